Context: an optimization exercise on an open-source flow, tuned for small area and a short achievable clock period. The choices shown serve that exercise and are no tape-out recipe.
At most, simulation tests tie the RTL to the original design; equivalence was not proved.
Runs are listed by start time; runs that overlapped did not see each other's results, and the first one shown may already differ from the original design.
The series may have gaps, and a smaller design here may also do less where the tests do not look.
Function not checked in runs 3 to 13: the RTL went through the layout flow alone.

<file path="flow/design.v">
module FIFO_BUFFER( 
    input clock,             
    input reset_n,           
    input write_enable,      
    input read_enable,       
    input [7:0] data_in,     
    input [5:0] full_tresh,  
    output [7:0] data_out,   
    output empty,            
    output full              
 );
 wire rd_en_mem, wr_en_mem;
 wire [5:0] full_tresh_limited;
 reg [4:0] write_ptr_reg, read_ptr_reg;
 reg [5:0] fifo_counter;
 reg [7:0] memory [0:31];
always@(posedge clock) begin
    if(reset_n == 0)
        write_ptr_reg <= 0;
    else if (wr_en_mem == 1)
        write_ptr_reg <= write_ptr_reg + 1;
end
always@(posedge clock) begin
    if(reset_n == 0)
        read_ptr_reg <= 0;
    else if (rd_en_mem == 1)
        read_ptr_reg <= read_ptr_reg + 1;
end
always@(posedge clock) begin
    if(reset_n == 0)
        fifo_counter <= 0;
    else if (rd_en_mem && !wr_en_mem)
        fifo_counter <= fifo_counter - 1;
    else if (!rd_en_mem && wr_en_mem)
        fifo_counter <= fifo_counter + 1;	
    end
assign wr_en_mem = write_enable & ~full;
assign rd_en_mem = read_enable & ~empty;
assign full_tresh_limited = (full_tresh > 6'd32) ? 6'd32 : full_tresh;
assign full  = (fifo_counter >= full_tresh_limited);
assign empty = (fifo_counter == 0);
always@(posedge clock) begin
    if(wr_en_mem)
        memory[write_ptr_reg] <= data_in;
end
assign data_out = memory[read_ptr_reg];
endmodule
module TX_BAUD_GEN(
    input clock,
    input reset_n,
    input [1:0] baudrate_select,
    output reg tx_baud
    );
reg [6:0] counter;
always@(posedge clock) begin
    if(~reset_n)
        counter <= 0;
    else 
        counter <= counter + 1;
end    
always@(*) begin
    case(baudrate_select)
        2'b00: tx_baud = counter[3:0] == 4'b1111;
        2'b01: tx_baud = counter[4:0] == 5'b11111;
        2'b10: tx_baud = counter[5:0] == 6'b111111;
        2'b11: tx_baud = counter[6:0] == 7'b1111111;
        default: tx_baud = counter[0]; 
    endcase
end    
endmodule
module UART_TX(
    input clock,
    input reset_n,
    input tx_start,
    input tx_baud,
    input [7:0] data_in,
    output reg tx_done,
    output reg tx
    );
localparam IDLE = 2'b00;
localparam START = 2'b01;
localparam DATA = 2'b10;
localparam STOP = 2'b11;  
reg [1:0] state, state_next;
reg tx_next;
reg [8:0] buffer_in, buffer_in_next;
wire control;
reg [3:0] bit_counter, bit_counter_next;
assign control = ^data_in;
always@(posedge clock) begin
    if(~reset_n) begin
        state <= IDLE;
        tx <= 1'b1;
        buffer_in <= 0;
        bit_counter <= 0;
    end else begin
        state <= state_next;
        tx <= tx_next;
        buffer_in <= buffer_in_next;
        bit_counter <= bit_counter_next;
    end
end
always@(*) begin
    tx_next = tx;
    tx_done = 1'b0;
    buffer_in_next = buffer_in;
    case(state)
        IDLE:   begin
                    tx_next = 1'b1;
                    if(tx_start) begin  
                        buffer_in_next = {control, data_in};
                    end
                end
        START:  begin
                    tx_next = 1'b0;       
                end
        DATA:   begin
                    tx_next = buffer_in[0];
                    if(tx_baud) begin
                        buffer_in_next = buffer_in >> 1;     
                    end        
                end
        STOP:   begin
                    tx_next = 1'b1;
                    if(tx_baud) begin
                        tx_done = 1'b1;   
                    end        
                end
    endcase
end
always@(*) begin
    state_next = state;
    bit_counter_next = bit_counter;
    case(state)
        IDLE:   begin
                    if(tx_start & tx_baud) begin  
                        state_next = START;
                    end
                end
        START:  begin
                    if(tx_baud) begin
                        state_next = DATA;
                        bit_counter_next = 1'b0;        
                    end        
                end
        DATA:   begin
                    if(tx_baud) begin
                        if(bit_counter == 8)
                            state_next = STOP;
                        bit_counter_next = bit_counter + 1;        
                    end        
                end
        STOP:   begin
                    if(tx_baud) begin
                        state_next = IDLE;
                    end        
                end
    endcase
end
endmodule
module UART_TRANSMITTER(
    input clock_i,
    input reset_n_i,
    input [7:0] data_i,
    input data_write_i,
    input [5:0] data_buffer_full_tresh_i,
    input [1:0] baudrate_select_i,
    output data_buffer_full_o,
    output uart_tx_o
    );
wire read_from_fifo;
wire [7:0] data_from_fifo;
wire empty_status_fifo;
wire baud_tick;
FIFO_BUFFER fifo_buffer( 
    .clock(clock_i),            
    .reset_n(reset_n_i),         
    .write_enable(data_write_i),    
    .read_enable(read_from_fifo),     
    .data_in(data_i),   
    .full_tresh(data_buffer_full_tresh_i),
    .data_out(data_from_fifo),  
    .empty(empty_status_fifo),           
    .full(data_buffer_full_o)            
 ); 
TX_BAUD_GEN tx_baud_gen(
    .clock(clock_i),
    .reset_n(reset_n_i),
    .baudrate_select(baudrate_select_i),
    .tx_baud(baud_tick)
    ); 
UART_TX uart_tx(
    .clock(clock_i),
    .reset_n(reset_n_i),
    .tx_start(~empty_status_fifo),
    .tx_baud(baud_tick),
    .data_in(data_from_fifo),
    .tx_done(read_from_fifo),
    .tx(uart_tx_o)
    );      
endmodule
</file>
<file path="flow/run.sh">
#!/bin/bash
# synth_recipe.tcl (not shown) runs the flow's synth.tcl, then flattens the netlist and writes it again
# the make line also repeats each setting of config.mk as NAME=value (left out here)
make -C /OpenROAD-flow-scripts/flow DESIGN_CONFIG=/design/flow/config.mk WORK_HOME=/design/flow/orfs CLKGATE_MAP_FILE= SYNTH_SCRIPT=/design/flow/synth_recipe.tcl finish
</file>
<file path="flow/config.mk">
export PLATFORM = sky130hd
export DESIGN_NAME = UART_TRANSMITTER
export DESIGN_NICKNAME = UART_TRANSMITTER
export VERILOG_FILES = /design/flow/design.v
export SDC_FILE = /design/flow/constraint.sdc
export NUM_CORES = 4
export LEC_CHECK = 0
export CAP_MARGIN = 20
export CORE_MARGIN = 2
export CORE_UTILIZATION = 40
export SLEW_MARGIN = 20
</file>
<file path="flow/constraint.sdc">
create_clock -name core_clock -period 4.6 [get_ports {clock_i}]
set_input_delay 0.9200 -clock core_clock [delete_from_list [all_inputs] [get_ports {clock_i}]]
set_output_delay 0.9200 -clock core_clock [all_outputs]
set_load 0.01 [all_outputs]
</file>
==> impl_metrics.ini, run 1 <==
[status]
status = finished clean

[sta]
final-max-slew-violation-count = 0
tightest_slew_ns = 0.9772
relSlewSlack_pct = 34.72
setup_viol = 0
grt_setup_unrepaired = no
period_needed_ns = 4.298
tns_ns = 0
max_clock_freq_mhz = 232.6
hold_violations = 0
post-route-period-util_pct = 93.44
skew_ns = 0.02722

[logic_synthesis]
syn_avg_cell_area_sq_um = 16.35
yosys_warnings = 3
async_reset_ff_share_pct = 0
syn_area_sq_um = 12410
synth-seq-cells = 300
synth_edf_count = 256
netlist-cell-type-count = 49
netlist_instances = 759
synthFlopType = edfxtp_1
ys_seq_area_share_pct = 69.04

[die]
core_sq_um = 30590
fp-row-count = 64
pin_count = 21
fp.dieW_um = 180.1
initial_utilization_pct = 40.57
fp.dieArea_sq_um = 32450
die-height_um = 180.1

[setup_path]
r2r_cells = 20
critical_path.endpoint = data_buffer_full_o
r2r_slack_ns = 0.99
r2r-end = fifo_buffer.fifo_counter[4]$_SDFFE_PN0P_
critPathArrivalTime_ns = 3.38
critPathLaunchType = input pin
setup.worst_path.end_class = primary output
critical_path_class = in2out
worstPathRequired_ns = 3.68
reg2reg_from = fifo_buffer.fifo_counter[0]$_SDFFE_PN0P_
critPathMaxFanout = 3
cp-startpoint = data_buffer_full_tresh_i[0]

[grt]
gr-total-overflow = 0
gr-usage-all-layers_pct = 15.82
grt_pass1_wl_mm = 39.70
grt_pass1_vias = 6557
antenna_found_initial = 0
grt_max_degree = 47

[placed_design]
dpl.hpwl_mm = 15.65
finalWeightedCongestion = 0.7826
io_buffer_count = 20

[clock_tree]
clk_pin_slew_ns = 0.06
cts_resized = 0
cts_tree = yes
clock_latency_ns = 0.58
numCtsBuffers = 31
cts_buffer_depth = 3
cts_setup_buffers = 0
root_buffer = clkbuf_16
h-tree-depth = 1
hold_buffers = 0
cts.sinks = 300

[cells_and_area]
regMostFlops = fifo_buffer.memory
drive_above_1_share_pct = 19.88
largest_register_ffs = 256
reg_top3 = fifo_buffer.memory (256), uart_tx.buffer_in (9), tx_baud_gen.counter (7)
diodes = 0
area_growth_pct = 14.59
register_area_sq_um = 8576
multi_input_area_sq_um = 3527
layout.nets = 861
fillers = 2649

[run]
cap_violations = 0

[detailed_routing]
wire_per_inst_um = 20.55
dr_total_vias = 6618
drc = 0
drt_wl_total_mm = 25.50
vias_per_cell = 5.333
drtAntennaViolNets = 0
drt_iter0_drc = 537
dr.pass1.iters = 5

[worst_hold_path]
hp-class = reg2reg
## logic make-up (layout without fill, tap and decap cells)
kind of cell | Yosys count | in the layout | synth area share (%)
muxes | 77 | 77 | 11.86
adders and majority gates | 22 | 22 | 2.218
buffers and inverters | 56 | 142 | 2.540
DFF | 300 | 300 | 69.04
and+or+nand+nor | 169 | 169 | 6.382
AOI/OAI and AO/OA | 112 | 112 | 6.341
xor gates and xnor gates | 23 | 23 | 1.623
## cells in the mapped netlist, types with 5 or more instances
cell	number	share of area, %
a221oi_2	8	0.97
buf_2	7	0.28
dfxtp_1	44	7.1
mux2i_1	21	1.7
inv_1	15	0.45
clkbuf_1	15	0.45
a21o_1	6	0.36
a21boi_0	7	0.42
buf_6	5	0.45
nor2b_1	5	0.25
buf_1	6	0.18
xnor2_1	14	0.99
nand3_1	7	0.28
a22oi_1	8	0.48
ha_1	22	2.2
nand2_1	37	1.1
mux4_2	56	10
nor2_1	72	2.2
a31oi_1	16	0.81
xor2_1	9	0.64
a21oi_1	22	0.89
o21bai_1	8	0.48
o21ai_0	21	0.85
edfxtp_1	256	62
nand3b_1	9	0.54
and2_1	11	0.55
and3_1	11	0.55
## layer usage
layer | part of all wire [%] | vias up | track usage [%] | wire length, um
li1 | - | 3062 | - | -
met4 | 2.5 | 0 | 3.871 | 628
met3 | 4.9 | 41 | 2.243 | 1241
met2 | 45 | 164 | 24.15 | 11550
met5 | 0 | - | 0 | 0
met1 | 47 | 3351 | 24.04 | 12080
## placed cells by master (no fill, tap or decap), drive strengths merged, types with 17 or more instances in the layout
cell type,n
nor2,73
edfxtp,256
nand2,37
dfxtp,44
a21oi,22
clkbuf,40
inv,18
ha,22
mux2i,21
clkdlybuf4s50,17
mux4,56
buf,51
o21ai,21
## metrics by stage
stage / util [%] / hold slack [ns] / worst slack [ns] / instances / cell area (sq um)
after floorplan: - / 0.4130 / 0.09758 / 759 / 12410
after global placement: 43.26 / 0.4287 / 0.05368 / 1183 / 13230
after global routing: 46.49 / 0.4842 / 0.1618 / 1241 / 14220
final: 46.49 / 0.4374 / 0.3017 / 1241 / 14220
after detailed placement: 43.24 / 0.4327 / 0.003805 / 1183 / 13230
after CTS: 46.52 / 0.4419 / 0.2995 / 1241 / 14230
## how the worst min path moves through the flow
stage,start,cells after the start,end
after floorplan,tx_baud_gen.counter[0]$_SDFF_PN0_,1,tx_baud_gen.counter[0]$_SDFF_PN0_
after global placement,tx_baud_gen.counter[0]$_SDFF_PN0_,1,tx_baud_gen.counter[0]$_SDFF_PN0_
after detailed placement,tx_baud_gen.counter[0]$_SDFF_PN0_,1,tx_baud_gen.counter[0]$_SDFF_PN0_
after CTS,tx_baud_gen.counter[0]$_SDFF_PN0_,1,tx_baud_gen.counter[0]$_SDFF_PN0_
after global routing,tx_baud_gen.counter[0]$_SDFF_PN0_,1,tx_baud_gen.counter[0]$_SDFF_PN0_
final,tx_baud_gen.counter[0]$_SDFF_PN0_,1,tx_baud_gen.counter[0]$_SDFF_PN0_
## critical path, stage by stage
cell             delay, ns
clkdlybuf4s50_1       0.45
nor2b_1               0.15
ha_1                  0.24
nand2b_1              0.14
a21o_1                0.17
a21o_1                0.16
a21o_1                0.16
a21o_1                0.19
buf_4                 0.14
a21o_1                0.17
clkdlybuf4s50_1       0.48
## cell type report
cell class                      count  area share [%]
Sequential cell                   300           60.30
Tap cell                          396           3.484
Timing Repair Buffer               68           3.924
Inverter                           16          0.4223
Clock inverter                     18           1.373
Multi-Input combinational cell    403           24.80
Clock buffer                       40           5.692
Power of run 1 is not shown: the default activity estimate is doubtful for this run.
==> run 2: changes to the inputs <==
==> flow/design.v (replaced) <==
module UART_TRANSMITTER(
    input clock_i,
    input reset_n_i,
    input [7:0] data_i,
    input data_write_i,
    input [5:0] data_buffer_full_tresh_i,
    input [1:0] baudrate_select_i,
    output data_buffer_full_o,
    output uart_tx_o
    );
localparam PARITY = 4'd0;
localparam STOP   = 4'd1;
localparam IDLE   = 4'd2;
localparam START  = 4'd3;
reg [5:0] count;
reg [7:0] mem [0:31];      
reg [6:0] baud;
reg [3:0] state;
reg       parity;
reg       tx;
wire [5:0] th = data_buffer_full_tresh_i;
assign data_buffer_full_o = count[5] | (~th[5] & (count[4:0] >= th[4:0]));
wire wr = data_write_i & ~data_buffer_full_o;
reg tick;
always @(*) begin
    case (baudrate_select_i)
        2'b00: tick = &baud[3:0];
        2'b01: tick = &baud[4:0];
        2'b10: tick = &baud[5:0];
        default: tick = &baud[6:0];
    endcase
end
wire rd = tick & (state == STOP);
wire empty = (count == 6'd0);
integer i;
always @(posedge clock_i) begin
    if (wr) begin
        mem[1] <= data_i;
        for (i = 2; i < 32; i = i + 1)
            mem[i] <= mem[i-1];
        mem[0] <= mem[31];
    end
end
wire [7:0] oldest = mem[count[4:0]];
wire bit_now = oldest[state[2:0]];
always @(posedge clock_i) begin
    if (~reset_n_i) begin
        count <= 6'd0;
        baud <= 7'd0;
        state <= IDLE;
        tx <= 1'b1;
    end else begin
        count <= count + {{5{rd & ~wr}}, rd ^ wr};
        baud <= baud + 7'd1;
        if (tick & (state != IDLE | ~empty))
            state <= (state == START) ? 4'd8 : state + 4'd1;
        tx <= state[3] ? bit_now : (state == PARITY) ? parity : (state != START);
    end
end
always @(posedge clock_i) begin
    if (state == START)
        parity <= 1'b0;
    else if (tick & state[3])
        parity <= parity ^ bit_now;
end
assign uart_tx_o = tx;
endmodule
==> impl_metrics.ini, run 2 <==
[logic_synthesis]
synth_area_leaders = edfxtp_1 66%, dfxtp_1 3.3%, nand3_1 2.1%, mux2i_1 2.0%, ha_1 1.8%
netlist_instances = 755
synth-seq-cells = 275
netlist-cell-type-count = 84
ys_seq_area_share_pct = 69.78
synthFlopType = edfxtp_1
synthTopCellsByCount = 256 x edfxtp_1, 49 x nand3_1, 28 x and3_1
synth_top_area_share_pct = 66.49
syn_avg_cell_area_sq_um = 15.31
synth_area_leader_cell = edfxtp_1
async_reset_ff_share_pct = 0
synth_edf_count = 256
yosys_warnings = 2
post-synth-top-count-cell = edfxtp_1
syn_area_sq_um = 11560

[clock_tree]
clock_latency_ns = 0.54
cts.sinks = 275
numCtsBuffers = 29
h-tree-depth = 1
cts_buffer_depth = 3
clk_pin_slew_ns = 0.06
cts_resized = 0
cts_tree = yes
hold_buffers = 0
cts_setup_buffers = 0
root_buffer = clkbuf_16

[sta]
relSlewSlack_pct = 23.18
period_needed_ns = 4.140
post-route-period-util_pct = 90.00
grt_setup_unrepaired = no
max_clock_freq_mhz = 241.5
setup_viol = 0
tightest_slew_ns = 1.149
hold_violations = 0
final-max-slew-violation-count = 0
tns_ns = 0
skew_ns = 0.007345

[grt]
gr-total-overflow = 0
grt_max_degree = 38
grt_pass1_wl_mm = 44.75
antenna_found_initial = 0
grt_pass1_vias = 6970
gr-usage-all-layers_pct = 19.61

[run]
cap_violations = 0

[cells_and_area]
largest_register_ffs = 256
layout.nets = 825
reg_top3 = mem (256), baud (7), count (6)
regMostFlops = mem
design_area_sq_um = 13080
final_common_cell = edfxtp_1
diodes = 0
area_growth_pct = 13.15
fillers = 2585
final_cell_mix = 256 x edfxtp_1, 49 x nand3_1, 29 x clkbuf_16
drive_above_1_share_pct = 13.26

[setup_path]
critPathMaxFanout = 9
critical_path_class = reg2out
cpMaxStageDelayCell = clkdlybuf4s50_1
cpMostUsedCell = a21o_1
crit_chain = clkinv_1, ha_1, nand2b_1, a21o_1, a21o_1, a21o_1, a21oi_1, nor2_1, nor2_1, inv_1, clkdlybuf4s50_1
cp_slowest_stage_delay_ns = 0.48
worstPathRequired_ns = 3.68
critPathLaunchType = flop
crit_family = buffers and inverters
setup.worst_path.end_class = primary output
cp_num_buf_inv = 3
critPathArrivalTime_ns = 3.22

[die]
fp.dieArea_sq_um = 30280
fp.dieW_um = 174.0
die-height_um = 174.0
fp-row-count = 62
pin_count = 21
core_sq_um = 28550
initial_utilization_pct = 40.50

[detailed_routing]
drtAntennaViolNets = 0
drt_iter0_drc = 901
dr_total_vias = 7056
wire_per_inst_um = 25.05
vias_per_cell = 5.924
drt_wl_total_mm = 29.84
drc = 0
dr.pass1.iters = 6

[worst_hold_path]
hp-class = reg2reg

[placed_design]
finalWeightedCongestion = 0.8399
dpl.hpwl_mm = 19.37
io_buffer_count = 20
place_area_sq_um = 12210

[status]
status = finished clean
run 2: cell types whose count changed after synthesis, moves of 17 or more:
cell     previous run  this run
a32oi_1             1        21
nand2_1            37        20
nand3_1             7        49
nor2_1             72        21
mux4_2             56         1
and3_1             11        28
dfxtp_1            44        19
run 2: final timing paths:
path | startpoint | to | slack (ns) | cells past startpoint
worst max-delay path | count[0]$_SDFF_PN0_ | data_buffer_full_o | 0.46 | 11
worst max register to register | count[0]$_SDFF_PN0_ | count[5]$_SDFF_PN0_ | 0.76 | 18
worst min-delay path | mem[30][5]$_DFFE_PP_ | mem[31][5]$_DFFE_PP_ | 0.43 | 0
worst min register to register | mem[30][5]$_DFFE_PP_ | mem[31][5]$_DFFE_PP_ | 0.43 | 0
run 2: worst register-to-register path: stages, from the launching register on:
cell	delay [ns]
dfxtp_1	0.33
clkinv_1	0.38
ha_1	0.44
nand2b_1	0.14
a21o_1	0.18
a21o_1	0.17
a21o_1	0.17
a21oi_1	0.13
nor2_1	0.05
nor2_1	0.16
nand2_1	0.08
ha_1	0.30
ha_1	0.30
a21o_1	0.17
a21oi_1	0.22
o21bai_1	0.09
a21oi_1	0.19
xnor2_1	0.09
and2_1	0.15
run 2: cell type report:
class	count	area, sq um	area share, %
multi-input combinational	423	3132	23.94
timing repair buffer	45	475.5	3.635
inverter	14	52.55	0.4017
sequential	275	8071	61.70
tap	384	480.5	3.673
clock inverter	15	121.4	0.9278
clock buffer	35	748.2	5.720
run 2: cells by family after synthesis:
group	Yosys count	synth area share, %
and+or+nand+nor	224	11.66
muxes	40	3.810
AOI/OAI and AO/OA	132	8.885
adders and majority gates	18	2.013
xor gates and xnor gates	9	0.6819
DFF	275	69.78
buffers and inverters	57	3.171
run 2: stage by stage:
step / hold WS, ns / worst slack (ns) / instances / util (%)
after detailed placement: 0.4251 / 0.2831 / 1141 / 42.78
after global routing: 0.4429 / 0.2971 / 1191 / 45.82
after global placement: 0.4217 / 0.3602 / 1141 / 42.77
after CTS: 0.4373 / 0.4462 / 1191 / 45.82
final: 0.4346 / 0.4599 / 1191 / 45.82
after floorplan: 0.4135 / 0.2172 / 755 / -
run 2: layer usage:
| metal | up-vias | global-route usage, % | wire [um] |
|---|---|---|---|
| met5 | - | 0 | 0 |
| met1 | 3509 | 27.87 | 12620 |
| met4 | 0 | 7.038 | 923 |
| met2 | 399 | 29.17 | 13140 |
| li1 | 3082 | - | - |
| met3 | 66 | 5.074 | 3158 |
Power of run 2 is not shown: the default activity estimate is doubtful for this run.
==> run 3: changes to the inputs <==
--- a/flow/design.v
+++ b/flow/design.v
@@ -43,4 +43,20 @@
 end
-wire [7:0] oldest = mem[count[4:0]];
-wire bit_now = oldest[state[2:0]];
+wire [255:0] flat;
+genvar g;
+generate for (g = 0; g < 32; g = g + 1) begin : fl
+    assign flat[g*8 +: 8] = mem[g];
+end endgenerate
+wire [7:0] sel = {count[4:0], state[2:0]};
+wire [127:0] l1; wire [63:0] l2; wire [31:0] l3; wire [15:0] l4;
+wire [7:0] l5; wire [3:0] l6; wire [1:0] l7;
+generate
+for (g = 0; g < 128; g = g + 1) begin : m1 assign l1[g] = sel[0] ? flat[2*g+1] : flat[2*g]; end
+for (g = 0; g < 64; g = g + 1) begin : m2 assign l2[g] = sel[1] ? l1[2*g+1] : l1[2*g]; end
+for (g = 0; g < 32; g = g + 1) begin : m3 assign l3[g] = sel[2] ? l2[2*g+1] : l2[2*g]; end
+for (g = 0; g < 16; g = g + 1) begin : m4 assign l4[g] = sel[3] ? l3[2*g+1] : l3[2*g]; end
+for (g = 0; g < 8; g = g + 1) begin : m5 assign l5[g] = sel[4] ? l4[2*g+1] : l4[2*g]; end
+for (g = 0; g < 4; g = g + 1) begin : m6 assign l6[g] = sel[5] ? l5[2*g+1] : l5[2*g]; end
+for (g = 0; g < 2; g = g + 1) begin : m7 assign l7[g] = sel[6] ? l6[2*g+1] : l6[2*g]; end
+endgenerate
+wire bit_now = sel[7] ? l7[1] : l7[0];
 always @(posedge clock_i) begin
--- a/flow/config.mk
+++ b/flow/config.mk
@@ -9,3 +9,4 @@
 export CORE_MARGIN = 2
-export CORE_UTILIZATION = 40
+export CORE_UTILIZATION = 60
+export SETUP_SLACK_MARGIN = 1.2
 export SLEW_MARGIN = 20
==> impl_metrics.ini, run 3 <==
[status]
status = finished clean

[logic_synthesis]
synth_edf_count = 256
synthFlopType = edfxtp_1
ys_seq_area_share_pct = 73.29
synth_top_area_share_pct = 69.83
synthTopCellsByCount = 256 x edfxtp_1, 57 x mux4_2, 24 x nor2_1
synth_area_leaders = edfxtp_1 70%, mux4_2 12%, dfxtp_1 3.5%, ha_1 1.9%, mux2i_1 1.5%
syn_avg_cell_area_sq_um = 19.14
synth_area_leader_cell = edfxtp_1
netlist_instances = 575
yosys_warnings = 2
async_reset_ff_share_pct = 0
synth-seq-cells = 275
post-synth-top-count-cell = edfxtp_1
netlist-cell-type-count = 53
syn_area_sq_um = 11010

[sta]
tns_ns = 0
final-max-slew-violation-count = 0
max_clock_freq_mhz = 303.7
setup_viol = 0
skew_ns = 0.02088
tightest_slew_ns = 0.8385
period_needed_ns = 3.292
grt_setup_unrepaired = no
hold_violations = 0
relSlewSlack_pct = 44.10
post-route-period-util_pct = 71.57

[placed_design]
dpl.hpwl_mm = 13.31
finalWeightedCongestion = 0.8049
io_buffer_count = 20

[worst_hold_path]
min_from = mem[24][0]$_DFFE_PP_
hold_depth = 0
hp-class = reg2reg

[detailed_routing]
dr_total_vias = 5468
routed.top_layer = met4
drc = 0
vias_per_cell = 6.271
drt_wl_total_mm = 20.48
dr.pass1.iters = 5
dr_wl_met3_mm = 1.509
wire_per_inst_um = 23.48
wl_met1_mm = 8.815
wl_met2_mm = 9.754
drt_iter0_drc = 422
drtAntennaViolNets = 0

[cells_and_area]
layout.nets = 659
reg_top3 = mem (256), baud (7), count (6)
area_growth_pct = 14.20
largest_register_ffs = 256
regMostFlops = mem
multi_input_area_sq_um = 2801
final_cell_mix = 256 x edfxtp_1, 57 x mux4_2, 28 x clkbuf_16
drive_above_1_share_pct = 22.40
register_area_sq_um = 8078
final_common_cell = edfxtp_1
fillers = 1156
diodes = 0

[clock_tree]
clock_latency_ns = 0.54
cts_buffer_depth = 3
cts.sinks = 275
h-tree-depth = 1
root_buffer = clkbuf_16
clk_pin_slew_ns = 0.06
cts_tree = yes
numCtsBuffers = 28
hold_buffers = 0

[setup_path]
cp-startpoint = data_buffer_full_tresh_i[1]
setup.worst_path.end_class = flop
worstPathRequired_ns = 5.01
cpMaxStageDelayCell = fa_2
critPathArrivalTime_ns = 3.70
r2r_cells = 19
critPathMaxFanout = 2
cp_slowest_stage_delay_ns = 0.37
critPathLaunchType = input pin
crit_chain = dlygate4sd2_1, inv_1, ha_1, a21o_1, a21o_1, a21o_1, a21oi_2, o21ba_4, buf_6, nand2_2, ha_4, inv_2, ha_4, fa_2, a21oi_2, nor2_1, nor2_1, xor2_1, nor2_1
critical_path_class = in2reg
reg2reg_from = count[0]$_SDFF_PN0_

[grt]
gr-usage-all-layers_pct = 21.66
antenna_found_initial = 0
gr-total-overflow = 0
grt_pass1_wl_mm = 32.41
grt_pass1_vias = 5603
grt_max_degree = 50

[die]
initial_utilization_pct = 61.28
pin_count = 21
core_sq_um = 17960
fp.dieArea_sq_um = 19450
fp-row-count = 49
die-height_um = 139.5
fp.dieW_um = 139.5

[run]
cap_violations = 0
[run 3: layout make-up]
cell class | count | share of cell area (%)
sequential | 275 | 64.26
clock inverter | 17 | 0.9157
clock buffer | 34 | 5.753
inverter | 16 | 0.4778
timing repair buffer | 44 | 4.031
tap | 229 | 2.279
multi-input combinational | 257 | 22.29
[run 3: repair_timing]
item                                    CTS  global route
gates resized for setup                  14             7
cloned                                    0             0
endpoints found under the setup margin    3             3
pin swaps                                10            11
buffers inserted                          2             2
[run 3: cell families after synthesis]
group                    synth area share, %
flip-flops                             73.29
AND/OR/NAND/NOR                        3.717
multiplexers                           14.03
AO/OA/AOI/OAI                          4.240
buffers and inverters                  1.898
adder cells (fa/ha/maj)                2.114
XOR/XNOR                              0.7161
[run 3: path summary, 6_finish.rpt]
kind	end	slack, ns
setup / recovery	count[4]$_SDFF_PN0_	1.31
hold / removal	mem[25][0]$_DFFE_PP_	0.44
setup reg to reg	count[4]$_SDFF_PN0_	1.38
hold reg to reg	mem[25][0]$_DFFE_PP_	0.44
[run 3: routing by layer]
layer	global-route usage, %	up-vias
met2	33.77	199
met4	4.891	0
li1	-	2443
met3	4.714	33
met1	32.25	2793
met5	0	-
[run 3: critical path, delay by kind of cell]
family | cells | cell delay (ns)
fa+ha+maj | 4 | 1.06
compound gates | 6 | 0.90
buf+inv | 4 | 0.37
simple gates | 4 | 0.28
xor+xnor | 1 | 0.16
[run 3: per-stage QoR]
stage	hold WS (ns)	cells	setup slack (ns)	utilization [%]	area [sq um]
2_1_floorplan	0.4132	575	0.4278	-	11040
5_1_grt	0.4510	872	1.195	69.98	12570
3_5_place_dp	0.4284	817	0.4958	64.92	11660
4_1_cts	0.4430	870	1.206	69.78	12530
6_report	0.4433	872	1.308	69.98	12570
3_3_place_gp	0.4244	817	0.5764	64.92	11660
Power of run 3 is not shown: the default activity estimate is doubtful for this run.
==> run 4: changes to the inputs <==
--- a/flow/config.mk
+++ b/flow/config.mk
@@ -10,3 +10,3 @@
 export CORE_UTILIZATION = 60
-export SETUP_SLACK_MARGIN = 1.2
+export SETUP_SLACK_MARGIN = 2.0
 export SLEW_MARGIN = 20
==> impl_metrics.ini, run 4 <==
[cells_and_area]
area_growth_pct = 18.46
final_cell_mix = 256 x edfxtp_1, 57 x mux4_2, 30 x clkbuf_16
reg_top3 = mem (256), baud (7), count (6)
largest_register_ffs = 256
drive_above_1_share_pct = 27.82
regMostFlops = mem
final_common_cell = edfxtp_1
diodes = 0
layout.nets = 680

[detailed_routing]
wire_per_inst_um = 23.53
drtAntennaViolNets = 0
dr_total_vias = 5602
vias_per_cell = 6.266
drt_wl_total_mm = 21.04
drc = 0
drt_iter0_drc = 645
dr.pass1.iters = 5

[die]
fp-row-count = 49
fp.dieArea_sq_um = 19450
core_sq_um = 17960
fp.dieW_um = 139.5
initial_utilization_pct = 61.28
pin_count = 21
die-height_um = 139.5

[logic_synthesis]
syn_avg_cell_area_sq_um = 19.14
synth_area_leaders = edfxtp_1 70%, mux4_2 12%, dfxtp_1 3.5%, ha_1 1.9%, mux2i_1 1.5%
syn_area_sq_um = 11010
synth-seq-cells = 275
post-synth-top-count-cell = edfxtp_1
async_reset_ff_share_pct = 0
ys_seq_area_share_pct = 73.29
netlist-cell-type-count = 53
synth_top_area_share_pct = 69.83
synth_area_leader_cell = edfxtp_1
synth_edf_count = 256
netlist_instances = 575
synthFlopType = edfxtp_1
yosys_warnings = 2
synthTopCellsByCount = 256 x edfxtp_1, 57 x mux4_2, 24 x nor2_1

[setup_path]
critPathArrivalTime_ns = 3.60
setup.worst_path.end_class = flop
critPathLaunchType = input pin
critPathMaxFanout = 2
reg2reg_from = count[0]$_SDFF_PN0_
worstPathRequired_ns = 5.00
critical_path_class = in2reg
cp-startpoint = data_buffer_full_tresh_i[0]

[sta]
post-route-period-util_pct = 69.50
max_clock_freq_mhz = 312.8
tns_ns = 0
skew_ns = 0.008039
hold_violations = 0
hold_ws_ns = 0.4404
period_needed_ns = 3.197
tightest_slew_ns = 0.5666
final-max-slew-violation-count = 0
relSlewSlack_pct = 62.23
setup_viol = 0
grt_setup_unrepaired = yes

[run]
cap_violations = 0

[status]
status = finished clean

[grt]
gr-usage-all-layers_pct = 21.81
grt_pass1_vias = 5707
grt_pass1_wl_mm = 32.50
antenna_found_initial = 0
gr-total-overflow = 0
grt_max_degree = 54

[placed_design]
dpl.hpwl_mm = 12.78
io_buffer_count = 20
finalWeightedCongestion = 0.7885

[clock_tree]
hold_buffers = 0
h-tree-depth = 1
cts_tree = yes
cts_buffer_depth = 3
clock_latency_ns = 0.53
clk_pin_slew_ns = 0.06
numCtsBuffers = 28
cts.sinks = 275
root_buffer = clkbuf_16

[worst_hold_path]
hp-class = reg2reg
min_from = mem[29][7]$_DFFE_PP_
[run 4: path summary, 6_finish.rpt]
check	to	slack, ns	depth (start not counted)
max	count[4]$_SDFF_PN0_	1.40	19
min	mem[30][7]$_DFFE_PP_	0.44	0
max reg2reg	count[4]$_SDFF_PN0_	1.48	19
min reg2reg	mem[30][7]$_DFFE_PP_	0.44	0
[run 4: metrics by stage]
| step | util, % | setup slack [ns] | instance area, sq um | instances |
|---|---|---|---|---|
| 4_1_cts | 71.46 | 1.383 | 12840 | 882 |
| 6_report | 72.59 | 1.403 | 13040 | 894 |
| 5_1_grt | 72.59 | 1.308 | 13040 | 894 |
| 3_5_place_dp | 64.60 | 0.4696 | 11600 | 816 |
| 2_1_floorplan | - | 0.4282 | 11060 | 575 |
| 3_3_place_gp | 64.60 | 0.5884 | 11600 | 816 |
[run 4: repair_timing]
item | CTS | global route
endpoints found under the hold margin | 0 | 0
setup endpoints to repair | 265 | 266
buffers inserted | 14 | 11
pin swaps | 17 | 26
gates cloned | 0 | 1
gates resized for setup | 37 | 19
[run 4: logic make-up (layout without fill, tap and decap cells)]
kind of cell	Yosys count	in the layout	synth area share [%]
multiplexers	82	82	14.03
adder cells (fa/ha/maj)	18	18	2.114
AO/OA/AOI/OAI	65	65	4.240
flip-flops	275	275	73.29
buffers and inverters	43	133	1.898
AND/OR/NAND/NOR	83	83	3.717
XOR/XNOR	9	9	0.7161
[run 4: cell type report]
type	instances	area [sq um]
timing repair buffer	65	726.9
fill	1092	4923
clock buffer	30	729.5
multi-input combinational	257	2894
inverter	16	60.06
tap	229	286.5
clock inverter	22	262.8
sequential	275	8080
[run 4: critical path: stages]
cell      delay (ns)
buf_6           0.10
ha_4            0.20
nand2b_4        0.12
a21o_1          0.14
a21o_1          0.15
a21o_1          0.15
a21oi_2         0.13
o21ba_4         0.17
buf_6           0.10
nand2_4         0.04
ha_4            0.26
inv_2           0.03
ha_4            0.16
fa_2            0.38
a21oi_2         0.15
nor2_1          0.06
nor2_1          0.12
xor2_1          0.14
nor2_1          0.06
[run 4: metal layers]
layer	routed length [um]	up-vias	GRT usage [%]	part of all wire (%)
li1	-	2490	-	-
met1	8913	2864	31.79	42
met2	10170	210	34.11	48
met3	1526	38	5.265	7.3
met4	426	0	5.476	2.0
met5	0	-	0	0
Power of run 4 is not shown: the default activity estimate is doubtful for this run.
==> run 5: changes to the inputs <==
--- a/flow/design.v
+++ b/flow/design.v
@@ -21,3 +21,11 @@
 wire [5:0] th = data_buffer_full_tresh_i;
-assign data_buffer_full_o = count[5] | (~th[5] & (count[4:0] >= th[4:0]));
+wire [4:0] c = count[4:0];
+wire [4:0] t = th[4:0];
+wire [4:0] e = c ~^ t;
+wire lt = (~c[4] & t[4])
+        | (e[4] & ~c[3] & t[3])
+        | (e[4] & e[3] & ~c[2] & t[2])
+        | (e[4] & e[3] & e[2] & ~c[1] & t[1])
+        | (e[4] & e[3] & e[2] & e[1] & ~c[0] & t[0]);
+assign data_buffer_full_o = count[5] | (~th[5] & ~lt);
 wire wr = data_write_i & ~data_buffer_full_o;
@@ -34,2 +42,23 @@
 wire empty = (count == 6'd0);
+wire [5:0] count_up, count_down;
+wire [6:0] baud_up;
+genvar k;
+generate
+for (k = 0; k < 6; k = k + 1) begin : cud
+    if (k == 0) begin : b0
+        assign count_up[k] = ~count[k];
+        assign count_down[k] = ~count[k];
+    end else begin : bk
+        assign count_up[k] = count[k] ^ (&count[k-1:0]);
+        assign count_down[k] = count[k] ^ ~(|count[k-1:0]);
+    end
+end
+for (k = 0; k < 7; k = k + 1) begin : bu
+    if (k == 0) begin : b0
+        assign baud_up[k] = ~baud[k];
+    end else begin : bk
+        assign baud_up[k] = baud[k] ^ (&baud[k-1:0]);
+    end
+end
+endgenerate
 integer i;
@@ -68,4 +97,7 @@
     end else begin
-        count <= count + {{5{rd & ~wr}}, rd ^ wr};
-        baud <= baud + 7'd1;
+        if (wr & ~rd)
+            count <= count_up;
+        else if (rd & ~wr)
+            count <= count_down;
+        baud <= baud_up;
         if (tick & (state != IDLE | ~empty))
==> impl_metrics.ini, run 5 <==
[detailed_routing]
drt_iter0_drc = 684
vias_per_cell = 6.441
wire_per_inst_um = 27.05
drc = 0
dr_total_vias = 5964
drt_wl_total_mm = 25.05
dr.pass1.iters = 6
drtAntennaViolNets = 0

[clock_tree]
cts.sinks = 275
root_buffer = clkbuf_16
numCtsBuffers = 27
clock_latency_ns = 0.52
clk_pin_slew_ns = 0.06
cts_tree = yes
h-tree-depth = 1
cts_buffer_depth = 3

[logic_synthesis]
synthFlopType = edfxtp_1
synth_top_area_share_pct = 68.91
syn_avg_cell_area_sq_um = 19.40
netlist-cell-type-count = 53
synth_area_leaders = edfxtp_1 69%, mux4_2 8.3%, mux4_1 3.5%, dfxtp_1 3.4%, mux2i_1 2.7%
netlist_instances = 575
yosys_warnings = 2
async_reset_ff_share_pct = 0
syn_area_sq_um = 11160
ys_seq_area_share_pct = 72.32
synth_edf_count = 256
post-synth-top-count-cell = edfxtp_1
synth_area_leader_cell = edfxtp_1
synth-seq-cells = 275
synthTopCellsByCount = 256 x edfxtp_1, 41 x mux4_2, 30 x mux2i_1

[sta]
hold_violations = 0
tightest_slew_ns = 0.6360
post-route-period-util_pct = 74.02
skew_ns = 0.01023
relSlewSlack_pct = 57.51
period_needed_ns = 3.405
fin_ws_ns = 1.195
setup_viol = 0
final-max-slew-violation-count = 0
max_clock_freq_mhz = 293.7
hold_ws_ns = 0.4424
tns_ns = 0
grt_setup_unrepaired = yes

[grt]
antenna_found_initial = 0
grt_pass1_vias = 5682
gr-total-overflow = 0
gr-usage-all-layers_pct = 23.80
grt_pass1_wl_mm = 34.88
grt_max_degree = 61

[setup_path]
worstPathRequired_ns = 3.68
critical_path_class = in2out
critPathMaxFanout = 2
critPathLaunchType = input pin
critPathArrivalTime_ns = 2.49
setup.worst_path.end_class = primary output

[die]
core_sq_um = 18090
fp-row-count = 49
fp.dieArea_sq_um = 19700
initial_utilization_pct = 61.68
pin_count = 21
die-height_um = 140.4
fp.dieW_um = 140.4

[cells_and_area]
reg_top3 = mem (256), baud (7), count (6)
diodes = 0
area_growth_pct = 23.39
drive_above_1_share_pct = 28.12
postLayoutCoreUtil_pct = 76.11
largest_register_ffs = 256
fillers = 978
layout.nets = 705
regMostFlops = mem
final_cell_mix = 256 x edfxtp_1, 50 x clkbuf_16, 46 x mux4_2
final_common_cell = edfxtp_1

[placed_design]
finalWeightedCongestion = 0.8949
io_buffer_count = 20
place_ws_ns = 0.3040
dpl.hpwl_mm = 13.27

[worst_hold_path]
hp-class = reg2reg

[run]
cap_violations = 0

[status]
status = finished clean
## run 5: stage by stage
stage	instance area, sq um	std cells
after floorplan	11180	575
after global placement	11430	804
after detailed placement	11430	804
after CTS	12810	877
after global routing	13760	926
final	13760	926
## run 5: routing by layer
metal / vias to the layer above / share of wire, % / track usage (%)
met1: 3071 / 42 / 36.33
met2: 301 / 48 / 36.38
met4: 0 / 1.3 / 4.891
li1: 2565 / - / -
met3: 27 / 9.0 / 5.128
met5: - / 0 / 0
## run 5: worst max-delay path: stages
cell,delay (ns)
buf_6,0.09
nor2b_4,0.11
maj3_2,0.31
maj3_2,0.30
maj3_2,0.31
a211o_1,0.28
nand2_2,0.08
buf_6,0.10
## run 5: what timing repair did
action / CTS / global route
pin swaps: 9 / 6
resized for setup: 56 / 42
hold endpoints to repair: 0 / 0
hold buffers: 0 / 0
endpoints found under the setup margin: 265 / 254
gates cloned: 8 / 34
setup buffers: 16 / 15
## run 5: path summary, 6_finish.rpt
check                                   start  cells after the start               endpoint  slack (ns)
hold / removal           mem[25][0]$_DFFE_PP_                      0   mem[26][0]$_DFFE_PP_        0.44
setup reg to reg        count[0]$_SDFFE_PN0P_                     13  count[5]$_SDFFE_PN0P_        1.58
setup / recovery  data_buffer_full_tresh_i[0]                      8     data_buffer_full_o        1.19
hold reg to reg          mem[25][0]$_DFFE_PP_                      0   mem[26][0]$_DFFE_PP_        0.44
## run 5: layout make-up
class | instances | area (sq um) | share of cell area [%]
tap | 229 | 286.5 | 2.082
multi-input combinational | 261 | 2801 | 20.35
clock buffer | 34 | 721.9 | 5.245
timing repair buffer | 101 | 1673 | 12.15
clock inverter | 15 | 145.1 | 1.054
sequential | 275 | 8088 | 58.76
inverter | 11 | 48.80 | 0.3545
## run 5: kinds of logic after synthesis
group / after synthesis / synth area share, %
buf+inv: 40 / 3.140
mux: 89 / 14.80
xor+xnor: 6 / 0.4711
fa+ha+maj: 12 / 1.279
compound gates: 68 / 4.105
simple gates: 85 / 3.881
flops: 275 / 72.32
Power of run 5 is not shown: the default activity estimate is doubtful for this run.
==> run 6: changes to the inputs <==
--- a/flow/config.mk
+++ b/flow/config.mk
@@ -7,2 +7,3 @@
 export LEC_CHECK = 0
+export ABC_AREA = 1
 export CAP_MARGIN = 20
==> impl_metrics.ini, run 6 <==
[status]
status = finished clean

[worst_hold_path]
hp-class = reg2reg
min_from = baud[0]$_SDFF_PN0_
hold_depth = 1
hold_end = baud[0]$_SDFF_PN0_

[clock_tree]
h-tree-depth = 1
cts_buffer_depth = 3
clk_pin_slew_ns = 0.06
clock_latency_ns = 0.54
numCtsBuffers = 29
cts_tree = yes
cts.sinks = 275
root_buffer = clkbuf_16

[logic_synthesis]
synthTopCellsByCount = 342 x nand2_1, 256 x edfxtp_1, 192 x nand3_1
yosys_warnings = 2
post-synth-top-count-cell = nand2_1
syn_avg_cell_area_sq_um = 11.35
async_reset_ff_share_pct = 0
synth_area_leader_cell = edfxtp_1
synth_area_leaders = edfxtp_1 67%, nand2_1 11%, nand3_1 8.4%, dfxtp_1 3.3%, buf_2 1.3%
netlist-cell-type-count = 29
ys_seq_area_share_pct = 70.66
synth-seq-cells = 275
netlist_instances = 1006
synth_edf_count = 256
synth_top_area_share_pct = 67.32
synthFlopType = edfxtp_1
syn_area_sq_um = 11420

[cells_and_area]
drive_above_1_share_pct = 7.225
multi_input_area_sq_um = 2898
area_growth_pct = 11.45
fin_cells = 1272
diodes = 0
fillers = 1395
final_common_cell = nand2_1
regMostFlops = mem
largest_register_ffs = 256
register_area_sq_um = 8082
reg_top3 = mem (256), baud (7), count (6)
final_cell_mix = 342 x nand2_1, 256 x edfxtp_1, 192 x nand3_1
layout.nets = 1043

[grt]
grt_max_degree = 153
grt_pass1_wl_mm = 36.94
gr-total-overflow = 0
use_met3_pct = 3.634
gr-usage-met2_pct = 38.43
antenna_found_initial = 0
grtUsageMet1_pct = 32.37
top_usage_layer = met2
gr-usage-all-layers_pct = 23.23
grt_pass1_vias = 7020

[die]
fp.dieW_um = 142.0
fp.dieArea_sq_um = 20150
die-height_um = 142.0
fp-row-count = 50
initial_utilization_pct = 61.04
core_sq_um = 18710
pin_count = 21

[placed_design]
dp.cells = 1214
io_buffer_count = 20
finalWeightedCongestion = 0.8408
dpl.hpwl_mm = 12.77

[detailed_routing]
drt_wl_total_mm = 23.34
vias_per_cell = 5.781
drt_iter0_drc = 565
drc = 0
dr_total_vias = 7353
wire_per_inst_um = 18.35
dr.pass1.iters = 5
drtAntennaViolNets = 0

[sta]
skew_ns = 0.009079
tightest_slew_ns = 0.8913
grt_setup_unrepaired = yes
relSlewSlack_pct = 40.36
final-max-slew-violation-count = 0
hold_violations = 0
period_needed_ns = 2.901
setup_viol = 0
hold_ws_ns = 0.4236
max_clock_freq_mhz = 344.8
post-route-period-util_pct = 63.05

[setup_path]
critPathMaxFanout = 2
critPathArrivalTime_ns = 1.98
worstPathRequired_ns = 3.68
r2r_cells = 6
r2r_slack_ns = 2.16
r2r-end = mem[16][0]$_DFFE_PP_
critPathLaunchType = input pin
setup.worst_path.end_class = primary output
critical_path_class = in2out
reg2reg_from = count[4]$_SDFFE_PN0P_

[run]
cap_violations = 0
## run 6: cell count changes after synthesis, sizes merged, moves of 21 or more
cell | before | now
nand2 | 21 | 342
nand3 | 13 | 192
mux4 | 56 | 0
buf | 18 | 48
mux2i | 30 | 0
inv | 10 | 36
nor2 | 12 | 33
## run 6: cell families (layout without fill, tap and decap cells)
group                      after synthesis  count (layout)  share of synthesized area, %
AOI/OAI and AO/OA                       58              58                         2.827
adders and majority gates                9               9                        0.9862
buffers and inverters                   90             122                         4.339
DFF                                    275             275                         70.66
and+or+nand+nor                        571             571                         20.96
xor gates and xnor gates                 3               3                        0.2302
## run 6: worst max-delay path, stage by stage
cell	delay (ns)
buf_6	0.09
o211ai_1	0.15
nand2_1	0.08
o21ai_1	0.08
nand3_1	0.10
o211a_1	0.15
o31ai_4	0.23
buf_2	0.18
## run 6: per-layer routing
layer	wire length, um	up-vias
li1	-	3513
met1	9886	3558
met2	11490	243
met3	1377	39
met4	583	0
met5	0	-
## run 6: stage by stage
step / setup slack, ns / utilization, % / TNS, ns / cell area [sq um]
floorplan: -1.805 / - / -286.91 / 11460
global placement: 0.9763 / 62.48 / 0 / 11690
detailed placement: 0.9146 / 62.48 / 0 / 11690
CTS: 1.604 / 67.70 / 0 / 12660
global route: 1.644 / 68.03 / 0 / 12730
finish: 1.699 / 68.03 / 0 / 12730
## run 6: worst max-delay path by stage
stage / startpoint / end / slack, ns / depth (start not counted)
2_1_floorplan: data_buffer_full_tresh_i[1] / count[5]$_SDFFE_PN0P_ / -1.80 / 12
3_3_place_gp: data_buffer_full_tresh_i[1] / data_buffer_full_o / 0.98 / 8
3_5_place_dp: data_buffer_full_tresh_i[1] / data_buffer_full_o / 0.91 / 8
4_1_cts: data_buffer_full_tresh_i[1] / data_buffer_full_o / 1.60 / 8
5_1_grt: count[1]$_SDFFE_PN0P_ / data_buffer_full_o / 1.64 / 8
6_report: data_buffer_full_tresh_i[1] / data_buffer_full_o / 1.70 / 8
## run 6: cell type report
cell class / instances / share of cell area (%)
well taps: 234 / 2.301
clock buffers: 36 / 5.909
repair buffers: 31 / 2.704
multi-input cells: 641 / 22.77
flip-flops and latches: 275 / 63.50
clock inverters: 18 / 1.524
inverters: 37 / 1.288
## run 6: what timing repair did
action	in CTS	in global routing
pin swaps	6	2
setup endpoints to repair	160	8
hold buffers	0	0
setup buffers	2	1
resized for setup	28	5
gates cloned	0	1
Power of run 6 is not shown: the default activity estimate is doubtful for this run.
==> run 7: changes to the inputs <==
--- a/flow/design.v
+++ b/flow/design.v
@@ -20,12 +20,7 @@
 reg       tx;
-wire [5:0] th = data_buffer_full_tresh_i;
-wire [4:0] c = count[4:0];
-wire [4:0] t = th[4:0];
-wire [4:0] e = c ~^ t;
-wire lt = (~c[4] & t[4])
-        | (e[4] & ~c[3] & t[3])
-        | (e[4] & e[3] & ~c[2] & t[2])
-        | (e[4] & e[3] & e[2] & ~c[1] & t[1])
-        | (e[4] & e[3] & e[2] & e[1] & ~c[0] & t[0]);
-assign data_buffer_full_o = count[5] | (~th[5] & ~lt);
+FULL_FLAG full_flag(
+    .count(count),
+    .th(data_buffer_full_tresh_i),
+    .full(data_buffer_full_o)
+    );
 wire wr = data_write_i & ~data_buffer_full_o;
@@ -78,14 +73,18 @@
 wire [7:0] sel = {count[4:0], state[2:0]};
-wire [127:0] l1; wire [63:0] l2; wire [31:0] l3; wire [15:0] l4;
-wire [7:0] l5; wire [3:0] l6; wire [1:0] l7;
+wire [63:0] l1;
+wire [15:0] l2;
+wire [3:0] l3;
+wire bit_now;
 generate
-for (g = 0; g < 128; g = g + 1) begin : m1 assign l1[g] = sel[0] ? flat[2*g+1] : flat[2*g]; end
-for (g = 0; g < 64; g = g + 1) begin : m2 assign l2[g] = sel[1] ? l1[2*g+1] : l1[2*g]; end
-for (g = 0; g < 32; g = g + 1) begin : m3 assign l3[g] = sel[2] ? l2[2*g+1] : l2[2*g]; end
-for (g = 0; g < 16; g = g + 1) begin : m4 assign l4[g] = sel[3] ? l3[2*g+1] : l3[2*g]; end
-for (g = 0; g < 8; g = g + 1) begin : m5 assign l5[g] = sel[4] ? l4[2*g+1] : l4[2*g]; end
-for (g = 0; g < 4; g = g + 1) begin : m6 assign l6[g] = sel[5] ? l5[2*g+1] : l5[2*g]; end
-for (g = 0; g < 2; g = g + 1) begin : m7 assign l7[g] = sel[6] ? l6[2*g+1] : l6[2*g]; end
+for (g = 0; g < 64; g = g + 1) begin : m1
+    MUX4 m(.d(flat[4*g +: 4]), .s(sel[1:0]), .y(l1[g]));
+end
+for (g = 0; g < 16; g = g + 1) begin : m2
+    MUX4 m(.d(l1[4*g +: 4]), .s(sel[3:2]), .y(l2[g]));
+end
+for (g = 0; g < 4; g = g + 1) begin : m3
+    MUX4 m(.d(l2[4*g +: 4]), .s(sel[5:4]), .y(l3[g]));
+end
 endgenerate
-wire bit_now = sel[7] ? l7[1] : l7[0];
+MUX4 m4(.d(l3), .s(sel[7:6]), .y(bit_now));
 always @(posedge clock_i) begin
@@ -115 +114,24 @@
 endmodule
+module MUX4(
+    input [3:0] d,
+    input [1:0] s,
+    output y
+    );
+assign y = d[s];
+endmodule
+module FULL_FLAG(
+    input [5:0] count,
+    input [5:0] th,
+    output full
+    );
+wire [4:0] c = count[4:0];
+wire [4:0] t = th[4:0];
+wire [4:0] g = t & ~c;           
+wire [4:0] e = ~(t ^ c);         
+wire gt = g[4]
+        | (e[4] & g[3])
+        | (e[4] & e[3] & g[2])
+        | (e[4] & e[3] & e[2] & g[1])
+        | (e[4] & e[3] & e[2] & e[1] & g[0]);
+assign full = count[5] | (~th[5] & ~gt);
+endmodule
--- a/flow/config.mk
+++ b/flow/config.mk
@@ -7,3 +7,2 @@
 export LEC_CHECK = 0
-export ABC_AREA = 1
 export CAP_MARGIN = 20
@@ -13 +12,3 @@
 export SLEW_MARGIN = 20
+export SYNTH_HIERARCHICAL = 1
+export TNS_END_PERCENT = 20
==> impl_metrics.ini, run 7 <==
[status]
status = finished clean

[detailed_routing]
drt_wl_total_mm = 18.33
drtAntennaViolNets = 0
dr_total_vias = 4935
drc = 0
vias_per_cell = 6.231
dr.pass1.iters = 7
wire_per_inst_um = 23.15
drt_iter0_drc = 461

[cells_and_area]
area_growth_pct = 19.60
register_area_sq_um = 8090
largest_register_ffs = 256
final_cell_mix = 256 x edfxtp_1, 85 x mux4_2, 28 x clkbuf_16
final_common_cell = edfxtp_1
regMostFlops = mem
drive_above_1_share_pct = 34.92
multi_input_area_sq_um = 2745
reg_top3 = mem (256), baud (7), count (6)
layout.nets = 577
diodes = 0
fillers = 1010

[sta]
post-route-period-util_pct = 70.79
setup_viol = 0
relSlewSlack_pct = 58.33
hold_ws_ns = 0.4414
grt_setup_unrepaired = yes
max_clock_freq_mhz = 307.1
period_needed_ns = 3.256
tightest_slew_ns = 0.6232
skew_ns = 0.006714
hold_violations = 0
final-max-slew-violation-count = 0

[clock_tree]
root_buffer = clkbuf_16
cts.sinks = 275
clock_latency_ns = 0.52
cts_buffer_depth = 3
h-tree-depth = 1
cts_tree = yes
numCtsBuffers = 27
clk_pin_slew_ns = 0.06

[setup_path]
critPathArrivalTime_ns = 3.66
critPathMaxFanout = 7
critical_path_class = reg2reg
critPathLaunchType = flop
worstPathRequired_ns = 5.00
setup.worst_path.end_class = flop

[die]
fp-row-count = 48
fp.dieArea_sq_um = 19000
pin_count = 21
initial_utilization_pct = 61.72
core_sq_um = 17420
fp.dieW_um = 137.9
die-height_um = 137.9

[placed_design]
finalWeightedCongestion = 0.7817
dpl.hpwl_mm = 9.905
io_buffer_count = 20

[logic_synthesis]
synthFlopType = edfxtp_1
yosys_warnings = 8
netlist_instances = 467
ys_seq_area_share_pct = 75.05
synth_top_area_share_pct = 71.51
post-synth-top-count-cell = edfxtp_1
synth-simple-area-share_pct = 2.642
synth-xor-area-share_pct = 0.6518
synth-seq-cells = 275
synth_compound_gate_area_share_pct = 1.350
netlist-cell-type-count = 38
synth_top_family_by_area = multiplexers
synth_area_leader_cell = edfxtp_1
syn_avg_cell_area_sq_um = 23.02
synth_edf_count = 256
synthTopCellsByCount = 256 x edfxtp_1, 85 x mux4_2, 19 x dfxtp_1
async_reset_ff_share_pct = 0
synthMuxAreaShare_pct = 18.28
synth_area_leaders = edfxtp_1 72%, mux4_2 18%, dfxtp_1 3.5%, ha_1 1.4%, and2_1 0.58%
syn_area_sq_um = 10750
synthAdderAreaFrac_pct = 1.397

[grt]
grt_pass1_wl_mm = 28.42
grt_pass1_vias = 4984
antenna_found_initial = 0
gr-usage-all-layers_pct = 20.19
gr-total-overflow = 0
grt_max_degree = 75

[run]
cap_violations = 0

[worst_hold_path]
hp-class = reg2reg
-- run 7: changes by cell type after synthesis, sizes merged, moves of 25 or more --
cell / delta
nand2: -337
nand3: -186
mux4: +85
buf: -47
nor2: -28
inv: -25
-- run 7: repair_timing --
item                       CTS  global route
cloned                       4             1
gates resized for setup     47            17
setup buffers               18             3
pin swaps                   12             7
hold buffers                 0             0
setup endpoints to repair  253           178
-- run 7: final timing paths --
| check | cells past startpoint | endpoint | startpoint | slack (ns) |
|---|---|---|---|---|
| worst min register to register | 0 | mem[19][0]$_DFFE_PP_ | mem[18][0]$_DFFE_PP_ | 0.44 |
| worst max-delay path | 10 | parity$_SDFFE_PP0P_ | state[0]$_SDFFE_PN0P_ | 1.34 |
| worst max register to register | 10 | parity$_SDFFE_PP0P_ | state[0]$_SDFFE_PN0P_ | 1.34 |
| worst min-delay path | 0 | mem[19][0]$_DFFE_PP_ | mem[18][0]$_DFFE_PP_ | 0.44 |
-- run 7: per-stage QoR --
| step | setup WS, ns | instance area (sq um) | setup TNS (ns) | std cells | util [%] |
|---|---|---|---|---|---|
| final | 1.344 | 12860 | 0 | 792 | 73.82 |
| after global routing | 1.225 | 12860 | 0 | 792 | 73.82 |
| after CTS | 1.353 | 12800 | 0 | 788 | 73.48 |
| after detailed placement | 0.8029 | 11380 | 0 | 716 | 65.37 |
| after global placement | 0.8750 | 11380 | 0 | 716 | 65.37 |
| after floorplan | -2.318 | 10820 | -334.08 | 467 | - |
-- run 7: cell families after synthesis --
group / count (synthesis)
flops: 275
fa+ha+maj: 12
simple gates: 46
buf+inv: 16
mux: 90
xor+xnor: 8
compound gates: 20
-- run 7: worst max-delay path: stages, from the launching register on --
cell and delay (ns):
dfxtp_4 0.44, buf_6 0.13, buf_12 0.10, buf_16 0.13
mux4_2 0.51, mux4_2 0.49, mux4_2 0.51, mux4_2 0.52
nand3_2 0.10, mux2_4 0.14, o211ai_1 0.07
-- run 7: Yosys stat by module, one instance, submodules excluded --
module	cell area [sq um]	flops+latches	cells	copies in the design
FULL_FLAG	118.9	0	16	1
MUX4	22.52	0	1	85
UART_TRANSMITTER	8717	275	366	1
-- run 7: final cells by class --
cell class	instances	share of cell area (%)
timing repair buffer	55	5.664
multi-input combinational	176	21.35
tap	225	2.190
inverter	11	0.3211
sequential	275	62.92
clock buffer	29	5.313
clock inverter	21	2.238
-- run 7: per-layer routing --
metal / track usage (%) / part of all wire (%)
met5: 0 / 0
met4: 4.365 / 1.6
met3: 3.838 / 5.9
met2: 31.02 / 49
met1: 31.16 / 44
Power of run 7 is not shown: the default activity estimate is doubtful for this run.
==> run 8: changes to the inputs <==
--- a/flow/config.mk
+++ b/flow/config.mk
@@ -10,2 +10,3 @@
 export CORE_UTILIZATION = 60
+export CTS_BUF_LIST = sky130_fd_sc_hd__clkbuf_4 sky130_fd_sc_hd__clkbuf_8
 export SETUP_SLACK_MARGIN = 2.0
==> impl_metrics.ini, run 8 <==
[sta]
grt_setup_unrepaired = yes
hold_violations = 0
relSlewSlack_pct = 60.33
period_needed_ns = 3.237
tightest_slew_ns = 0.5932
skew_ns = 0.01412
hold_ws_ns = 0.4351
setup_viol = 0
final-max-slew-violation-count = 0
max_clock_freq_mhz = 308.9
post-route-period-util_pct = 70.38

[grt]
grt_max_degree = 75
gr-usage-all-layers_pct = 20.61
grt_pass1_wl_mm = 28.75
antenna_found_initial = 0
grt_pass1_vias = 5164
gr-total-overflow = 0

[setup_path]
critPathLaunchType = flop
critPathMaxFanout = 7
critPathArrivalTime_ns = 3.65
reg2reg_from = state[0]$_SDFFE_PN0P_
r2r-end = parity$_SDFFE_PP0P_
cp_num_buf_inv = 3
crit_chain = buf_6, buf_12, buf_16, mux4_2, mux4_2, mux4_2, mux4_2, nand3_2, mux2_4, o211ai_1
r2r_cells = 10
r2r_slack_ns = 1.36
critical_path_class = reg2reg
cpMostUsedCell = mux4_2
worstPathRequired_ns = 5.01
setup.worst_path.end_class = flop
crit_family = multiplexers
cpMaxStageDelayCell = mux4_2
cp_slowest_stage_delay_ns = 0.53

[clock_tree]
numCtsBuffers = 42
root_buffer = clkbuf_8
clk_pin_slew_ns = 0.07
cts_tree = yes
cts.sinks = 275
hold_buffers = 0
cts_buffer_depth = 3
h-tree-depth = 2
clock_latency_ns = 0.53

[logic_synthesis]
synth_edf_count = 256
netlist-cell-type-count = 38
synth_top_area_share_pct = 71.51
synthFlopType = edfxtp_1
syn_area_sq_um = 10750
netlist_instances = 467
synth_area_leaders = edfxtp_1 72%, mux4_2 18%, dfxtp_1 3.5%, ha_1 1.4%, and2_1 0.58%
post-synth-top-count-cell = edfxtp_1
syn_avg_cell_area_sq_um = 23.02
synthTopCellsByCount = 256 x edfxtp_1, 85 x mux4_2, 19 x dfxtp_1
async_reset_ff_share_pct = 0
synth-seq-cells = 275
ys_seq_area_share_pct = 75.05
yosys_warnings = 8
synth_area_leader_cell = edfxtp_1

[detailed_routing]
wire_per_inst_um = 22.56
vias_per_cell = 6.067
drtAntennaViolNets = 0
dr.pass1.iters = 4
drt_wl_total_mm = 18.45
dr_total_vias = 4963
drt_iter0_drc = 423
drc = 0

[placed_design]
place_area_sq_um = 11380
dp.cells = 716
io_buffer_count = 20
dpl.hpwl_mm = 9.905
finalWeightedCongestion = 0.7817

[cells_and_area]
area_growth_pct = 18.19
diodes = 0
largest_register_ffs = 256
final_common_cell = edfxtp_1
design_area_sq_um = 12710
postLayoutCoreUtil_pct = 72.95
final_cell_mix = 256 x edfxtp_1, 85 x mux4_2, 46 x clkbuf_8
reg_top3 = mem (256), baud (7), count (6)
layout.nets = 592
fillers = 1019
drive_above_1_share_pct = 36.93
regMostFlops = mem
fin_cells = 818

[die]
die-height_um = 137.9
fp-row-count = 48
fp.dieW_um = 137.9
initial_utilization_pct = 61.72
fp.dieArea_sq_um = 19000
pin_count = 21
core_sq_um = 17420

[worst_hold_path]
min_from = mem[21][0]$_DFFE_PP_
hp-class = reg2reg
hold_end = mem[22][0]$_DFFE_PP_
hold_depth = 0

[status]
status = finished clean

[run]
cap_violations = 0
==> run 8: changes by cell type in the layout (fill, tap and decap cells not counted), moves of 3 or more <==
cell       previous run  this run
clkbuf_8              0        46
clkbuf_16            28         1
clkinv_2              6         3
clkinv_1              4        11
bufinv_16             7         0
clkbuf_4              0        15
buf_6                 5         2
==> run 8: kinds of logic (layout without fill, tap and decap cells) <==
logic type / after synthesis / after routing / synth area share, %
AO/OA/AOI/OAI: 20 / 20 / 1.350
XOR/XNOR: 8 / 8 / 0.6518
adder cells (fa/ha/maj): 12 / 12 / 1.397
buffers and inverters: 16 / 142 / 0.6284
flip-flops: 275 / 275 / 75.05
multiplexers: 90 / 90 / 18.28
AND/OR/NAND/NOR: 46 / 46 / 2.642
==> run 8: modules after synthesis, one instance, submodules excluded <==
module	flip-flops and latches	cells inside	area, sq um
FULL_FLAG	0	16	118.9
MUX4	0	1	22.52
UART_TRANSMITTER	275	366	8717
==> run 8: worst max path at each step <==
stage | start | to | slack [ns] | depth (start not counted)
2_1_floorplan | data_buffer_full_tresh_i[3] | count[5]$_SDFFE_PN0P_ | -2.32 | 10
3_3_place_gp | data_buffer_full_tresh_i[3] | count[5]$_SDFFE_PN0P_ | 0.87 | 11
3_5_place_dp | data_buffer_full_tresh_i[3] | count[5]$_SDFFE_PN0P_ | 0.80 | 11
4_1_cts | state[0]$_SDFFE_PN0P_ | parity$_SDFFE_PP0P_ | 1.36 | 9
5_1_grt | state[0]$_SDFFE_PN0P_ | parity$_SDFFE_PP0P_ | 1.24 | 10
6_report | state[0]$_SDFFE_PN0P_ | parity$_SDFFE_PP0P_ | 1.36 | 10
==> run 8: cell type report <==
| class | instances | area [sq um] | area share (%) |
|---|---|---|---|
| Tap cell | 225 | 281.5 | 2.216 |
| Sequential cell | 275 | 8090 | 63.67 |
| Inverter | 11 | 41.29 | 0.3250 |
| Clock inverter | 15 | 63.81 | 0.5022 |
| Multi-Input combinational cell | 176 | 2745 | 21.61 |
| Clock buffer | 61 | 745.7 | 5.869 |
| Timing Repair Buffer | 55 | 738.2 | 5.810 |
==> run 8: layer usage <==
metal	wire, um	GRT usage (%)	share of wire (%)
met4	269	6.349	1.5
met3	1045	5.080	5.7
met2	8773	31.05	48
met1	8365	30.64	45
met5	0	0	0
==> run 8: worst reg2reg max path, cell delays in order, from the launching register on <==
cell	delay [ns]
dfxtp_4	0.41
buf_6	0.15
buf_12	0.11
buf_16	0.13
mux4_2	0.53
mux4_2	0.49
mux4_2	0.50
mux4_2	0.52
nand3_2	0.10
mux2_4	0.14
o211ai_1	0.07
==> run 8: repair_timing <==
action / in CTS / in global routing
setup endpoints to repair: 253 / 178
cloned: 4 / 1
setup buffers: 17 / 4
resized for setup: 45 / 17
pin swaps: 12 / 7
==> run 8: per-stage QoR <==
step                setup WS [ns]  setup TNS, ns
floorplan                  -2.318        -334.08
global placement           0.8750              0
detailed placement         0.8029              0
CTS                         1.359              0
global route                1.235              0
finish                      1.363              0
Power of run 8 is not shown: the default activity estimate is doubtful for this run.
==> run 9: changes to the inputs <==
--- a/flow/design.v
+++ b/flow/design.v
@@ -67,24 +67,19 @@
 end
-wire [255:0] flat;
-genvar g;
-generate for (g = 0; g < 32; g = g + 1) begin : fl
-    assign flat[g*8 +: 8] = mem[g];
-end endgenerate
-wire [7:0] sel = {count[4:0], state[2:0]};
-wire [63:0] l1;
-wire [15:0] l2;
-wire [3:0] l3;
-wire bit_now;
+wire [31:0] entry_sel;
+DECODE32 decode(.a(count[4:0]), .y(entry_sel));
+reg [7:0] oldest;
+wire [7:0] oldest_next;
+genvar g, h;
 generate
-for (g = 0; g < 64; g = g + 1) begin : m1
-    MUX4 m(.d(flat[4*g +: 4]), .s(sel[1:0]), .y(l1[g]));
-end
-for (g = 0; g < 16; g = g + 1) begin : m2
-    MUX4 m(.d(l1[4*g +: 4]), .s(sel[3:2]), .y(l2[g]));
-end
-for (g = 0; g < 4; g = g + 1) begin : m3
-    MUX4 m(.d(l2[4*g +: 4]), .s(sel[5:4]), .y(l3[g]));
+for (h = 0; h < 8; h = h + 1) begin : rb
+    wire [31:0] column;
+    for (g = 0; g < 32; g = g + 1) begin : cl
+        assign column[g] = mem[g][h];
+    end
+    SELECT32 select(.d(column), .s(entry_sel), .y(oldest_next[h]));
 end
 endgenerate
-MUX4 m4(.d(l3), .s(sel[7:6]), .y(bit_now));
+always @(posedge clock_i)
+    oldest <= oldest_next;
+wire bit_now = oldest[state[2:0]];
 always @(posedge clock_i) begin
@@ -114,8 +109,14 @@
 endmodule
-module MUX4(
-    input [3:0] d,
-    input [1:0] s,
+module DECODE32(
+    input [4:0] a,
+    output [31:0] y
+    );
+assign y = 32'd1 << a;
+endmodule
+module SELECT32(
+    input [31:0] d,
+    input [31:0] s,
     output y
     );
-assign y = d[s];
+assign y = |(d & s);
 endmodule
==> impl_metrics.ini, run 9 <==
[sta]
period_needed_ns = 2.718
setup_viol = 0
tightest_slew_ns = 1.238
final-max-slew-violation-count = 0
post-route-period-util_pct = 59.08
relSlewSlack_pct = 17.17
hold_violations = 0
grt_setup_unrepaired = yes
max_clock_freq_mhz = 368.0
fin_ws_ns = 1.882
skew_ns = 0.01943

[grt]
gr-total-overflow = 0
gr-usage-all-layers_pct = 28.66
grt_pass1_vias = 6282
antenna_found_initial = 0
grt_max_degree = 96
grt_pass1_wl_mm = 37.87

[placed_design]
dpl.hpwl_mm = 16.07
place_ws_ns = 0.9692
finalWeightedCongestion = 0.8497
io_buffer_count = 20

[logic_synthesis]
synthMuxAreaShare_pct = 0.9977
ys_seq_area_share_pct = 78.11
synthFlopType = edfxtp_1
synth_top_family_by_area = compound AO/OA/AOI/OAI gates
synth_area_leaders = edfxtp_1 73%, a22oi_1 8.6%, dfxtp_1 5.1%, nand4_1 2.0%, ha_1 1.4%
post-synth-top-count-cell = edfxtp_1
yosys_warnings = 8
async_reset_ff_share_pct = 0
synth_compound_gate_area_share_pct = 11.25
synth_top_area_share_pct = 72.98
synth_area_leader_cell = edfxtp_1
synth-xor-area-share_pct = 0.4989
syn_avg_cell_area_sq_um = 17.16
synthTopCellsByCount = 256 x edfxtp_1, 120 x a22oi_1, 40 x nor2_1
netlist-cell-type-count = 47
syn_area_sq_um = 10530
netlist_instances = 614
synth_edf_count = 256
synthAdderAreaFrac_pct = 1.425
synth-seq-cells = 283
synth-simple-area-share_pct = 6.984

[setup_path]
cp_slowest_stage_delay_ns = 0.26
r2r_slack_ns = 2.03
setup.worst_path.end_class = primary output
cp-startpoint = data_buffer_full_tresh_i[4]
r2r_cells = 5
critPathLaunchType = input pin
reg2reg_from = count[0]$_SDFFE_PN0P_
critical_path.endpoint = data_buffer_full_o
r2r-end = oldest[5]$_DFF_P_
cpMaxStageDelayCell = ha_4
cpMostUsedCell = buf_2
crit_chain = buf_2, ha_4, nand2b_4, o22a_1, o31a_1, buf_2
critPathMaxFanout = 2
critical_path_class = in2out
critPathArrivalTime_ns = 1.80
worstPathRequired_ns = 3.68

[cells_and_area]
final_common_cell = edfxtp_1
final_cell_mix = 256 x edfxtp_1, 120 x a22oi_1, 51 x clkbuf_8
largest_register_ffs = 256
layout.nets = 727
regMostFlops = mem
register_area_sq_um = 8244
area_growth_pct = 15.32
drive_above_1_share_pct = 19.70
fillers = 1107
multi_input_area_sq_um = 2320
reg_top3 = mem (256), oldest (8), baud (7)

[detailed_routing]
drc = 0
dr.pass1.iters = 7
vias_per_cell = 6.742
drtAntennaViolNets = 0
drt_wl_total_mm = 26.18
drt_iter0_drc = 941
dr_total_vias = 6418
wire_per_inst_um = 27.50

[die]
die-height_um = 136.5
core_sq_um = 17240
initial_utilization_pct = 61.11
fp.dieArea_sq_um = 18630
fp-row-count = 48
pin_count = 21
fp.dieW_um = 136.5

[clock_tree]
cts_buffer_depth = 3
clock_latency_ns = 0.54
cts.sinks = 283
h-tree-depth = 2
numCtsBuffers = 44
cts_tree = yes
clk_pin_slew_ns = 0.06
root_buffer = clkbuf_8

[status]
status = finished clean

[run]
cap_violations = 0

[worst_hold_path]
hp-class = reg2reg
run 9: area by class of cell:
class | instances | area share, %
Inverter | 12 | 0.3708
Multi-Input combinational cell | 311 | 19.10
Tap cell | 225 | 2.317
Antenna cell | 1 | 0.02060
Timing Repair Buffer | 44 | 3.131
Clock buffer | 69 | 6.891
Sequential cell | 283 | 67.86
Clock inverter | 7 | 0.3090
run 9: layer usage:
layer | vias to the layer above | wire (um) | GRT usage, %
met5 | - | 0 | 0
met2 | 400 | 12660 | 46.28
met1 | 3213 | 10170 | 38.14
li1 | 2723 | - | -
met3 | 82 | 2470 | 6.889
met4 | 0 | 886 | 11.11
run 9: per-stage QoR:
step	TNS [ns]	hold slack [ns]	util [%]	instance area, sq um	cells
3_5_place_dp	0	0.4207	64.79	11170	864
5_1_grt	0	0.4472	70.46	12150	951
2_1_floorplan	-331.91	0.3992	-	10600	614
6_report	0	0.4280	70.48	12150	952
4_1_cts	0	0.4297	70.30	12120	948
3_3_place_gp	0	0.4088	64.63	11140	861
run 9: worst max-delay path, delay by kind of cell:
family	cells	cell delay, ns
AOI/OAI and AO/OA	2	0.31
adders and majority gates	1	0.26
buffers and inverters	2	0.25
and+or+nand+nor	1	0.05
run 9: cells by family after synthesis:
group                      count (synthesis)
AOI/OAI and AO/OA                        153
xor gates and xnor gates                   6
adders and majority gates                 12
buffers and inverters                     20
DFF                                      283
muxes                                      8
and+or+nand+nor                          132
run 9: worst min-delay path by stage:
stage | end | start | depth (start not counted)
final | baud[0]$_SDFF_PN0_ | baud[0]$_SDFF_PN0_ | 1
after CTS | baud[0]$_SDFF_PN0_ | baud[0]$_SDFF_PN0_ | 1
after global placement | baud[0]$_SDFF_PN0_ | baud[0]$_SDFF_PN0_ | 1
after floorplan | baud[0]$_SDFF_PN0_ | baud[0]$_SDFF_PN0_ | 1
after detailed placement | baud[0]$_SDFF_PN0_ | baud[0]$_SDFF_PN0_ | 1
after global routing | baud[0]$_SDFF_PN0_ | baud[0]$_SDFF_PN0_ | 1
run 9: timing repair:
item | in CTS | in global routing
pin swaps | 9 | 2
setup buffers | 8 | 2
hold buffers | 0 | 0
resized for setup | 37 | 0
endpoints found under the setup margin | 260 | 5
run 9: modules after synthesis (local to each module, per instance):
module | copies in the design | area [sq um] | cells inside | flops+latches
DECODE32 | 1 | 214.0 | 47 | 0
FULL_FLAG | 1 | 118.9 | 16 | 0
SELECT32 | 8 | 157.7 | 21 | 0
UART_TRANSMITTER | 1 | 8940 | 383 | 283
Power of run 9 is not shown: the default activity estimate is doubtful for this run.
==> run 10: changes to the inputs <==
--- a/flow/config.mk
+++ b/flow/config.mk
@@ -11,3 +11,3 @@
 export CTS_BUF_LIST = sky130_fd_sc_hd__clkbuf_4 sky130_fd_sc_hd__clkbuf_8
-export SETUP_SLACK_MARGIN = 2.0
+export SETUP_SLACK_MARGIN = 1.6
 export SLEW_MARGIN = 20
==> impl_metrics.ini, run 10 <==
[clock_tree]
h-tree-depth = 2
cts_buffer_depth = 3
cts_tree = yes
clk_pin_slew_ns = 0.07
numCtsBuffers = 44
hold_buffers = 0
cts.sinks = 283
root_buffer = clkbuf_8
clock_latency_ns = 0.54

[logic_synthesis]
synth_area_leader_cell = edfxtp_1
synth_edf_count = 256
ys_seq_area_share_pct = 78.11
syn_area_sq_um = 10530
post-synth-top-count-cell = edfxtp_1
netlist_instances = 614
synth-seq-cells = 283
async_reset_ff_share_pct = 0
synthTopCellsByCount = 256 x edfxtp_1, 120 x a22oi_1, 40 x nor2_1
synth_top_area_share_pct = 72.98
synthFlopType = edfxtp_1
netlist-cell-type-count = 47
syn_avg_cell_area_sq_um = 17.16
synth_area_leaders = edfxtp_1 73%, a22oi_1 8.6%, dfxtp_1 5.1%, nand4_1 2.0%, ha_1 1.4%
yosys_warnings = 8

[cells_and_area]
final_common_cell = edfxtp_1
layout.nets = 720
reg_top3 = mem (256), oldest (8), baud (7)
fillers = 1111
regMostFlops = mem
diodes = 0
final_cell_mix = 256 x edfxtp_1, 120 x a22oi_1, 51 x clkbuf_8
largest_register_ffs = 256
register_area_sq_um = 8230
area_growth_pct = 14.73
drive_above_1_share_pct = 17.39
multi_input_area_sq_um = 2296

[grt]
grt_pass1_wl_mm = 37.74
gr-total-overflow = 0
grt_pass1_vias = 6250
gr-usage-all-layers_pct = 28.57
antenna_found_initial = 0
grt_max_degree = 96

[setup_path]
critPathArrivalTime_ns = 3.33
setup.worst_path.end_class = flop
worstPathRequired_ns = 5.02
critPathMaxFanout = 9
critical_path_class = in2reg
critPathLaunchType = input pin

[sta]
hold_violations = 0
post-route-period-util_pct = 63.32
max_clock_freq_mhz = 343.3
grt_setup_unrepaired = yes
setup_viol = 0
period_needed_ns = 2.913
hold_ws_ns = 0.4267
relSlewSlack_pct = 19.25
final-max-slew-violation-count = 0
tightest_slew_ns = 1.207
skew_ns = 0.02185

[placed_design]
finalWeightedCongestion = 0.8497
io_buffer_count = 20
dpl.hpwl_mm = 16.07

[detailed_routing]
drtAntennaViolNets = 0
wire_per_inst_um = 27.63
vias_per_cell = 6.733
dr_total_vias = 6356
drc = 0
drt_wl_total_mm = 26.08
drt_iter0_drc = 899
dr.pass1.iters = 5

[die]
fp-row-count = 48
fp.dieW_um = 136.5
core_sq_um = 17240
pin_count = 21
die-height_um = 136.5
fp.dieArea_sq_um = 18630
initial_utilization_pct = 61.11

[status]
status = finished clean

[worst_hold_path]
hp-class = reg2reg

[run]
cap_violations = 0
## run 10: changes by cell type in the layout (fill, tap and decap cells not counted), sizes merged
cell and delta:
buf -11, clkdlybuf4s50 +3, diode -1, dlygate4sd2 -2, dlymetal6s2s +3
## run 10: through the flow
stage | cell area [sq um] | utilization [%] | worst slack (ns) | setup TNS (ns) | instances
after global routing | 12090 | 70.11 | 1.545 | 0 | 944
after floorplan | 10600 | - | -2.074 | -331.91 | 614
final | 12090 | 70.11 | 1.687 | 0 | 944
after global placement | 11140 | 64.63 | 1.049 | 0 | 861
after detailed placement | 11170 | 64.79 | 0.9692 | 0 | 864
after CTS | 12070 | 70.00 | 1.448 | 0 | 943
## run 10: layer usage
metal	global-route usage (%)	share of wire, %	up-vias
met3	6.963	9.9	80
met1	38.22	39	3172
met4	11.11	3.4	0
met2	45.83	48	402
met5	0	0	-
li1	-	-	2702
## run 10: cells by family after synthesis
family / count (synthesis) / synth area share, %
flip-flops: 283 / 78.11
XOR/XNOR: 6 / 0.4989
buffers and inverters: 20 / 0.7364
AND/OR/NAND/NOR: 132 / 6.984
adder cells (fa/ha/maj): 12 / 1.425
multiplexers: 8 / 0.9977
AO/OA/AOI/OAI: 153 / 11.25
## run 10: final cells by class
class	instances	area share, %
inverters	12	0.3727
clock buffers	69	6.926
multi-input cells	311	19.00
repair buffers	37	2.961
flip-flops and latches	283	68.10
clock inverters	7	0.3106
well taps	225	2.329
## run 10: worst max-delay path, stage by stage
cell and delay, ns:
clkdlybuf4s50_1 0.43, and2b_1 0.18, or4b_4 0.57, nand2_1 0.09, nand3_1 0.08, ha_1 0.30
or4_1 0.44, a21oi_2 0.15, xnor2_1 0.12, nor2_1 0.05
## run 10: repair_timing
action	4_1_cts	5_1_grt
resized for setup	4	7
endpoints found under the setup margin	3	4
pin swaps	0	3
buffers inserted	3	0
## run 10: final timing paths
path                                               to             startpoint  cells after the start  slack [ns]
worst max-delay path            count[3]$_SDFFE_PN0P_   baudrate_select_i[0]                     10        1.69
worst max register to register      oldest[6]$_DFF_P_  count[0]$_SDFFE_PN0P_                      5        1.87
worst min register to register     baud[0]$_SDFF_PN0_     baud[0]$_SDFF_PN0_                      1        0.43
worst min-delay path               baud[0]$_SDFF_PN0_     baud[0]$_SDFF_PN0_                      1        0.43
## run 10: Yosys stat by module, one instance, submodules excluded
module            flops+latches  copies in the design  cells  cell area, sq um
DECODE32                      0                     1     47             214.0
FULL_FLAG                     0                     1     16             118.9
SELECT32                      0                     8     21             157.7
UART_TRANSMITTER            283                     1    383              8940
Power of run 10 is not shown: the default activity estimate is doubtful for this run.
==> run 11: changes to the inputs <==
--- a/flow/design.v
+++ b/flow/design.v
@@ -20,4 +20,6 @@
 reg       tx;
+reg [4:0] count_n;
 FULL_FLAG full_flag(
-    .count(count),
+    .c5(count[5]),
+    .nc(count_n),
     .th(data_buffer_full_tresh_i),
@@ -26,14 +28,8 @@
 wire wr = data_write_i & ~data_buffer_full_o;
-reg tick;
-always @(*) begin
-    case (baudrate_select_i)
-        2'b00: tick = &baud[3:0];
-        2'b01: tick = &baud[4:0];
-        2'b10: tick = &baud[5:0];
-        default: tick = &baud[6:0];
-    endcase
-end
+wire tick;
+TICK_SEL tick_sel(.baud(baud), .sel(baudrate_select_i), .tick(tick));
 wire rd = tick & (state == STOP);
 wire empty = (count == 6'd0);
-wire [5:0] count_up, count_down;
+wire [5:0] count_next;
+COUNT_NEXT count_step(.count(count), .wr(wr), .rd(rd), .next(count_next));
 wire [6:0] baud_up;
@@ -41,11 +37,2 @@
 generate
-for (k = 0; k < 6; k = k + 1) begin : cud
-    if (k == 0) begin : b0
-        assign count_up[k] = ~count[k];
-        assign count_down[k] = ~count[k];
-    end else begin : bk
-        assign count_up[k] = count[k] ^ (&count[k-1:0]);
-        assign count_down[k] = count[k] ^ ~(|count[k-1:0]);
-    end
-end
 for (k = 0; k < 7; k = k + 1) begin : bu
@@ -87,2 +74,3 @@
         count <= 6'd0;
+        count_n <= 5'h1f;
         baud <= 7'd0;
@@ -91,6 +79,4 @@
     end else begin
-        if (wr & ~rd)
-            count <= count_up;
-        else if (rd & ~wr)
-            count <= count_down;
+        count <= count_next;
+        count_n <= ~count_next[4:0];
         baud <= baud_up;
@@ -123,3 +109,4 @@
 module FULL_FLAG(
-    input [5:0] count,
+    input c5,
+    input [4:0] nc,
     input [5:0] th,
@@ -127,6 +114,5 @@
     );
-wire [4:0] c = count[4:0];
 wire [4:0] t = th[4:0];
-wire [4:0] g = t & ~c;           
-wire [4:0] e = ~(t ^ c);         
+wire [4:0] g = t & nc;           
+wire [4:0] e = t ^ nc;           
 wire gt = g[4]
@@ -136,3 +122,35 @@
         | (e[4] & e[3] & e[2] & e[1] & g[0]);
-assign full = count[5] | (~th[5] & ~gt);
+assign full = c5 | (~th[5] & ~gt);
 endmodule
+module TICK_SEL(
+    input [6:0] baud,
+    input [1:0] sel,
+    output tick
+    );
+wire a4 = &baud[3:0];
+wire a5 = a4 & baud[4];
+wire a6 = a5 & baud[5];
+wire a7 = a6 & baud[6];
+assign tick = sel[1] ? (sel[0] ? a7 : a6) : (sel[0] ? a5 : a4);
+endmodule
+module COUNT_NEXT(
+    input [5:0] count,
+    input wr,
+    input rd,
+    output [5:0] next
+    );
+wire [5:0] up, down;
+genvar k;
+generate
+for (k = 0; k < 6; k = k + 1) begin : ud
+    if (k == 0) begin : b0
+        assign up[k] = ~count[k];
+        assign down[k] = ~count[k];
+    end else begin : bk
+        assign up[k] = count[k] ^ (&count[k-1:0]);
+        assign down[k] = count[k] ^ ~(|count[k-1:0]);
+    end
+end
+endgenerate
+assign next = (wr == rd) ? count : wr ? up : down;
+endmodule
--- a/flow/config.mk
+++ b/flow/config.mk
@@ -11,3 +11,3 @@
 export CTS_BUF_LIST = sky130_fd_sc_hd__clkbuf_4 sky130_fd_sc_hd__clkbuf_8
-export SETUP_SLACK_MARGIN = 1.6
+export SETUP_SLACK_MARGIN = 2.0
 export SLEW_MARGIN = 20
==> impl_metrics.ini, run 11 <==
[sta]
final-max-slew-violation-count = 0
hold_violations = 0
tns_ns = 0
tightest_slew_ns = 1.203
setup_viol = 0
fin_ws_ns = 1.926
period_needed_ns = 2.674
grt_setup_unrepaired = yes
relSlewSlack_pct = 19.52
hold_ws_ns = 0.4471
max_clock_freq_mhz = 373.9
post-route-period-util_pct = 58.14
skew_ns = 0.01512

[cells_and_area]
register_area_sq_um = 8328
multi_input_area_sq_um = 2291
fin_cells = 942
reg_top3 = mem (256), oldest (8), baud (7)
fillers = 1120
diodes = 0
final_common_cell = edfxtp_1
area_growth_pct = 15.63
largest_register_ffs = 256
layout.nets = 710
regMostFlops = mem
final_cell_mix = 256 x edfxtp_1, 120 x a22oi_1, 56 x clkbuf_8
drive_above_1_share_pct = 17.99

[logic_synthesis]
ys_seq_area_share_pct = 78.81
synth_top_family_by_area = compound AO/OA/AOI/OAI gates
synth-xor-area-share_pct = 0.8288
synthAdderAreaFrac_pct = 1.302
synth_area_leader_cell = edfxtp_1
syn_area_sq_um = 10570
synth-simple-area-share_pct = 6.832
syn_avg_cell_area_sq_um = 17.41
yosys_warnings = 8
synthTopCellsByCount = 256 x edfxtp_1, 120 x a22oi_1, 39 x nor2_1
synth_edf_count = 256
synth_top_area_share_pct = 72.74
synth_area_leaders = edfxtp_1 73%, a22oi_1 8.5%, dfxtp_1 6.1%, nand4_1 2.0%, nor2_1 1.4%
synthFlopType = edfxtp_1
synthMuxAreaShare_pct = 0.8880
post-synth-top-count-cell = edfxtp_1
synth-seq-cells = 288
netlist-cell-type-count = 44
synth_compound_gate_area_share_pct = 10.74
async_reset_ff_share_pct = 0
netlist_instances = 607

[status]
status = finished clean

[die]
die-height_um = 136.7
pin_count = 21
fp-row-count = 48
initial_utilization_pct = 61.31
fp.dieW_um = 136.7
core_sq_um = 17240
fp.dieArea_sq_um = 18690

[setup_path]
critPathArrivalTime_ns = 1.75
worstPathRequired_ns = 3.68
critPathLaunchType = input pin
critical_path_class = in2out
critPathMaxFanout = 2
setup.worst_path.end_class = primary output

[detailed_routing]
drt_wl_total_mm = 25.88
drtAntennaViolNets = 0
wire_per_inst_um = 27.48
vias_per_cell = 6.692
dr.pass1.iters = 5
drt_iter0_drc = 807
dr_total_vias = 6304
drc = 0

[placed_design]
place_ws_ns = 1.073
io_buffer_count = 20
finalWeightedCongestion = 0.8968
dp.cells = 851
dpl.hpwl_mm = 14.78

[worst_hold_path]
hp-class = reg2reg

[clock_tree]
cts_tree = yes
hold_buffers = 0
numCtsBuffers = 47
clock_latency_ns = 0.55
clk_pin_slew_ns = 0.06
h-tree-depth = 2
cts.sinks = 288
cts_buffer_depth = 3
root_buffer = clkbuf_8

[grt]
grt_max_degree = 131
grt_pass1_wl_mm = 37.27
gr-total-overflow = 0
antenna_found_initial = 0
grt_pass1_vias = 6304
gr-usage-all-layers_pct = 28.20

[run]
cap_violations = 0
-- run 11: worst max-delay path: stages --
cell and delay (ns):
buf_6 0.10, ha_4 0.25, nand4b_1 0.09, o221a_1 0.26, buf_2 0.14
-- run 11: logic make-up after synthesis --
family          after synthesis
xor+xnor                     10
buf+inv                      16
mux                           6
compound gates              147
flops                       288
simple gates                129
fa+ha+maj                    11
-- run 11: per-stage QoR --
stage                     area, sq um  util, %
final                           12220    70.89
after global routing            12220    70.89
after CTS                       12190    70.72
after detailed placement        11130    64.57
after global placement          11120    64.51
after floorplan                 10610        -
-- run 11: final timing paths --
path | from | end | slack [ns] | cells after the start
worst max-delay path | data_buffer_full_tresh_i[4] | data_buffer_full_o | 1.93 | 5
worst min-delay path | mem[18][6]$_DFFE_PP_ | mem[19][6]$_DFFE_PP_ | 0.45 | 0
worst max register to register | count[1]$_SDFF_PN0_ | oldest[3]$_DFF_P_ | 1.98 | 5
worst min register to register | mem[18][6]$_DFFE_PP_ | mem[19][6]$_DFFE_PP_ | 0.45 | 0
-- run 11: per-layer routing --
metal	GRT usage (%)	wire [um]
met1	37.02	10090
met2	44.06	12050
met3	8.519	2740
met4	12.27	1011
met5	0	0
-- run 11: repair_timing --
action | CTS | global route
hold endpoints to repair | 0 | 0
setup buffers | 3 | 0
cloned | 0 | 1
resized for setup | 34 | 2
setup endpoints to repair | 268 | 15
pin swaps | 13 | 3
-- run 11: Yosys stat by module (local to each module, per instance) --
module	cells	flops+latches	cell area, sq um	times used
TICK_SEL	6	0	30.03	1
UART_TRANSMITTER	355	288	8810	1
SELECT32	21	0	157.7	8
FULL_FLAG	10	0	98.84	1
DECODE32	47	0	214.0	1
COUNT_NEXT	21	0	153.9	1
-- run 11: final cells by class --
class	instances	area share, %
clock buffers	80	7.782
clock inverters	6	0.2458
inverters	11	0.3379
multi-input cells	303	18.75
flip-flops and latches	288	68.15
well taps	225	2.304
repair buffers	29	2.427
Power of run 11 is not shown: the default activity estimate is doubtful for this run.
==> run 12: changes to the inputs <==
--- a/flow/design.v
+++ b/flow/design.v
@@ -114,11 +114,30 @@
     );
-wire [4:0] t = th[4:0];
-wire [4:0] g = t & nc;           
-wire [4:0] e = t ^ nc;           
+wire [4:0] ng, np;
+CMP_GP gp(.t(th[4:0]), .nc(nc), .ng(ng), .np(np));
+CMP_TREE tree(.ng(ng), .np(np), .c5(c5), .t5(th[5]), .full(full));
+endmodule
+module CMP_GP(
+    input [4:0] t,
+    input [4:0] nc,
+    output [4:0] ng,
+    output [4:0] np
+    );
+assign ng = ~(t & nc);
+assign np = ~(t | nc);
+endmodule
+module CMP_TREE(
+    input [4:0] ng,
+    input [4:0] np,
+    input c5,
+    input t5,
+    output full
+    );
+wire [4:0] g = ~ng;
+wire [4:0] p = ~np;
 wire gt = g[4]
-        | (e[4] & g[3])
-        | (e[4] & e[3] & g[2])
-        | (e[4] & e[3] & e[2] & g[1])
-        | (e[4] & e[3] & e[2] & e[1] & g[0]);
-assign full = c5 | (~th[5] & ~gt);
+        | (p[4] & g[3])
+        | (p[4] & p[3] & g[2])
+        | (p[4] & p[3] & p[2] & g[1])
+        | (p[4] & p[3] & p[2] & p[1] & g[0]);
+assign full = c5 | (~t5 & ~gt);
 endmodule
@@ -141,3 +160,11 @@
     );
-wire [5:0] up, down;
+wire [5:0] cu, cd;
+COUNT_CARRY carry(.count(count), .cu(cu), .cd(cd));
+COUNT_PICK pick(.count(count), .cu(cu), .cd(cd), .wr(wr), .rd(rd), .next(next));
+endmodule
+module COUNT_CARRY(
+    input [5:0] count,
+    output [5:0] cu,
+    output [5:0] cd
+    );
 genvar k;
@@ -146,7 +173,7 @@
     if (k == 0) begin : b0
-        assign up[k] = ~count[k];
-        assign down[k] = ~count[k];
+        assign cu[k] = 1'b1;
+        assign cd[k] = 1'b1;
     end else begin : bk
-        assign up[k] = count[k] ^ (&count[k-1:0]);
-        assign down[k] = count[k] ^ ~(|count[k-1:0]);
+        assign cu[k] = &count[k-1:0];
+        assign cd[k] = ~(|count[k-1:0]);
     end
@@ -154,3 +181,14 @@
 endgenerate
-assign next = (wr == rd) ? count : wr ? up : down;
 endmodule
+module COUNT_PICK(
+    input [5:0] count,
+    input [5:0] cu,
+    input [5:0] cd,
+    input wr,
+    input rd,
+    output [5:0] next
+    );
+wire inc = wr & ~rd;
+wire dec = rd & ~wr;
+assign next = count ^ ({6{inc}} & cu | {6{dec}} & cd);
+endmodule
--- a/flow/config.mk
+++ b/flow/config.mk
@@ -10,6 +10,7 @@
 export CORE_UTILIZATION = 60
-export CTS_BUF_LIST = sky130_fd_sc_hd__clkbuf_4 sky130_fd_sc_hd__clkbuf_8
-export SETUP_SLACK_MARGIN = 2.0
+export CTS_BUF_LIST = sky130_fd_sc_hd__clkbuf_8 sky130_fd_sc_hd__clkbuf_16
+export CTS_CLUSTER_DIAMETER = 60
+export CTS_CLUSTER_SIZE = 24
+export SETUP_SLACK_MARGIN = 2.2
 export SLEW_MARGIN = 20
 export SYNTH_HIERARCHICAL = 1
-export TNS_END_PERCENT = 20
==> impl_metrics.ini, run 12 <==
[cells_and_area]
final_cell_mix = 256 x edfxtp_1, 120 x a22oi_1, 33 x nand4_1
postLayoutCoreUtil_pct = 68.73
reg_top3 = mem (256), oldest (8), baud (7)
drive_above_1_share_pct = 15.28
regMostFlops = mem
area_growth_pct = 11.74
largest_register_ffs = 256
final_common_cell = edfxtp_1
multi_input_area_sq_um = 2352
register_area_sq_um = 8328
layout.nets = 689
fillers = 1133
diodes = 0

[logic_synthesis]
yosys_warnings = 8
syn_area_sq_um = 10640
syn_avg_cell_area_sq_um = 17.19
netlist_instances = 619

[setup_path]
cpMaxStageDelayCell = nor4b_2
setup.worst_path.end_class = primary output
critPathMaxFanout = 2
critical_path_class = in2out
cp_num_buf_inv = 2
critPathArrivalTime_ns = 1.77
cp_slowest_stage_delay_ns = 0.28
critPathLaunchType = input pin
cpMostUsedCell = buf_2
worstPathRequired_ns = 3.68
crit_family = simple AND/OR/NAND/NOR gates
crit_chain = buf_2, nor2_4, nor3_2, nor4b_2, a21o_1, buf_2

[sta]
tightest_slew_ns = 0.8591
relSlewSlack_pct = 42.66
period_needed_ns = 2.686
post-route-period-util_pct = 58.39
grt_setup_unrepaired = yes
setup_viol = 0
skew_ns = 0.02374
hold_violations = 0
final-max-slew-violation-count = 0
max_clock_freq_mhz = 372.3

[status]
status = finished clean

[placed_design]
io_buffer_count = 20
finalWeightedCongestion = 0.8508
dpl.hpwl_mm = 14.93

[detailed_routing]
wire_per_inst_um = 28.68
dr_total_vias = 6169
vias_per_cell = 6.862
dr.pass1.iters = 5
drc = 0
drtAntennaViolNets = 0
drt_wl_total_mm = 25.78
drt_iter0_drc = 841

[die]
die-height_um = 137.2
initial_utilization_pct = 61.51
fp.dieW_um = 137.2
core_sq_um = 17300
fp.dieArea_sq_um = 18810
pin_count = 21
fp-row-count = 48

[clock_tree]
root_buffer = clkbuf_16
cts_tree = yes
numCtsBuffers = 17
cts.sinks = 288
hold_buffers = 0
clk_pin_slew_ns = 0.09
h-tree-depth = 1
clock_latency_ns = 0.51
cts_buffer_depth = 3

[grt]
antenna_found_initial = 0
grt_pass1_wl_mm = 36.57
gr-total-overflow = 0
gr-usage-all-layers_pct = 27.43
grt_max_degree = 140
grt_pass1_vias = 6050

[run]
cap_violations = 0

[worst_hold_path]
hp-class = reg2reg
==> run 12: cell type report <==
cell class                      count  area share (%)
Sequential cell                   288           70.06
Multi-Input combinational cell    313           19.79
Clock buffer                       19           3.810
Timing Repair Buffer               31           2.737
Tap cell                          225           2.368
Clock inverter                     11          0.8631
Inverter                           12          0.3789
==> run 12: worst reg2reg max path: stages (launching register included) <==
cell	delay [ns]
dfxtp_1	0.70
or3b_1	0.50
nor2_2	0.66
a22oi_1	0.25
nand4_1	0.15
or4_1	0.12
==> run 12: worst paths after layout <==
kind / start / to / slack (ns) / depth (start not counted)
worst min register to register: mem[2][3]$_DFFE_PP_ / mem[3][3]$_DFFE_PP_ / 0.45 / 0
worst max-delay path: data_buffer_full_tresh_i[3] / data_buffer_full_o / 1.91 / 6
worst min-delay path: mem[2][3]$_DFFE_PP_ / mem[3][3]$_DFFE_PP_ / 0.45 / 0
worst max register to register: count[0]$_SDFF_PN0_ / oldest[5]$_DFF_P_ / 2.18 / 5
==> run 12: repair_timing <==
| action | in CTS | in global routing |
|---|---|---|
| pin swaps | 8 | 9 |
| buffers inserted | 1 | 2 |
| gates cloned | 0 | 2 |
| endpoints found under the setup margin | 277 | 153 |
| resized for setup | 38 | 23 |
==> run 12: per-layer routing <==
| metal | vias to the layer above | global-route usage [%] | wire [um] |
|---|---|---|---|
| met2 | 376 | 43.01 | 12020 |
| met5 | - | 0 | 0 |
| met4 | 0 | 9.565 | 878 |
| li1 | 2626 | - | - |
| met3 | 70 | 5.222 | 2544 |
| met1 | 3097 | 39.08 | 10340 |
==> run 12: stage by stage <==
step	TNS [ns]	worst slack (ns)	hold WS [ns]	instances	cell area (sq um)
finish	0	1.914	0.4500	899	11890
global route	0	1.877	0.4635	899	11890
CTS	0	1.915	0.4522	895	11780
detailed placement	0	1.091	0.4347	864	11190
global placement	0	1.157	0.4321	864	11190
floorplan	-296.85	-1.812	0.4207	620	10670
Power of run 12 is not shown: the default activity estimate is doubtful for this run.
==> run 13: changes to the inputs <==
--- a/flow/config.mk
+++ b/flow/config.mk
@@ -10,5 +10,3 @@
 export CORE_UTILIZATION = 60
-export CTS_BUF_LIST = sky130_fd_sc_hd__clkbuf_8 sky130_fd_sc_hd__clkbuf_16
-export CTS_CLUSTER_DIAMETER = 60
-export CTS_CLUSTER_SIZE = 24
+export CTS_BUF_LIST = sky130_fd_sc_hd__clkbuf_4 sky130_fd_sc_hd__clkbuf_8
 export SETUP_SLACK_MARGIN = 2.2
==> impl_metrics.ini, run 13 <==
[status]
status = finished clean

[placed_design]
place_area_sq_um = 11190
finalWeightedCongestion = 0.8508
dpl.hpwl_mm = 14.93
io_buffer_count = 20
place_ws_ns = 1.091

[clock_tree]
cts_tree = yes
hold_buffers = 0
cts.sinks = 288
clock_latency_ns = 0.54
root_buffer = clkbuf_8
numCtsBuffers = 44
h-tree-depth = 2
clk_pin_slew_ns = 0.07
cts_buffer_depth = 3

[setup_path]
cp_num_buf_inv = 2
worstPathRequired_ns = 3.68
crit_family = buffers and inverters
critPathMaxFanout = 2
r2r-end = oldest[7]$_DFF_P_
r2r_cells = 5
setup.worst_path.end_class = primary output
critical_path_class = in2out
r2r_slack_ns = 2.11
crit_chain = dlygate4sd2_1, nor4b_2, a21o_1, buf_2
cpMaxStageDelayCell = nor4b_2
critPathLaunchType = input pin
critPathArrivalTime_ns = 1.73
reg2reg_from = count[1]$_SDFF_PN0_
cp_slowest_stage_delay_ns = 0.27

[grt]
grt_pass1_vias = 6354
antenna_found_initial = 0
grt_max_degree = 140
grt_pass1_wl_mm = 37.47
gr-total-overflow = 0
gr-usage-all-layers_pct = 28.27

[worst_hold_path]
hp-class = reg2reg
hold_depth = 0
min_from = mem[2][3]$_DFFE_PP_
hold_end = mem[3][3]$_DFFE_PP_

[detailed_routing]
drc = 0
vias_per_cell = 6.739
drt_wl_total_mm = 26.51
drtAntennaViolNets = 0
wire_per_inst_um = 27.99
dr_total_vias = 6382
dr.pass1.iters = 6
drt_iter0_drc = 909

[cells_and_area]
postLayoutCoreUtil_pct = 70.53
final_cell_mix = 256 x edfxtp_1, 120 x a22oi_1, 44 x clkbuf_8
largest_register_ffs = 256
multi_input_area_sq_um = 2349
regMostFlops = mem
diodes = 0
reg_top3 = mem (256), oldest (8), baud (7)
area_growth_pct = 14.67
layout.nets = 717
fillers = 1111
register_area_sq_um = 8329
final_common_cell = edfxtp_1
design_area_sq_um = 12200
drive_above_1_share_pct = 19.67

[sta]
fin_ws_ns = 1.955
hold_ws_ns = 0.4448
hold_violations = 0
setup_viol = 0
period_needed_ns = 2.645
skew_ns = 0.01375
grt_setup_unrepaired = yes
max_clock_freq_mhz = 378.0
post-route-period-util_pct = 57.50
relSlewSlack_pct = 15.84
tightest_slew_ns = 1.258
final-max-slew-violation-count = 0

[die]
fp.dieW_um = 137.2
pin_count = 21
die-height_um = 137.2
core_sq_um = 17300
fp.dieArea_sq_um = 18810
initial_utilization_pct = 61.51
fp-row-count = 48

[logic_synthesis]
syn_avg_cell_area_sq_um = 17.19
syn_area_sq_um = 10640
netlist_instances = 619
yosys_warnings = 8

[run]
cap_violations = 0
## run 13: layer usage
metal | track usage (%) | vias to the layer above | part of all wire (%)
li1 | - | 2698 | -
met1 | 38.81 | 3177 | 38
met2 | 43.56 | 428 | 47
met3 | 7.000 | 79 | 11
met4 | 12.14 | 0 | 3.5
met5 | 0 | - | 0
## run 13: layout make-up
cell class,count,area share [%]
timing repair buffer,32,2.821
tap,225,2.308
clock inverter,20,1.210
inverter,12,0.3692
multi-input combinational,313,19.25
sequential,288,68.28
clock buffer,57,5.764
## run 13: how the worst max path moves through the flow
stage / startpoint / end / slack (ns) / depth (start not counted)
finish: data_buffer_full_tresh_i[5] / data_buffer_full_o / 1.95 / 4
global route: data_buffer_full_tresh_i[4] / data_buffer_full_o / 1.88 / 6
CTS: data_buffer_full_tresh_i[4] / data_buffer_full_o / 1.92 / 6
detailed placement: data_buffer_full_tresh_i[4] / data_buffer_full_o / 1.09 / 6
global placement: data_buffer_full_tresh_i[4] / data_buffer_full_o / 1.16 / 6
floorplan: data_buffer_full_tresh_i[2] / count_n[3]$_SDFF_PN1_ / -1.81 / 10
## run 13: stage by stage
step	setup TNS, ns	std cells
after global placement	0	864
after floorplan	-296.85	620
after CTS	0	942
after global routing	0	947
after detailed placement	0	864
final	0	947
## run 13: what timing repair did
item                       in CTS  in global routing
pin swaps                       8                  7
resized for setup              39                 25
gates cloned                    0                  2
setup buffers                   1                  3
setup endpoints to repair     276                131
## run 13: worst register-to-register path: cells and delay by family (launching register included)
kind               cells  cell delay (ns)
DFF                    1             0.65
AOI/OAI and AO/OA      1             0.18
and+or+nand+nor        4             1.59
Power of run 13 is not shown: the default activity estimate is doubtful for this run.
==> run 14: changes to the inputs <==
--- a/flow/design.v
+++ b/flow/design.v
@@ -20,5 +20,4 @@
 reg       tx;
-reg [4:0] count_n;
+reg [5:0] count_n;
 FULL_FLAG full_flag(
-    .c5(count[5]),
     .nc(count_n),
@@ -74,3 +73,3 @@
         count <= 6'd0;
-        count_n <= 5'h1f;
+        count_n <= 6'h3f;
         baud <= 7'd0;
@@ -80,3 +79,3 @@
         count <= count_next;
-        count_n <= ~count_next[4:0];
+        count_n <= ~count_next;
         baud <= baud_up;
@@ -109,4 +108,3 @@
 module FULL_FLAG(
-    input c5,
-    input [4:0] nc,
+    input [5:0] nc,
     input [5:0] th,
@@ -115,29 +113,31 @@
 wire [4:0] ng, np;
-CMP_GP gp(.t(th[4:0]), .nc(nc), .ng(ng), .np(np));
-CMP_TREE tree(.ng(ng), .np(np), .c5(c5), .t5(th[5]), .full(full));
+wire gt10, gt32, p32_n, gt30_n, gt;
+NAND2 g0(.a(th[0]), .b(nc[0]), .y(ng[0]));
+NAND2 g1(.a(th[1]), .b(nc[1]), .y(ng[1]));
+NAND2 g2(.a(th[2]), .b(nc[2]), .y(ng[2]));
+NAND2 g3(.a(th[3]), .b(nc[3]), .y(ng[3]));
+NAND2 g4(.a(th[4]), .b(nc[4]), .y(ng[4]));
+NOR2 p1(.a(th[1]), .b(nc[1]), .y(np[1]));
+NOR2 p2(.a(th[2]), .b(nc[2]), .y(np[2]));
+NOR2 p3(.a(th[3]), .b(nc[3]), .y(np[3]));
+NOR2 p4(.a(th[4]), .b(nc[4]), .y(np[4]));
+assign np[0] = 1'b0;
+OAI21 c10(.a1(np[1]), .a2(ng[0]), .b(ng[1]), .y(gt10));
+OAI21 c32(.a1(np[3]), .a2(ng[2]), .b(ng[3]), .y(gt32));
+NOR2 q32(.a(np[3]), .b(np[2]), .y(p32_n));    
+AOI21 c30(.a1(p32_n), .a2(gt10), .b(gt32), .y(gt30_n));
+OAI21 c40(.a1(np[4]), .a2(gt30_n), .b(ng[4]), .y(gt));
+OAI21 f(.a1(th[5]), .a2(gt), .b(nc[5]), .y(full));
 endmodule
-module CMP_GP(
-    input [4:0] t,
-    input [4:0] nc,
-    output [4:0] ng,
-    output [4:0] np
-    );
-assign ng = ~(t & nc);
-assign np = ~(t | nc);
+module NAND2(input a, input b, output y);
+assign y = ~(a & b);
 endmodule
-module CMP_TREE(
-    input [4:0] ng,
-    input [4:0] np,
-    input c5,
-    input t5,
-    output full
-    );
-wire [4:0] g = ~ng;
-wire [4:0] p = ~np;
-wire gt = g[4]
-        | (p[4] & g[3])
-        | (p[4] & p[3] & g[2])
-        | (p[4] & p[3] & p[2] & g[1])
-        | (p[4] & p[3] & p[2] & p[1] & g[0]);
-assign full = c5 | (~t5 & ~gt);
+module NOR2(input a, input b, output y);
+assign y = ~(a | b);
+endmodule
+module OAI21(input a1, input a2, input b, output y);
+assign y = ~((a1 | a2) & b);
+endmodule
+module AOI21(input a1, input a2, input b, output y);
+assign y = ~((a1 & a2) | b);
 endmodule
--- a/flow/config.mk
+++ b/flow/config.mk
@@ -10,4 +10,6 @@
 export CORE_UTILIZATION = 60
-export CTS_BUF_LIST = sky130_fd_sc_hd__clkbuf_4 sky130_fd_sc_hd__clkbuf_8
-export SETUP_SLACK_MARGIN = 2.2
+export CTS_BUF_LIST = sky130_fd_sc_hd__clkbuf_16
+export CTS_CLUSTER_DIAMETER = 70
+export CTS_CLUSTER_SIZE = 32
+export SETUP_SLACK_MARGIN = 2.3
 export SLEW_MARGIN = 20
==> impl_metrics.ini, run 14 <==
[status]
status = finished clean

[sta]
setup_viol = 0
period_needed_ns = 2.594
grt_setup_unrepaired = yes
max_clock_freq_mhz = 385.5
hold_violations = 0
relSlewSlack_pct = 24.74
tns_ns = 0
final-max-slew-violation-count = 0
tightest_slew_ns = 1.125
skew_ns = 0.01594
post-route-period-util_pct = 56.39

[logic_synthesis]
netlist_instances = 620
yosys_warnings = 8
async_reset_ff_share_pct = 0
synth_area_leader_cell = edfxtp_1
syn_area_sq_um = 10640
synth-seq-cells = 289
ys_seq_area_share_pct = 78.44
synth_top_area_share_pct = 72.23
netlist-cell-type-count = 45
synth_area_leaders = edfxtp_1 72%, a22oi_1 8.5%, dfxtp_1 6.2%, nand4_1 1.9%, a22oi_2 1.6%
synth_edf_count = 256
syn_avg_cell_area_sq_um = 17.17
post-synth-top-count-cell = edfxtp_1
synthFlopType = edfxtp_1
synthTopCellsByCount = 256 x edfxtp_1, 120 x a22oi_1, 42 x nor2_1

[setup_path]
cp_num_buf_inv = 2
critical_path_class = in2out
critPathArrivalTime_ns = 1.67
crit_family = buffers and inverters
setup.worst_path.end_class = primary output
crit_chain = dlygate4sd2_1, nor2_2, o21ai_2, o21ai_2, buf_2
cpMaxStageDelayCell = dlygate4sd2_1
worstPathRequired_ns = 3.68
critPathMaxFanout = 2
critPathLaunchType = input pin
cpMostUsedCell = o21ai_2
cp_slowest_stage_delay_ns = 0.25

[placed_design]
finalWeightedCongestion = 0.8671
dpl.hpwl_mm = 15.54
place_area_sq_um = 11250
io_buffer_count = 20

[detailed_routing]
dr_total_vias = 6233
drt_wl_total_mm = 25.99
vias_per_cell = 6.865
wire_per_inst_um = 28.62
drt_iter0_drc = 898
drtAntennaViolNets = 0
dr.pass1.iters = 7
drc = 0

[grt]
antenna_found_initial = 0
grt_max_degree = 68
grt_pass1_wl_mm = 37.26
gr-total-overflow = 0
gr-usage-all-layers_pct = 27.96
grt_pass1_vias = 6115

[clock_tree]
root_buffer = clkbuf_16
numCtsBuffers = 14
h-tree-depth = 1
clock_latency_ns = 0.51
cts_tree = yes
cts.sinks = 289
cts_buffer_depth = 3
clk_pin_slew_ns = 0.11

[worst_hold_path]
hp-class = reg2reg

[cells_and_area]
area_growth_pct = 12.84
reg_top3 = mem (256), oldest (8), baud (7)
diodes = 0
drive_above_1_share_pct = 17.86
final_cell_mix = 256 x edfxtp_1, 120 x a22oi_1, 33 x nand4_1
design_area_sq_um = 12010
largest_register_ffs = 256
final_common_cell = edfxtp_1
regMostFlops = mem
postLayoutCoreUtil_pct = 69.43
fillers = 1162
layout.nets = 701

[die]
fp.dieW_um = 137.2
core_sq_um = 17300
initial_utilization_pct = 61.53
die-height_um = 137.2
pin_count = 21
fp-row-count = 48
fp.dieArea_sq_um = 18820

[run]
cap_violations = 0
-- run 14: final timing paths --
kind                            cells after the start                   end                   startpoint  slack [ns]
worst max-delay path                                5    data_buffer_full_o  data_buffer_full_tresh_i[4]        2.01
worst max register to register                      5     oldest[3]$_DFF_P_          count[1]$_SDFF_PN0_        2.37
worst min register to register                      0  mem[10][0]$_DFFE_PP_          mem[9][0]$_DFFE_PP_        0.45
worst min-delay path                                0  mem[10][0]$_DFFE_PP_          mem[9][0]$_DFFE_PP_        0.45
-- run 14: cells by family after synthesis --
group                    after synthesis  share of synthesized area, %
flip-flops                           289                         78.44
AO/OA/AOI/OAI                        150                         11.09
AND/OR/NAND/NOR                      138                         7.183
buffers and inverters                 20                        0.8112
XOR/XNOR                               9                        0.7407
adder cells (fa/ha/maj)                7                        0.8229
multiplexers                           6                        0.8817
other                                  1                       0.03524
-- run 14: worst reg2reg max path, cell delays in order (launching register included) --
cell	delay [ns]
dfxtp_2	0.52
nand3b_1	0.24
nor2_1	0.90
a22oi_1	0.18
nand4_1	0.14
or4_1	0.18
-- run 14: modules after synthesis (local to each module, per instance), a selection --
module | flip-flops and latches | area [sq um]
UART_TRANSMITTER | 289 | 8831
SELECT32 | 0 | 157.7
COUNT_PICK | 0 | 151.4
AOI21 | 0 | 8.758
OAI21 | 0 | 5.005
NAND2 | 0 | 3.754
-- run 14: routing by layer --
metal,GRT usage [%],part of all wire (%),routed length (um),vias to the layer above
met1,39.35,38,9865,3138
met4,9.336,3.2,828,0
met3,4.231,10,2596,66
met2,45.52,49,12700,391
li1,-,-,-,2638
met5,0,0,0,-
-- run 14: final cells by class --
| type | count | area [sq um] | area share (%) |
|---|---|---|---|
| repair buffers | 45 | 481.7 | 4.011 |
| well taps | 225 | 281.5 | 2.344 |
| inverters | 13 | 48.80 | 0.4063 |
| multi-input cells | 312 | 2356 | 19.62 |
| clock inverters | 9 | 108.9 | 0.9064 |
| flip-flops and latches | 289 | 8357 | 69.59 |
| clock buffers | 15 | 375.4 | 3.126 |
-- run 14: repair_timing --
action	4_1_cts	5_1_grt
setup endpoints to repair	280	248
gates cloned	1	2
pin swaps	14	6
hold buffers	0	0
setup buffers	4	5
resized for setup	58	16
-- run 14: through the flow --
stage / cells / hold slack [ns] / setup WS, ns
after detailed placement: 872 / 0.4334 / 1.149
after floorplan: 621 / 0.4207 / -1.782
after global placement: 872 / 0.4313 / 1.195
final: 908 / 0.4524 / 2.006
after CTS: 901 / 0.4564 / 2.005
after global routing: 908 / 0.4685 / 1.970
Power of run 14 is not shown: the default activity estimate is doubtful for this run.
==> run 15: changes to the inputs <==
--- a/flow/config.mk
+++ b/flow/config.mk
@@ -10,5 +10,5 @@
 export CORE_UTILIZATION = 60
-export CTS_BUF_LIST = sky130_fd_sc_hd__clkbuf_16
-export CTS_CLUSTER_DIAMETER = 70
-export CTS_CLUSTER_SIZE = 32
+export CTS_BUF_LIST = sky130_fd_sc_hd__clkbuf_8 sky130_fd_sc_hd__clkbuf_16
+export CTS_CLUSTER_DIAMETER = 60
+export CTS_CLUSTER_SIZE = 24
 export SETUP_SLACK_MARGIN = 2.3
==> impl_metrics.ini, run 15 <==
[setup_path]
r2r-end = oldest[3]$_DFF_P_
r2r_cells = 6
critPathMaxFanout = 2
cpMostUsedCell = o21ai_2
reg2reg_from = count[1]$_SDFF_PN0_
critical_path_class = in2out
cp_slowest_stage_delay_ns = 0.25
setup.worst_path.end_class = primary output
worstPathRequired_ns = 3.68
cp_num_buf_inv = 2
r2r_slack_ns = 2.40
cpMaxStageDelayCell = dlygate4sd2_1
crit_chain = dlygate4sd2_1, nor2_2, o21ai_2, o21ai_2, buf_2
critPathArrivalTime_ns = 1.64
crit_family = buffers and inverters
critPathLaunchType = input pin

[clock_tree]
root_buffer = clkbuf_16
cts_buffer_depth = 3
hold_buffers = 0
h-tree-depth = 1
cts.sinks = 289
numCtsBuffers = 18
clock_latency_ns = 0.51
cts_tree = yes
clk_pin_slew_ns = 0.09

[placed_design]
place_area_sq_um = 11250
finalWeightedCongestion = 0.8671
io_buffer_count = 20
dpl.hpwl_mm = 15.54

[cells_and_area]
final_cell_mix = 256 x edfxtp_1, 120 x a22oi_1, 33 x nand4_1
design_area_sq_um = 12140
area_growth_pct = 14.06
diodes = 0
final_common_cell = edfxtp_1
largest_register_ffs = 256
drive_above_1_share_pct = 17.73
regMostFlops = mem
layout.nets = 702
reg_top3 = mem (256), oldest (8), baud (7)

[grt]
antenna_found_initial = 1
gr-usage-all-layers_pct = 28.29
grt_pass1_vias = 6136
grt_pass1_wl_mm = 37.63
grt_max_degree = 68
gr-total-overflow = 0

[detailed_routing]
drtAntennaViolNets = 0
wire_per_inst_um = 28.47
dr.pass1.iters = 5
drt_iter0_drc = 840
dr_total_vias = 6231
drc = 0
drt_wl_total_mm = 26.00
vias_per_cell = 6.825

[die]
die-height_um = 137.2
fp.dieW_um = 137.2
fp-row-count = 48
pin_count = 21
initial_utilization_pct = 61.53
fp.dieArea_sq_um = 18820
core_sq_um = 17300

[sta]
relSlewSlack_pct = 44.76
skew_ns = 0.01518
max_clock_freq_mhz = 391.3
tightest_slew_ns = 0.8277
post-route-period-util_pct = 55.56
period_needed_ns = 2.556
final-max-slew-violation-count = 0
hold_violations = 0
grt_setup_unrepaired = yes
setup_viol = 0

[logic_synthesis]
async_reset_ff_share_pct = 0
synth_area_leader_cell = edfxtp_1
synthMuxAreaShare_pct = 0.8817
syn_avg_cell_area_sq_um = 17.17
synthAdderAreaFrac_pct = 0.8229
netlist_instances = 620
syn_area_sq_um = 10640
synthTopCellsByCount = 256 x edfxtp_1, 120 x a22oi_1, 42 x nor2_1
synthFlopType = edfxtp_1
netlist-cell-type-count = 45
yosys_warnings = 8
synth_area_leaders = edfxtp_1 72%, a22oi_1 8.5%, dfxtp_1 6.2%, nand4_1 1.9%, a22oi_2 1.6%
synth-simple-area-share_pct = 7.183
synth-seq-cells = 289
synth_top_family_by_area = compound AO/OA/AOI/OAI gates
ys_seq_area_share_pct = 78.44
synth_compound_gate_area_share_pct = 11.09
post-synth-top-count-cell = edfxtp_1
synth-xor-area-share_pct = 0.7407
synth_top_area_share_pct = 72.23
synth_edf_count = 256

[worst_hold_path]
hold_depth = 0
hp-class = reg2reg
min_from = mem[22][1]$_DFFE_PP_
hold_end = mem[23][1]$_DFFE_PP_

[run]
cap_violations = 0

[status]
status = finished clean
-- run 15: cell types whose count changed in the layout (fill, tap and decap cells not counted), sizes merged --
cell | before | now
bufinv | 1 | 3
clkinvlp | 1 | 0
buf | 28 | 27
clkbuf | 17 | 19
dlymetal6s2s | 1 | 2
dlygate4sd2 | 3 | 2
clkinv | 2 | 3
inv | 18 | 20
-- run 15: modules after synthesis (local to each module, per instance), a selection --
module	flops+latches	cells	times used	cell area, sq um
OAI21	0	1	4	5.005
AOI21	0	1	1	8.758
UART_TRANSMITTER	289	357	1	8831
TICK_SEL	0	6	1	30.03
NOR2	0	1	5	3.754
DECODE32	0	47	1	214.0
COUNT_CARRY	0	13	1	88.84
SELECT32	0	21	8	157.7
COUNT_PICK	0	14	1	151.4
NAND2	0	1	5	3.754
-- run 15: cell families after synthesis --
| group | Yosys count |
|---|---|
| compound gates | 150 |
| xor+xnor | 9 |
| fa+ha+maj | 7 |
| buf+inv | 20 |
| flops | 289 |
| mux | 6 |
| other cells | 1 |
| simple gates | 138 |
-- run 15: metal layers --
metal | track usage (%) | part of all wire (%)
met1 | 39.57 | 38
met2 | 45.66 | 48
met3 | 5.408 | 10
met4 | 9.049 | 3.5
met5 | 0 | 0.050
-- run 15: metrics by stage --
step	hold WS [ns]	worst slack [ns]	setup TNS [ns]	cells	util, %
2_1_floorplan	0.4207	-1.782	-284.70	621	-
6_report	0.4551	2.044	0	913	70.18
3_3_place_gp	0.4313	1.195	0	872	65.04
4_1_cts	0.4563	2.004	0	908	69.68
3_5_place_dp	0.4334	1.149	0	872	65.07
5_1_grt	0.4611	1.987	0	913	70.18
-- run 15: worst max path at each step --
| stage | from | end | slack, ns | cells past startpoint |
|---|---|---|---|---|
| 2_1_floorplan | data_buffer_full_tresh_i[1] | count_n[2]$_SDFF_PN1_ | -1.78 | 11 |
| 3_3_place_gp | data_buffer_full_tresh_i[2] | data_buffer_full_o | 1.19 | 7 |
| 6_report | data_buffer_full_tresh_i[4] | data_buffer_full_o | 2.04 | 5 |
| 4_1_cts | data_buffer_full_tresh_i[3] | data_buffer_full_o | 2.00 | 7 |
| 3_5_place_dp | data_buffer_full_tresh_i[2] | data_buffer_full_o | 1.15 | 7 |
| 5_1_grt | data_buffer_full_tresh_i[1] | data_buffer_full_o | 1.99 | 7 |
-- run 15: final cells by class --
type	count	area, sq um
Clock inverter	13	173.9
Inverter	13	48.80
Fill cell	1134	5157
Sequential cell	289	8357
Multi-Input combinational cell	312	2351
Timing Repair Buffer	42	451.7
Tap cell	225	281.5
Clock buffer	19	475.5
-- run 15: repair_timing --
item / CTS / global route
pin swaps: 13 / 6
cloned: 1 / 0
resized for setup: 60 / 9
buffers inserted: 3 / 4
setup endpoints to repair: 280 / 44
Power of run 15 is not shown: the default activity estimate is doubtful for this run.
==> run 16: changes to the inputs <==
==> flow/flow/run.sh (new file) <==
#!/bin/bash
# The standard layout, with plain buf_2 cells as the port buffers and
# timing repair free to resize cells across footprints.
set -o pipefail
bash standard.sh "BUFFER_PORTS_ARGS=-buffer_cell sky130_fd_sc_hd__buf_2" MATCH_CELL_FOOTPRINT=0 finish > standard_flow.log 2>&1
==> flow/standard.sh (new file) <==
#!/bin/bash
# synth_recipe.tcl (not shown) runs the flow's synth.tcl, then flattens the netlist and writes it again
# the make line also repeats each setting of config.mk as NAME=value (left out here)
make -C /OpenROAD-flow-scripts/flow DESIGN_CONFIG=/design/flow/config.mk WORK_HOME=/design/flow/orfs CLKGATE_MAP_FILE= SYNTH_SCRIPT=/design/flow/synth_recipe.tcl "${@:-finish}"
removed: flow/run.sh
==> impl_metrics.ini, run 16 <==
[die]
die-height_um = 137.2
core_sq_um = 17300
fp-row-count = 48
initial_utilization_pct = 61.53
pin_count = 21
fp.dieArea_sq_um = 18820
fp.dieW_um = 137.2

[detailed_routing]
wire_per_inst_um = 28.52
drtAntennaViolNets = 0
drc = 0
drt_wl_total_mm = 25.93
dr_total_vias = 6234
vias_per_cell = 6.858
drt_iter0_drc = 777
dr.pass1.iters = 8

[cells_and_area]
largest_register_ffs = 256
area_growth_pct = 13.04
layout.nets = 699
diodes = 0
regMostFlops = mem
reg_top3 = mem (256), oldest (8), baud (7)
drive_above_1_share_pct = 19.74
final_cell_mix = 256 x edfxtp_1, 120 x a22oi_1, 33 x nand4_1
final_common_cell = edfxtp_1

[clock_tree]
clock_latency_ns = 0.51
h-tree-depth = 1
cts.sinks = 289
numCtsBuffers = 18
clk_pin_slew_ns = 0.09
root_buffer = clkbuf_16
cts_buffer_depth = 3
cts_tree = yes

[logic_synthesis]
netlist_instances = 620
async_reset_ff_share_pct = 0
synth_area_leaders = edfxtp_1 72%, a22oi_1 8.5%, dfxtp_1 6.2%, nand4_1 1.9%, a22oi_2 1.6%
yosys_warnings = 8
synth_top_area_share_pct = 72.23
synth_area_leader_cell = edfxtp_1
synthTopCellsByCount = 256 x edfxtp_1, 120 x a22oi_1, 42 x nor2_1
synth-seq-cells = 289
synthFlopType = edfxtp_1
syn_area_sq_um = 10640
netlist-cell-type-count = 45
post-synth-top-count-cell = edfxtp_1
syn_avg_cell_area_sq_um = 17.17
synth_edf_count = 256
ys_seq_area_share_pct = 78.44

[setup_path]
reg2reg_from = count_n[2]$_SDFF_PN1_
critPathLaunchType = input pin
critPathMaxFanout = 2
setup.worst_path.end_class = primary output
critical_path_class = in2out
cp-startpoint = data_buffer_full_tresh_i[3]
critPathArrivalTime_ns = 1.65
worstPathRequired_ns = 3.68

[grt]
gr-total-overflow = 0
antenna_found_initial = 0
gr-usage-all-layers_pct = 28.24
grt_max_degree = 85
grt_pass1_wl_mm = 37.40
grt_pass1_vias = 6020

[placed_design]
dpl.hpwl_mm = 15.43
io_buffer_count = 20
place_ws_ns = 1.629
finalWeightedCongestion = 0.8528

[sta]
grt_setup_unrepaired = yes
final-max-slew-violation-count = 0
period_needed_ns = 2.575
tns_ns = 0
max_clock_freq_mhz = 388.4
skew_ns = 0.02025
tightest_slew_ns = 0.7740
setup_viol = 0
hold_violations = 0
fin_ws_ns = 2.025
post-route-period-util_pct = 55.97
relSlewSlack_pct = 48.34

[worst_hold_path]
min_from = mem[3][2]$_DFFE_PP_
hp-class = reg2reg

[status]
status = finished clean

[run]
cap_violations = 0
-- run 16: cell families after synthesis --
group,count (synthesis),share of synthesized area (%)
AO/OA/AOI/OAI,150,11.09
XOR/XNOR,9,0.7407
adder cells (fa/ha/maj),7,0.8229
buffers and inverters,20,0.8112
flip-flops,289,78.44
multiplexers,6,0.8817
other,1,0.03524
AND/OR/NAND/NOR,138,7.183
-- run 16: final timing paths --
kind              slack (ns)  cells past startpoint                    to
setup / recovery        2.03                      7    data_buffer_full_o
hold / removal          0.45                      0   mem[4][2]$_DFFE_PP_
setup reg to reg        2.30                     10  mem[29][3]$_DFFE_PP_
hold reg to reg         0.45                      0   mem[4][2]$_DFFE_PP_
-- run 16: worst max-delay path, cell delays in order --
cell	delay, ns
buf_8	0.10
nor2_4	0.13
nor2_4	0.04
a21oi_2	0.12
o21ai_1	0.08
o21ai_2	0.12
buf_2	0.14
-- run 16: modules after synthesis (local to each module, per instance), excerpt --
module	flops+latches	cell area (sq um)	cells	copies in the design
COUNT_CARRY	0	88.84	13	1
TICK_SEL	0	30.03	6	1
COUNT_PICK	0	151.4	14	1
UART_TRANSMITTER	289	8831	357	1
SELECT32	0	157.7	21	8
AOI21	0	8.758	1	1
NOR2	0	3.754	1	5
-- run 16: metrics by stage --
stage               area, sq um  instances  hold slack [ns]  utilization, %
floorplan                 10700        621           0.4207               -
global placement          11100        866           0.4307           64.20
detailed placement        11130        869           0.4325           64.35
CTS                       11910        904           0.4537           68.84
global route              12030        909           0.4601           69.55
finish                    12030        909           0.4515           69.55
-- run 16: final cells by class --
cell class / instances / area (sq um)
repair buffers: 39 / 357.8
well taps: 225 / 281.5
clock inverters: 9 / 95.09
flip-flops and latches: 289 / 8356
inverters: 13 / 48.80
clock buffers: 22 / 528.0
fillers: 1162 / 5266
multi-input cells: 312 / 2364
-- run 16: layer usage --
metal,up-vias,wire length [um],global-route usage [%]
li1,2652,-,-
met1,3133,9930,37.41
met2,370,12550,45.74
met3,79,2411,6.586
met4,0,1032,11.40
met5,-,0,0
-- run 16: timing repair --
item,CTS,global route
buffers inserted,3,2
endpoints found under the setup margin,235,240
resized for setup,38,18
hold buffers,0,0
pin swaps,6,11
cloned,1,3
Power of run 16 is not shown: the default activity estimate is doubtful for this run.
==> run 17: changes to the inputs <==
--- a/flow/design.v
+++ b/flow/design.v
@@ -105,3 +105,16 @@
     );
-assign y = |(d & s);
+wire [10:0] n;
+genvar g;
+generate for (g = 0; g < 10; g = g + 1) begin : a3
+    AOI222 a(.a1(d[3*g]), .a2(s[3*g]), .b1(d[3*g+1]), .b2(s[3*g+1]),
+             .c1(d[3*g+2]), .c2(s[3*g+2]), .y(n[g]));
+end endgenerate
+AOI22 a2(.a1(d[30]), .a2(s[30]), .b1(d[31]), .b2(s[31]), .y(n[10]));
+assign y = ~&n;
+endmodule
+module AOI222(input a1, input a2, input b1, input b2, input c1, input c2, output y);
+assign y = ~(a1 & a2 | b1 & b2 | c1 & c2);
+endmodule
+module AOI22(input a1, input a2, input b1, input b2, output y);
+assign y = ~(a1 & a2 | b1 & b2);
 endmodule
==> flow/run.sh (new file) <==
#!/bin/bash
# synth_recipe.tcl (not shown) runs the flow's synth.tcl, then flattens the netlist and writes it again
# the make line also repeats each setting of config.mk as NAME=value (left out here)
make -C /OpenROAD-flow-scripts/flow DESIGN_CONFIG=/design/flow/config.mk WORK_HOME=/design/flow/orfs CLKGATE_MAP_FILE= SYNTH_SCRIPT=/design/flow/synth_recipe.tcl finish
removed: flow/flow/run.sh
removed: flow/standard.sh
==> impl_metrics.ini, run 17 <==
[setup_path]
cp_slowest_stage_delay_ns = 0.26
setup.worst_path.end_class = primary output
cpMostUsedCell = o21ai_2
critPathMaxFanout = 2
crit_chain = dlygate4sd2_1, nor2_2, o21ai_2, o21ai_2, buf_2
worstPathRequired_ns = 3.68
critical_path_class = in2out
cpMaxStageDelayCell = dlygate4sd2_1
critPathArrivalTime_ns = 1.67
critPathLaunchType = input pin

[logic_synthesis]
syn_avg_cell_area_sq_um = 18.31
yosys_warnings = 8
syn_area_sq_um = 10470
post-synth-top-count-cell = edfxtp_1
netlist_instances = 572
synth_area_leaders = edfxtp_1 73%, a222oi_1 7.6%, dfxtp_1 6.3%, a22oi_2 1.7%, nor2_1 1.5%
synth_edf_count = 256
synth-seq-cells = 289
async_reset_ff_share_pct = 0
synth_top_area_share_pct = 73.41
ys_seq_area_share_pct = 79.71
synth_area_leader_cell = edfxtp_1
synthTopCellsByCount = 256 x edfxtp_1, 80 x a222oi_1, 42 x nor2_1
netlist-cell-type-count = 44
synthFlopType = edfxtp_1

[placed_design]
finalWeightedCongestion = 0.8577
place_ws_ns = 1.137
io_buffer_count = 20
place_area_sq_um = 11010
dpl.hpwl_mm = 14.48

[detailed_routing]
dr.pass1.iters = 8
wire_per_inst_um = 25.64
vias_per_cell = 6.929
drt_iter0_drc = 996
drt_wl_total_mm = 21.95
dr_total_vias = 5931
drc = 0
drtAntennaViolNets = 0

[clock_tree]
numCtsBuffers = 18
cts.sinks = 289
clk_pin_slew_ns = 0.09
root_buffer = clkbuf_16
clock_latency_ns = 0.51
h-tree-depth = 1
hold_buffers = 0
cts_tree = yes
cts_buffer_depth = 3

[sta]
period_needed_ns = 2.587
setup_viol = 0
skew_ns = 0.02152
grt_setup_unrepaired = yes
final-max-slew-violation-count = 0
hold_violations = 0
max_clock_freq_mhz = 386.6
post-route-period-util_pct = 56.24
relSlewSlack_pct = 33.52
fin_ws_ns = 2.013
hold_ws_ns = 0.4423
tns_ns = 0
tightest_slew_ns = 0.9936

[die]
core_sq_um = 17180
fp.dieArea_sq_um = 18530
die-height_um = 136.1
fp.dieW_um = 136.1
pin_count = 21
initial_utilization_pct = 60.97
fp-row-count = 48

[status]
status = finished clean

[worst_hold_path]
hp-class = reg2reg

[grt]
gr-usage-all-layers_pct = 23.88
grt_max_degree = 67
grt_pass1_vias = 5522
antenna_found_initial = 0
gr-total-overflow = 0
grt_pass1_wl_mm = 32.42

[run]
cap_violations = 0

[cells_and_area]
fillers = 1104
drive_above_1_share_pct = 14.74
regMostFlops = mem
layout.nets = 646
reg_top3 = mem (256), oldest (8), baud (7)
register_area_sq_um = 8359
area_growth_pct = 12.81
final_cell_mix = 256 x edfxtp_1, 80 x a222oi_1, 34 x nor2_1
design_area_sq_um = 11810
diodes = 0
multi_input_area_sq_um = 2127
largest_register_ffs = 256
final_common_cell = edfxtp_1
[run 17: changes by cell type after synthesis, sizes merged]
cell	change
or3	+8
a22oi	-120
or4	-8
nand4	-16
a222oi	+80
nand3	+8
[run 17: worst paths after layout]
kind | from | to | slack [ns] | cells after the start
worst max-delay path | data_buffer_full_tresh_i[4] | data_buffer_full_o | 2.01 | 5
worst min-delay path | mem[2][6]$_DFFE_PP_ | mem[3][6]$_DFFE_PP_ | 0.44 | 0
worst max register to register | count[2]$_SDFF_PN0_ | oldest[3]$_DFF_P_ | 2.30 | 5
worst min register to register | mem[2][6]$_DFFE_PP_ | mem[3][6]$_DFFE_PP_ | 0.44 | 0
[run 17: cell families after synthesis]
logic type                 share of synthesized area, %
and+or+nand+nor                                   6.631
adders and majority gates                        0.8363
DFF                                               79.71
buffers and inverters                            0.8243
AOI/OAI and AO/OA                                 10.31
other                                           0.03581
xor gates and xnor gates                         0.7527
muxes                                            0.8961
[run 17: final cells by class]
class                           instances  share of cell area (%)
Clock inverter                         12                   1.070
Tap cell                              225                   2.383
Sequential cell                       289                   70.76
Clock buffer                           19                   4.025
Inverter                               13                  0.4130
Timing Repair Buffer                   34                   3.347
Multi-Input combinational cell        264                   18.00
[run 17: per-layer routing]
metal	up-vias	wire, um	global-route usage, %
met1	2986	9093	36.22
met4	0	433	6.134
met5	-	0	0
met2	377	10040	36.32
met3	32	2377	4.474
li1	2536	-	-
[run 17: repair_timing]
item	in CTS	in global routing
buffers inserted	6	4
cloned	2	0
gates resized for setup	40	9
endpoints found under the setup margin	281	111
pin swaps	13	9
[run 17: Yosys stat by module, one instance, submodules excluded, excerpt]
module | flip-flops and latches | times used
SELECT32 | 0 | 8
COUNT_CARRY | 0 | 1
AOI222 | 0 | 80
UART_TRANSMITTER | 289 | 1
TICK_SEL | 0 | 1
OAI21 | 0 | 4
NAND2 | 0 | 5
DECODE32 | 0 | 1
NOR2 | 0 | 5
COUNT_PICK | 0 | 1
AOI21 | 0 | 1
AOI22 | 0 | 8
[run 17: per-stage QoR]
step	instances	utilization, %
after floorplan	573	-
after global routing	856	68.78
after detailed placement	813	64.10
after CTS	852	68.48
after global placement	813	64.10
final	856	68.78
[run 17: worst max-delay path, delay by kind of cell]
family	cells	cell delay, ns
compound gates	2	0.21
buf+inv	2	0.41
simple gates	1	0.13
Power of run 17 is not shown: the default activity estimate is doubtful for this run.
==> run 18: changes to the inputs <==
==> flow/flow/run.sh (new file) <==
#!/bin/bash
# The standard layout, with plain buf_2 cells as the port buffers and
# timing repair free to resize cells across footprints.
set -o pipefail
bash standard.sh "BUFFER_PORTS_ARGS=-buffer_cell sky130_fd_sc_hd__buf_2" MATCH_CELL_FOOTPRINT=0 finish > standard_flow.log 2>&1
==> flow/standard.sh (new file) <==
#!/bin/bash
# synth_recipe.tcl (not shown) runs the flow's synth.tcl, then flattens the netlist and writes it again
# the make line also repeats each setting of config.mk as NAME=value (left out here)
make -C /OpenROAD-flow-scripts/flow DESIGN_CONFIG=/design/flow/config.mk WORK_HOME=/design/flow/orfs CLKGATE_MAP_FILE= SYNTH_SCRIPT=/design/flow/synth_recipe.tcl "${@:-finish}"
removed: flow/run.sh
==> impl_metrics.ini, run 18 <==
[status]
status = finished clean

[clock_tree]
cts.sinks = 289
hold_buffers = 0
root_buffer = clkbuf_16
numCtsBuffers = 17
clock_latency_ns = 0.49
cts_buffer_depth = 3
clk_pin_slew_ns = 0.09
h-tree-depth = 1
cts_tree = yes

[logic_synthesis]
synth_edf_count = 256
netlist_instances = 572
synth-seq-cells = 289
synth_area_leaders = edfxtp_1 73%, a222oi_1 7.6%, dfxtp_1 6.3%, a22oi_2 1.7%, nor2_1 1.5%
ys_seq_area_share_pct = 79.71
syn_avg_cell_area_sq_um = 18.31
netlist-cell-type-count = 44
synth_top_area_share_pct = 73.41
syn_area_sq_um = 10470
yosys_warnings = 8
synth_area_leader_cell = edfxtp_1
synthTopCellsByCount = 256 x edfxtp_1, 80 x a222oi_1, 42 x nor2_1
synthFlopType = edfxtp_1
post-synth-top-count-cell = edfxtp_1
async_reset_ff_share_pct = 0

[cells_and_area]
area_growth_pct = 10.60
fin_cells = 848
fillers = 1168
largest_register_ffs = 256
design_area_sq_um = 11580
drive_above_1_share_pct = 15.73
final_cell_mix = 256 x edfxtp_1, 80 x a222oi_1, 34 x nor2_1
regMostFlops = mem
diodes = 0
layout.nets = 641
final_common_cell = edfxtp_1
reg_top3 = mem (256), oldest (8), baud (7)

[setup_path]
critPathMaxFanout = 2
critPathArrivalTime_ns = 1.65
critical_path_class = in2out
cpMaxStageDelayCell = a21oi_2
crit_family = compound AO/OA/AOI/OAI gates
setup.worst_path.end_class = primary output
cp_num_buf_inv = 2
cp_num_cells = 7
crit_chain = buf_8, nor2_4, nor2_2, a21oi_2, o21ai_2, o21ai_2, buf_2
r2r_cells = 5
cp_slowest_stage_delay_ns = 0.15
critPathLaunchType = input pin
cpMostUsedCell = o21ai_2
worstPathRequired_ns = 3.68

[worst_hold_path]
hp-class = reg2reg
hold_depth = 0

[die]
fp.dieArea_sq_um = 18530
fp-row-count = 48
initial_utilization_pct = 60.97
core_sq_um = 17180
fp.dieW_um = 136.1
pin_count = 21
die-height_um = 136.1

[detailed_routing]
dr.pass1.iters = 12
drtAntennaViolNets = 0
drt_wl_total_mm = 21.30
wire_per_inst_um = 25.12
drt_iter0_drc = 989
dr_total_vias = 5774
drc = 0
vias_per_cell = 6.809

[grt]
grt_max_degree = 66
grt_pass1_vias = 5374
gr-usage-all-layers_pct = 23.22
grt_pass1_wl_mm = 31.91
antenna_found_initial = 0
gr-total-overflow = 0

[sta]
setup_viol = 0
tightest_slew_ns = 0.9600
grt_setup_unrepaired = yes
max_clock_freq_mhz = 389.4
post-route-period-util_pct = 55.82
fin_ws_ns = 2.032
final-max-slew-violation-count = 0
hold_violations = 0
period_needed_ns = 2.568
relSlewSlack_pct = 35.76
skew_ns = 0.01701

[run]
cap_violations = 0

[placed_design]
dp.cells = 815
place_area_sq_um = 10910
dpl.hpwl_mm = 14.33
io_buffer_count = 20
finalWeightedCongestion = 0.8480
place_ws_ns = 1.674
==> run 18: cell types whose count changed in the layout (fill, tap and decap cells not counted), sizes merged <==
| cell | previous run | this run |
|---|---|---|
| buf | 18 | 28 |
| bufbuf | 1 | 0 |
| clkdlybuf4s50 | 11 | 0 |
| clkinv | 3 | 4 |
| clkinvlp | 2 | 0 |
| dlygate4sd2 | 2 | 0 |
| dlymetal6s2s | 2 | 0 |
| inv | 19 | 18 |
==> run 18: kinds of logic after synthesis <==
logic type | count (synthesis) | share of synthesized area, %
adder cells (fa/ha/maj) | 7 | 0.8363
XOR/XNOR | 9 | 0.7527
other | 1 | 0.03581
flip-flops | 289 | 79.71
multiplexers | 6 | 0.8961
buffers and inverters | 20 | 0.8243
AND/OR/NAND/NOR | 130 | 6.631
AO/OA/AOI/OAI | 110 | 10.31
==> run 18: area by class of cell <==
type	instances	area [sq um]	area share, %
Inverter	13	48.80	0.4213
Timing Repair Buffer	30	246.5	2.128
Multi-Input combinational cell	264	2122	18.32
Sequential cell	289	8359	72.17
Clock inverter	10	98.84	0.8534
Clock buffer	17	425.4	3.673
Tap cell	225	281.5	2.431
==> run 18: stage by stage <==
step | TNS, ns | util [%] | hold WS, ns
final | 0 | 67.43 | 0.4429
after global placement | 0 | 63.53 | 0.4291
after CTS | 0 | 67.14 | 0.4455
after floorplan | -284.70 | - | 0.4207
after global routing | 0 | 67.43 | 0.4647
after detailed placement | 0 | 63.53 | 0.4328
==> run 18: worst paths after layout <==
check,slack (ns),start,endpoint
setup reg to reg,2.36,count[0]$_SDFF_PN0_,oldest[2]$_DFF_P_
hold / removal,0.44,mem[19][3]$_DFFE_PP_,mem[20][3]$_DFFE_PP_
setup / recovery,2.03,data_buffer_full_tresh_i[3],data_buffer_full_o
hold reg to reg,0.44,mem[19][3]$_DFFE_PP_,mem[20][3]$_DFFE_PP_
==> run 18: Yosys stat by module, one instance, submodules excluded, a selection <==
module,cells inside,flops+latches,copies in the design
AOI222,1,0,80
AOI21,1,0,1
TICK_SEL,6,0,1
OAI21,1,0,4
DECODE32,47,0,1
SELECT32,4,0,8
UART_TRANSMITTER,357,289,1
COUNT_CARRY,13,0,1
NOR2,1,0,5
==> run 18: timing repair <==
action	in CTS	in global routing
cloned	1	0
buffers inserted	4	1
gates resized for setup	17	14
endpoints found under the setup margin	235	124
pin swaps	9	11
==> run 18: routing by layer <==
metal	GRT usage [%]	vias up	share of wire, %	wire length (um)
met2	36.04	286	47	9997
met1	35.38	2931	43	9084
met4	3.877	0	1.6	348
li1	-	2529	-	-
met3	4.512	28	8.8	1869
met5	0	-	0	0
Power of run 18 is not shown: the default activity estimate is doubtful for this run.
==> run 19: changes to the inputs <==
--- a/flow/config.mk
+++ b/flow/config.mk
@@ -13,3 +13,3 @@
 export CTS_CLUSTER_SIZE = 24
-export SETUP_SLACK_MARGIN = 2.3
+export SETUP_SLACK_MARGIN = 2.0
 export SLEW_MARGIN = 20
==> impl_metrics.ini, run 19 <==
[die]
die-height_um = 136.1
fp.dieArea_sq_um = 18530
core_sq_um = 17180
pin_count = 21
initial_utilization_pct = 60.97
fp-row-count = 48
fp.dieW_um = 136.1

[logic_synthesis]
post-synth-top-count-cell = edfxtp_1
synthFlopType = edfxtp_1
synthTopCellsByCount = 256 x edfxtp_1, 80 x a222oi_1, 42 x nor2_1
ys_seq_area_share_pct = 79.71
synth_area_leaders = edfxtp_1 73%, a222oi_1 7.6%, dfxtp_1 6.3%, a22oi_2 1.7%, nor2_1 1.5%
synthMuxAreaShare_pct = 0.8961
synth_edf_count = 256
synth_compound_gate_area_share_pct = 10.31
yosys_warnings = 8
synth_area_leader_cell = edfxtp_1
netlist_instances = 572
synth-xor-area-share_pct = 0.7527
synthAdderAreaFrac_pct = 0.8363
synth-seq-cells = 289
synth_top_area_share_pct = 73.41
async_reset_ff_share_pct = 0
netlist-cell-type-count = 44
syn_area_sq_um = 10470
syn_avg_cell_area_sq_um = 18.31
synth_top_family_by_area = compound AO/OA/AOI/OAI gates
synth-simple-area-share_pct = 6.631

[cells_and_area]
largest_register_ffs = 256
reg_top3 = mem (256), oldest (8), baud (7)
area_growth_pct = 10.13
final_common_cell = edfxtp_1
layout.nets = 642
regMostFlops = mem
final_cell_mix = 256 x edfxtp_1, 80 x a222oi_1, 38 x nor2_1
fin_cells = 849
drive_above_1_share_pct = 13.94
diodes = 0

[placed_design]
dpl.hpwl_mm = 14.64
finalWeightedCongestion = 0.8401
place_ws_ns = 1.616
io_buffer_count = 20
dp.cells = 814

[sta]
setup_viol = 0
grt_setup_unrepaired = yes
post-route-period-util_pct = 56.67
skew_ns = 0.02335
fin_ws_ns = 1.993
tightest_slew_ns = 0.9840
max_clock_freq_mhz = 383.6
period_needed_ns = 2.607
relSlewSlack_pct = 34.16
tns_ns = 0
final-max-slew-violation-count = 0
hold_violations = 0

[worst_hold_path]
hp-class = reg2reg
min_from = mem[20][5]$_DFFE_PP_
hold_depth = 0
hold_end = mem[21][5]$_DFFE_PP_

[setup_path]
r2r-end = oldest[0]$_DFF_P_
r2r_cells = 5
crit_chain = buf_8, nor2_4, o21ai_2, a21oi_2, o21ai_2, o21ai_2, buf_2
cp_slowest_stage_delay_ns = 0.15
critPathMaxFanout = 2
setup.worst_path.end_class = primary output
cpMaxStageDelayCell = a21oi_2
reg2reg_from = count[0]$_SDFF_PN0_
cpMostUsedCell = o21ai_2
critPathArrivalTime_ns = 1.69
critPathLaunchType = input pin
r2r_slack_ns = 2.11
critical_path_class = in2out
worstPathRequired_ns = 3.68

[detailed_routing]
drtAntennaViolNets = 0
vias_per_cell = 6.775
dr.pass1.iters = 8
dr_total_vias = 5752
drt_iter0_drc = 921
drc = 0
wire_per_inst_um = 24.81
drt_wl_total_mm = 21.07

[clock_tree]
cts.sinks = 289
clk_pin_slew_ns = 0.09
root_buffer = clkbuf_16
cts_tree = yes
cts_buffer_depth = 3
hold_buffers = 0
clock_latency_ns = 0.50
h-tree-depth = 1
numCtsBuffers = 17

[status]
status = finished clean

[grt]
antenna_found_initial = 0
grt_pass1_vias = 5405
grt_max_degree = 120
gr-total-overflow = 0
gr-usage-all-layers_pct = 23.10
grt_pass1_wl_mm = 31.58

[run]
cap_violations = 0
run 19: cell counts after synthesis:
Identical to the previous run, type by type.
run 19: per-module statistics from Yosys (local to each module, per instance), a selection:
module / cells / flops+latches / copies in the design
UART_TRANSMITTER: 357 / 289 / 1
DECODE32: 47 / 0 / 1
COUNT_PICK: 14 / 0 / 1
COUNT_CARRY: 13 / 0 / 1
TICK_SEL: 6 / 0 / 1
SELECT32: 4 / 0 / 8
AOI22: 1 / 0 / 8
AOI222: 1 / 0 / 80
AOI21: 1 / 0 / 1
OAI21: 1 / 0 / 4
NAND2: 1 / 0 / 5
NOR2: 1 / 0 / 5
run 19: per-stage QoR:
stage               cell area [sq um]  hold slack [ns]  utilization [%]
detailed placement              10910           0.4320            63.54
CTS                             11450           0.4481            66.67
global route                    11530           0.4610            67.15
finish                          11530           0.4529            67.15
floorplan                       10520           0.4207                -
global placement                10910           0.4305            63.54
run 19: worst max-delay path by stage:
| stage | startpoint | end | depth (start not counted) |
|---|---|---|---|
| floorplan | data_buffer_full_tresh_i[1] | count_n[2]$_SDFF_PN1_ | 11 |
| global placement | data_buffer_full_tresh_i[1] | mem[15][4]$_DFFE_PP_ | 8 |
| detailed placement | data_buffer_full_tresh_i[1] | mem[18][5]$_DFFE_PP_ | 8 |
| CTS | data_buffer_full_tresh_i[3] | data_buffer_full_o | 7 |
| global route | data_buffer_full_tresh_i[1] | data_buffer_full_o | 7 |
| finish | data_buffer_full_tresh_i[1] | data_buffer_full_o | 7 |
run 19: layer usage:
metal / GRT usage (%) / up-vias / wire length (um)
li1: - / 2533 / -
met5: 0 / - / 0
met2: 36.80 / 312 / 10140
met4: 4.572 / 0 / 306
met3: 3.095 / 23 / 1931
met1: 34.97 / 2884 / 8685
run 19: logic make-up after synthesis:
family          after synthesis
other cells                   1
mux                           6
buf+inv                      20
compound gates              110
xor+xnor                      9
flops                       289
simple gates                130
fa+ha+maj                     7
run 19: layout make-up:
cell class / count / area (sq um)
Sequential cell: 289 / 8348
Fill cell: 1180 / 5643
Multi-Input combinational cell: 264 / 2095
Clock buffer: 17 / 425.4
Tap cell: 225 / 281.5
Timing Repair Buffer: 31 / 236.5
Clock inverter: 10 / 98.84
Inverter: 13 / 48.80
run 19: timing repair:
| item | in CTS | in global routing |
|---|---|---|
| pin swaps | 1 | 7 |
| endpoints found under the setup margin | 1 | 170 |
| gates resized for setup | 2 | 5 |
| setup buffers | 1 | 7 |
run 19: worst max-delay path, delay by kind of cell:
family	cells	cell delay [ns]
AOI/OAI and AO/OA	4	0.43
buffers and inverters	2	0.25
and+or+nand+nor	1	0.09
Power of run 19 is not shown: the default activity estimate is doubtful for this run.
==> run 20: changes to the inputs <==
--- a/flow/config.mk
+++ b/flow/config.mk
@@ -13,3 +13,3 @@
 export CTS_CLUSTER_SIZE = 24
-export SETUP_SLACK_MARGIN = 2.0
+export SETUP_SLACK_MARGIN = 2.6
 export SLEW_MARGIN = 20
==> impl_metrics.ini, run 20 <==
[status]
status = finished clean

[logic_synthesis]
synth_top_area_share_pct = 73.41
syn_area_sq_um = 10470
netlist_instances = 572
synthFlopType = edfxtp_1
synth_area_leaders = edfxtp_1 73%, a222oi_1 7.6%, dfxtp_1 6.3%, a22oi_2 1.7%, nor2_1 1.5%
async_reset_ff_share_pct = 0
synth_area_leader_cell = edfxtp_1
ys_seq_area_share_pct = 79.71
yosys_warnings = 8
syn_avg_cell_area_sq_um = 18.31
synth_edf_count = 256
synthTopCellsByCount = 256 x edfxtp_1, 80 x a222oi_1, 42 x nor2_1
post-synth-top-count-cell = edfxtp_1
netlist-cell-type-count = 44
synth-seq-cells = 289

[grt]
antenna_found_initial = 1
gr-total-overflow = 0
grt_max_degree = 26
grt_pass1_wl_mm = 35.04
gr-usage-all-layers_pct = 25.88
grt_pass1_vias = 5816

[die]
initial_utilization_pct = 60.97
die-height_um = 136.1
fp.dieW_um = 136.1
fp-row-count = 48
core_sq_um = 17180
fp.dieArea_sq_um = 18530
pin_count = 21

[cells_and_area]
final_cell_mix = 256 x edfxtp_1, 80 x a222oi_1, 39 x clkbuf_16
design_area_sq_um = 12850
postLayoutCoreUtil_pct = 74.84
final_common_cell = edfxtp_1
reg_top3 = mem (256), oldest (8), baud (7)
drive_above_1_share_pct = 28.51
regMostFlops = mem
diodes = 0
area_growth_pct = 22.75
fin_cells = 909
largest_register_ffs = 256
layout.nets = 699

[setup_path]
setup.worst_path.end_class = primary output
cpMaxStageDelayCell = buf_2
cp_num_buf_inv = 2
critPathLaunchType = input pin
crit_family = compound AO/OA/AOI/OAI gates
worstPathRequired_ns = 3.68
cp_slowest_stage_delay_ns = 0.16
crit_chain = buf_6, nor2_4, nor2_2, a21oi_2, o21ai_1, o21ai_2, buf_2
critPathArrivalTime_ns = 1.64
critical_path_class = in2out
critPathMaxFanout = 2

[clock_tree]
cts_buffer_depth = 3
numCtsBuffers = 18
clock_latency_ns = 0.51
cts.sinks = 289
hold_buffers = 0
h-tree-depth = 1
cts_tree = yes
root_buffer = clkbuf_16
clk_pin_slew_ns = 0.09

[sta]
hold_violations = 0
max_clock_freq_mhz = 390.6
setup_viol = 0
grt_setup_unrepaired = yes
tightest_slew_ns = 0.8798
post-route-period-util_pct = 55.66
skew_ns = 0.01632
fin_ws_ns = 2.040
relSlewSlack_pct = 41.13
period_needed_ns = 2.560
final-max-slew-violation-count = 0

[detailed_routing]
drt_wl_total_mm = 24.81
drc = 0
drt_iter0_drc = 1157
dr_total_vias = 6264
drtAntennaViolNets = 0
vias_per_cell = 6.891
wire_per_inst_um = 27.29
dr.pass1.iters = 9

[worst_hold_path]
hp-class = reg2reg

[placed_design]
place_area_sq_um = 10950
dpl.hpwl_mm = 14.72
io_buffer_count = 20
dp.cells = 816
finalWeightedCongestion = 0.8893
place_ws_ns = 1.399

[run]
cap_violations = 0
## run 20: final timing paths
check,from,endpoint,slack [ns],cells past startpoint
worst max-delay path,data_buffer_full_tresh_i[2],data_buffer_full_o,2.04,7
worst max register to register,count_n[1]$_SDFF_PN1_,mem[11][6]$_DFFE_PP_,2.46,11
worst min-delay path,mem[20][7]$_DFFE_PP_,mem[21][7]$_DFFE_PP_,0.44,0
worst min register to register,mem[20][7]$_DFFE_PP_,mem[21][7]$_DFFE_PP_,0.44,0
## run 20: cell families after synthesis
group	after synthesis	share of synthesized area [%]
DFF	289	79.71
and+or+nand+nor	130	6.631
AOI/OAI and AO/OA	110	10.31
buffers and inverters	20	0.8243
xor gates and xnor gates	9	0.7527
adders and majority gates	7	0.8363
muxes	6	0.8961
other	1	0.03581
## run 20: through the flow
| step | hold slack, ns | TNS [ns] |
|---|---|---|
| floorplan | 0.4207 | -284.70 |
| global placement | 0.4291 | 0 |
| detailed placement | 0.4344 | 0 |
| CTS | 0.4471 | 0 |
| global route | 0.4527 | 0 |
| finish | 0.4418 | 0 |
## run 20: modules after synthesis (local to each module, per instance), excerpt
module / cells / copies in the design
AOI21: 1 / 1
COUNT_CARRY: 13 / 1
DECODE32: 47 / 1
OAI21: 1 / 4
SELECT32: 4 / 8
UART_TRANSMITTER: 357 / 1
## run 20: cell type report
cell class	instances	area (sq um)
Clock buffer	19	475.5
Clock inverter	12	97.59
Fill cell	1027	4322
Inverter	13	48.80
Multi-Input combinational cell	265	2295
Sequential cell	289	8367
Tap cell	225	281.5
Timing Repair Buffer	86	1290
## run 20: routing by layer
layer  part of all wire [%]  vias to the layer above  track usage, %
li1                       -                     2666               -
met1                     41                     3215           38.99
met2                     48                      357           40.20
met3                     10                       24           4.996
met4                   0.85                        2           5.266
met5                  0.052                        -               0
## run 20: worst reg2reg max path: stages, from the launching register on
cell and delay, ns:
dfxtp_1 0.39, nor2_4 0.06, o21ai_2 0.16, a21oi_2 0.06, o21ai_1 0.14, o21ai_2 0.07, buf_4 0.16, nor2b_4 0.17
buf_6 0.13, buf_12 0.13, clkbuf_16 0.21, clkbuf_16 0.18
## run 20: what timing repair did
action,4_1_cts,5_1_grt
buffers inserted,21,7
pin swaps,29,39
endpoints found under the setup margin,277,265
resized for setup,70,46
endpoints found under the hold margin,0,0
gates cloned,18,16
Power of run 20 is not shown: the default activity estimate is doubtful for this run.
==> run 21: changes to the inputs <==
--- a/flow/config.mk
+++ b/flow/config.mk
@@ -10,6 +10,7 @@
 export CORE_UTILIZATION = 60
-export CTS_BUF_LIST = sky130_fd_sc_hd__clkbuf_8 sky130_fd_sc_hd__clkbuf_16
-export CTS_CLUSTER_DIAMETER = 60
-export CTS_CLUSTER_SIZE = 24
-export SETUP_SLACK_MARGIN = 2.6
+export CTS_BUF_LIST = sky130_fd_sc_hd__clkbuf_16
+export CTS_CLUSTER_DIAMETER = 65
+export CTS_CLUSTER_SIZE = 28
+export GPL_TIMING_DRIVEN = 1
+export SETUP_SLACK_MARGIN = 2.3
 export SLEW_MARGIN = 20
==> impl_metrics.ini, run 21 <==
[status]
status = finished clean

[worst_hold_path]
hp-class = reg2reg

[logic_synthesis]
async_reset_ff_share_pct = 0
ys_seq_area_share_pct = 79.71
synthTopCellsByCount = 256 x edfxtp_1, 80 x a222oi_1, 42 x nor2_1
syn_avg_cell_area_sq_um = 18.31
yosys_warnings = 8
synth_edf_count = 256
synth_area_leaders = edfxtp_1 73%, a222oi_1 7.6%, dfxtp_1 6.3%, a22oi_2 1.7%, nor2_1 1.5%
synth_top_area_share_pct = 73.41
synthAdderAreaFrac_pct = 0.8363
synth-seq-cells = 289
synth_compound_gate_area_share_pct = 10.31
syn_area_sq_um = 10470
netlist-cell-type-count = 44
synthMuxAreaShare_pct = 0.8961
netlist_instances = 572
synthFlopType = edfxtp_1
synth-simple-area-share_pct = 6.631
synth-xor-area-share_pct = 0.7527
synth_area_leader_cell = edfxtp_1
synth_top_family_by_area = compound AO/OA/AOI/OAI gates
post-synth-top-count-cell = edfxtp_1

[sta]
final-max-slew-violation-count = 0
skew_ns = 0.02590
grt_setup_unrepaired = yes
relSlewSlack_pct = 35.68
period_needed_ns = 2.568
post-route-period-util_pct = 55.83
setup_viol = 0
hold_violations = 0
tightest_slew_ns = 0.9613
max_clock_freq_mhz = 389.4

[setup_path]
cpMaxStageDelayCell = a21oi_2
r2r_slack_ns = 2.29
setup.worst_path.end_class = primary output
critPathMaxFanout = 2
cp_num_buf_inv = 2
critical_path_class = in2out
critPathArrivalTime_ns = 1.65
crit_chain = buf_8, nor2_4, nor2_2, a21oi_2, o21ai_2, o21ai_2, buf_2
crit_family = compound AO/OA/AOI/OAI gates
worstPathRequired_ns = 3.68
cp_slowest_stage_delay_ns = 0.15
cpMostUsedCell = o21ai_2
critPathLaunchType = input pin

[detailed_routing]
wire_per_inst_um = 25.29
dr.pass1.iters = 9
dr_total_vias = 5718
drt_wl_total_mm = 21.34
vias_per_cell = 6.775
drt_iter0_drc = 1079
drc = 0
drtAntennaViolNets = 0

[clock_tree]
clock_latency_ns = 0.50
cts_tree = yes
root_buffer = clkbuf_16
cts.sinks = 289
clk_pin_slew_ns = 0.11
cts_buffer_depth = 3
numCtsBuffers = 15
h-tree-depth = 1
hold_buffers = 0

[cells_and_area]
register_area_sq_um = 8357
design_area_sq_um = 11510
final_common_cell = edfxtp_1
drive_above_1_share_pct = 15.02
multi_input_area_sq_um = 2117
final_cell_mix = 256 x edfxtp_1, 80 x a222oi_1, 35 x nor2_1
diodes = 0
largest_register_ffs = 256
layout.nets = 638
area_growth_pct = 9.868
reg_top3 = mem (256), oldest (8), baud (7)
fillers = 1177
regMostFlops = mem

[die]
die-height_um = 136.1
core_sq_um = 17180
fp-row-count = 48
initial_utilization_pct = 60.97
fp.dieArea_sq_um = 18530
fp.dieW_um = 136.1
pin_count = 21

[grt]
grt_max_degree = 66
grt_pass1_vias = 5344
gr-total-overflow = 0
antenna_found_initial = 0
grt_pass1_wl_mm = 31.84
gr-usage-all-layers_pct = 23.26

[placed_design]
place_area_sq_um = 10910
finalWeightedCongestion = 0.8480
io_buffer_count = 20
dpl.hpwl_mm = 14.33

[run]
cap_violations = 0
run 21: cell counts after synthesis:
No cell type changed its count.
run 21: path summary, 6_finish.rpt:
kind | from | end | depth (start not counted)
max | data_buffer_full_tresh_i[3] | data_buffer_full_o | 7
min | mem[19][3]$_DFFE_PP_ | mem[20][3]$_DFFE_PP_ | 0
max reg2reg | count[1]$_SDFF_PN0_ | oldest[2]$_DFF_P_ | 5
min reg2reg | mem[19][3]$_DFFE_PP_ | mem[20][3]$_DFFE_PP_ | 0
run 21: Yosys stat by module, one instance, submodules excluded, a selection:
module            copies in the design  area, sq um  flops+latches
SELECT32                             8        23.77              0
AOI21                                1        8.758              0
COUNT_PICK                           1        151.4              0
AOI22                                8        12.51              0
NAND2                                5        3.754              0
OAI21                                4        5.005              0
TICK_SEL                             1        30.03              0
UART_TRANSMITTER                     1         8831            289
DECODE32                             1        214.0              0
COUNT_CARRY                          1        88.84              0
AOI222                              80        10.01              0
NOR2                                 5        3.754              0
run 21: per-layer routing:
metal	global-route usage (%)	routed length (um)	vias up
li1	-	-	2516
met1	35.34	9302	2883
met2	36.29	10050	296
met3	4.325	1780	23
met4	3.993	211	0
met5	0	0	-
run 21: timing repair:
action	CTS	global route
cloned	1	0
gates resized for setup	16	11
endpoints found under the setup margin	236	124
pin swaps	9	8
setup buffers	4	0
run 21: layout make-up:
class	instances	share of cell area (%)
inverter	13	0.4241
tap	225	2.447
sequential	289	72.63
clock buffer	16	3.480
clock inverter	8	0.5655
timing repair buffer	29	2.055
multi-input combinational	264	18.40
run 21: through the flow:
step / util [%] / std cells / setup slack [ns] / setup TNS, ns / hold slack [ns]
after detailed placement: 63.53 / 815 / 1.674 / 0 / 0.4328
after global routing: 66.99 / 844 / 1.958 / 0 / 0.4537
after global placement: 63.53 / 815 / 1.740 / 0 / 0.4291
final: 66.99 / 844 / 2.032 / 0 / 0.4420
after CTS: 66.78 / 844 / 1.986 / 0 / 0.4478
after floorplan: - / 573 / -1.782 / -284.70 / 0.4207
run 21: cells by family (layout without fill, tap and decap cells):
kind of cell	count (synthesis)	in the layout
and+or+nand+nor	130	130
adders and majority gates	7	7
DFF	289	289
other	1	2
AOI/OAI and AO/OA	110	110
buffers and inverters	20	66
xor gates and xnor gates	9	9
muxes	6	6
Power of run 21 is not shown: the default activity estimate is doubtful for this run.
==> run 22: changes to the inputs <==
--- a/flow/config.mk
+++ b/flow/config.mk
@@ -13,4 +13,3 @@
 export CTS_CLUSTER_SIZE = 28
-export GPL_TIMING_DRIVEN = 1
-export SETUP_SLACK_MARGIN = 2.3
+export SETUP_SLACK_MARGIN = 2.2
 export SLEW_MARGIN = 20
==> impl_metrics.ini, run 22 <==
[sta]
final-max-slew-violation-count = 0
max_clock_freq_mhz = 383.1
tns_ns = 0
tightest_slew_ns = 0.9777
relSlewSlack_pct = 34.58
hold_ws_ns = 0.4522
post-route-period-util_pct = 56.74
period_needed_ns = 2.610
skew_ns = 0.01605
fin_ws_ns = 1.990
grt_setup_unrepaired = yes
setup_viol = 0
hold_violations = 0

[logic_synthesis]
synth_area_leaders = edfxtp_1 73%, a222oi_1 7.6%, dfxtp_1 6.3%, a22oi_2 1.7%, nor2_1 1.5%
async_reset_ff_share_pct = 0
post-synth-top-count-cell = edfxtp_1
ys_seq_area_share_pct = 79.71
synth_top_area_share_pct = 73.41
netlist-cell-type-count = 44
yosys_warnings = 8
synth-seq-cells = 289
synth_area_leader_cell = edfxtp_1
syn_avg_cell_area_sq_um = 18.31
netlist_instances = 572
synthFlopType = edfxtp_1
synthTopCellsByCount = 256 x edfxtp_1, 80 x a222oi_1, 42 x nor2_1
syn_area_sq_um = 10470
synth_edf_count = 256

[cells_and_area]
reg_top3 = mem (256), oldest (8), baud (7)
regMostFlops = mem
drive_above_1_share_pct = 15.36
final_cell_mix = 256 x edfxtp_1, 80 x a222oi_1, 38 x nor2_1
postLayoutCoreUtil_pct = 67.45
layout.nets = 641
largest_register_ffs = 256
diodes = 0
final_common_cell = edfxtp_1
fillers = 1173
area_growth_pct = 10.62

[setup_path]
cpMostUsedCell = o21ai_2
cpMaxStageDelayCell = a21oi_2
critPathArrivalTime_ns = 1.69
critical_path_class = in2out
setup.worst_path.end_class = primary output
critPathMaxFanout = 2
cp_slowest_stage_delay_ns = 0.15
critPathLaunchType = input pin
r2r_slack_ns = 2.24
worstPathRequired_ns = 3.68
crit_chain = buf_8, nor2_4, o21ai_2, a21oi_2, o21ai_2, o21ai_2, buf_2

[placed_design]
dpl.hpwl_mm = 14.64
finalWeightedCongestion = 0.8401
io_buffer_count = 20
place_ws_ns = 1.616

[grt]
antenna_found_initial = 0
gr-usage-all-layers_pct = 23.37
gr-total-overflow = 0
grt_pass1_wl_mm = 31.88
grt_pass1_vias = 5385
grt_max_degree = 87

[clock_tree]
hold_buffers = 0
clock_latency_ns = 0.50
cts_tree = yes
cts.sinks = 289
cts_buffer_depth = 3
clk_pin_slew_ns = 0.10
h-tree-depth = 1
numCtsBuffers = 16
root_buffer = clkbuf_16

[status]
status = finished clean

[detailed_routing]
drc = 0
dr.pass1.iters = 10
wire_per_inst_um = 25.25
vias_per_cell = 6.768
drtAntennaViolNets = 0
dr_total_vias = 5753
drt_wl_total_mm = 21.47
drt_iter0_drc = 975

[die]
fp.dieW_um = 136.1
initial_utilization_pct = 60.97
die-height_um = 136.1
pin_count = 21
fp-row-count = 48
core_sq_um = 17180
fp.dieArea_sq_um = 18530

[worst_hold_path]
hp-class = reg2reg

[run]
cap_violations = 0
[run 22: metrics by stage]
step	area [sq um]	std cells
after floorplan	10520	573
after global placement	10910	814
after global routing	11580	850
after CTS	11530	848
final	11580	850
after detailed placement	10910	814
[run 22: final timing paths]
kind | cells past startpoint | endpoint | from
min | 0 | mem[19][4]$_DFFE_PP_ | mem[18][4]$_DFFE_PP_
min reg2reg | 0 | mem[19][4]$_DFFE_PP_ | mem[18][4]$_DFFE_PP_
max reg2reg | 5 | oldest[6]$_DFF_P_ | count[3]$_SDFF_PN0_
max | 7 | data_buffer_full_o | data_buffer_full_tresh_i[1]
[run 22: cells by family after synthesis]
| group | synth area share (%) |
|---|---|
| buf+inv | 0.8243 |
| mux | 0.8961 |
| simple gates | 6.631 |
| other cells | 0.03581 |
| compound gates | 10.31 |
| fa+ha+maj | 0.8363 |
| xor+xnor | 0.7527 |
| flops | 79.71 |
[run 22: area by class of cell]
type	count	area [sq um]	area share (%)
sequential	289	8353	72.10
multi-input combinational	264	2102	18.14
clock buffer	17	425.4	3.672
tap	225	281.5	2.430
timing repair buffer	31	261.5	2.257
clock inverter	11	112.6	0.9720
inverter	13	48.80	0.4212
[run 22: timing repair]
item | in CTS | in global routing
pin swaps | 1 | 12
buffers inserted | 5 | 2
cloned | 1 | 0
endpoints found under the hold margin | 0 | 0
resized for setup | 6 | 13
endpoints found under the setup margin | 128 | 11
[run 22: per-module statistics from Yosys, one instance, submodules excluded, a selection]
| module | times used | area (sq um) | flip-flops and latches | cells |
|---|---|---|---|---|
| UART_TRANSMITTER | 1 | 8831 | 289 | 357 |
| DECODE32 | 1 | 214.0 | 0 | 47 |
| COUNT_PICK | 1 | 151.4 | 0 | 14 |
| NOR2 | 5 | 3.754 | 0 | 1 |
| COUNT_CARRY | 1 | 88.84 | 0 | 13 |
| TICK_SEL | 1 | 30.03 | 0 | 6 |
| OAI21 | 4 | 5.005 | 0 | 1 |
| SELECT32 | 8 | 23.77 | 0 | 4 |
| AOI21 | 1 | 8.758 | 0 | 1 |
| NAND2 | 5 | 3.754 | 0 | 1 |
| AOI22 | 8 | 12.51 | 0 | 1 |
| AOI222 | 80 | 10.01 | 0 | 1 |
[run 22: layer usage]
metal	vias to the layer above	GRT usage, %	wire [um]
li1	2535	-	-
met1	2927	35.25	9030
met2	268	37.38	10350
met3	23	3.132	1805
met4	0	4.572	280
met5	-	0	0
[run 22: worst max-delay path: cells and delay by family]
kind,cells,cell delay [ns]
AO/OA/AOI/OAI,4,0.43
buffers and inverters,2,0.25
AND/OR/NAND/NOR,1,0.09
Power of run 22 is not shown: the default activity estimate is doubtful for this run.
==> run 23: changes to the inputs <==
--- a/flow/config.mk
+++ b/flow/config.mk
@@ -13,3 +13,3 @@
 export CTS_CLUSTER_SIZE = 28
-export SETUP_SLACK_MARGIN = 2.2
+export SETUP_SLACK_MARGIN = 2.3
 export SLEW_MARGIN = 20
==> impl_metrics.ini, run 23 <==
[cells_and_area]
diodes = 0
reg_top3 = mem (256), oldest (8), baud (7)
postLayoutCoreUtil_pct = 66.99
largest_register_ffs = 256
area_growth_pct = 9.868
fillers = 1177
regMostFlops = mem
final_cell_mix = 256 x edfxtp_1, 80 x a222oi_1, 35 x nor2_1
drive_above_1_share_pct = 15.02
layout.nets = 638
final_common_cell = edfxtp_1

[setup_path]
crit_family = compound AO/OA/AOI/OAI gates
r2r_cells = 5
r2r_slack_ns = 2.29
critPathLaunchType = input pin
worstPathRequired_ns = 3.68
r2r-end = oldest[2]$_DFF_P_
reg2reg_from = count[1]$_SDFF_PN0_
setup.worst_path.end_class = primary output
cpMostUsedCell = o21ai_2
cpMaxStageDelayCell = a21oi_2
cp_num_buf_inv = 2
critPathArrivalTime_ns = 1.65
critical_path_class = in2out
crit_chain = buf_8, nor2_4, nor2_2, a21oi_2, o21ai_2, o21ai_2, buf_2
critPathMaxFanout = 2
cp_slowest_stage_delay_ns = 0.15

[logic_synthesis]
syn_area_sq_um = 10470
synth_area_leaders = edfxtp_1 73%, a222oi_1 7.6%, dfxtp_1 6.3%, a22oi_2 1.7%, nor2_1 1.5%
netlist_instances = 572
synthFlopType = edfxtp_1
synth_area_leader_cell = edfxtp_1
synth-seq-cells = 289
synth_top_area_share_pct = 73.41
yosys_warnings = 8
post-synth-top-count-cell = edfxtp_1
ys_seq_area_share_pct = 79.71
synthTopCellsByCount = 256 x edfxtp_1, 80 x a222oi_1, 42 x nor2_1
netlist-cell-type-count = 44
synth_edf_count = 256
async_reset_ff_share_pct = 0
syn_avg_cell_area_sq_um = 18.31

[detailed_routing]
wire_per_inst_um = 25.29
routed.top_layer = met4
dr_total_vias = 5718
drc = 0
wl_met1_mm = 9.302
drt_wl_total_mm = 21.34
dr.pass1.iters = 9
drtAntennaViolNets = 0
drt_iter0_drc = 1079
dr_wl_met3_mm = 1.780
vias_per_cell = 6.775
wl_met2_mm = 10.05

[sta]
tightest_slew_ns = 0.9613
hold_violations = 0
skew_ns = 0.02590
max_clock_freq_mhz = 389.4
relSlewSlack_pct = 35.68
grt_setup_unrepaired = yes
post-route-period-util_pct = 55.83
final-max-slew-violation-count = 0
period_needed_ns = 2.568
setup_viol = 0
hold_ws_ns = 0.4420
tns_ns = 0

[worst_hold_path]
hold_end = mem[20][3]$_DFFE_PP_
hp-class = reg2reg
hold_depth = 0
min_from = mem[19][3]$_DFFE_PP_

[grt]
antenna_found_initial = 0
grt_pass1_vias = 5344
gr-usage-all-layers_pct = 23.26
grt_pass1_wl_mm = 31.84
grt_max_degree = 66
gr-total-overflow = 0

[die]
fp.dieW_um = 136.1
fp.dieArea_sq_um = 18530
initial_utilization_pct = 60.97
core_sq_um = 17180
die-height_um = 136.1
fp-row-count = 48
pin_count = 21

[clock_tree]
clk_pin_slew_ns = 0.11
root_buffer = clkbuf_16
h-tree-depth = 1
numCtsBuffers = 15
cts.sinks = 289
hold_buffers = 0
cts_tree = yes
cts_buffer_depth = 3
clock_latency_ns = 0.50

[status]
status = finished clean

[placed_design]
io_buffer_count = 20
dpl.hpwl_mm = 14.33
finalWeightedCongestion = 0.8480

[run]
cap_violations = 0
[run 23: modules after synthesis, one instance, submodules excluded, a selection]
| module | cell area (sq um) | cells | flip-flops and latches | copies in the design |
|---|---|---|---|---|
| AOI21 | 8.758 | 1 | 0 | 1 |
| COUNT_PICK | 151.4 | 14 | 0 | 1 |
| COUNT_CARRY | 88.84 | 13 | 0 | 1 |
| DECODE32 | 214.0 | 47 | 0 | 1 |
| NOR2 | 3.754 | 1 | 0 | 5 |
| UART_TRANSMITTER | 8831 | 357 | 289 | 1 |
| SELECT32 | 23.77 | 4 | 0 | 8 |
| OAI21 | 5.005 | 1 | 0 | 4 |
[run 23: layer usage]
layer  vias to the layer above  global-route usage, %
met1                      2883                  35.34
met5                         -                      0
met2                       296                  36.29
met4                         0                  3.993
met3                        23                  4.325
li1                       2516                      -
[run 23: worst max-delay path by stage]
stage | startpoint | slack (ns) | cells after the start | end
after detailed placement | data_buffer_full_tresh_i[1] | 1.67 | 8 | mem[1][2]$_DFFE_PP_
after global placement | data_buffer_full_tresh_i[2] | 1.74 | 8 | mem[1][2]$_DFFE_PP_
after floorplan | data_buffer_full_tresh_i[1] | -1.78 | 11 | count_n[2]$_SDFF_PN1_
after CTS | data_buffer_full_tresh_i[3] | 1.99 | 7 | data_buffer_full_o
final | data_buffer_full_tresh_i[3] | 2.03 | 7 | data_buffer_full_o
after global routing | data_buffer_full_tresh_i[3] | 1.96 | 7 | data_buffer_full_o
[run 23: cell families (layout without fill, tap and decap cells)]
kind of cell	Yosys count	after routing	share of synthesized area [%]
AO/OA/AOI/OAI	110	110	10.31
XOR/XNOR	9	9	0.7527
adder cells (fa/ha/maj)	7	7	0.8363
buffers and inverters	20	66	0.8243
flip-flops	289	289	79.71
multiplexers	6	6	0.8961
other	1	2	0.03581
AND/OR/NAND/NOR	130	130	6.631
[run 23: final cells by class]
class | instances | area, sq um | share of cell area (%)
Timing Repair Buffer | 29 | 236.5 | 2.055
Clock buffer | 16 | 400.4 | 3.480
Multi-Input combinational cell | 264 | 2117 | 18.40
Clock inverter | 8 | 65.06 | 0.5655
Inverter | 13 | 48.80 | 0.4241
Tap cell | 225 | 281.5 | 2.447
Sequential cell | 289 | 8357 | 72.63
[run 23: metrics by stage]
step / cell area (sq um) / cells / worst slack, ns
after detailed placement: 10910 / 815 / 1.674
after global placement: 10910 / 815 / 1.740
final: 11510 / 844 / 2.032
after CTS: 11470 / 844 / 1.986
after floorplan: 10530 / 573 / -1.782
after global routing: 11510 / 844 / 1.958
[run 23: what timing repair did]
action,in CTS,in global routing
gates resized for setup,16,11
pin swaps,9,8
setup buffers,4,0
endpoints found under the hold margin,0,0
endpoints found under the setup margin,236,124
cloned,1,0
Power of run 23 is not shown: the default activity estimate is doubtful for this run.
==> run 24: changes to the inputs <==
--- a/flow/config.mk
+++ b/flow/config.mk
@@ -9,3 +9,3 @@
 export CORE_MARGIN = 2
-export CORE_UTILIZATION = 60
+export CORE_UTILIZATION = 75
 export CTS_BUF_LIST = sky130_fd_sc_hd__clkbuf_16
==> impl_metrics.ini, run 24 <==
[status]
status = finished clean

[placed_design]
dpl.hpwl_mm = 14.25
place_ws_ns = 1.751
finalWeightedCongestion = 0.9598
io_buffer_count = 20

[grt]
gr-total-overflow = 0
gr-usage-all-layers_pct = 29.66
antenna_found_initial = 0
grt_max_degree = 90
grt_pass1_vias = 5497
grt_pass1_wl_mm = 32.12

[detailed_routing]
dr_total_vias = 6012
drtAntennaViolNets = 0
drc = 0
wire_per_inst_um = 27.30
drt_wl_total_mm = 21.87
dr.pass1.iters = 10
drt_iter0_drc = 1161
vias_per_cell = 7.506

[clock_tree]
clk_pin_slew_ns = 0.10
h-tree-depth = 1
clock_latency_ns = 0.49
root_buffer = clkbuf_16
cts_tree = yes
hold_buffers = 0
cts_buffer_depth = 3
cts.sinks = 289
numCtsBuffers = 15

[logic_synthesis]
async_reset_ff_share_pct = 0
netlist-cell-type-count = 44
synth_top_area_share_pct = 73.41
netlist_instances = 572
ys_seq_area_share_pct = 79.71
post-synth-top-count-cell = edfxtp_1
yosys_warnings = 8
synth-seq-cells = 289
syn_area_sq_um = 10470
synth_edf_count = 256
synth_area_leader_cell = edfxtp_1
syn_avg_cell_area_sq_um = 18.31
synthFlopType = edfxtp_1
synthTopCellsByCount = 256 x edfxtp_1, 80 x a222oi_1, 42 x nor2_1
synth_area_leaders = edfxtp_1 73%, a222oi_1 7.6%, dfxtp_1 6.3%, a22oi_2 1.7%, nor2_1 1.5%

[die]
initial_utilization_pct = 76.04
fp.dieArea_sq_um = 14920
die-height_um = 122.2
core_sq_um = 13770
fp-row-count = 43
fp.dieW_um = 122.2
pin_count = 21

[setup_path]
cp_slowest_stage_delay_ns = 0.19
critPathArrivalTime_ns = 1.71
crit_chain = buf_2, nand2_2, o21ai_2, a21oi_2, o21ai_1, o21ai_2, buf_2
cp_num_buf_inv = 2
setup.worst_path.end_class = primary output
critPathMaxFanout = 2
critical_path_class = in2out
crit_family = compound AO/OA/AOI/OAI gates
cpMaxStageDelayCell = o21ai_1
worstPathRequired_ns = 3.68
critPathLaunchType = input pin

[sta]
hold_violations = 0
tns_ns = 0
skew_ns = 0.01701
grt_setup_unrepaired = yes
hold_ws_ns = 0.4562
period_needed_ns = 2.633
setup_viol = 0
tightest_slew_ns = 0.9391
final-max-slew-violation-count = 0
post-route-period-util_pct = 57.23
max_clock_freq_mhz = 379.9
relSlewSlack_pct = 37.16
fin_ws_ns = 1.967

[cells_and_area]
area_growth_pct = 9.224
reg_top3 = mem (256), oldest (8), baud (7)
drive_above_1_share_pct = 15.46
largest_register_ffs = 256
final_cell_mix = 256 x edfxtp_1, 80 x a222oi_1, 35 x nor2_1
final_common_cell = edfxtp_1
regMostFlops = mem
layout.nets = 641
diodes = 0

[worst_hold_path]
hp-class = reg2reg

[run]
cap_violations = 0
[run 24: cell counts after synthesis]
Identical to the previous run, type by type.
[run 24: per-stage QoR]
step           cell area, sq um  instances  utilization (%)
2_1_floorplan             10530        573                -
3_3_place_gp              10850        768            78.80
3_5_place_dp              10850        768            78.80
4_1_cts                   11360        794            82.49
5_1_grt                   11440        801            83.05
6_report                  11440        801            83.05
[run 24: kinds of logic after synthesis]
family                   Yosys count  synth area share (%)
AO/OA/AOI/OAI                    110                 10.31
XOR/XNOR                           9                0.7527
adder cells (fa/ha/maj)            7                0.8363
buffers and inverters             20                0.8243
flip-flops                       289                 79.71
multiplexers                       6                0.8961
other                              1               0.03581
AND/OR/NAND/NOR                  130                 6.631
[run 24: modules after synthesis (local to each module, per instance), a selection]
| module | cells | cell area (sq um) | flip-flops and latches |
|---|---|---|---|
| AOI21 | 1 | 8.758 | 0 |
| AOI22 | 1 | 12.51 | 0 |
| COUNT_CARRY | 13 | 88.84 | 0 |
| COUNT_PICK | 14 | 151.4 | 0 |
| DECODE32 | 47 | 214.0 | 0 |
| NAND2 | 1 | 3.754 | 0 |
| NOR2 | 1 | 3.754 | 0 |
| OAI21 | 1 | 5.005 | 0 |
| SELECT32 | 4 | 23.77 | 0 |
| TICK_SEL | 6 | 30.03 | 0 |
| UART_TRANSMITTER | 357 | 8831 | 289 |
[run 24: metal layers]
metal / wire (um) / part of all wire, % / global-route usage, %
met5: 0 / 0 / 0
met1: 8183 / 37 / 43.25
met4: 381 / 1.7 / 5.819
met3: 2494 / 11 / 4.822
met2: 10810 / 49 / 49.06
[run 24: final cells by class]
cell class              count  area (sq um)
flip-flops and latches    289          8362
fillers                   663          2335
multi-input cells         264          2106
clock buffers              15         375.4
repair buffers             32         256.5
well taps                 180         225.2
clock inverters             8         65.06
inverters                  13         48.80
[run 24: path summary, 6_finish.rpt]
check | start | end | cells past startpoint | slack, ns
hold reg to reg | mem[27][4]$_DFFE_PP_ | mem[28][4]$_DFFE_PP_ | 0 | 0.46
setup / recovery | data_buffer_full_tresh_i[0] | data_buffer_full_o | 7 | 1.97
setup reg to reg | count[0]$_SDFF_PN0_ | oldest[2]$_DFF_P_ | 5 | 2.30
hold / removal | mem[27][4]$_DFFE_PP_ | mem[28][4]$_DFFE_PP_ | 0 | 0.46
[run 24: repair_timing]
action,CTS,global route
gates cloned,2,0
setup endpoints to repair,176,210
pin swaps,8,5
buffers inserted,1,7
hold endpoints to repair,0,0
gates resized for setup,8,9
Power of run 24 is not shown: the default activity estimate is doubtful for this run.
==> run 25: changes to the inputs <==
--- a/flow/config.mk
+++ b/flow/config.mk
@@ -9,3 +9,3 @@
 export CORE_MARGIN = 2
-export CORE_UTILIZATION = 75
+export CORE_UTILIZATION = 60
 export CTS_BUF_LIST = sky130_fd_sc_hd__clkbuf_16
@@ -13,3 +13,3 @@
 export CTS_CLUSTER_SIZE = 28
-export SETUP_SLACK_MARGIN = 2.3
+export SETUP_SLACK_MARGIN = 2.4
 export SLEW_MARGIN = 20
==> impl_metrics.ini, run 25 <==
[cells_and_area]
largest_register_ffs = 256
diodes = 0
layout.nets = 650
design_area_sq_um = 11840
final_cell_mix = 256 x edfxtp_1, 80 x a222oi_1, 28 x dfxtp_1
fin_cells = 858
regMostFlops = mem
final_common_cell = edfxtp_1
area_growth_pct = 13.09
fillers = 1142
reg_top3 = mem (256), oldest (8), baud (7)
drive_above_1_share_pct = 19.27

[setup_path]
cp_slowest_stage_delay_ns = 0.15
crit_family = compound AO/OA/AOI/OAI gates
cp_num_cells = 7
critPathLaunchType = input pin
critPathArrivalTime_ns = 1.66
worstPathRequired_ns = 3.68
crit_chain = buf_6, nor2_4, o21ai_2, a21oi_2, o21ai_1, o21ai_2, buf_2
r2r_cells = 12
cpMaxStageDelayCell = buf_2
critPathMaxFanout = 2
cpMostUsedCell = o21ai_2
critical_path_class = in2out
cp_num_buf_inv = 2
setup.worst_path.end_class = primary output

[sta]
hold_ws_ns = 0.4479
post-route-period-util_pct = 56.17
tightest_slew_ns = 0.9712
relSlewSlack_pct = 35.02
hold_violations = 0
period_needed_ns = 2.584
tns_ns = 0
skew_ns = 0.01416
max_clock_freq_mhz = 387.0
setup_viol = 0
final-max-slew-violation-count = 0
grt_setup_unrepaired = yes

[die]
pin_count = 21
die-height_um = 136.1
core_sq_um = 17180
fp.dieW_um = 136.1
fp.dieArea_sq_um = 18530
initial_utilization_pct = 60.97
fp-row-count = 48

[logic_synthesis]
ys_seq_area_share_pct = 79.71
yosys_warnings = 8
syn_avg_cell_area_sq_um = 18.31
synth_top_area_share_pct = 73.41
post-synth-top-count-cell = edfxtp_1
synth-seq-cells = 289
synth_area_leaders = edfxtp_1 73%, a222oi_1 7.6%, dfxtp_1 6.3%, a22oi_2 1.7%, nor2_1 1.5%
async_reset_ff_share_pct = 0
synth_area_leader_cell = edfxtp_1
synthTopCellsByCount = 256 x edfxtp_1, 80 x a222oi_1, 42 x nor2_1
synth_edf_count = 256
syn_area_sq_um = 10470
netlist_instances = 572
netlist-cell-type-count = 44
synthFlopType = edfxtp_1

[grt]
grt_pass1_vias = 5525
antenna_found_initial = 0
grt_pass1_wl_mm = 32.66
grt_max_degree = 87
gr-total-overflow = 0
gr-usage-all-layers_pct = 24.04

[detailed_routing]
dr.pass1.iters = 10
drc = 0
dr_total_vias = 5813
wl_met1_mm = 9.198
dr_wl_met3_mm = 1.955
wl_met2_mm = 10.76
drtAntennaViolNets = 0
routed.top_layer = met4
wire_per_inst_um = 25.88
drt_iter0_drc = 958
drt_wl_total_mm = 22.21
vias_per_cell = 6.775

[placed_design]
io_buffer_count = 20
dpl.hpwl_mm = 14.63
dp.cells = 814
place_area_sq_um = 10920
finalWeightedCongestion = 0.8969

[clock_tree]
cts_tree = yes
clock_latency_ns = 0.50
cts_buffer_depth = 3
cts.sinks = 289
h-tree-depth = 1
numCtsBuffers = 16
clk_pin_slew_ns = 0.10
root_buffer = clkbuf_16

[run]
cap_violations = 0

[worst_hold_path]
hold_depth = 0
hp-class = reg2reg

[status]
status = finished clean
## run 25: cell counts after synthesis
No cell type changed its count.
## run 25: worst paths after layout
path                               start                    end  slack, ns
max          data_buffer_full_tresh_i[1]     data_buffer_full_o       2.02
min                  mem[5][4]$_DFFE_PP_    mem[6][4]$_DFFE_PP_       0.45
max reg2reg        count_n[2]$_SDFF_PN1_  count_n[4]$_SDFF_PN1_       2.42
min reg2reg          mem[5][4]$_DFFE_PP_    mem[6][4]$_DFFE_PP_       0.45
## run 25: what timing repair did
action                                  in CTS  in global routing
setup buffers                                1                 12
endpoints found under the setup margin     136                276
pin swaps                                    3                 18
gates cloned                                 3                  1
resized for setup                           19                 30
hold buffers                                 0                  0
hold endpoints to repair                     0                  0
## run 25: cells by family after synthesis
kind of cell	count (synthesis)	share of synthesized area, %
other	1	0.03581
AND/OR/NAND/NOR	130	6.631
multiplexers	6	0.8961
flip-flops	289	79.71
adder cells (fa/ha/maj)	7	0.8363
buffers and inverters	20	0.8243
XOR/XNOR	9	0.7527
AO/OA/AOI/OAI	110	10.31
## run 25: cell type report
| cell class | instances | area (sq um) | share of cell area [%] |
|---|---|---|---|
| clock buffers | 17 | 425.4 | 3.592 |
| clock inverters | 10 | 170.2 | 1.437 |
| inverters | 13 | 48.80 | 0.4120 |
| multi-input cells | 264 | 2163 | 18.27 |
| flip-flops and latches | 289 | 8367 | 70.64 |
| well taps | 225 | 281.5 | 2.377 |
| repair buffers | 40 | 387.9 | 3.275 |
## run 25: stage by stage
step | utilization (%) | setup WS [ns]
floorplan | - | -1.782
global placement | 63.59 | 1.888
detailed placement | 63.59 | 1.849
CTS | 67.62 | 2.001
global route | 68.95 | 1.943
finish | 68.95 | 2.016
## run 25: worst reg2reg max path: stages, from the launching register on
cell and delay (ns):
dfxtp_1 0.42, nand2_4 0.06, o21ai_2 0.14, a21oi_2 0.04, o21ai_1 0.16, o21ai_2 0.08, buf_4 0.14, nor2b_4 0.20
nor2b_4 0.31, a22oi_2 0.13, xnor2_1 0.19, and2_1 0.18, inv_1 0.05
## run 25: routing by layer
metal / global-route usage, % / up-vias
met5: 0 / -
met4: 3.993 / 0
met3: 4.325 / 21
met2: 39.14 / 319
met1: 35.21 / 2923
li1: - / 2550
## run 25: Yosys stat by module (local to each module, per instance), excerpt
module	cells inside	flops+latches	times used	area [sq um]
AOI22	1	0	8	12.51
COUNT_PICK	14	0	1	151.4
AOI21	1	0	1	8.758
NAND2	1	0	5	3.754
NOR2	1	0	5	3.754
UART_TRANSMITTER	357	289	1	8831
AOI222	1	0	80	10.01
TICK_SEL	6	0	1	30.03
OAI21	1	0	4	5.005
SELECT32	4	0	8	23.77
DECODE32	47	0	1	214.0
Power of run 25 is not shown: the default activity estimate is doubtful for this run.
==> run 26: changes to the inputs <==
--- a/flow/config.mk
+++ b/flow/config.mk
@@ -13,3 +13,3 @@
 export CTS_CLUSTER_SIZE = 28
-export SETUP_SLACK_MARGIN = 2.4
+export SETUP_SLACK_MARGIN = 2.35
 export SLEW_MARGIN = 20
==> impl_metrics.ini, run 26 <==
[status]
status = finished clean

[clock_tree]
h-tree-depth = 1
cts_tree = yes
cts.sinks = 289
numCtsBuffers = 15
hold_buffers = 0
root_buffer = clkbuf_16
cts_buffer_depth = 3
clock_latency_ns = 0.50
clk_pin_slew_ns = 0.10

[setup_path]
critical_path_class = in2out
cpMostUsedCell = o21ai_2
cp_num_buf_inv = 2
worstPathRequired_ns = 3.68
critPathLaunchType = input pin
crit_family = compound AO/OA/AOI/OAI gates
crit_chain = buf_8, nor2_4, nor2_2, a21oi_2, o21ai_2, o21ai_2, buf_2
r2r-end = oldest[2]$_DFF_P_
cp_slowest_stage_delay_ns = 0.15
critPathArrivalTime_ns = 1.65
reg2reg_from = count[0]$_SDFF_PN0_
critPathMaxFanout = 2
r2r_cells = 5
r2r_slack_ns = 2.36
cpMaxStageDelayCell = a21oi_2
setup.worst_path.end_class = primary output

[worst_hold_path]
min_from = mem[19][3]$_DFFE_PP_
hp-class = reg2reg
hold_end = mem[20][3]$_DFFE_PP_
hold_depth = 0

[logic_synthesis]
synth_area_leader_cell = edfxtp_1
syn_area_sq_um = 10470
syn_avg_cell_area_sq_um = 18.31
yosys_warnings = 8
netlist-cell-type-count = 44
synth_top_area_share_pct = 73.41
async_reset_ff_share_pct = 0
synth_edf_count = 256
post-synth-top-count-cell = edfxtp_1
synthFlopType = edfxtp_1
synthTopCellsByCount = 256 x edfxtp_1, 80 x a222oi_1, 42 x nor2_1
netlist_instances = 572
synth-seq-cells = 289
synth_area_leaders = edfxtp_1 73%, a222oi_1 7.6%, dfxtp_1 6.3%, a22oi_2 1.7%, nor2_1 1.5%
ys_seq_area_share_pct = 79.71

[die]
fp.dieW_um = 136.1
pin_count = 21
core_sq_um = 17180
fp.dieArea_sq_um = 18530
initial_utilization_pct = 60.97
die-height_um = 136.1
fp-row-count = 48

[cells_and_area]
multi_input_area_sq_um = 2127
area_growth_pct = 10.13
diodes = 0
fillers = 1175
drive_above_1_share_pct = 15.65
layout.nets = 639
largest_register_ffs = 256
regMostFlops = mem
register_area_sq_um = 8359
final_cell_mix = 256 x edfxtp_1, 80 x a222oi_1, 33 x nor2_1
final_common_cell = edfxtp_1
reg_top3 = mem (256), oldest (8), baud (7)

[sta]
skew_ns = 0.02267
grt_setup_unrepaired = yes
hold_violations = 0
period_needed_ns = 2.568
post-route-period-util_pct = 55.83
setup_viol = 0
relSlewSlack_pct = 35.24
fin_ws_ns = 2.032
final-max-slew-violation-count = 0
tightest_slew_ns = 0.9678
max_clock_freq_mhz = 389.4

[grt]
grt_pass1_wl_mm = 31.84
grt_max_degree = 66
gr-total-overflow = 0
antenna_found_initial = 0
grt_pass1_vias = 5344
gr-usage-all-layers_pct = 23.26

[detailed_routing]
dr.pass1.iters = 10
drt_wl_total_mm = 21.30
dr_total_vias = 5731
drt_iter0_drc = 1033
drc = 0
wire_per_inst_um = 25.20
vias_per_cell = 6.782
drtAntennaViolNets = 0

[run]
cap_violations = 0

[placed_design]
io_buffer_count = 20
place_ws_ns = 1.674
dpl.hpwl_mm = 14.33
finalWeightedCongestion = 0.8480
==> run 26: cell counts after synthesis <==
No cell type changed its count.
==> run 26: metal layers <==
metal | up-vias | global-route usage, % | wire, um
li1 | 2523 | - | -
met1 | 2916 | 35.34 | 9066
met2 | 270 | 36.29 | 10110
met3 | 22 | 4.325 | 1904
met4 | 0 | 3.993 | 218
met5 | - | 0 | 0
==> run 26: worst max path at each step <==
stage | from | to | depth (start not counted)
finish | data_buffer_full_tresh_i[3] | data_buffer_full_o | 7
global route | data_buffer_full_tresh_i[3] | data_buffer_full_o | 7
floorplan | data_buffer_full_tresh_i[1] | count_n[2]$_SDFF_PN1_ | 11
detailed placement | data_buffer_full_tresh_i[1] | mem[1][2]$_DFFE_PP_ | 8
global placement | data_buffer_full_tresh_i[2] | mem[1][2]$_DFFE_PP_ | 8
CTS | data_buffer_full_tresh_i[3] | data_buffer_full_o | 7
==> run 26: cell type report <==
class | count | share of cell area, %
Sequential cell | 289 | 72.48
Multi-Input combinational cell | 264 | 18.44
Clock buffer | 16 | 3.471
Tap cell | 225 | 2.441
Timing Repair Buffer | 30 | 2.181
Clock inverter | 8 | 0.5641
Inverter | 13 | 0.4231
==> run 26: stage by stage <==
stage                     cell area, sq um  cells  hold WS, ns  setup TNS, ns  util, %
final                                11530    845       0.4439              0    67.15
after global routing                 11530    845       0.4537              0    67.15
after CTS                            11480    844       0.4478              0    66.83
after detailed placement             10910    815       0.4328              0    63.53
after global placement               10910    815       0.4291              0    63.53
after floorplan                      10530    573       0.4207        -284.70        -
==> run 26: cells by family (layout without fill, tap and decap cells) <==
family          Yosys count  in the layout  synth area share [%]
compound gates          110            110                 10.31
buf+inv                  20             67                0.8243
fa+ha+maj                 7              7                0.8363
simple gates            130            130                 6.631
mux                       6              6                0.8961
flops                   289            289                 79.71
xor+xnor                  9              9                0.7527
other cells               1              2               0.03581
==> run 26: what timing repair did <==
action                                  in CTS  in global routing
hold endpoints to repair                     0                  0
cloned                                       1                  0
setup buffers                                4                  1
gates resized for setup                     20                 15
pin swaps                                    9                 12
endpoints found under the setup margin     243                240
==> run 26: modules after synthesis, one instance, submodules excluded, a selection <==
module / cells / times used
OAI21: 1 / 4
DECODE32: 47 / 1
AOI222: 1 / 80
COUNT_PICK: 14 / 1
TICK_SEL: 6 / 1
AOI22: 1 / 8
UART_TRANSMITTER: 357 / 1
NOR2: 1 / 5
Power of run 26 is not shown: the default activity estimate is doubtful for this run.

## re-timing with driven ports
The flow's constraints put no driver on any port. The routed layouts listed below were extracted and timed again, unchanged, in two steps. Step 1 (the two cells are an assumption about what drives the block):
set clk [get_ports {clock_i}]
set_driving_cell -lib_cell sky130_fd_sc_hd__clkbuf_16 $clk
set_driving_cell -lib_cell sky130_fd_sc_hd__buf_2 [delete_from_list [all_inputs] $clk]
Step 2, shift: input delay + t, output delay - t, t = (earliest + latest rising clock arrival at the registers) / 2. This alone moves slack from input paths to output paths. Slacks: ideal / step 1 / step 2; pairs: ideal / step 1.
| run | t (ns) | setup slack, ns | worst setup path after step 2 |
|---|---|---|---|
| run 1 | 0.615 | 0.302 / 0.273 / -0.013 | input to register |
| run 2 | 0.585 | 0.460 / 0.413 / 0.277 | input to register |
| run 3 | 0.572 | 1.308 / 1.292 / 0.751 | input to register |
| run 4 | 0.568 | 1.403 / 1.414 / 0.846 | input to register |
| run 5 | 0.565 | 1.195 / 1.157 / 0.963 | input to register |
| run 6 | 0.585 | 1.699 / 1.667 / 1.573 | input to register |
| run 7 | 0.560 | 1.344 / 1.344 / 1.344 | register to register |
| run 8 | 0.564 | 1.363 / 1.363 / 1.333 | input to register |
| run 9 | 0.571 | 1.882 / 1.857 / 1.414 | input to register |
| run 10 | 0.573 | 1.687 / 1.655 / 1.134 | input to register |
| run 11 | 0.577 | 1.926 / 1.890 / 1.487 | input to register |
| run 12 | 0.540 | 1.914 / 1.872 / 1.665 | input to register |
| run 13 | 0.575 | 1.955 / 1.916 / 1.649 | input to register |
| run 14 | 0.542 | 2.006 / 1.981 / 1.802 | input to register |
| run 15 | 0.548 | 2.044 / 2.017 / 1.903 | input to register |
| run 16 | 0.549 | 2.025 / 1.986 / 1.707 | input to register |
| run 17 | 0.540 | 2.013 / 1.990 / 1.844 | input to register |
| run 18 | 0.526 | 2.032 / 1.994 / 1.866 | input to register |
| run 19 | 0.528 | 1.993 / 1.954 / 1.627 | input to register |
| run 20 | 0.540 | 2.040 / 2.008 / 1.843 | input to register |
| run 21 | 0.531 | 2.032 / 1.994 / 1.873 | input to register |
| run 22 | 0.534 | 1.990 / 1.945 / 1.716 | input to register |
| run 23 | 0.531 | 2.032 / 1.994 / 1.873 | input to register |
| run 24 | 0.526 | 1.967 / 1.936 / 1.770 | input to register |
| run 25 | 0.539 | 2.016 / 1.984 / 1.797 | input to register |
| run 26 | 0.529 | 2.032 / 1.994 / 1.908 | input to register |
Met with ideal ports but missed after step 2: setup timing in run 1.
